Source: an optimization exercise on an open RTL-to-GDS flow (aim: small area). Production flows keep margins and buffers that such runs may drop. Where RTL was checked, it was by simulation tests only, not by an equivalence proof against the original. Runs are listed by start time; runs that overlapped did not see each other's results, and the first one shown may already differ from the original design. The series may have gaps, and a smaller design here may also do less where the tests do not look. No functional check of the RTL was part of runs 3 to 12. No driver is modelled on the clock port, so clock power and skew are understated where the tree is cut down; a real chip needs a root buffer or a tree.

==> flow/design.v <==
`timescale 1ns / 1ps
module clkdiv #(parameter N = 8, parameter LOG2_N = 3)(
    input clkin, reset,
    output reg clkout,
    output tick
    );
    reg [LOG2_N-1:0] div;
    assign tick = ~reset & ~clkout & (div == N-1);
    always@(posedge clkin)
    begin
    if (reset) begin div <= 0; clkout <= 1'b1; end
    else begin
        if(div == N-1)
        begin
            clkout <= ~clkout;
            div <= 0;
        end
        else begin clkout <= clkout; div <= div + 1; end
    end
    end
endmodule
`timescale 1ns / 1ps
module register #(parameter WIDTH_DATA = 8)(
    input [WIDTH_DATA-1:0] datain,
    input clk, enable, reset,
    output reg [WIDTH_DATA-1:0] dataout
    );   
    always@(posedge clk, posedge reset)
    begin
    if (reset)
        dataout <= 'b0;
    else 
        if (enable)
            dataout <= datain;
        else dataout <= dataout;
    end
endmodule
`timescale 1ns / 1ps
 module counter_up #(parameter LOG2_N_TAPS = 4)(
    input reset, clk,
    output reg [(LOG2_N_TAPS-1):0] counter
);
      always@(posedge clk)
      begin
      if (reset)
        counter <= 0;
      else
        counter <= (counter + 1);
      end
endmodule
`timescale 1ns / 1ps
module counter_down #(parameter LOG2_N_TAPS=8)(
    input reset, clk,
    output reg [(LOG2_N_TAPS-1):0] counter
);
  always@(posedge clk)
  begin
  if (reset)
    counter <= {LOG2_N_TAPS{1'b1}};
  else
    counter <= (counter - 1);
  end
endmodule
`timescale 1ns / 1ps
module asr #(parameter WIDTH_DATA = 8, parameter N_TAPS = 16, parameter LOG2_N_TAPS = 4)(
    input clk, reset,
    input [WIDTH_DATA-1:0] q,
    input [LOG2_N_TAPS-1:0] addr,
    input enable,
    output reg [WIDTH_DATA-1:0] dataout,
    output reg [WIDTH_DATA-1:0] en
    );
   reg [WIDTH_DATA-1:0] rom [N_TAPS-1:0];
   integer index;
   always@(posedge clk, posedge reset)
   begin
   if (reset)
        for(index = 0; index < N_TAPS; index = index + 1) rom[index] <= 0;
   else if (enable)
       begin
        rom[0] <= q;
        for(index = 1; index < N_TAPS; index = index + 1) rom[index] <= rom[index-1];
       end
   end
   always@(*) begin dataout = rom[addr]; en = rom[N_TAPS-1]; end
endmodule
`timescale 1ns / 1ps
module adder #(parameter WIDTH_DATA=8)(
    input clk, rst,
    input [WIDTH_DATA-1:0] sum1,
    input [WIDTH_DATA-1:0] sum2,
    output reg [WIDTH_DATA-1:0] res
    );
    always@(posedge clk) begin
        if(rst) res <= 0; 
        else res <= sum1 + sum2;
    end
endmodule
`timescale 1ns / 1ps
module rom #(parameter WIDTH_COEF0 = 8, parameter N_TAPS = 16, parameter LOG2_N_TAPS = 4)(
    input clk, reset,
    input [LOG2_N_TAPS-1:0] address,
    output reg [WIDTH_COEF0-1:0] data
    );
    reg [WIDTH_COEF0-1:0] rom [0:N_TAPS-1];
  always @(posedge clk) 
    begin
      if (reset)
          data <= 'b0;
      else 
          data <= rom[address];
      end
  initial begin
    $readmemb("rom.mem",rom);
  end
endmodule
`timescale 1ns / 1ps
module comparador #(parameter LOG2_N_TAPS = 4)(
    input [(LOG2_N_TAPS-1):0] datain,
    input clk, rst,
    output reg dataout
    );
    always@(posedge clk) begin
        if(rst) dataout <= 0;
        else begin 
		if (datain == 0) dataout <= 1;
        	else dataout <= 0; end
    end
endmodule
`timescale 1ns/1ns
module retardo #(parameter WIDTH = 8, parameter R = 2)(
    input [WIDTH - 1:0] datain,
    input clk, rst, enable,
    output reg [WIDTH - 1:0] dataout);
    integer i;
    reg [WIDTH-1:0] rf [R-1:0];
    always @(posedge clk)
    begin
    if (rst) 
	begin
        dataout <= 'b0;
        for(i = 0; i < R; i=i+1)
            rf[i] <= 0;
	end
    else 
        if (enable)
            begin
              rf[0] <= datain;
              for(i = 0; i < R-1; i = i+1) begin
                  rf[i+1] <= rf[i];
                  end
              dataout <= rf[R-1];
            end
        else dataout <= 0;
    end
endmodule
`timescale 1ns / 1ps
module mac #(parameter WIDTH_DATA = 8, parameter N_TAPS = 16, parameter WIDTH_MAC_OUT = 8, parameter WIDTH_COEF0 = 8)(
    input [WIDTH_DATA - 1:0] a,
    input [WIDTH_COEF0 - 1:0]b,
    input rst, reset, clk,
    output reg [WIDTH_MAC_OUT - 1:0] dataout);
    reg [WIDTH_MAC_OUT - 1:0] q;
    always@(*)begin
        q = dataout + a*b;
    end
    always@(posedge clk)
    begin
    if (rst)
        dataout <= 0;
    else if (reset)
        dataout <= a*b;
    else 
        dataout <= q;
    end
endmodule
`timescale 1ns / 1ps
module fir2n #(parameter WIDTH_DATA = 8, parameter N_TAPS = 16, parameter LOG2_N_TAPS = 4, parameter WIDTH_COEF0 = 8, parameter WIDTH_MAC_OUT = 8)(
    input clk, rst,
    input [WIDTH_DATA-1:0] din,
    output [WIDTH_MAC_OUT-1:0] dout
    );
    wire clkout;
    wire tick;
    wire [WIDTH_DATA-1:0] q;
    wire [WIDTH_DATA-1:0] a;
    wire [WIDTH_DATA-1:0] b;
    wire [(LOG2_N_TAPS-1):0] addr1;
    wire [(LOG2_N_TAPS-1):0] addr2;
    wire [WIDTH_DATA - 1:0] m1;
    wire [WIDTH_COEF0 - 1:0] m2;
    wire r2;
    wire r3;
    wire [WIDTH_MAC_OUT-1:0] q1;
    wire [WIDTH_MAC_OUT-1:0] qfinal;
    wire [WIDTH_DATA - 1:0] aux1;
    wire [WIDTH_DATA - 1:0] nada;
    clkdiv #(N_TAPS>>1,3) clk2(.clkin(clk),.clkout(clkout), .tick(tick), .reset(rst));
    register #(WIDTH_DATA) reg1(.datain(din), .dataout(q), .reset(rst) ,.clk(clk), .enable(tick));
    counter_up #(LOG2_N_TAPS) counterup(.reset(rst), .clk(clk), .counter(addr1));
    counter_down #(LOG2_N_TAPS) counterdown(.reset(rst), .clk(clk), .counter(addr2));
    asr #(WIDTH_DATA, N_TAPS, LOG2_N_TAPS) asr1(.q(q), .addr(addr1), .clk(clk), .reset(rst), .enable(tick), .dataout(a), .en(aux1));
    asr #(WIDTH_DATA, N_TAPS, LOG2_N_TAPS) asr2(.q(aux1), .addr(addr2), .clk(clk), .reset(rst), .enable(tick), .dataout(b), .en(nada));
    adder #(WIDTH_DATA) sumador(.sum1(a), .sum2(b), .clk(clk), .res(m1), .rst(rst));
    rom #(WIDTH_COEF0, N_TAPS, LOG2_N_TAPS) rom1(.clk(clk), .reset(rst), .address(addr1), .data(m2));
    comparador #(LOG2_N_TAPS) comp(.datain(addr1), .clk(clk), .dataout(r2), .rst(rst));
    retardo #(1, 15) ret2(.datain(r2), .dataout(r3), .clk(clk), .rst(rst), .enable(1'b1));
    mac #(WIDTH_DATA, N_TAPS, WIDTH_MAC_OUT, WIDTH_COEF0) mac1(.a(m1), .b(m2), .rst(rst), .reset(r3), .clk(clk), .dataout(q1));
    register #(WIDTH_DATA) reg2(.datain(q1), .dataout(qfinal), .reset(rst) ,.clk(clk), .enable(r3));
    register #(WIDTH_DATA) reg3(.datain(qfinal), .dataout(dout), .reset(rst) ,.clk(clk), .enable(tick));
endmodule
==> flow/rom.mem <==
0000_0001
0000_0010
0000_0011
0000_0100
0000_0101
0000_0110
0000_0111
0000_1000
0000_1001
0000_1010
0000_1011
0000_1100
0000_1101
0000_1110
0000_1111
0001_0000
==> flow/run.sh <==
#!/bin/bash
# synth_recipe.tcl (not shown) runs the flow's synth.tcl, then flattens the netlist and writes it again
# the make line also repeats each setting of config.mk as NAME=value (left out here)
make -C /OpenROAD-flow-scripts/flow DESIGN_CONFIG=/design/flow/config.mk WORK_HOME=/design/flow/orfs CLKGATE_MAP_FILE= SYNTH_SCRIPT=/design/flow/synth_recipe.tcl finish
==> flow/config.mk <==
export PLATFORM = sky130hd
export DESIGN_NAME = fir2n
export DESIGN_NICKNAME = fir2n
export VERILOG_FILES = /design/flow/design.v
export SDC_FILE = /design/flow/constraint.sdc
export NUM_CORES = 4
export LEC_CHECK = 0
export CAP_MARGIN = 20
export CORE_MARGIN = 2
export CORE_UTILIZATION = 40
export SLEW_MARGIN = 20
==> flow/constraint.sdc <==
create_clock -name core_clock -period 4.5 [get_ports {clk}]
set_input_delay 0.9000 -clock core_clock [delete_from_list [all_inputs] [get_ports {clk}]]
set_output_delay 0.9000 -clock core_clock [all_outputs]
set_load 0.01 [all_outputs]
==> summary.txt, run 1 <==
slowest CP cell=fa_1; DRC=0; CTS max path bufs=3; IO Port Bufs=17; kind of critical path=reg2reg; Async SR Flop Fraction=0.854; Tmin final=~4.2 ns; largest net degree at the start of global routing=130; Yosys reg bits=328; Mean Syn Cell Area=12.7 um2; metal1 wirelength=14.1 mm; Die X=approximately 200 um; syn nets=1255; RSZ-0062 raised after global routing=false; Cell Chain, Critical Path=and2_1 > ha_1 > fa_1 > ha_1 > inv_1 > fa_1 > inv_1 > fa_1 > ha_1 > nand3_1 > o211ai_1 > o41ai_1 > xor2_1 > or3_1 > a21oi_1; Finished Layout Cells=around 1700; commonest non-fill, non-tap cells in the layout=280 x dfrtp_1, 264 x mux2_2, 54 x nand2_1; Final Hold Viols=0; Final Setup Violations=0; Mapped Cells=approximately 1200; via count=between 9000 and 10000; Inst Count DP=between 1500 and 2000; Cell variety after synth=52; # IOs=18; biggest cell delay along the critical path=0.52 ns; metal2 WL=between 10 and 15 mm; Worst Hold Class=reg2reg; HPWL after DPL=18.5 mm; mapped cell area=approximately 0.015 mm2; outcome=timing/DRC/antenna clean; Seq/Total Area, Yosys=0.526; clk root buf=clkbuf_16; critical path arrival=4.65 ns; starting density of the core=0.404; # Post-CTS Setup Buffers=0; # rows=71; core area=roughly 0.037 mm2; H-tree levels=2; Final nets=1264; first-pass GRT wire length=~49 mm; final WL=~29 mm; area leader, netlist=dfrtp_1; DR top layer=met4; GRT overflow=0; DR WL/cell=between 15 and 20 um; Most used DFF post-synth=dfrtp_1; Ys Warns=12; final worst slack=approximately 0.30 ns; Final Skew=between 0.01 and 0.015 ns; total track usage=0.155; GPL Wtd Cong=a little under 0.8; Achievable Freq=roughly 240 MHz; Die Height=199 um; CP endpoint kind=flop; TritonCTS Buffers=37; EDFF count, synth=0; growth of design area from synthesis to finish=12.8%; CTS tree=yes; commonest non-fill, non-tap cell in the layout=dfrtp_1; CP required=4.95 ns; max-slew violation count=0; Startpoint Class=flop; initial antenna violation count=0; vias per inst=about 5.3; post_cts resized=0; die area=0.0394 mm2; Worst slew margin=0.378; number of global-route vias before repair=around 9400; Max-Cap Viols=0; ANT nets after route=0; R2R Setup Slk=slightly above 0.3 ns; clock transition at the registers of the reported paths=roughly 0.060 ns; met3 wire len=roughly 900 um; worst slack, placed=slightly below 0.3 ns; Initial DRT Pass Iterations=5; antenna cells=0; clk sink count=328; Synth area leaders=dfrtp_1 46%, mux2_2 20%, dfxtp_1 6.3%, ha_1 3.4%, a222oi_1 1.8%; Worst Tran Pin Value=slightly above 0.9 ns; end-of-flow core utilization=0.455; Final Hold Slack=~0.43 ns; post-synth top area share=0.463; CP Max Fanout=6; Final period util=0.932; layout cell share with drive strength beyond 1=0.298; Post-CTS Hold Fix Bufs=0; clock latency (worst-skew pair)=between 0.5 and 0.6 ns; Iter 0 DRT Violations=between 500 and 600
-- worst max-delay path: cells and delay by family, from the launching register on --
kind	cells	cell delay [ns]
flops	1	0.34
fa+ha+maj	6	2.36
buf+inv	2	0.11
xor+xnor	1	0.13
compound gates	3	0.61
simple gates	3	0.57
-- routing by layer --
layer	track usage	vias to the layer above
met5	0	-
li1	-	4359
met2	0.244	128
met4	0.0509	0
met1	0.219	4640
met3	0.0234	48
-- cell usage after synthesis, drive strengths merged (2+ instances only) --
master	n
mux2	285
dfrtp	280
buf	65
nand2	54
dfxtp	48
ha	41
nor2	41
a21oi	33
inv	33
a222oi	27
a22oi	27
nand3	27
o21ai	27
nor2b	25
and2	23
a221oi	16
a22o	14
xnor2	14
clkbuf	13
fa	13
a31oi	12
nor3	10
xor2	7
a211oi	6
nor3b	6
a21o	5
mux2i	5
mux4	5
o211ai	5
or3	3
a21boi	2
a221o	2
a311oi	2
nand4	2
o41ai	2
xnor3	2
-- area by class of cell --
cell class | instances | area [um2]
repair buffers | 48 | 423
clock inverters | 11 | 141
fillers | 3460 | 20400
clock buffers | 54 | 1090
inverters | 33 | 128
flip-flops and latches | 328 | 7970
well taps | 511 | 639
multi-input cells | 752 | 6680
-- path summary, 6_finish.rpt --
path,startpoint,endpoint,cells after the start
max,rom1.data[2],mac1.dataout[7],15
min,clk2.div[0],clk2.div[0],1
max reg2reg,rom1.data[2],mac1.dataout[7],15
min reg2reg,clk2.div[0],clk2.div[0],1
max in group asynchronous,rst,asr2.rom[5][2],3
min in group asynchronous,rst,asr2.rom[15][0],2
-- sequential cells by signal, indices dropped and copies added, names as in the netlist --
signal / count
asr1.rom: 128
counterdown.counter: 4
asr2.rom: 128
reg3.dataout: 8
ret2.rf: 15
mac1.dataout: 8
rom1.data: 3
reg2.dataout: 8
ret2.dataout: 1
comp.dataout: 1
sumador.res: 8
reg1.dataout: 8
clk2.div: 3
counterup.counter: 4
clk2.clkout: 1
-- stage by stage --
| step | instance area (um2) | TNS, ns |
|---|---|---|
| global route | 17100 | 0 |
| detailed placement | 15800 | 0 |
| global placement | 15800 | 0 |
| finish | 17100 | 0 |
| CTS | 17100 | 0 |
| floorplan | 15200 | -95.98 |
-- cells by family (layout without fill, tap and decap cells) --
family / count (synthesis) / in the layout / synth area share
AND/OR/NAND/NOR: 194 / 194 / 0.0620
adder cells (fa/ha/maj): 54 / 54 / 0.0511
AO/OA/AOI/OAI: 186 / 186 / 0.0893
XOR/XNOR: 23 / 23 / 0.0156
flip-flops: 328 / 328 / 0.526
multiplexers: 295 / 295 / 0.223
buffers and inverters: 111 / 146 / 0.0327
Power of run 1 is not shown: the default activity estimate is doubtful for this run.
==> run 2, diff against run 1 <==
==> flow/design.v (replaced) <==
`timescale 1ns / 1ps
module fir2n #(parameter WIDTH_DATA = 8, parameter N_TAPS = 16, parameter LOG2_N_TAPS = 4, parameter WIDTH_COEF0 = 8, parameter WIDTH_MAC_OUT = 8)(
    input clk, rst,
    input [WIDTH_DATA-1:0] din,
    output reg [WIDTH_MAC_OUT-1:0] dout
    );
    reg [4:0] cnt;           
    reg       flush;         
    wire [3:0] ph = cnt[3:0];
    always @(posedge clk) begin
        if (rst) begin
            cnt <= 5'd0;
            flush <= 1'b1;
        end else begin
            cnt <= cnt + 5'd1;
            if (cnt == 5'd30) flush <= 1'b0;
        end
    end
    reg [7:0] e0, e1;
    reg [7:0] l1 [0:16];
    reg [7:0] l2 [0:14];
    integer i;
    always @(posedge clk) begin
        if (ph == 4'd15) begin
            e0 <= din;
            e1 <= e0;
        end
        l1[0] <= flush ? 8'd0 : (ph == 4'd14 ? e1 : l1[16]);
        for (i = 1; i < 17; i = i + 1) l1[i] <= l1[i-1];
        l2[0] <= flush ? 8'd0 : (ph == 4'd13 ? l1[15] : l2[14]);
        for (i = 1; i < 15; i = i + 1) l2[i] <= l2[i-1];
    end
    reg [7:0] a, b;
    wire first = (ph == 4'd15);
    always @(posedge clk) begin
        a <= (first ? 8'd0 : a) + l1[0] + l2[0];
        b <= first ? 8'd0 : b + a;
    end
    always @(posedge clk) begin
        if (rst)
            dout <= 8'd0;
        else if (first)
            dout <= flush ? 8'd0 : {a[3:0], 4'd0} - b;
    end
endmodule
removed: flow/rom.mem
==> run 2 against run 1 <==
Compared with the run above:
- global-route usage is 4.6 points lower
- clock-buffer cell count is 7 lower
- sequential share of layout area is 22 points higher
- worst hold slack worse by 0.11 ns
- cell count is 53% lower
- critical path depth is 4 lower
- critical path type unchanged
==> summary.txt, run 2 <==
growth of design area from synthesis to finish=18.2%; starting density of the core=0.409 (+0.00502); Initial DRT Pass Iterations=4 (-1); DR WL/cell=12.8 um (-24%); critical path arrival=3.59 ns (-1.06 ns); slowest CP cell=fa_1; EDFF count, synth=16 (+16); core area=0.0188 mm2 (-50%); number of global-route vias before repair=3709 (-60%); TritonCTS Buffers=29 (-22%); CP dominant cell by count=fa_1; # Post-CTS Setup Buffers=0 (unchanged); area leader, netlist=dfxtp_1; Seq/Total Area, Yosys=0.809 (+0.283); largest net degree at the start of global routing=26 (-80%); Post-CTS Hold Fix Bufs=0 (unchanged); max-slew violation count=0 (unchanged); RR Startpoint=cnt[0]; Final Hold Viols=0 (unchanged); HP Start=l1[2][5]; clock latency (worst-skew pair)=0.51 ns (-0.02 ns); Iter 0 DRT Violations=82 (-86%); CP endpoint kind=flop; CTS tree=yes; Final nets=597 (-53%); CP Max Fanout=24 (+18); clk sink count=302 (-7.9%); Worst slew margin=0.380 (+0.00139); HPWL after DPL=6.10 mm (-67%); WP buf/inv=1 (-1); Setup TNS=0 ns (unchanged); Biggest register=l1; H-tree levels=1 (-1); CP required=4.90 ns (-0.05 ns); Final period util=0.710 (-0.222); post_cts resized=0 (unchanged); max FFs per register=136; vias per inst=4.27 (-19%); initial antenna violation count=0 (unchanged); clk root buf=clkbuf_16; most common cell in the netlist=dfxtp_1; post-synth top area share=0.746 (+0.283); mapped cell area=0.00767 mm2 (-49%); Final Skew=0.0134 ns (+0.000638 ns); fill cell count=1647 (-52%); Die Height=142 um (-28%); registers with the most flip-flops=l1 (136), l2 (120); Achievable Freq=313 MHz (+31%); Cell variety after synth=42 (-19%); clock transition at the registers of the reported paths=0.06 ns (about the same); Worst Hold Class=reg2reg; first-pass GRT wire length=17.8 mm (-64%); DRC=0 (unchanged); final WL=10.4 mm (-64%); GPL Wtd Cong=0.744 (-6.0%); critical path depth=11 (-4); commonest non-fill, non-tap cells in the layout=286 x dfxtp_1, 31 x nor2_1, 31 x clkbuf_16; commonest non-fill, non-tap cell in the layout=dfxtp_1; Die X=142 um (-28%); Worst Tran Pin Value=0.929 ns (-0.00336 ns); Mapped Cells=516 (-57%); CTS max path bufs=3 (unchanged); Async SR Flop Fraction=0 (-0.854); Mean Syn Cell Area=14.9 um2 (+17%); antenna cells=0 (unchanged); Most used DFF post-synth=dfxtp_1; RSZ-0062 raised after global routing=false; Ys Warns=3 (-9); Commonest cells post-synth=286 x dfxtp_1, 31 x nor2_1, 24 x nand2_1; die area=0.0203 mm2 (-48%); syn nets=555 (-56%); Tmin final=3.20 ns (-0.999 ns); Cell Chain, Critical Path=ha_1 > nand3_2 > and2_1 > fa_1 > inv_1 > fa_1 > nor2b_1 > nor3_1 > o21bai_1 > a21oi_1 > xnor2_1; GRT overflow=0 (unchanged); kind of critical path=reg2reg; Synth area leaders=dfxtp_1 75%, edfxtp_1 6.3%, ha_1 3.3%, fa_1 2.3%, xnor2_1 1.7%; # rows=50 (-30%); outcome=timing/DRC/antenna clean; Final Setup Violations=0 (unchanged); Max-Cap Viols=0 (unchanged); Yosys reg bits=302 (-7.9%); hold path cells=0 (-1); layout cell share with drive strength beyond 1=0.0830 (-0.215); IO Port Bufs=17 (unchanged); Setup crit start=cnt[0]; worst reg-to-reg path cell count=11 (-4); Startpoint Class=flop; via count=3470 (-62%); CP delay by family, top=adder cells; total track usage=0.109 (-0.0457); # IOs=18 (unchanged); ANT nets after route=0 (unchanged); biggest cell delay along the critical path=0.51 ns (about the same)
run 2: metal layers:
metal | up-vias | GRT usage | wire (um)
li1 | 1755 | - | -
met1 | 1664 | 0.149 | 5250
met2 | 38 | 0.170 | 4650
met3 | 13 | 0.0259 | 345
met4 | 0 | 0.0401 | 142
met5 | - | 0 | 0
run 2: path summary, 6_finish.rpt:
path	to	slack [ns]
worst min-delay path	l1[3][5]	0.32
worst max register to register	a[7]	1.30
worst max-delay path	a[7]	1.30
worst min register to register	l1[3][5]	0.32
run 2: cells by family (layout without fill, tap and decap cells):
kind of cell    count (synthesis)  count (layout)  share of synthesized area
xor+xnor                       19              19                     0.0217
buf+inv                        30              92                     0.0150
flops                         302             302                      0.809
fa+ha+maj                      29              29                     0.0561
mux                             9               9                     0.0117
compound gates                 45              45                     0.0367
simple gates                   82              82                     0.0497
run 2: stage by stage:
step / instance area, um2 / instances / util / setup WS, ns / hold slack [ns]
3_5_place_dp: 8110 / 761 / 0.432 / 1.35 / 0.312
2_1_floorplan: 7670 / 516 / - / 1.59 / 0.310
5_1_grt: 9060 / 812 / 0.483 / 1.12 / 0.330
3_3_place_gp: 8110 / 761 / 0.432 / 1.48 / 0.311
4_1_cts: 9060 / 812 / 0.483 / 1.34 / 0.322
6_report: 9060 / 812 / 0.483 / 1.30 / 0.319
run 2: area by class of cell:
class,instances,area (um2),share of cell area
Sequential cell,302,6210,0.685
Multi-Input combinational cell,184,1350,0.149
Clock buffer,47,896,0.0988
Tap cell,234,293,0.0323
Timing Repair Buffer,18,178,0.0196
Inverter,23,86.3,0.00952
Clock inverter,4,56.3,0.00621
Power of run 2 is not shown: the default activity estimate is doubtful for this run.
==> run 3, diff against run 2 <==
--- a/flow/design.v
+++ b/flow/design.v
@@ -34,12 +34,12 @@
     wire first = (ph == 4'd15);
     always @(posedge clk) begin
         a <= (first ? 8'd0 : a) + l1[0] + l2[0];
-        b <= first ? 8'd0 : b + a;
+        b <= first ? 8'd0 : b - a;
     end
     always @(posedge clk) begin
         if (rst)
             dout <= 8'd0;
         else if (first)
-            dout <= flush ? 8'd0 : {a[3:0], 4'd0} - b;
+            dout <= flush ? 8'd0 : {a[3:0] + b[7:4], b[3:0]};
     end
 endmodule
--- a/flow/config.mk
+++ b/flow/config.mk
@@ -5,7 +5,8 @@
 export SDC_FILE = /design/flow/constraint.sdc
 export NUM_CORES = 4
 export LEC_CHECK = 0
+export ABC_AREA = 1
 export CAP_MARGIN = 20
 export CORE_MARGIN = 2
-export CORE_UTILIZATION = 40
+export CORE_UTILIZATION = 70
 export SLEW_MARGIN = 20
==> run 3 against run 2 <==
Compared with the run above:
- still clean on timing, DRC and antenna
- setup slack gained 0.11 ns
- via count grew 7.7%
- wire length grew 11%
- worst hold slack gained 0.00071 ns
- cell count shrank 5.0%
- clock skew grew 0.0063 ns
- area after synthesis grew 2.3%
- sequential share of layout area grew 1.0 points
- design area shrank 1.4%
- non-clock buffer count shrank 1
- critical endpoint unchanged
- highest routed layer unchanged
==> summary.txt, run 3 <==
outcome=timing/DRC/antenna clean; mapped cell area=0.00785 mm2 (+2.3%); Most used DFF post-synth=dfxtp_1; H-tree levels=1 (unchanged); Post-CTS Hold Fix Bufs=0 (unchanged); antenna cells=0 (unchanged); EDFF count, synth=16 (unchanged); Initial DRT Pass Iterations=4 (unchanged); commonest non-fill, non-tap cells in the layout=286 x dfxtp_1, 77 x nand2_1, 53 x inv_1; Final Skew=0.0197 ns (+0.00631 ns); number of global-route vias before repair=3845 (+3.7%); Tmin final=3.09 ns (-0.107 ns); Biggest register=l1; Final Setup Violations=0 (unchanged); Seq/Total Area, Yosys=0.791 (-0.0182); Max-Cap Viols=0 (unchanged); Final period util=0.687 (-0.0238); initial antenna violation count=0 (unchanged); Yosys reg bits=302 (unchanged); post_cts resized=0 (unchanged); TritonCTS Buffers=26 (-10%); CTS tree=yes; GRT overflow=0 (unchanged); Async SR Flop Fraction=0 (unchanged); # rows=38 (-24%); vias per inst=4.85 (+13%); clk sink count=302 (unchanged); Multi-input gate area=0.00135 mm2 (+0.28%); Startpoint Class=flop; DR WL/cell=14.9 um (+17%); Iter 0 DRT Violations=164 (+100%); # Post-CTS Setup Buffers=0 (unchanged); core area=0.0109 mm2 (-42%); Worst Hold Class=reg2reg; Cell variety after synth=29 (-31%); clk root buf=clkbuf_8; syn nets=617 (+11%); registers with the most flip-flops=l1 (136), l2 (120); max FFs per register=136 (unchanged); clock transition at the registers of the reported paths=0.07 ns (about the same); CP Max Fanout=26 (+8.3%); most common cell in the netlist=dfxtp_1; Final Hold Slack=0.320 ns (+0.000711 ns); die area=0.0121 mm2 (-41%); critical path arrival=3.57 ns (-0.02 ns); starting density of the core=0.721 (+0.312); growth of design area from synthesis to finish=13.8%; total track usage=0.205 (+0.0962); Mapped Cells=578 (+12%); Achievable Freq=324 MHz (+3.5%); final WL=11.5 mm (+11%); CP required=4.98 ns (+0.08 ns); layout cell share with drive strength beyond 1=0.0745 (-0.00856); Die Height=110 um (-23%); via count=3736 (+7.7%); commonest non-fill, non-tap cell in the layout=dfxtp_1; CTS max path bufs=3 (unchanged); DRC=0 (unchanged); Setup TNS=0 ns (unchanged); Mean Syn Cell Area=13.6 um2 (-8.7%); ANT nets after route=0 (unchanged); largest net degree at the start of global routing=27 (+3.8%); kind of critical path=reg2reg; Worst Tran Pin Value=0.850 ns (-0.0786 ns); GPL Wtd Cong=0.842 (+13%); Synth area leaders=dfxtp_1 73%, edfxtp_1 6.1%, nand2_1 3.7%, ha_1 3.0%, fa_1 2.6%; Final nets=651 (+9.0%); HPWL after DPL=6.84 mm (+12%); max-slew violation count=0 (unchanged); clock latency (worst-skew pair)=0.60 ns (+0.09 ns); first-pass GRT wire length=18.9 mm (+6.2%); Ys Warns=3 (unchanged); Worst slew margin=0.432 (+0.0525); CP endpoint kind=flop; # IOs=18 (unchanged); IO Port Bufs=17 (unchanged); post-synth top area share=0.730 (-0.0168); Final Hold Viols=0 (unchanged); FF/Latch Area=0.00621 mm2 (unchanged); area leader, netlist=dfxtp_1; end-of-flow core utilization=0.821 (+0.338); RSZ-0062 raised after global routing=false; Commonest cells post-synth=286 x dfxtp_1, 77 x nand2_1, 53 x inv_1; Die X=110 um (-23%); fill cell count=581 (-65%)
## run 3: kinds of logic (layout without fill, tap and decap cells)
family	Yosys count	after routing	share of synthesized area
DFF	302	302	0.791
and+or+nand+nor	132	132	0.0797
buffers and inverters	64	117	0.0367
AOI/OAI and AO/OA	44	44	0.0292
adders and majority gates	29	29	0.0558
xor gates and xnor gates	7	7	0.00781
## run 3: metrics by stage
stage	cells	setup WS (ns)	instance area, um2
finish	771	1.41	8930
global placement	724	1.54	8100
global route	771	1.19	8930
detailed placement	724	1.48	8100
CTS	771	1.42	8930
floorplan	578	2.03	7850
## run 3: area by class of cell
cell class                      count  area share
Sequential cell                   302       0.695
Multi-Input combinational cell    212       0.152
Clock buffer                       38      0.0775
Inverter                           53      0.0223
Tap cell                          140      0.0196
Timing Repair Buffer               17      0.0190
Clock inverter                      9      0.0154
## run 3: worst max-delay path: stages, from the launching register on
cell	delay [ns]
dfxtp_1	0.82
nand3_4	0.48
nand2_1	0.16
inv_1	0.07
fa_1	0.43
ha_1	0.23
fa_1	0.42
nand4_1	0.11
nand3_1	0.09
nand3_1	0.08
nand2_1	0.06
## run 3: path summary, 6_finish.rpt
path,to,slack (ns),from,cells after the start
setup / recovery,a[7],1.41,cnt[2],10
hold / removal,l1[3][5],0.32,l1[2][5],0
setup reg to reg,a[7],1.41,cnt[2],10
hold reg to reg,l1[3][5],0.32,l1[2][5],0
## run 3: per-layer routing
metal | GRT usage | part of all wire
met1 | 0.279 | 0.47
met2 | 0.336 | 0.47
met3 | 0.0350 | 0.039
met4 | 0.0705 | 0.026
met5 | 0 | 0
Power of run 3 is not shown: the default activity estimate is doubtful for this run.
==> run 4, diff against run 3 <==
--- a/flow/config.mk
+++ b/flow/config.mk
@@ -5,8 +5,10 @@
 export SDC_FILE = /design/flow/constraint.sdc
 export NUM_CORES = 4
 export LEC_CHECK = 0
-export ABC_AREA = 1
 export CAP_MARGIN = 20
 export CORE_MARGIN = 2
 export CORE_UTILIZATION = 70
+export CTS_BUF_LIST = sky130_fd_sc_hd__clkbuf_4 sky130_fd_sc_hd__clkbuf_8
+export CTS_CLUSTER_DIAMETER = 40
+export CTS_CLUSTER_SIZE = 16
 export SLEW_MARGIN = 20
==> run 4 against run 3 <==
Compared with the run above:
- still clean
- synthesized cell count fell by 11%
- non-clock buffer count rose by 1
- worst hold slack improved by 0.0030 ns
- cell count fell by 8.2%
- sequential share of layout area rose by 3.8 points
- critical path depth rose by 2
- clock-buffer cell count fell by 5
- register-to-register slack got worse by 0.53 ns
- setup slack got worse by 0.53 ns
- critical path type unchanged
==> summary.txt, run 4 <==
Final period util=0.804 (+0.117); syn nets=551 (-11%); Async SR Flop Fraction=0 (unchanged); area leader, netlist=dfxtp_1; outcome=timing/DRC/antenna clean; initial antenna violation count=0 (unchanged); slowest CP cell=fa_1; WP buf/inv=1 (unchanged); Achievable Freq=276 MHz (-15%); GRT overflow=0 (unchanged); HPWL after DPL=6.51 mm (-4.8%); Mean Syn Cell Area=14.9 um2 (+9.5%); mapped cell area=0.00761 mm2 (-3.0%); Mapped Cells=512 (-11%); first-pass GRT wire length=17.1 mm (-9.3%); # rows=38 (unchanged); final WL=10.3 mm (-10%); EDFF count, synth=16 (unchanged); Startpoint Class=flop; critical path depth=12 (+2); hold path cells=0 (unchanged); HP Start=l2[11][5]; Worst Hold Class=reg2reg; # IOs=18 (unchanged); critical path arrival=4.05 ns (+0.48 ns); Die X=108 um (-1.5%); Worst Tran Pin Value=1.06 ns (+0.208 ns); Worst slew margin=0.294 (-0.139); Die Height=108 um (-1.5%); Iter 0 DRT Violations=103 (-37%); core area=0.0107 mm2 (-1.3%); commonest non-fill, non-tap cell in the layout=dfxtp_1; Cell variety after synth=35 (+21%); clock transition at the registers of the reported paths=0.09 ns (+0.02 ns); CTS tree=yes; Post-CTS Hold Fix Bufs=0 (unchanged); FF/Latch Area=0.00621 mm2 (unchanged); starting density of the core=0.708 (-0.0123); DR WL/cell=14.5 um (-2.4%); post_cts resized=0 (unchanged); CP endpoint kind=flop; Setup TNS=0 ns (unchanged); fill cell count=647 (+11%); Synth area leaders=dfxtp_1 75%, edfxtp_1 6.3%, ha_1 3.1%, fa_1 2.6%, nand2_1 1.5%; clk sink count=302 (unchanged); IO Port Bufs=17 (unchanged); Max-Cap Viols=0 (unchanged); Multi-input gate area=0.00126 mm2 (-6.8%); antenna cells=0 (unchanged); total track usage=0.191 (-0.0145); CTS max path bufs=3 (unchanged); layout cell share with drive strength beyond 1=0.0863 (+0.0118); Ys Warns=3 (unchanged); number of global-route vias before repair=3583 (-6.8%); R2R Setup Slk=0.88 ns (-0.53 ns); Initial DRT Pass Iterations=4 (unchanged); DRC=0 (unchanged); post-synth top area share=0.752 (+0.0225); Seq/Total Area, Yosys=0.815 (+0.0244); Most used DFF post-synth=dfxtp_1; Final Skew=0.0179 ns (-0.00185 ns); kind of critical path=reg2reg; max-slew violation count=0 (unchanged); clock latency (worst-skew pair)=0.54 ns (-0.06 ns); worst reg-to-reg path cell count=12 (+2); most common cell in the netlist=dfxtp_1; via count=3410 (-8.7%); registers with the most flip-flops=l1 (136), l2 (120); largest net degree at the start of global routing=27 (unchanged); Tmin final=3.62 ns (+0.529 ns); TritonCTS Buffers=28 (+7.7%); Final Hold Viols=0 (unchanged); CP required=4.93 ns (-0.05 ns); vias per inst=4.82 (-0.60%); Final Setup Violations=0 (unchanged); CP Max Fanout=26 (unchanged); Biggest register=l1; Final nets=592 (-9.1%); CP delay by family, top=adder cells; max FFs per register=136 (unchanged); RSZ-0062 raised after global routing=false; Setup crit start=cnt[0]; ANT nets after route=0 (unchanged); clk root buf=clkbuf_8; # Post-CTS Setup Buffers=0 (unchanged); RR Startpoint=cnt[0]; commonest non-fill, non-tap cells in the layout=286 x dfxtp_1, 31 x nand2_1, 30 x clkbuf_8; Commonest cells post-synth=286 x dfxtp_1, 31 x nand2_1, 29 x inv_1; Cell Chain, Critical Path=ha_1 > nand3_2 > inv_2 > nor2_1 > fa_1 > ha_1 > fa_1 > a21o_1 > a21oi_1 > o21bai_1 > a21oi_1 > xnor2_1; Yosys reg bits=302 (unchanged); biggest cell delay along the critical path=0.45 ns (-0.37 ns); die area=0.0117 mm2 (-2.9%); GPL Wtd Cong=0.773 (-8.2%); growth of design area from synthesis to finish=11.3%; H-tree levels=1 (unchanged)
run 4: changes by cell type after synthesis, moves of 11 or more:
cell / delta
a21oi_1: -14
nor2_1: +15
nand2_1: -46
inv_1: -24
nand4_1: -17
nand3_1: -11
run 4: routing by layer:
metal,vias to the layer above,global-route usage,share of wire
met1,1621,0.271,0.50
met3,27,0.0392,0.032
met2,47,0.294,0.44
met4,0,0.0705,0.030
li1,1715,-,-
met5,-,0,0
run 4: final timing paths:
path,end
min reg2reg,l2[12][5]
max reg2reg,a[7]
min,l2[12][5]
max,a[7]
run 4: final cells by class:
class / count / share of cell area
Clock buffer: 33 / 0.0514
Clock inverter: 12 / 0.0125
Inverter: 30 / 0.0133
Multi-Input combinational cell: 173 / 0.149
Sequential cell: 302 / 0.732
Tap cell: 140 / 0.0207
Timing Repair Buffer: 18 / 0.0210
run 4: kinds of logic after synthesis:
group | after synthesis | share of synthesized area
flops | 302 | 0.815
simple gates | 80 | 0.0464
mux | 10 | 0.0131
xor+xnor | 16 | 0.0184
compound gates | 38 | 0.0302
buf+inv | 37 | 0.0191
fa+ha+maj | 29 | 0.0575
run 4: per-stage QoR:
stage / worst slack [ns] / instances / utilization / hold WS, ns / instance area, um2
2_1_floorplan: 1.49 / 512 / - / 0.310 / 7610
3_3_place_gp: 1.09 / 663 / 0.738 / 0.310 / 7930
3_5_place_dp: 0.878 / 663 / 0.738 / 0.312 / 7930
4_1_cts: 0.865 / 708 / 0.789 / 0.325 / 8470
5_1_grt: 0.605 / 708 / 0.789 / 0.325 / 8470
6_report: 0.881 / 708 / 0.789 / 0.323 / 8470
Power of run 4 is not shown: the default activity estimate is doubtful for this run.
==> run 5, diff against run 4 <==
--- a/flow/config.mk
+++ b/flow/config.mk
@@ -8,7 +8,7 @@
 export CAP_MARGIN = 20
 export CORE_MARGIN = 2
 export CORE_UTILIZATION = 70
-export CTS_BUF_LIST = sky130_fd_sc_hd__clkbuf_4 sky130_fd_sc_hd__clkbuf_8
-export CTS_CLUSTER_DIAMETER = 40
-export CTS_CLUSTER_SIZE = 16
+export CTS_BUF_LIST = sky130_fd_sc_hd__clkbuf_8 sky130_fd_sc_hd__clkbuf_16
+export CTS_CLUSTER_DIAMETER = 50
+export CTS_CLUSTER_SIZE = 20
 export SLEW_MARGIN = 20
==> run 5 against run 4 <==
Compared with the run above:
- sequential share of layout area rose by 0.39 points
- synthesized cell count did not move
- utilization fell by 0.42 points
- maximum frequency fell by 1.6%
- via count rose by 1.0%
- design area fell by 0.53%
- first-iteration DRC count rose by 43%
- critical path depth did not move
- setup slack got worse by 0.058 ns
- wire length rose by 11%
- largest cell class unchanged
==> summary.txt, run 5 <==
Max-Cap Viols=0 (unchanged); Final Setup Violations=0 (unchanged); biggest cell delay along the critical path=0.46 ns (about the same); post_cts resized=0 (unchanged); post-synth top area share=0.752 (unchanged); outcome=timing/DRC/antenna clean; # rows=38 (unchanged); clk root buf=clkbuf_8; Commonest cells post-synth=286 x dfxtp_1, 31 x nand2_1, 29 x inv_1; Most used DFF post-synth=dfxtp_1; HPWL after DPL=6.51 mm (unchanged); total track usage=0.211 (+0.0205); Final period util=0.817 (+0.0128); Startpoint Class=flop; number of global-route vias before repair=3676 (+2.6%); Cell variety after synth=35 (unchanged); Mean Syn Cell Area=14.9 um2 (unchanged); CTS tree=yes; WHS Endpoint=l1[14][2]; EDFF count, synth=16 (unchanged); max FFs per register=136 (unchanged); growth of design area from synthesis to finish=10.7%; Setup TNS=0 ns (unchanged); kind of critical path=reg2reg; syn nets=551 (unchanged); final WL=11.5 mm (+11%); hold path cells=0 (unchanged); critical path arrival=4.10 ns (+0.05 ns); Final Skew=0.0199 ns (+0.00196 ns); clock latency (worst-skew pair)=0.55 ns (about the same); Final nets=583 (-1.5%); worst reg-to-reg path cell count=12 (unchanged); RR Startpoint=cnt[0]; commonest non-fill, non-tap cell in the layout=dfxtp_1; CTS max path bufs=3 (unchanged); IO Port Bufs=17 (unchanged); CP required=4.92 ns (about the same); slowest CP cell=fa_1; largest net degree at the start of global routing=27 (unchanged); GRT overflow=0 (unchanged); dpl cell area=0.00793 mm2 (unchanged); clk sink count=302 (unchanged); Finished Cell Area=0.00843 mm2 (-0.53%); clock transition at the registers of the reported paths=0.08 ns (about the same); TritonCTS Buffers=19 (-32%); Achievable Freq=272 MHz (-1.6%); fill cell count=634 (-2.0%); via count=3445 (+1.0%); initial antenna violation count=0 (unchanged); commonest non-fill, non-tap cells in the layout=286 x dfxtp_1, 33 x inv_1, 31 x nand2_1; registers with the most flip-flops=l1 (136), l2 (120); R2R Setup Slk=0.82 ns (-0.06 ns); # Post-CTS Setup Buffers=0 (unchanged); die area=0.0117 mm2 (unchanged); Yosys reg bits=302 (unchanged); Worst slew margin=0.310 (+0.0160); Tmin final=3.68 ns (+0.0576 ns); max-slew violation count=0 (unchanged); area leader, netlist=dfxtp_1; Final Hold Viols=0 (unchanged); RSZ-0062 raised after global routing=false; most common cell in the netlist=dfxtp_1; ANT nets after route=0 (unchanged); first-pass GRT wire length=18.7 mm (+9.2%); Ys Warns=3 (unchanged); GPL Wtd Cong=0.773 (unchanged); mapped cell area=0.00761 mm2 (unchanged); Iter 0 DRT Violations=147 (+43%); Biggest register=l1; Initial DRT Pass Iterations=4 (unchanged); layout cell share with drive strength beyond 1=0.0509 (-0.0354); H-tree levels=1 (unchanged); CP Max Fanout=26 (unchanged); Worst Hold Class=reg2reg; DR WL/cell=16.6 um (+14%); # IOs=18 (unchanged); CP endpoint kind=flop; Synth area leaders=dfxtp_1 75%, edfxtp_1 6.3%, ha_1 3.1%, fa_1 2.6%, nand2_1 1.5%; Seq/Total Area, Yosys=0.815 (unchanged); FF-to-FF End=a[7]; starting density of the core=0.708 (unchanged); Die Height=108 um (unchanged); HP Start=l1[13][2]; Worst Tran Pin Value=1.03 ns (-0.0240 ns); Async SR Flop Fraction=0 (unchanged); Cell Chain, Critical Path=ha_1 > nand3_2 > inv_2 > nor2_1 > fa_1 > ha_1 > fa_1 > a21o_1 > a21oi_1 > o21bai_1 > a21oi_1 > xnor2_1; DRC=0 (unchanged); core area=0.0107 mm2 (unchanged); Die X=108 um (unchanged); Mapped Cells=512 (unchanged); vias per inst=4.99 (+3.7%); Post-CTS Hold Fix Bufs=0 (unchanged); antenna cells=0 (unchanged)
[run 5: worst max-delay path: cells and delay by family (launching register included)]
family | cells | cell delay [ns]
AND/OR/NAND/NOR | 2 | 0.54
XOR/XNOR | 1 | 0.09
AO/OA/AOI/OAI | 4 | 0.72
adder cells (fa/ha/maj) | 4 | 1.36
flip-flops | 1 | 0.42
buffers and inverters | 1 | 0.42
[run 5: cell type report]
type,instances,area (um2),share of cell area
clock buffer,20,455,0.0540
clock inverter,7,41.3,0.00490
inverter,30,113,0.0134
multi-input combinational,173,1260,0.150
sequential,302,6210,0.736
tap,140,175,0.0208
timing repair buffer,18,178,0.0211
[run 5: kinds of logic (layout without fill, tap and decap cells)]
logic type	Yosys count	in the layout	synth area share
compound gates	38	38	0.0302
xor+xnor	16	16	0.0184
fa+ha+maj	29	29	0.0575
buf+inv	37	75	0.0191
flops	302	302	0.815
mux	10	10	0.0131
simple gates	80	80	0.0464
[run 5: per-layer routing]
layer  vias up  track usage  part of all wire
li1       1690            -                 -
met2        55        0.343              0.47
met4         0       0.0650             0.028
met1      1677        0.297              0.47
met5         -            0                 0
met3        23       0.0344             0.028
[run 5: how the worst max path moves through the flow]
| stage | from | endpoint | slack [ns] | cells past startpoint |
|---|---|---|---|---|
| floorplan | cnt[0] | a[7] | 1.49 | 13 |
| global placement | cnt[0] | a[7] | 1.09 | 12 |
| detailed placement | cnt[0] | a[7] | 0.88 | 12 |
| CTS | cnt[0] | a[7] | 0.83 | 12 |
| global route | cnt[0] | a[7] | 0.57 | 12 |
| finish | cnt[0] | a[7] | 0.82 | 12 |
[run 5: through the flow]
step                worst slack [ns]  std cells   util  hold slack (ns)
detailed placement             0.878        663  0.738            0.312
global placement                1.09        663  0.738            0.310
finish                         0.824        690  0.784            0.317
global route                   0.565        690  0.784            0.325
floorplan                       1.49        512      -            0.310
CTS                            0.831        690  0.784            0.318
Power of run 5 is not shown: the default activity estimate is doubtful for this run.
==> run 6, diff against run 5 <==
==> flow/config.mk (replaced) <==
export PLATFORM = sky130hd
export DESIGN_NAME = fir2n
export DESIGN_NICKNAME = fir2n
export VERILOG_FILES = /design/flow/design.v
export SDC_FILE = /design/flow/constraint.sdc
export NUM_CORES = 4
export LEC_CHECK = 0
export CAP_MARGIN = 20
export CORE_MARGIN = 2
export CORE_UTILIZATION = 80
export CTS_BUF_LIST = sky130_fd_sc_hd__clkbuf_16
export CTS_CLUSTER_DIAMETER = 60
export CTS_CLUSTER_SIZE = 30
export SLEW_MARGIN = 20
==> run 6 against run 5 <==
Compared with the run above:
- still clean
- register-to-register slack got worse by 0.43 ns
- non-clock buffer count rose by 1
- sequential share of layout area rose by 0.69 points
- worst hold slack improved by 0.015 ns
- wire length rose by 64%
- cell count fell by 2.2%
- global-route usage rose by 17 points
- critical path type unchanged
- critical endpoint unchanged
==> summary.txt, run 6 <==
total track usage=0.381 (+0.170); Worst slew margin=0.286 (-0.0231); core area=0.00924 mm2 (-14%); FF-to-FF End=a[7]; Worst Tran Pin Value=1.07 ns (+0.0346 ns); final worst slack=0.392 ns (-0.431 ns); RR Startpoint=cnt[0]; outcome=timing/DRC/antenna clean; CP required=4.91 ns (about the same); grt met2 use=0.675 (+0.332); GPL Wtd Cong=0.770 (-0.44%); growth of design area from synthesis to finish=9.70%; CTS max path bufs=3 (unchanged); Mapped Cells=512 (unchanged); worst reg-to-reg path cell count=13 (+1); Worst Hold Class=reg2reg; fill cell count=238 (-62%); EDFF count, synth=16 (unchanged); Startpoint Class=flop; WHS Endpoint=l2[9][3]; HP Start=l2[8][3]; commonest non-fill, non-tap cell in the layout=dfxtp_1; Die X=102 um (-6.2%); Seq/Total Area, Yosys=0.815 (unchanged); kind of critical path=reg2reg; GRT overflow=0 (unchanged); HPWL after DPL=8.48 mm (+30%); hold path cells=0 (unchanged); Final nets=579 (-0.69%); Async SR Flop Fraction=0 (unchanged); CP endpoint kind=flop; number of global-route vias before repair=4425 (+20%); area leader, netlist=dfxtp_1; IO Port Bufs=17 (unchanged); via count=4060 (+18%); TritonCTS Buffers=14 (-5); Inst Count DP=653 (-1.5%); antenna cells=0 (unchanged); mapped cell area=0.00761 mm2 (unchanged); GRT met1 Usage=0.419 (+0.122); Tmin final=4.11 ns (+0.431 ns); largest net degree at the start of global routing=32 (+19%); CTS tree=yes; Most used DFF post-synth=dfxtp_1; Iter 0 DRT Violations=361 (+150%); most common cell in the netlist=dfxtp_1; post-synth top area share=0.752 (unchanged); Final Hold Viols=0 (unchanged); max FFs per register=136 (unchanged); Mean Syn Cell Area=14.9 um2 (unchanged); DRC=0 (unchanged); Biggest register=l1; H-tree levels=1 (unchanged); max-slew violation count=0 (unchanged); vias per inst=6.01 (+20%); ANT nets after route=0 (unchanged); Final period util=0.913 (+0.0959); Final Hold Slack=0.332 ns (+0.0147 ns); Yosys reg bits=302 (unchanged); clock latency (worst-skew pair)=0.50 ns (-0.05 ns); Final Setup Violations=0 (unchanged); # rows=35 (-7.9%); post_cts resized=0 (unchanged); Finished Layout Cells=675 (-2.2%); clk root buf=clkbuf_16; # IOs=18 (unchanged); Commonest cells post-synth=286 x dfxtp_1, 31 x nand2_1, 29 x inv_1; DR WL/cell=27.8 um (+67%); worst slack, placed=1.03 ns (+0.156 ns); clock transition at the registers of the reported paths=0.12 ns (+0.04 ns); Max-Cap Viols=0 (unchanged); registers with the most flip-flops=l1 (136), l2 (120); M3 GR Usage=0.0794 (+0.0450); die area=0.0103 mm2 (-12%); Ys Warns=3 (unchanged); RSZ-0062 raised after global routing=false; layout cell share with drive strength beyond 1=0.0458 (-0.00512); Initial DRT Pass Iterations=5 (+1); critical path arrival=4.51 ns (+0.41 ns); Final Skew=0.0256 ns (+0.00570 ns); commonest non-fill, non-tap cells in the layout=286 x dfxtp_1, 32 x inv_1, 31 x nand2_1; first-pass GRT wire length=27.4 mm (+46%); # Post-CTS Setup Buffers=0 (unchanged); CP Max Fanout=26 (unchanged); syn nets=551 (unchanged); Post-CTS Hold Fix Bufs=0 (unchanged); Achievable Freq=243 MHz (-11%); Die Height=102 um (-6.2%); Synth area leaders=dfxtp_1 75%, edfxtp_1 6.3%, ha_1 3.1%, fa_1 2.6%, nand2_1 1.5%; R2R Setup Slk=0.39 ns (-0.43 ns); gr busiest metal=met2; Setup TNS=0 ns (unchanged); initial antenna violation count=1 (+1); Cell variety after synth=35 (unchanged); starting density of the core=0.824 (+0.115); clk sink count=302 (unchanged); final WL=18.8 mm (+64%)
==> run 6: changes by cell type in the layout (fill, tap and decap cells not counted), sizes merged <==
cell and change:
buf +1, clkinv +2, clkbuf -5, inv -3, clkinvlp +1
==> run 6: final cells by class <==
| cell class | count | area [um2] | share of cell area |
|---|---|---|---|
| Timing Repair Buffer | 19 | 185 | 0.0222 |
| Sequential cell | 302 | 6210 | 0.743 |
| Multi-Input combinational cell | 173 | 1260 | 0.151 |
| Clock buffer | 15 | 375 | 0.0450 |
| Inverter | 30 | 113 | 0.0135 |
| Clock inverter | 7 | 48.8 | 0.00584 |
| Tap cell | 129 | 161 | 0.0193 |
==> run 6: kinds of logic after synthesis <==
kind of cell / Yosys count / synth area share
fa+ha+maj: 29 / 0.0575
flops: 302 / 0.815
xor+xnor: 16 / 0.0184
simple gates: 80 / 0.0464
mux: 10 / 0.0131
compound gates: 38 / 0.0302
buf+inv: 37 / 0.0191
==> run 6: how the worst max path moves through the flow <==
stage | start | end | slack (ns) | cells after the start
after floorplan | cnt[0] | a[7] | 1.49 | 13
after global placement | cnt[0] | a[7] | 1.36 | 13
after detailed placement | cnt[0] | a[7] | 1.03 | 13
after CTS | cnt[0] | a[7] | 0.52 | 13
after global routing | cnt[0] | a[7] | 0.37 | 13
final | cnt[0] | a[7] | 0.39 | 13
==> run 6: critical path, stage by stage (launching register included) <==
cell and delay [ns]:
dfxtp_1 0.48, ha_1 0.33, nand3_2 0.14, buf_4 0.28, inv_2 0.32, nor2_1 0.15
fa_1 0.48, ha_1 0.27, fa_1 0.44, a21o_1 0.21, a21oi_1 0.34, o21bai_1 0.11
a21oi_1 0.27, xnor2_1 0.19
==> run 6: per-stage QoR <==
stage	util	area, um2
floorplan	-	7610
global placement	0.858	7930
CTS	0.904	8350
global route	0.904	8350
finish	0.904	8350
detailed placement	0.858	7930
==> run 6: metal layers <==
| layer | part of all wire | wire, um | vias up |
|---|---|---|---|
| li1 | - | - | 1671 |
| met1 | 0.34 | 6450 | 1958 |
| met2 | 0.51 | 9550 | 309 |
| met3 | 0.074 | 1390 | 122 |
| met4 | 0.074 | 1390 | 0 |
| met5 | 0 | 0 | - |
Power of run 6 is not shown: the default activity estimate is doubtful for this run.
==> run 7, diff against run 6 <==
--- a/flow/design.v
+++ b/flow/design.v
@@ -13,7 +13,7 @@
             flush <= 1'b1;
         end else begin
             cnt <= cnt + 5'd1;
-            if (cnt == 5'd30) flush <= 1'b0;
+            if (cnt == 5'd31) flush <= 1'b0;
         end
     end
     reg [7:0] e0, e1;
@@ -27,7 +27,7 @@
         end
         l1[0] <= flush ? 8'd0 : (ph == 4'd14 ? e1 : l1[16]);
         for (i = 1; i < 17; i = i + 1) l1[i] <= l1[i-1];
-        l2[0] <= flush ? 8'd0 : (ph == 4'd13 ? l1[15] : l2[14]);
+        l2[0] <= (flush | ph == 4'd13) ? l1[15] : l2[14];
         for (i = 1; i < 15; i = i + 1) l2[i] <= l2[i-1];
     end
     reg [7:0] a, b;
--- a/flow/config.mk
+++ b/flow/config.mk
@@ -7,8 +7,8 @@
 export LEC_CHECK = 0
 export CAP_MARGIN = 20
 export CORE_MARGIN = 2
-export CORE_UTILIZATION = 80
+export CORE_UTILIZATION = 70
 export CTS_BUF_LIST = sky130_fd_sc_hd__clkbuf_16
-export CTS_CLUSTER_DIAMETER = 60
-export CTS_CLUSTER_SIZE = 30
+export CTS_CLUSTER_DIAMETER = 50
+export CTS_CLUSTER_SIZE = 40
 export SLEW_MARGIN = 20
==> run 7 against run 6 <==
Compared with the run above:
- non-clock buffer count unchanged
- clock-buffer cell count rose by 1
- maximum frequency increased by 28%
- global-route usage is 17 points lower
- clock skew decreased by 0.0022 ns
- register-to-register slack improved by 0.89 ns
- setup slack improved by 0.89 ns
- critical path type unchanged
==> summary.txt, run 7 <==
clk root buf=clkbuf_16; clock latency (worst-skew pair)=0.49 ns (about the same); Startpoint Class=flop; syn nets=535 (-2.9%); outcome=timing/DRC/antenna clean; clk sink count=302 (unchanged); Mean Syn Cell Area=15.4 um2 (+3.5%); Setup TNS=0 ns (unchanged); CTS max path bufs=3 (unchanged); number of global-route vias before repair=3512 (-21%); Worst Tran Pin Value=0.846 ns (-0.223 ns); Final Setup Violations=0 (unchanged); Synth area leaders=dfxtp_1 75%, edfxtp_1 6.3%, ha_1 3.3%, fa_1 2.6%, inv_1 1.5%; Seq/Total Area, Yosys=0.815 (about the same); clock transition at the registers of the reported paths=0.12 ns (about the same); layout cell share with drive strength beyond 1=0.0769 (+0.0311); Inst Count DP=647 (-0.92%); starting density of the core=0.709 (-0.115); Mapped Cells=495 (-3.3%); CP required=4.90 ns (about the same); CP endpoint kind=flop; Final Hold Viols=0 (unchanged); Biggest register=l1; Die X=108 um (+6.7%); critical path depth=12 (-1); worst reg-to-reg path cell count=12 (-1); CTS tree=yes; initial antenna violation count=0 (-1); TritonCTS Buffers=15 (+1); DR WL/cell=16.5 um (-41%); first-pass GRT wire length=18.2 mm (-33%); area leader, netlist=dfxtp_1; slowest CP cell=fa_1; Simple-Gate Fraction of Synth Area=0.0375 (-0.00889); CP delay by family, top=adder cells; commonest non-fill, non-tap cell in the layout=dfxtp_1; Iter 0 DRT Violations=131 (-64%); # IOs=18 (unchanged); max FFs per register=136 (unchanged); IO Port Bufs=17 (unchanged); Ys Warns=3 (unchanged); Final Skew=0.0234 ns (-0.00215 ns); ANT nets after route=0 (unchanged); dpl cell area=0.00794 mm2 (+0.21%); commonest non-fill, non-tap cells in the layout=286 x dfxtp_1, 31 x inv_1, 26 x nor2_1; biggest cell delay along the critical path=0.46 ns (-0.02 ns); Worst Hold Class=reg2reg; Final nets=564 (-2.6%); Post-CTS Hold Fix Bufs=0 (unchanged); Cell Chain, Critical Path=ha_1 > nand3_2 > inv_1 > nor2_1 > fa_1 > ha_1 > fa_1 > a21o_1 > a21oi_1 > o21bai_1 > a21oi_1 > xnor2_1; end-of-flow core utilization=0.791 (-0.113); RSZ-0062 raised after global routing=false; EDFF count, synth=16 (unchanged); max-slew violation count=0 (unchanged); H-tree levels=1 (unchanged); CP Max Fanout=11 (-58%); # Post-CTS Setup Buffers=0 (unchanged); kind of critical path=reg2reg; total track usage=0.207 (-0.174); Max-Cap Viols=0 (unchanged); via count=3274 (-19%); die area=0.0117 mm2 (+14%); mapped cell area=0.00762 mm2 (about the same); Async SR Flop Fraction=0 (unchanged); vias per inst=4.86 (-19%); registers with the most flip-flops=l1 (136), l2 (120); hold path cells=0 (unchanged); Commonest cells post-synth=286 x dfxtp_1, 31 x inv_1, 26 x nor2_1; Tmin final=3.21 ns (-0.894 ns); Yosys reg bits=302 (unchanged); critical path arrival=3.61 ns (-0.90 ns); GPL Wtd Cong=0.757 (-1.7%); HPWL after DPL=6.64 mm (-22%); Achievable Freq=311 MHz (+28%); Initial DRT Pass Iterations=4 (-1); growth of design area from synthesis to finish=11.6%; Cell variety after synth=35 (unchanged); Worst slew margin=0.434 (+0.148); adder-cell share of the synthesized area=0.0591 (+0.00161); core area=0.0107 mm2 (+16%); antenna cells=0 (unchanged); post-synth top area share=0.752 (about the same); largest net degree at the start of global routing=38 (+19%); main combinational cell family by area after synthesis=adder cells; post-synthesis mux area share=0.0250 (+0.0118); Finished Layout Cells=673 (-0.30%); final WL=11.1 mm (-41%); WP buf/inv=1 (-1); most common cell in the netlist=dfxtp_1; Finished Cell Area=0.00850 mm2 (+1.8%); Post-Synth XOR/XNOR Area=0.0172 (-0.00116); post_cts resized=0 (unchanged); compound-gate portion of the synthesized area=0.0266 (-0.00363); Most used DFF post-synth=dfxtp_1; # rows=38 (+8.6%); GRT overflow=0 (unchanged); fill cell count=597 (+150%); Final period util=0.714 (-0.199); Die Height=108 um (+6.7%); DRC=0 (unchanged)
## run 7: changes by cell type in the layout (fill, tap and decap cells not counted), moves of 4 or more
| cell | previous run | this run |
|---|---|---|
| clkinv_8 | 0 | 4 |
| nand2_1 | 31 | 14 |
| a21oi_1 | 21 | 13 |
| mux2_2 | 0 | 8 |
## run 7: metal layers
layer  track usage  wire, um
met1         0.286      5310
met2         0.352      5370
met3        0.0319       262
met4        0.0449       182
met5             0         0
## run 7: metrics by stage
step                setup WS (ns)  hold slack [ns]
finish                       1.29            0.328
global route                 1.11            0.331
global placement             1.48            0.311
floorplan                    1.48            0.310
detailed placement           1.34            0.312
CTS                          1.30            0.329
## run 7: worst register-to-register path, stage by stage (launching register included)
cell and delay, ns:
dfxtp_1 0.43, ha_1 0.25, nand3_2 0.09, inv_1 0.33
nor2_1 0.11, fa_1 0.47, ha_1 0.25, fa_1 0.41
a21o_1 0.19, a21oi_1 0.21, o21bai_1 0.09, a21oi_1 0.17
xnor2_1 0.13
## run 7: layout make-up
class | count | area [um2] | share of cell area
flip-flops and latches | 302 | 6210 | 0.730
clock inverters | 10 | 155 | 0.0183
repair buffers | 19 | 185 | 0.0218
multi-input cells | 155 | 1260 | 0.148
well taps | 140 | 175 | 0.0206
inverters | 31 | 116 | 0.0137
clock buffers | 16 | 400 | 0.0471
## run 7: path summary, 6_finish.rpt
kind                            slack, ns         to  startpoint
worst min register to register       0.33  l1[13][7]   l1[12][7]
worst min-delay path                 0.33  l1[13][7]   l1[12][7]
worst max-delay path                 1.29       a[7]      cnt[0]
worst max register to register       1.29       a[7]      cnt[0]
## run 7: cells by family (layout without fill, tap and decap cells)
kind of cell,count (synthesis),count (layout)
AND/OR/NAND/NOR,61,61
XOR/XNOR,15,15
AO/OA/AOI/OAI,31,31
adder cells (fa/ha/maj),30,30
flip-flops,302,302
multiplexers,18,18
buffers and inverters,38,76
Power of run 7 is not shown: the default activity estimate is doubtful for this run.
==> run 8, diff against run 7 <==
--- a/flow/config.mk
+++ b/flow/config.mk
@@ -9,6 +9,6 @@
 export CORE_MARGIN = 2
 export CORE_UTILIZATION = 70
 export CTS_BUF_LIST = sky130_fd_sc_hd__clkbuf_16
-export CTS_CLUSTER_DIAMETER = 50
-export CTS_CLUSTER_SIZE = 40
+export CTS_CLUSTER_DIAMETER = 60
+export CTS_CLUSTER_SIZE = 35
 export SLEW_MARGIN = 20
==> run 8 against run 7 <==
Compared with the run above:
- still clean
- clock skew rose by 0.0026 ns
- design area is 1.0% lower
- global-route usage grew 0.11 points
- largest cell class unchanged
- highest routed layer unchanged
==> summary.txt, run 8 <==
Max-Cap Viols=0 (unchanged); Finished Layout Cells=670 (-0.45%); layout cell share with drive strength beyond 1=0.0679 (-0.00900); post-synthesis mux area share=0.0250 (unchanged); Most used DFF post-synth=dfxtp_1; vias per inst=4.83 (-0.69%); clk sink count=302 (unchanged); most common cell in the netlist=dfxtp_1; FF/Latch Area=0.00621 mm2 (unchanged); Synth area leaders=dfxtp_1 75%, edfxtp_1 6.3%, ha_1 3.3%, fa_1 2.6%, inv_1 1.5%; DR WL/cell=16.8 um (+2.0%); total track usage=0.208 (+0.00107); Initial DRT Pass Iterations=4 (unchanged); growth of design area from synthesis to finish=10.4%; Tmin final=3.19 ns (-0.0265 ns); adder-cell share of the synthesized area=0.0591 (unchanged); RSZ-0062 raised after global routing=false; max FFs per register=136 (unchanged); DRC=0 (unchanged); CP endpoint kind=flop; mapped cell area=0.00762 mm2 (unchanged); post-synth top area share=0.752 (unchanged); main combinational cell family by area after synthesis=adder cells; CTS tree=yes; Final Hold Viols=0 (unchanged); Yosys reg bits=302 (unchanged); syn nets=535 (unchanged); Post-CTS Hold Fix Bufs=0 (unchanged); Commonest cells post-synth=286 x dfxtp_1, 31 x inv_1, 26 x nor2_1; final worst slack=1.31 ns (+0.0265 ns); Die Height=108 um (unchanged); Inst Count DP=647 (unchanged); HPWL after DPL=6.64 mm (unchanged); CP Max Fanout=11 (unchanged); Multi-input gate area=0.00126 mm2 (unchanged); Biggest register=l1; registers with the most flip-flops=l1 (136), l2 (120); Ys Warns=3 (unchanged); Startpoint Class=flop; max-slew violation count=0 (unchanged); antenna cells=0 (unchanged); post_cts resized=0 (unchanged); # Post-CTS Setup Buffers=0 (unchanged); RR Startpoint=cnt[0]; Mean Syn Cell Area=15.4 um2 (unchanged); HP Start=l1[6][3]; Mapped Cells=495 (unchanged); Achievable Freq=314 MHz (+0.83%); GPL Wtd Cong=0.757 (unchanged); Cell variety after synth=35 (unchanged); clock transition at the registers of the reported paths=0.11 ns (about the same); Worst slew margin=0.438 (+0.00387); # rows=38 (unchanged); EDFF count, synth=16 (unchanged); worst slack, placed=1.34 ns (unchanged); via count=3237 (-1.1%); Final nets=563 (-0.18%); Async SR Flop Fraction=0 (unchanged); core area=0.0107 mm2 (unchanged); fill cell count=615 (+3.0%); clock latency (worst-skew pair)=0.49 ns (about the same); Setup crit start=cnt[0]; starting density of the core=0.709 (unchanged); commonest non-fill, non-tap cell in the layout=dfxtp_1; Worst Tran Pin Value=0.840 ns (-0.00578 ns); initial antenna violation count=0 (unchanged); GRT overflow=0 (unchanged); clk root buf=clkbuf_16; number of global-route vias before repair=3488 (-0.68%); die area=0.0117 mm2 (unchanged); kind of critical path=reg2reg; outcome=timing/DRC/antenna clean; # IOs=18 (unchanged); largest net degree at the start of global routing=37 (-2.6%); Finished Cell Area=0.00841 mm2 (-1.0%); Simple-Gate Fraction of Synth Area=0.0375 (unchanged); TritonCTS Buffers=14 (-1); Final Setup Violations=0 (unchanged); area leader, netlist=dfxtp_1; final WL=11.3 mm (+1.5%); Die X=108 um (unchanged); H-tree levels=1 (unchanged); Final period util=0.708 (-0.00589); Setup TNS=0 ns (unchanged); dpl cell area=0.00794 mm2 (unchanged); CP required=4.91 ns (about the same); first-pass GRT wire length=18.3 mm (+0.38%); Post-Synth XOR/XNOR Area=0.0172 (unchanged); commonest non-fill, non-tap cells in the layout=286 x dfxtp_1, 32 x inv_1, 26 x nor2_1; Seq/Total Area, Yosys=0.815 (unchanged); compound-gate portion of the synthesized area=0.0266 (unchanged); critical path arrival=3.60 ns (about the same); Final Skew=0.0260 ns (+0.00259 ns); Worst Hold Class=reg2reg; ANT nets after route=0 (unchanged); CTS max path bufs=3 (unchanged); Iter 0 DRT Violations=137 (+4.6%); IO Port Bufs=17 (unchanged)
run 8: cell counts after synthesis:
No cell type changed its count.
run 8: path summary, 6_finish.rpt:
check             endpoint  slack, ns  depth (start not counted)
setup reg to reg      a[7]       1.31                         12
setup / recovery      a[7]       1.31                         12
hold reg to reg   l1[7][3]       0.31                          0
hold / removal    l1[7][3]       0.31                          0
run 8: critical path, cell delays in order, from the launching register on:
cell and delay, ns:
dfxtp_1 0.43, ha_1 0.24, nand3_2 0.09, inv_1 0.33, nor2_1 0.11, fa_1 0.46, ha_1 0.24, fa_1 0.40
a21o_1 0.19, a21oi_1 0.22, o21bai_1 0.09, a21oi_1 0.18, xnor2_1 0.14
run 8: cell families (layout without fill, tap and decap cells):
group | after synthesis | in the layout
fa+ha+maj | 30 | 30
mux | 18 | 18
simple gates | 61 | 61
xor+xnor | 15 | 15
compound gates | 31 | 31
flops | 302 | 302
buf+inv | 38 | 73
run 8: stage by stage:
stage | hold slack, ns | util
after floorplan | 0.310 | -
after global placement | 0.311 | 0.739
after detailed placement | 0.312 | 0.739
after CTS | 0.321 | 0.783
after global routing | 0.317 | 0.783
final | 0.315 | 0.783
run 8: layer usage:
layer  up-vias  wire length, um  GRT usage
met2        32             5410      0.349
met4         0              190     0.0440
met1      1560             5450      0.293
li1       1633                -          -
met3        12              236     0.0313
met5         -                0          0
run 8: area by class of cell:
cell class | count | share of cell area
clock buffer | 15 | 0.0446
inverter | 31 | 0.0138
multi-input combinational | 155 | 0.150
timing repair buffer | 19 | 0.0220
sequential | 302 | 0.738
tap | 140 | 0.0208
clock inverter | 8 | 0.0110
Power of run 8 is not shown: the default activity estimate is doubtful for this run.
==> run 9, diff against run 8 <==
==> flow/flow/run.sh (new file) <==
#!/bin/bash
# Standard layout, with small port buffers and power (size) recovery.
bash standard.sh BUFFER_PORTS_ARGS="-buffer_cell sky130_fd_sc_hd__buf_1" RECOVER_POWER=100 finish > standard.log 2>&1
==> flow/standard.sh (new file) <==
#!/bin/bash
# synth_recipe.tcl (not shown) runs the flow's synth.tcl, then flattens the netlist and writes it again
# the make line also repeats each setting of config.mk as NAME=value (left out here)
make -C /OpenROAD-flow-scripts/flow DESIGN_CONFIG=/design/flow/config.mk WORK_HOME=/design/flow/orfs CLKGATE_MAP_FILE= SYNTH_SCRIPT=/design/flow/synth_recipe.tcl "${@:-finish}"
removed: flow/run.sh
==> run 9 against run 8 <==
Compared with the run above:
- still clean
- sequential share of layout area up 1.7 points
- first-iteration DRC count up 12%
- critical path depth up 1
- cell count down 0.45%
- utilization down 1.8 points
- clock-buffer cell count down 2
- largest cell class unchanged
==> summary.txt, run 9 <==
outcome=timing/DRC/antenna clean; post-synth top area share=0.752 (unchanged); Final Skew=0.0158 ns (-0.0102 ns); R2R Setup Slk=1.36 ns (+0.04 ns); commonest non-fill, non-tap cells in the layout=286 x dfxtp_1, 33 x inv_1, 26 x nor2_1; # Post-CTS Setup Buffers=0 (unchanged); Initial DRT Pass Iterations=4 (unchanged); main combinational cell family by area after synthesis=adder cells; critical path depth=13 (+1); TritonCTS Buffers=13 (-1); initial antenna violation count=0 (unchanged); Setup crit start=cnt[0]; biggest cell delay along the critical path=0.43 ns (-0.03 ns); Iter 0 DRT Violations=153 (+12%); Worst Hold Class=reg2reg; Finished Layout Cells=667 (-0.45%); RR Startpoint=cnt[0]; Mapped Cells=495 (unchanged); RSZ-0062 raised after global routing=false; FF/Latch Area=0.00621 mm2 (unchanged); FF-to-FF End=a[7]; Post-Synth XOR/XNOR Area=0.0172 (unchanged); post_cts resized=0 (unchanged); CP required=4.91 ns (about the same); Inst Count DP=647 (unchanged); Worst Tran Pin Value=1.33 ns (+0.488 ns); HPWL after DPL=6.29 mm (-5.2%); compound-gate portion of the synthesized area=0.0266 (unchanged); adder-cell share of the synthesized area=0.0591 (unchanged); Die Height=108 um (unchanged); Final nets=562 (-0.18%); total track usage=0.199 (-0.00946); commonest non-fill, non-tap cell in the layout=dfxtp_1; Final period util=0.699 (-0.00967); H-tree levels=1 (unchanged); CP Max Fanout=26 (+15); final WL=10.9 mm (-3.3%); clock latency (worst-skew pair)=0.48 ns (about the same); Most used DFF post-synth=dfxtp_1; starting density of the core=0.709 (unchanged); DRC=0 (unchanged); via count=3235 (-0.062%); clk root buf=clkbuf_16; Synth area leaders=dfxtp_1 75%, edfxtp_1 6.3%, ha_1 3.3%, fa_1 2.6%, inv_1 1.5%; CTS tree=yes; Mean Syn Cell Area=15.4 um2 (unchanged); critical path arrival=3.56 ns (-0.04 ns); Async SR Flop Fraction=0 (unchanged); post-synthesis mux area share=0.0250 (unchanged); Die X=108 um (unchanged); Max-Cap Viols=0 (unchanged); first-pass GRT wire length=17.6 mm (-4.1%); GRT overflow=0 (unchanged); CTS max path bufs=3 (unchanged); WP buf/inv=2 (+1); layout cell share with drive strength beyond 1=0.0550 (-0.0129); Worst slew margin=0.110 (-0.328); Cell Chain, Critical Path=ha_1 > nand3_2 > buf_4 > inv_1 > nor2_1 > fa_1 > ha_1 > fa_1 > a21o_1 > a21oi_1 > o21bai_1 > a21oi_1 > xnor2_1; worst reg-to-reg path cell count=13 (+1); Ys Warns=3 (unchanged); slowest CP cell=fa_1; Startpoint Class=flop; most common cell in the netlist=dfxtp_1; Commonest cells post-synth=286 x dfxtp_1, 31 x inv_1, 26 x nor2_1; ANT nets after route=0 (unchanged); syn nets=535 (unchanged); Tmin final=3.14 ns (-0.0435 ns); Setup TNS=0 ns (unchanged); core area=0.0107 mm2 (unchanged); clock transition at the registers of the reported paths=0.12 ns (about the same); CP endpoint kind=flop; Final Hold Slack=0.329 ns (+0.0142 ns); IO Port Bufs=17 (unchanged); Biggest register=l1; mapped cell area=0.00762 mm2 (unchanged); EDFF count, synth=16 (unchanged); Yosys reg bits=302 (unchanged); GPL Wtd Cong=0.805 (+6.4%); area leader, netlist=dfxtp_1; die area=0.0117 mm2 (unchanged); Achievable Freq=318 MHz (+1.4%); antenna cells=0 (unchanged); Simple-Gate Fraction of Synth Area=0.0375 (unchanged); kind of critical path=reg2reg; Final Setup Violations=0 (unchanged); max-slew violation count=0 (unchanged); clk sink count=302 (unchanged); # rows=38 (unchanged); fill cell count=618 (+0.49%); # IOs=18 (unchanged); end-of-flow core utilization=0.765 (-0.0179); max FFs per register=136 (unchanged); number of global-route vias before repair=3389 (-2.8%); Seq/Total Area, Yosys=0.815 (unchanged); Post-CTS Hold Fix Bufs=0 (unchanged); Cell variety after synth=35 (unchanged); registers with the most flip-flops=l1 (136), l2 (120); vias per inst=4.85 (+0.39%); growth of design area from synthesis to finish=7.90%; largest net degree at the start of global routing=37 (unchanged); Multi-input gate area=0.00124 mm2 (-1.2%); CP delay by family, top=adder cells; Critical Path End=a[7]; Final Hold Viols=0 (unchanged); DR WL/cell=16.4 um (-2.9%)
run 9: cell families after synthesis:
family / count (synthesis)
xor gates and xnor gates: 15
buffers and inverters: 38
muxes: 18
adders and majority gates: 30
and+or+nand+nor: 61
DFF: 302
AOI/OAI and AO/OA: 31
run 9: per-stage QoR:
step,instance area (um2),setup WS [ns]
final,8220,1.36
after global routing,8220,1.15
after CTS,8230,1.34
after detailed placement,7840,1.33
after global placement,7840,1.47
after floorplan,7620,1.48
run 9: cell type report:
type                    instances  share of cell area
repair buffers                 19             0.00959
flip-flops and latches        302               0.755
clock inverters                 7             0.00868
multi-input cells             155               0.151
clock buffers                  13              0.0396
inverters                      31              0.0142
well taps                     140              0.0213
run 9: worst register-to-register path: stages (launching register included):
cell      delay, ns
dfxtp_1        0.37
ha_1           0.25
nand3_2        0.08
buf_4          0.27
inv_1          0.12
nor2_1         0.15
fa_1           0.43
ha_1           0.23
fa_1           0.40
a21o_1         0.19
a21oi_1        0.22
o21bai_1       0.09
a21oi_1        0.17
xnor2_1        0.13
run 9: worst min-delay path by stage:
| stage | start | endpoint | slack, ns | depth (start not counted) |
|---|---|---|---|---|
| final | l2[9][6] | l2[10][6] | 0.33 | 0 |
| after CTS | l2[13][6] | l2[14][6] | 0.33 | 0 |
| after detailed placement | l1[2][3] | l1[3][3] | 0.31 | 0 |
| after floorplan | l1[9][0] | l1[10][0] | 0.31 | 0 |
| after global placement | l2[6][4] | l2[7][4] | 0.31 | 0 |
| after global routing | l2[6][0] | l2[7][0] | 0.33 | 0 |
run 9: metal layers:
| metal | routed length [um] | share of wire | GRT usage | vias to the layer above |
|---|---|---|---|---|
| li1 | - | - | - | 1619 |
| met1 | 5150 | 0.47 | 0.281 | 1554 |
| met2 | 5130 | 0.47 | 0.318 | 46 |
| met3 | 427 | 0.039 | 0.0404 | 16 |
| met4 | 203 | 0.019 | 0.0549 | 0 |
| met5 | 0 | 0 | 0 | - |
Power of run 9 is not shown: the default activity estimate is doubtful for this run.
==> run 10, diff against run 9 <==
==> flow/flow/run.sh (replaced) <==
#!/bin/bash
# Standard layout, with small port buffers and power (size) recovery.
bash standard.sh BUFFER_PORTS_ARGS="-buffer_cell sky130_fd_sc_hd__buf_1" finish > standard.log 2>&1
==> run 10 against run 9 <==
Compared with the run above:
- critical path depth unchanged
- design area increased by 0.18%
- sequential cell count unchanged
- worst hold slack about the same
- critical path type unchanged
- largest cell class unchanged
==> summary.txt, run 10 <==
commonest non-fill, non-tap cells in the layout=286 x dfxtp_1, 33 x inv_1, 26 x nor2_1; Final Hold Viols=0 (unchanged); # IOs=18 (unchanged); fill cell count=614 (-0.65%); HPWL after DPL=6.29 mm (unchanged); CTS max path bufs=3 (unchanged); clock transition at the registers of the reported paths=0.12 ns (about the same); antenna cells=0 (unchanged); # Post-CTS Setup Buffers=0 (unchanged); Worst Hold Class=reg2reg; Initial DRT Pass Iterations=4 (unchanged); kind of critical path=reg2reg; first-pass GRT wire length=17.6 mm (unchanged); RSZ-0062 raised after global routing=false; post_cts resized=0 (unchanged); DR WL/cell=16.4 um (about the same); Yosys reg bits=302 (unchanged); Cell Chain, Critical Path=ha_1 > nand3_2 > buf_4 > inv_1 > nor2_1 > fa_1 > ha_1 > fa_1 > a21o_1 > a21oi_1 > o21bai_1 > a21oi_1 > xnor2_1; starting density of the core=0.709 (unchanged); Inst Count DP=647 (unchanged); largest net degree at the start of global routing=37 (unchanged); GRT overflow=0 (unchanged); max-slew violation count=0 (unchanged); clock latency (worst-skew pair)=0.48 ns (about the same); Final Hold Slack=0.329 ns (-0.0000810 ns); total track usage=0.199 (unchanged); Die Height=108 um (unchanged); die area=0.0117 mm2 (unchanged); syn nets=535 (unchanged); Biggest register=l1; outcome=timing/DRC/antenna clean; worst reg-to-reg path cell count=13 (unchanged); hold path cells=0 (unchanged); Final nets=562 (unchanged); max FFs per register=136 (unchanged); CP Max Fanout=26 (unchanged); CTS tree=yes; initial antenna violation count=0 (unchanged); CP required=4.91 ns (about the same); Post-CTS Hold Fix Bufs=0 (unchanged); Cell variety after synth=35 (unchanged); EDFF count, synth=16 (unchanged); Mapped Cells=495 (unchanged); vias per inst=4.86 (+0.28%); end-of-flow core utilization=0.766 (+0.00140); IO Port Bufs=17 (unchanged); layout cell share with drive strength beyond 1=0.0626 (+0.00759); mapped cell area=0.00762 mm2 (unchanged); number of global-route vias before repair=3389 (unchanged); CP endpoint kind=flop; Seq/Total Area, Yosys=0.815 (unchanged); Iter 0 DRT Violations=157 (+2.6%); core area=0.0107 mm2 (unchanged); Max-Cap Viols=0 (unchanged); commonest non-fill, non-tap cell in the layout=dfxtp_1; H-tree levels=1 (unchanged); Mean Syn Cell Area=15.4 um2 (unchanged); Synth area leaders=dfxtp_1 75%, edfxtp_1 6.3%, ha_1 3.3%, fa_1 2.6%, inv_1 1.5%; Commonest cells post-synth=286 x dfxtp_1, 31 x inv_1, 26 x nor2_1; CP delay by family, top=adder cells; Startpoint Class=flop; final WL=10.9 mm (about the same); slowest CP cell=fa_1; registers with the most flip-flops=l1 (136), l2 (120); most common cell in the netlist=dfxtp_1; area leader, netlist=dfxtp_1; Most used DFF post-synth=dfxtp_1; via count=3244 (+0.28%); DRC=0 (unchanged); Finished Layout Cells=667 (unchanged); biggest cell delay along the critical path=0.43 ns (about the same); # rows=38 (unchanged); growth of design area from synthesis to finish=8.10%; Worst slew margin=0.469 (+0.359); TritonCTS Buffers=13 (unchanged); Ys Warns=3 (unchanged); critical path depth=13 (unchanged); clk root buf=clkbuf_16; Worst Tran Pin Value=0.796 ns (-0.533 ns); clk sink count=302 (unchanged); Die X=108 um (unchanged); Final period util=0.701 (+0.00293); post-synth top area share=0.752 (unchanged); GPL Wtd Cong=0.805 (unchanged); Achievable Freq=317 MHz (-0.42%); Setup TNS=0 ns (unchanged); Final Skew=0.0158 ns (-0.00000330 ns); ANT nets after route=0 (unchanged); critical path arrival=3.57 ns (about the same); WP buf/inv=2 (unchanged); Tmin final=3.16 ns (+0.0132 ns); Async SR Flop Fraction=0 (unchanged); Final Setup Violations=0 (unchanged)
[run 10: layer usage]
metal / GRT usage / up-vias / routed length, um
met4: 0.0549 / 0 / 244
met2: 0.318 / 39 / 5080
met5: 0 / - / 0
met3: 0.0404 / 19 / 356
met1: 0.281 / 1563 / 5240
li1: - / 1623 / -
[run 10: logic make-up (layout without fill, tap and decap cells)]
logic type,count (synthesis),after routing,synth area share
xor gates and xnor gates,15,15,0.0172
buffers and inverters,38,70,0.0197
muxes,18,18,0.0250
adders and majority gates,30,30,0.0591
AOI/OAI and AO/OA,31,31,0.0266
DFF,302,302,0.815
and+or+nand+nor,61,61,0.0375
[run 10: worst reg2reg max path: stages, from the launching register on]
cell and delay (ns):
dfxtp_1 0.37, ha_1 0.26, nand3_2 0.08, buf_4 0.27, inv_1 0.12, nor2_1 0.15
fa_1 0.43, ha_1 0.23, fa_1 0.40, a21o_1 0.19, a21oi_1 0.22, o21bai_1 0.09
a21oi_1 0.17, xnor2_1 0.13
[run 10: metrics by stage]
step           setup slack, ns  area [um2]
3_3_place_gp              1.47        7840
6_report                  1.34        8230
2_1_floorplan             1.48        7620
5_1_grt                   1.15        8230
3_5_place_dp              1.33        7840
4_1_cts                   1.34        8230
[run 10: area by class of cell]
type / count / area (um2) / area share
Tap cell: 140 / 175 / 0.0213
Clock buffer: 13 / 325 / 0.0395
Multi-Input combinational cell: 155 / 1260 / 0.153
Timing Repair Buffer: 19 / 78.8 / 0.00957
Sequential cell: 302 / 6210 / 0.754
Clock inverter: 7 / 71.3 / 0.00866
Inverter: 31 / 116 / 0.0141
[run 10: final timing paths]
kind,from,to,slack [ns]
max,cnt[0],a[7],1.34
min,l2[9][6],l2[10][6],0.33
max reg2reg,cnt[0],a[7],1.34
min reg2reg,l2[9][6],l2[10][6],0.33
Power of run 10 is not shown: the default activity estimate is doubtful for this run.
==> run 11, diff against run 10 <==
==> flow/flow/run.sh (replaced) <==
#!/bin/bash
# Standard layout, with small port buffers, no CTS dummy loads and power (size) recovery.
bash standard.sh BUFFER_PORTS_ARGS="-buffer_cell sky130_fd_sc_hd__buf_1" RECOVER_POWER=100 \
  CTS_ARGS="-sink_clustering_enable -repair_clock_nets -dont_use_dummy_load -buf_list sky130_fd_sc_hd__clkbuf_16 -sink_clustering_size 45 -sink_clustering_max_diameter 50" \
  finish > standard.log 2>&1
==> flow/config.mk (replaced) <==
export PLATFORM = sky130hd
export DESIGN_NAME = fir2n
export DESIGN_NICKNAME = fir2n
export VERILOG_FILES = /design/flow/design.v
export SDC_FILE = /design/flow/constraint.sdc
export NUM_CORES = 4
export LEC_CHECK = 0
export CAP_MARGIN = 20
export CORE_MARGIN = 2
export CORE_UTILIZATION = 85
export PLACE_DENSITY = 0.9
export SLEW_MARGIN = 20
==> run 11 against run 10 <==
Compared with the run above:
- the run now fails in 4_1_cts
- synthesized cell count stayed put
- area after synthesis stayed put
==> summary.txt, run 11 <==
outcome=aborted with a tool error; area leader, netlist=dfxtp_1; syn nets=535 (unchanged); post-synth top area share=0.752 (unchanged); # rows=34 (-11%); Mapped Cells=495 (unchanged); Synth area leaders=dfxtp_1 75%, edfxtp_1 6.3%, ha_1 3.3%, fa_1 2.6%, inv_1 1.5%; Mean Syn Cell Area=15.4 um2 (unchanged); TritonCTS Buffers=15 (+2); Die X=98.7 um (-8.9%); Most used DFF post-synth=dfxtp_1; Stopped at=4_1_cts; Post-CTS Hold Fix Bufs=0 (unchanged); clk sink count=302 (unchanged); most common cell in the netlist=dfxtp_1; Cell variety after synth=35 (unchanged); EDFF count, synth=16 (unchanged); # IOs=18 (unchanged); GPL Wtd Cong=0.843 (+4.7%); Ys Warns=3 (unchanged); HPWL after DPL=8.47 mm (+35%); # Post-CTS Setup Buffers=0 (unchanged); H-tree levels=1 (unchanged); starting density of the core=0.873 (+0.165); stop err=[ERROR DPL-0033] detailed placement checks failed during check placement.; Inst Count DP=615 (-4.9%); Async SR Flop Fraction=0 (unchanged); Commonest cells post-synth=286 x dfxtp_1, 31 x inv_1, 26 x nor2_1; Die Height=98.7 um (-8.9%); clk root buf=clkbuf_16; Seq/Total Area, Yosys=0.815 (unchanged); Yosys reg bits=302 (unchanged); mapped cell area=0.00762 mm2 (unchanged); post_cts resized=0 (unchanged); IO Port Bufs=17 (unchanged); dpl cell area=0.00780 mm2 (-0.51%); CTS max path bufs=3 (unchanged)
[run 11: kinds of logic after synthesis]
| family | Yosys count | share of synthesized area |
|---|---|---|
| flip-flops | 302 | 0.815 |
| AND/OR/NAND/NOR | 61 | 0.0375 |
| buffers and inverters | 38 | 0.0197 |
| AO/OA/AOI/OAI | 31 | 0.0266 |
| adder cells (fa/ha/maj) | 30 | 0.0591 |
| multiplexers | 18 | 0.0250 |
| XOR/XNOR | 15 | 0.0172 |
[run 11: how the worst max path moves through the flow]
stage / end / slack (ns) / depth (start not counted)
after detailed placement: a[7] / 0.75 / 13
after global placement: a[7] / 1.31 / 13
after floorplan: a[7] / 1.48 / 13
[run 11: stage by stage]
stage | hold slack [ns] | setup slack [ns] | utilization
detailed placement | 0.312 | 0.751 | 0.894
floorplan | 0.310 | 1.48 | -
global placement | 0.310 | 1.31 | 0.894
==> run 12, diff against run 11 <==
==> flow/flow/run.sh (replaced) <==
#!/bin/bash
# Standard layout, with small port buffers, no CTS dummy loads and power (size) recovery.
bash standard.sh BUFFER_PORTS_ARGS="-buffer_cell sky130_fd_sc_hd__buf_1" RECOVER_POWER=100 \
  CTS_ARGS="-sink_clustering_enable -repair_clock_nets -dont_use_dummy_load -buf_list sky130_fd_sc_hd__clkbuf_16 -sink_clustering_size 35 -sink_clustering_max_diameter 60" \
  finish > standard.log 2>&1
--- a/flow/config.mk
+++ b/flow/config.mk
@@ -7,6 +7,5 @@
 export LEC_CHECK = 0
 export CAP_MARGIN = 20
 export CORE_MARGIN = 2
-export CORE_UTILIZATION = 85
-export PLACE_DENSITY = 0.9
+export CORE_UTILIZATION = 70
 export SLEW_MARGIN = 20
==> run 12 against run 11 <==
Compared with the run above:
- now clean on timing, DRC and antenna
- synthesized cell count stayed put
- area after synthesis did not move
==> summary.txt, run 12 <==
Most used DFF post-synth=dfxtp_1; area leader, netlist=dfxtp_1; DR WL/cell=about 16 um; Final Skew=roughly 0.037 ns; Achievable Freq=approximately 320 MHz; RSZ-0062 raised after global routing=false; clk root buf=clkbuf_16; commonest non-fill, non-tap cells in the layout=286 x dfxtp_1, 31 x inv_1, 26 x nor2_1; HPWL after DPL=6.29 mm (-26%); Mapped Cells=495 (unchanged); via count=around 3200; clk sink count=302 (unchanged); Mean Syn Cell Area=15.4 um2 (unchanged); Post-CTS Hold Fix Bufs=0 (unchanged); post_cts resized=0 (unchanged); DRC=0; registers with the most flip-flops=l1 (136), l2 (120); final WL=between 10 and 15 mm; first-pass GRT wire length=17.0 mm; Cell variety after synth=35 (unchanged); Final Hold Viols=0; main combinational cell family by area after synthesis=adder cells; antenna cells=0; clock latency (worst-skew pair)=0.48 ns; starting density of the core=0.709 (-0.165); initial antenna violation count=0; Setup TNS=0 ns; dpl cell area=0.00784 mm2 (+0.51%); CTS max path bufs=3 (unchanged); IO Port Bufs=17 (unchanged); Worst slew margin=0.113; die area=about 0.012 mm2; Worst Tran Pin Value=~1.3 ns; Initial DRT Pass Iterations=4; CP required=about 4.9 ns; Final nets=about 560; max FFs per register=roughly 140; growth of design area from synthesis to finish=6.97%; R2R Setup Slk=between 1 and 1.5 ns; number of global-route vias before repair=between 3000 and 4000; Seq/Total Area, Yosys=0.815 (unchanged); Commonest cells post-synth=286 x dfxtp_1, 31 x inv_1, 26 x nor2_1; max-slew violation count=0; most common cell in the netlist=dfxtp_1; GPL Wtd Cong=0.805 (-4.5%); core area=between 0.01 and 0.015 mm2; TritonCTS Buffers=13 (-2); adder-cell share of the synthesized area=0.0591 (unchanged); total track usage=0.190; Finished Layout Cells=between 600 and 700; Startpoint Class=flop; Inst Count DP=647 (+5.2%); Async SR Flop Fraction=0 (unchanged); commonest non-fill, non-tap cell in the layout=dfxtp_1; Yosys reg bits=302 (unchanged); post-synth top area share=0.752 (unchanged); critical path arrival=approximately 3.5 ns; Iter 0 DRT Violations=about 100; worst slack, placed=1.33 ns (+0.579 ns); Die Height=108 um (+9.8%); Finished Cell Area=0.00815 mm2; Synth area leaders=dfxtp_1 75%, edfxtp_1 6.3%, ha_1 3.3%, fa_1 2.6%, inv_1 1.5%; Final Setup Violations=0; layout cell share with drive strength beyond 1=0.0481; CP Max Fanout=26; ANT nets after route=0; # IOs=18 (unchanged); clock transition at the registers of the reported paths=0.12 ns; syn nets=535 (unchanged); Ys Warns=3 (unchanged); post-synthesis mux area share=0.0250 (unchanged); GRT overflow=0; Biggest register=l1; final worst slack=about 1.4 ns; # Post-CTS Setup Buffers=0 (unchanged); vias per inst=4.86; kind of critical path=reg2reg; Max-Cap Viols=0; outcome=timing/DRC/antenna clean; CTS tree=yes; Post-Synth XOR/XNOR Area=0.0172 (unchanged); Tmin final=roughly 3.1 ns; EDFF count, synth=16 (unchanged); compound-gate portion of the synthesized area=0.0266 (unchanged); # rows=38 (+12%); Simple-Gate Fraction of Synth Area=0.0375 (unchanged); Die X=108 um (+9.8%); CP endpoint kind=flop; largest net degree at the start of global routing=36; Worst Hold Class=reg2reg; H-tree levels=1 (unchanged); Final period util=0.696; mapped cell area=0.00762 mm2 (unchanged)
-- run 12: cell counts after synthesis --
No cell type changed its count.
-- run 12: layout make-up --
cell class                      count  area [um2]
Timing Repair Buffer               19        78.8
Sequential cell                   302        6210
Multi-Input combinational cell    155        1240
Fill cell                         621        2600
Tap cell                          140         175
Clock buffer                       13         325
Inverter                           31         116
-- run 12: kinds of logic (layout without fill, tap and decap cells) --
group	after synthesis	in the layout
AOI/OAI and AO/OA	31	31
xor gates and xnor gates	15	15
DFF	302	302
and+or+nand+nor	61	61
buffers and inverters	38	63
adders and majority gates	30	30
muxes	18	18
-- run 12: worst paths after layout --
kind | to | startpoint | depth (start not counted)
setup / recovery | a[7] | cnt[0] | 13
hold / removal | l2[7][0] | l2[6][0] | 0
setup reg to reg | a[7] | cnt[0] | 13
hold reg to reg | l2[7][0] | l2[6][0] | 0
-- run 12: metrics by stage --
step / hold WS [ns] / util
5_1_grt: 0.304 / 0.758
4_1_cts: 0.310 / 0.760
2_1_floorplan: 0.310 / -
3_5_place_dp: 0.312 / 0.729
6_report: 0.306 / 0.758
3_3_place_gp: 0.310 / 0.729
-- run 12: metal layers --
layer  wire [um]  vias to the layer above  track usage
met5           0                        -            0
met4         184                        0       0.0540
met3         399                       17       0.0338
met2        4830                       46        0.306
met1        5060                     1535        0.270
li1            -                     1612            -
-- run 12: critical path, stage by stage (launching register included) --
cell	delay [ns]
dfxtp_1	0.36
ha_1	0.25
nand3_2	0.08
buf_4	0.27
inv_1	0.11
nor2_1	0.15
fa_1	0.43
ha_1	0.23
fa_1	0.40
a21o_1	0.19
a21oi_1	0.22
o21bai_1	0.09
a21oi_1	0.17
xnor2_1	0.13
Power of run 12 is not shown: the default activity estimate is doubtful for this run.
==> run 13, diff against run 12 <==
--- a/flow/design.v
+++ b/flow/design.v
@@ -30,16 +30,27 @@
         l2[0] <= (flush | ph == 4'd13) ? l1[15] : l2[14];
         for (i = 1; i < 15; i = i + 1) l2[i] <= l2[i-1];
     end
-    reg [7:0] a, b;
+    reg [7:0] a, nb;
     wire first = (ph == 4'd15);
+    wire [7:0] a0 = first ? 8'd0 : a;
+    wire [7:0] s1 = a0 ^ l1[0] ^ l2[0];
+    wire [7:0] c1 = (a0 & l1[0]) | (a0 & l2[0]) | (l1[0] & l2[0]);
+    wire [7:0] sa, ca;
+    wire [7:0] x2 = {c1[6:0], 1'b0};
+    assign sa = s1 ^ x2 ^ {ca[6:0], 1'b0};
+    assign ca = (s1 & x2) | (s1 & {ca[6:0], 1'b0}) | (x2 & {ca[6:0], 1'b0});
+    wire [7:0] sb, cb;
+    assign sb = nb ^ a ^ {cb[6:0], 1'b0};
+    assign cb = (nb & a) | (nb & {cb[6:0], 1'b0}) | (a & {cb[6:0], 1'b0});
     always @(posedge clk) begin
-        a <= (first ? 8'd0 : a) + l1[0] + l2[0];
-        b <= first ? 8'd0 : b - a;
+        a <= sa;
+        nb <= first ? 8'hff : sb;
     end
+    wire [7:0] y = {a[3:0] + ~nb[7:4], ~nb[3:0]};
     always @(posedge clk) begin
         if (rst)
             dout <= 8'd0;
         else if (first)
-            dout <= flush ? 8'd0 : {a[3:0] + b[7:4], b[3:0]};
+            dout <= flush ? 8'd0 : y;
     end
 endmodule
==> run 13 against run 12 <==
Compared with the run above:
- synthesized cell count shrank 13%
- die area down 3.2%
- first-iteration DRC count grew 25%
- sequential cell count stayed put
- critical path depth stayed put
- register-to-register slack got worse by 1.1 ns
- worst hold slack worse by 0.047 ns
- design area down 3.2%
- via count shrank 12%
- clock-buffer cell count unchanged
- sequential share of layout area grew 2.5 points
- setup slack worse by 1.1 ns
- highest routed layer unchanged
==> summary.txt, run 13 <==
Final nets=496 (-12%); GPL Wtd Cong=0.734 (-8.9%); WP buf/inv=0 (-2); CP Max Fanout=10 (-62%); post-synth top area share=0.778 (+0.0262); Seq/Total Area, Yosys=0.843 (+0.0284); area leader, netlist=dfxtp_1; worst slack, placed=0.263 ns (-1.07 ns); Mean Syn Cell Area=17.0 um2 (+11%); syn nets=470 (-12%); Worst Hold Class=reg2reg; RR Startpoint=cnt[0]; outcome=timing/DRC/antenna clean; Achievable Freq=235 MHz (-27%); Final period util=0.948 (+0.251); fill cell count=619 (-0.32%); Post-CTS Hold Fix Bufs=0 (unchanged); Final Hold Viols=0 (unchanged); # IOs=18 (unchanged); mapped cell area=0.00736 mm2 (-3.4%); number of global-route vias before repair=3043 (-11%); DRC=0 (unchanged); hold path cells=0 (unchanged); final worst slack=0.236 ns (-1.13 ns); initial antenna violation count=0 (unchanged); GRT overflow=0 (unchanged); CP delay by family, top=adder cells; growth of design area from synthesis to finish=7.12%; antenna cells=0 (unchanged); Async SR Flop Fraction=0 (unchanged); starting density of the core=0.716 (+0.00731); most common cell in the netlist=dfxtp_1; registers with the most flip-flops=l1 (136), l2 (120); CTS max path bufs=3 (unchanged); worst reg-to-reg path cell count=13 (unchanged); WHS Endpoint=l2[7][6]; max-slew violation count=0 (unchanged); critical path arrival=4.66 ns (+1.12 ns); # rows=37 (-2.6%); Setup TNS=0 ns (unchanged); DR WL/cell=15.5 um (-2.3%); ANT nets after route=0 (unchanged); first-pass GRT wire length=15.3 mm (-10%); CP required=4.90 ns (about the same); CP dominant cell by count=fa_1; biggest cell delay along the critical path=0.46 ns (+0.03 ns); clk sink count=302 (unchanged); Yosys reg bits=302 (unchanged); total track usage=0.175 (-0.0154); Final Setup Violations=0 (unchanged); Mapped Cells=432 (-13%); Max-Cap Viols=0 (unchanged); max FFs per register=136 (unchanged); core area=0.0103 mm2 (-4.4%); HPWL after DPL=5.36 mm (-15%); Die X=107 um (-1.6%); RSZ-0062 raised after global routing=false; FF-to-FF End=a[7]; HP Start=l2[6][6]; Die Height=107 um (-1.6%); CTS tree=yes; Final Skew=0.0603 ns (+0.0237 ns); IO Port Bufs=17 (unchanged); Startpoint Class=flop; H-tree levels=1 (unchanged); clock transition at the registers of the reported paths=0.11 ns (about the same); Iter 0 DRT Violations=127 (+25%); clk root buf=clkbuf_16; Most used DFF post-synth=dfxtp_1; slowest CP cell=fa_1; Ys Warns=3 (unchanged); kind of critical path=reg2reg; Synth area leaders=dfxtp_1 78%, edfxtp_1 6.5%, fa_1 5.2%, ha_1 1.5%, mux2_2 1.2%; CP endpoint kind=flop; layout cell share with drive strength beyond 1=0.0504 (+0.00236); largest net degree at the start of global routing=36 (unchanged); Tmin final=4.26 ns (+1.13 ns); Worst Tran Pin Value=1.23 ns (-0.0925 ns); vias per inst=4.74 (-2.4%); EDFF count, synth=16 (unchanged); clock latency (worst-skew pair)=0.46 ns (-0.02 ns); Cell Chain, Critical Path=ha_1 > nand3_2 > and2_0 > fa_1 > ha_1 > fa_1 > fa_1 > fa_1 > fa_1 > fa_1 > xor2_1 > xnor2_1 > xnor2_1; post_cts resized=0 (unchanged); Cell variety after synth=27 (-23%); Biggest register=l1; via count=2809 (-12%); Worst slew margin=0.175 (+0.0619); Initial DRT Pass Iterations=4 (unchanged); final WL=9.18 mm (-12%); Commonest cells post-synth=286 x dfxtp_1, 19 x fa_1, 16 x edfxtp_1; TritonCTS Buffers=13 (unchanged); commonest non-fill, non-tap cells in the layout=286 x dfxtp_1, 19 x fa_1, 16 x edfxtp_1, 16 x buf_1, 13 x clkbuf_16; # Post-CTS Setup Buffers=0 (unchanged); commonest non-fill, non-tap cell in the layout=dfxtp_1; die area=0.0113 mm2 (-3.2%); R2R Setup Slk=0.24 ns (-1.13 ns)
==> run 13: cell types whose count changed after synthesis, sizes merged, moves of 5 or more <==
cell,previous run,this run
nor3,6,0
fa,10,19
xnor2,11,6
and2,1,7
ha,20,9
inv,31,7
nor2,26,12
a21oi,15,9
nand2,14,9
==> run 13: metrics by stage <==
stage / utilization / cell area (um2) / std cells / hold WS (ns)
floorplan: - / 7360 / 432 / 0.310
global placement: 0.737 / 7570 / 579 / 0.311
detailed placement: 0.737 / 7570 / 579 / 0.312
CTS: 0.768 / 7900 / 592 / 0.262
global route: 0.767 / 7880 / 592 / 0.253
finish: 0.767 / 7880 / 592 / 0.259
==> run 13: worst register-to-register path, stage by stage (launching register included) <==
cell,delay (ns)
dfxtp_1,0.42
ha_1,0.24
nand3_2,0.20
and2_0,0.24
fa_1,0.46
ha_1,0.24
fa_1,0.38
fa_1,0.39
fa_1,0.39
fa_1,0.39
fa_1,0.39
xor2_1,0.16
xnor2_1,0.18
xnor2_1,0.13
==> run 13: how the worst max path moves through the flow <==
stage | end | start | depth (start not counted) | slack [ns]
after floorplan | a[7] | cnt[0] | 15 | 0.32
after global placement | a[7] | cnt[0] | 13 | 0.36
after detailed placement | a[7] | cnt[0] | 13 | 0.26
after CTS | a[7] | cnt[0] | 13 | 0.22
after global routing | a[7] | cnt[0] | 13 | 0.06
final | a[7] | cnt[0] | 13 | 0.24
==> run 13: routing by layer <==
layer | track usage | wire, um | vias to the layer above
met5 | 0 | 0 | -
met4 | 0.0492 | 176 | 0
met3 | 0.0325 | 272 | 14
met2 | 0.282 | 4220 | 28
met1 | 0.248 | 4520 | 1358
li1 | - | - | 1409
==> run 13: kinds of logic (layout without fill, tap and decap cells) <==
group / after synthesis / in the layout / synth area share
and+or+nand+nor: 50 / 50 / 0.0369
buffers and inverters: 14 / 38 / 0.00782
xor gates and xnor gates: 10 / 10 / 0.0119
adders and majority gates: 28 / 28 / 0.0670
muxes: 16 / 16 / 0.0231
DFF: 302 / 302 / 0.843
AOI/OAI and AO/OA: 12 / 12 / 0.0100
==> run 13: area by class of cell <==
class	instances	area, um2	area share
repair buffers	18	71.3	0.00905
flip-flops and latches	302	6210	0.787
clock buffers	13	325	0.0413
well taps	136	170	0.0216
inverters	7	26.3	0.00333
multi-input cells	116	1080	0.138
Power of run 13 is not shown: the default activity estimate is doubtful for this run.
==> run 14, diff against run 13 <==
--- a/flow/design.v
+++ b/flow/design.v
@@ -16,19 +16,18 @@
             if (cnt == 5'd31) flush <= 1'b0;
         end
     end
-    reg [7:0] e0, e1;
+    reg [7:0] e1;
     reg [7:0] l1 [0:16];
     reg [7:0] l2 [0:14];
     integer i;
     always @(posedge clk) begin
-        if (ph == 4'd15) begin
-            e0 <= din;
-            e1 <= e0;
-        end
-        l1[0] <= flush ? 8'd0 : (ph == 4'd14 ? e1 : l1[16]);
-        for (i = 1; i < 17; i = i + 1) l1[i] <= l1[i-1];
         l2[0] <= (flush | ph == 4'd13) ? l1[15] : l2[14];
-        for (i = 1; i < 15; i = i + 1) l2[i] <= l2[i-1];
+        l2[1] <= (ph == 4'd15) ? din : l2[0];
+        for (i = 2; i < 15; i = i + 1) l2[i] <= l2[i-1];
+        if (ph == 4'd13) e1 <= l2[14];
+        l1[0] <= flush ? 8'd0 : l1[16];
+        for (i = 1; i < 16; i = i + 1) l1[i] <= l1[i-1];
+        l1[16] <= (ph == 4'd13) ? e1 : l1[15];
     end
     reg [7:0] a, nb;
     wire first = (ph == 4'd15);
==> run 14 against run 13 <==
Compared with the run above:
- wire length is 2.2% higher
- synthesized cell count is 3.7% higher
- critical endpoint unchanged
- highest routed layer unchanged
- global-route usage increased by 0.46 points
- maximum frequency is 0.62% higher
- non-clock buffer count up 1
- clock skew fell by 0.021 ns
- cell count increased by 2.5%
- register-to-register slack gained 0.03 ns
==> summary.txt, run 14 <==
die area=0.0112 mm2 (-1.0%); Biggest register=l1; CP required=4.89 ns (about the same); Post-Synth XOR/XNOR Area=0.0120 (+0.000127); commonest non-fill, non-tap cell in the layout=dfxtp_1; Async SR Flop Fraction=0 (unchanged); compound-gate portion of the synthesized area=0.00893 (-0.00110); Simple-Gate Fraction of Synth Area=0.0545 (+0.0176); main combinational cell family by area after synthesis=adder cells; Seq/Total Area, Yosys=0.819 (-0.0240); Final nets=510 (+2.8%); Multi-input gate area=0.00120 mm2 (+10%); vias per inst=4.77 (+0.62%); Most used DFF post-synth=dfxtp_1; Mean Syn Cell Area=16.3 um2 (-4.6%); clock latency (worst-skew pair)=0.47 ns (about the same); post_cts resized=0 (unchanged); DR WL/cell=15.5 um (-0.35%); clk root buf=clkbuf_16; Achievable Freq=236 MHz (+0.62%); Die Height=106 um (-0.51%); layout cell share with drive strength beyond 1=0.0594 (+0.00901); syn nets=485 (+3.2%); CTS max path bufs=3 (unchanged); GRT overflow=0 (unchanged); total track usage=0.180 (+0.00457); EDFF count, synth=8 (-8); Iter 0 DRT Violations=98 (-23%); post-synthesis mux area share=0.0289 (+0.00574); growth of design area from synthesis to finish=6.46%; FF/Latch Area=0.00597 mm2 (-3.9%); worst slack, placed=0.342 ns (+0.0793 ns); final worst slack=0.262 ns (+0.0262 ns); TritonCTS Buffers=13 (unchanged); Final period util=0.942 (-0.00582); CP endpoint kind=flop; area leader, netlist=dfxtp_1; Tmin final=4.24 ns (-0.0262 ns); end-of-flow core utilization=0.758 (-0.00937); Worst slew margin=0.301 (+0.126); kind of critical path=reg2reg; number of global-route vias before repair=3007 (-1.2%); adder-cell share of the synthesized area=0.0660 (-0.00100); most common cell in the netlist=dfxtp_1; ANT nets after route=0 (unchanged); IO Port Bufs=17 (unchanged); Ys Warns=3 (unchanged); max-slew violation count=0 (unchanged); antenna cells=0 (unchanged); largest net degree at the start of global routing=36 (unchanged); CTS tree=yes; first-pass GRT wire length=15.3 mm (about the same); HPWL after DPL=5.69 mm (+6.2%); Commonest cells post-synth=286 x dfxtp_1, 33 x nand2_1, 19 x fa_1; Worst Tran Pin Value=1.05 ns (-0.183 ns); # Post-CTS Setup Buffers=0 (unchanged); max FFs per register=136 (unchanged); Worst Hold Class=reg2reg; Cell variety after synth=29 (+7.4%); via count=2898 (+3.2%); Startpoint Class=flop; Final Setup Violations=0 (unchanged); Initial DRT Pass Iterations=7 (+3); GPL Wtd Cong=0.756 (+3.0%); Post-CTS Hold Fix Bufs=0 (unchanged); Final Hold Viols=0 (unchanged); outcome=timing/DRC/antenna clean; clock transition at the registers of the reported paths=0.11 ns (about the same); # rows=37 (unchanged); H-tree levels=1 (unchanged); initial antenna violation count=0 (unchanged); mapped cell area=0.00728 mm2 (-1.1%); starting density of the core=0.712 (-0.00434); RSZ-0062 raised after global routing=false; fill cell count=620 (+0.16%); Die X=106 um (-0.51%); registers with the most flip-flops=l1 (136), l2 (120); Yosys reg bits=294 (-2.6%); CP Max Fanout=8 (-2); DRC=0 (unchanged); # IOs=18 (unchanged); Final Skew=0.0389 ns (-0.0214 ns); post-synth top area share=0.786 (+0.00829); Mapped Cells=448 (+3.7%); final WL=9.38 mm (+2.2%); Setup TNS=0 ns (unchanged); Synth area leaders=dfxtp_1 79%, fa_1 5.2%, edfxtp_1 3.3%, nand2_1 1.7%, mux2_4 1.6%; core area=0.0102 mm2 (-0.45%); critical path arrival=4.63 ns (-0.03 ns); commonest non-fill, non-tap cells in the layout=286 x dfxtp_1, 33 x nand2_1, 19 x fa_1; Max-Cap Viols=0 (unchanged); clk sink count=294 (-2.6%)
==> run 14: changes by cell type after synthesis, sizes merged, moves of 2 or more <==
cell | previous run | this run
nor2 | 12 | 5
edfxtp | 16 | 8
mux2 | 8 | 16
mux2i | 8 | 0
clkbuf | 4 | 6
nor2b | 1 | 9
nand2 | 9 | 33
==> run 14: logic make-up after synthesis <==
family,count (synthesis)
adder cells (fa/ha/maj),27
buffers and inverters,15
flip-flops,294
XOR/XNOR,10
AND/OR/NAND/NOR,75
multiplexers,16
AO/OA/AOI/OAI,11
==> run 14: layout make-up <==
| cell class | instances | area share |
|---|---|---|
| multi-input cells | 139 | 0.154 |
| well taps | 136 | 0.0219 |
| clock buffers | 13 | 0.0420 |
| repair buffers | 19 | 0.00920 |
| inverters | 6 | 0.00291 |
| flip-flops and latches | 294 | 0.770 |
==> run 14: routing by layer <==
layer,vias to the layer above,part of all wire,GRT usage
met1,1409,0.48,0.247
met4,0,0.014,0.0479
met5,-,0,0
met3,13,0.030,0.0300
li1,1445,-,-
met2,31,0.48,0.301
==> run 14: critical path, stage by stage (launching register included) <==
cell and delay, ns:
dfxtp_1 0.41, ha_1 0.22, nand3_2 0.16, clkbuf_1 0.22, and2_0 0.20, fa_1 0.46, fa_1 0.45, fa_1 0.40
fa_1 0.40, fa_1 0.39, fa_1 0.38, xor2_1 0.16, xnor2_1 0.20, xnor2_1 0.13
==> run 14: path summary, 6_finish.rpt <==
kind	start	end	slack [ns]	depth (start not counted)
worst min-delay path	l2[3][0]	l2[4][0]	0.29	0
worst max register to register	cnt[0]	a[7]	0.26	13
worst max-delay path	cnt[0]	a[7]	0.26	13
worst min register to register	l2[3][0]	l2[4][0]	0.29	0
==> run 14: per-stage QoR <==
stage,hold WS (ns),std cells,cell area [um2]
6_report,0.293,607,7750
5_1_grt,0.303,607,7750
4_1_cts,0.296,607,7800
3_5_place_dp,0.312,594,7480
3_3_place_gp,0.311,594,7480
2_1_floorplan,0.310,448,7280
Power of run 14 is not shown: the default activity estimate is doubtful for this run.
==> run 15, diff against run 14 <==
==> flow/flow/run.sh (replaced) <==
#!/bin/bash
# Standard layout, with small port buffers, no CTS dummy loads and power (size) recovery.
bash standard.sh BUFFER_PORTS_ARGS="-buffer_cell sky130_fd_sc_hd__buf_1" RECOVER_POWER=100 \
  CTS_ARGS="-sink_clustering_enable -repair_clock_nets -dont_use_dummy_load -buf_list sky130_fd_sc_hd__clkbuf_16 -sink_clustering_size 30 -sink_clustering_max_diameter 80" \
  finish > standard.log 2>&1
==> run 15 against run 14 <==
Compared with the run above:
- still clean on timing, DRC and antenna
- clock-buffer cell count stayed put
- synthesized cell count unchanged
- wire length increased by 3.2%
- maximum frequency increased by 0.11%
- sequential share of layout area about the same
- sequential cell count stayed put
- utilization about the same
- first-iteration DRC count up 22%
- non-clock buffer count unchanged
- setup slack improved by 0.0048 ns
==> summary.txt, run 15 <==
CP dominant cell by count=fa_1; ANT nets after route=0 (unchanged); Worst Hold Class=reg2reg; CP required=4.90 ns (about the same); Mean Syn Cell Area=16.3 um2 (unchanged); CP Max Fanout=8 (unchanged); # rows=37 (unchanged); Post-CTS Hold Fix Bufs=0 (unchanged); HPWL after DPL=5.69 mm (unchanged); final WL=9.68 mm (+3.2%); Die X=106 um (unchanged); layout cell share with drive strength beyond 1=0.0594 (unchanged); die area=0.0112 mm2 (unchanged); Most used DFF post-synth=dfxtp_1; Final Setup Violations=0 (unchanged); Final nets=510 (unchanged); Cell Chain, Critical Path=ha_1 > nand3_1 > buf_4 > and2_1 > fa_1 > fa_1 > fa_1 > fa_1 > fa_1 > fa_1 > xor2_1 > xnor2_1 > xnor2_1; core area=0.0102 mm2 (unchanged); EDFF count, synth=8 (unchanged); syn nets=485 (unchanged); max-slew violation count=0 (unchanged); CTS max path bufs=3 (unchanged); biggest cell delay along the critical path=0.46 ns (about the same); registers with the most flip-flops=l1 (136), l2 (120); Setup TNS=0 ns (unchanged); Seq/Total Area, Yosys=0.819 (unchanged); area leader, netlist=dfxtp_1; post-synth top area share=0.786 (unchanged); first-pass GRT wire length=16.0 mm (+4.8%); Final period util=0.941 (-0.00106); H-tree levels=1 (unchanged); WP buf/inv=1 (unchanged); Startpoint Class=flop; Achievable Freq=236 MHz (+0.11%); clock transition at the registers of the reported paths=0.10 ns (about the same); CTS tree=yes; Async SR Flop Fraction=0 (unchanged); Mapped Cells=448 (unchanged); RSZ-0062 raised after global routing=false; Initial DRT Pass Iterations=6 (-1); Yosys reg bits=294 (unchanged); # IOs=18 (unchanged); # Post-CTS Setup Buffers=0 (unchanged); Worst slew margin=0.310 (+0.00935); via count=2891 (-0.24%); CP endpoint kind=flop; critical path arrival=4.63 ns (about the same); commonest non-fill, non-tap cell in the layout=dfxtp_1; antenna cells=0 (unchanged); total track usage=0.186 (+0.00677); max FFs per register=136 (unchanged); clock latency (worst-skew pair)=0.46 ns (about the same); Commonest cells post-synth=286 x dfxtp_1, 33 x nand2_1, 19 x fa_1; DR WL/cell=15.9 um (+3.2%); vias per inst=4.76 (-0.24%); outcome=timing/DRC/antenna clean; largest net degree at the start of global routing=31 (-14%); Biggest register=l1; most common cell in the netlist=dfxtp_1; Max-Cap Viols=0 (unchanged); kind of critical path=reg2reg; IO Port Bufs=17 (unchanged); Cell variety after synth=29 (unchanged); Iter 0 DRT Violations=120 (+22%); commonest non-fill, non-tap cells in the layout=286 x dfxtp_1, 33 x nand2_1, 19 x fa_1; post_cts resized=0 (unchanged); CP delay by family, top=adder cells; DRC=0 (unchanged); Tmin final=4.23 ns (-0.00479 ns); clk sink count=294 (unchanged); TritonCTS Buffers=13 (unchanged); Die Height=106 um (unchanged); Final Skew=0.0218 ns (-0.0171 ns); GRT overflow=0 (unchanged); Synth area leaders=dfxtp_1 79%, fa_1 5.2%, edfxtp_1 3.3%, nand2_1 1.7%, mux2_4 1.6%; initial antenna violation count=0 (unchanged); Final Hold Viols=0 (unchanged); Worst Tran Pin Value=1.03 ns (-0.0178 ns); starting density of the core=0.712 (unchanged); GPL Wtd Cong=0.756 (unchanged); mapped cell area=0.00728 mm2 (unchanged); number of global-route vias before repair=3149 (+4.7%); Ys Warns=3 (unchanged); slowest CP cell=fa_1; clk root buf=clkbuf_16; growth of design area from synthesis to finish=6.44% (about the same)
run 15: cell counts after synthesis:
No cell type changed its count.
run 15: layer usage:
metal,part of all wire,vias to the layer above,global-route usage,wire (um)
met5,0,-,0,0
li1,-,1445,-,-
met4,0.013,0,0.0432,122
met2,0.48,28,0.318,4680
met1,0.48,1407,0.255,4660
met3,0.023,11,0.0300,220
run 15: layout make-up:
class / instances / area (um2)
well taps: 136 / 170
flip-flops and latches: 294 / 5970
inverters: 6 / 22.5
clock buffers: 13 / 325
multi-input cells: 139 / 1190
fillers: 588 / 2480
repair buffers: 19 / 75.1
run 15: worst paths after layout:
kind                               start       end  slack (ns)  depth (start not counted)
worst max-delay path              cnt[0]      a[7]        0.27                         13
worst min-delay path            l1[7][5]  l1[8][5]        0.31                          0
worst max register to register    cnt[0]      a[7]        0.27                         13
worst min register to register  l1[7][5]  l1[8][5]        0.31                          0
run 15: stage by stage:
stage          instances  hold WS, ns  worst slack (ns)   util  instance area [um2]
2_1_floorplan        448        0.310             0.361      -                 7280
3_3_place_gp         594        0.311             0.433  0.731                 7480
3_5_place_dp         594        0.312             0.342  0.731                 7480
4_1_cts              607        0.315             0.331  0.763                 7800
5_1_grt              607        0.319             0.102  0.758                 7750
6_report             607        0.311             0.267  0.758                 7750
run 15: cell families (layout without fill, tap and decap cells):
group,count (synthesis),after routing,synth area share
compound gates,11,11,0.00894
mux,16,16,0.0289
xor+xnor,10,10,0.0120
simple gates,75,75,0.0545
flops,294,294,0.819
buf+inv,15,38,0.0105
fa+ha+maj,27,27,0.0660
run 15: worst reg2reg max path, stage by stage (launching register included):
cell,delay (ns)
dfxtp_1,0.40
ha_1,0.21
nand3_1,0.22
buf_4,0.24
and2_1,0.16
fa_1,0.46
fa_1,0.45
fa_1,0.39
fa_1,0.39
fa_1,0.38
fa_1,0.38
xor2_1,0.16
xnor2_1,0.20
xnor2_1,0.13
Power of run 15 is not shown: the default activity estimate is doubtful for this run.
==> run 16, diff against run 15 <==
==> flow/flow/run.sh (replaced) <==
#!/bin/bash
# Standard layout, with small port buffers, no CTS dummy loads and power (size) recovery.
bash standard.sh BUFFER_PORTS_ARGS="-buffer_cell sky130_fd_sc_hd__buf_1" RECOVER_POWER=100 \
  CTS_ARGS="-sink_clustering_enable -repair_clock_nets -dont_use_dummy_load -buf_list sky130_fd_sc_hd__clkbuf_16 -sink_clustering_size 40 -sink_clustering_max_diameter 60" \
  finish > standard.log 2>&1
==> run 16 against run 15 <==
Compared with the run above:
- via count decreased by 0.59%
- global-route usage down 1.8 points
- critical path depth is the same
- worst hold slack worse by 0.010 ns
- critical endpoint unchanged
- area after synthesis unchanged
- clock skew rose by 0.011 ns
- wire length is 9.2% lower
- synthesized cell count did not move
- still clean
- die area did not move
==> summary.txt, run 16 <==
slowest CP cell=fa_1; commonest non-fill, non-tap cell in the layout=dfxtp_1; Async SR Flop Fraction=0 (unchanged); Biggest register=l1; Final nets=509 (-0.20%); Mapped Cells=448 (unchanged); # rows=37 (unchanged); critical path depth=13 (unchanged); HPWL after DPL=5.69 mm (unchanged); syn nets=485 (unchanged); Synth area leaders=dfxtp_1 79%, fa_1 5.2%, edfxtp_1 3.3%, nand2_1 1.7%, mux2_4 1.6%; GPL Wtd Cong=0.756 (unchanged); Tmin final=4.22 ns (-0.0170 ns); RSZ-0062 raised after global routing=false; die area=0.0112 mm2 (unchanged); CP Max Fanout=8 (unchanged); worst reg-to-reg path cell count=13 (unchanged); CTS tree=yes; WP buf/inv=1 (unchanged); outcome=timing/DRC/antenna clean; Final Hold Viols=0 (unchanged); end-of-flow core utilization=0.755 (-0.00232); clk root buf=clkbuf_16; Final Setup Violations=0 (unchanged); Max-Cap Viols=0 (unchanged); Post-CTS Hold Fix Bufs=0 (unchanged); # Post-CTS Setup Buffers=0 (unchanged); Initial DRT Pass Iterations=6 (unchanged); most common cell in the netlist=dfxtp_1; EDFF count, synth=8 (unchanged); CTS max path bufs=3 (unchanged); clk sink count=294 (unchanged); CP endpoint kind=flop; DR WL/cell=14.5 um (-9.0%); mapped cell area=0.00728 mm2 (unchanged); kind of critical path=reg2reg; commonest non-fill, non-tap cells in the layout=286 x dfxtp_1, 33 x nand2_1, 19 x fa_1; CP dominant cell by count=fa_1; Ys Warns=3 (unchanged); post_cts resized=0 (unchanged); CP delay by family, top=adder cells; total track usage=0.168 (-0.0184); max-slew violation count=0 (unchanged); CP required=4.90 ns (about the same); first-pass GRT wire length=14.5 mm (-9.4%); M3 GR Usage=0.0270 (-0.00307); via count=2874 (-0.59%); Startpoint Class=flop; final WL=8.80 mm (-9.2%); Worst Hold Class=reg2reg; Mean Syn Cell Area=16.3 um2 (unchanged); initial antenna violation count=0 (unchanged); ANT nets after route=0 (unchanged); Iter 0 DRT Violations=82 (-32%); Cell variety after synth=29 (unchanged); core area=0.0102 mm2 (unchanged); registers with the most flip-flops=l1 (136), l2 (120); grt met2 use=0.276 (-0.0419); post-synth top area share=0.786 (unchanged); GRT overflow=0 (unchanged); gr busiest metal=met2; clock latency (worst-skew pair)=0.47 ns (about the same); Commonest cells post-synth=286 x dfxtp_1, 33 x nand2_1, 19 x fa_1; number of global-route vias before repair=2940 (-6.6%); H-tree levels=1 (unchanged); Final period util=0.937 (-0.00378); IO Port Bufs=17 (unchanged); Most used DFF post-synth=dfxtp_1; area leader, netlist=dfxtp_1; Setup TNS=0 ns (unchanged); fill cell count=619 (+5.3%); starting density of the core=0.712 (unchanged); Final Skew=0.0328 ns (+0.0110 ns); antenna cells=0 (unchanged); layout cell share with drive strength beyond 1=0.0596 (+0.000126); Achievable Freq=237 MHz (+0.40%); Yosys reg bits=294 (unchanged); growth of design area from synthesis to finish=6.12%; max FFs per register=136 (unchanged); Die X=106 um (unchanged); Worst slew margin=0.328 (+0.0177); clock transition at the registers of the reported paths=0.11 ns (about the same); # IOs=18 (unchanged); hold path cells=0 (unchanged); GRT met1 Usage=0.238 (-0.0169); critical path arrival=4.61 ns (-0.02 ns); Worst Tran Pin Value=1.01 ns (-0.0227 ns); Cell Chain, Critical Path=ha_1 > nand3_2 > clkbuf_1 > and2_0 > fa_1 > fa_1 > fa_1 > fa_1 > fa_1 > fa_1 > xor2_1 > xnor2_1 > xnor2_1; Die Height=106 um (unchanged); Seq/Total Area, Yosys=0.819 (unchanged); biggest cell delay along the critical path=0.46 ns (about the same); largest net degree at the start of global routing=41 (+32%); vias per inst=4.74 (-0.42%); TritonCTS Buffers=12 (-1); DRC=0 (unchanged)
## run 16: cell types whose count changed in the layout (fill, tap and decap cells not counted), sizes merged
cell / previous run / this run
buf: 17 / 16
## run 16: path summary, 6_finish.rpt
check           start        to  slack, ns
max            cnt[0]      a[7]       0.28
min          l1[5][1]  l1[6][1]       0.30
max reg2reg    cnt[0]      a[7]       0.28
min reg2reg  l1[5][1]  l1[6][1]       0.30
## run 16: final cells by class
type | instances | area [um2] | area share
multi-input cells | 139 | 1200 | 0.155
clock buffers | 12 | 300 | 0.0389
inverters | 6 | 22.5 | 0.00291
flip-flops and latches | 294 | 5970 | 0.772
repair buffers | 19 | 71.3 | 0.00923
well taps | 136 | 170 | 0.0220
## run 16: routing by layer
metal	part of all wire	vias to the layer above
li1	-	1440
met3	0.028	13
met1	0.50	1389
met5	0	-
met4	0.015	0
met2	0.46	32
## run 16: cells by family after synthesis
family                   after synthesis  synth area share
flip-flops                           294             0.819
AND/OR/NAND/NOR                       75            0.0545
adder cells (fa/ha/maj)               27            0.0660
buffers and inverters                 15            0.0105
AO/OA/AOI/OAI                         11           0.00894
multiplexers                          16            0.0289
XOR/XNOR                              10            0.0120
## run 16: worst reg2reg max path, stage by stage (launching register included)
cell and delay (ns):
dfxtp_1 0.41, ha_1 0.22, nand3_2 0.16, clkbuf_1 0.21
and2_0 0.20, fa_1 0.46, fa_1 0.44, fa_1 0.40
fa_1 0.40, fa_1 0.39, fa_1 0.38, xor2_1 0.16
xnor2_1 0.20, xnor2_1 0.13
## run 16: metrics by stage
step           area, um2  hold WS [ns]  std cells  setup slack, ns
2_1_floorplan       7280         0.310        448            0.361
3_3_place_gp        7480         0.311        594            0.433
3_5_place_dp        7480         0.312        594            0.342
4_1_cts             7780         0.305        606            0.298
5_1_grt             7730         0.306        606           0.0832
6_report            7730         0.301        606            0.284
Power of run 16 is not shown: the default activity estimate is doubtful for this run.
==> run 17, diff against run 16 <==
==> flow/flow/run.sh (replaced) <==
#!/bin/bash
# Standard layout, with small port buffers, no CTS dummy loads, a clock tree
# of one root buffer and leaf buffers, and power (size) recovery.
bash standard.sh BUFFER_PORTS_ARGS="-buffer_cell sky130_fd_sc_hd__buf_1" RECOVER_POWER=100 \
  CTS_ARGS="-sink_clustering_enable -repair_clock_nets -dont_use_dummy_load -buf_list sky130_fd_sc_hd__clkbuf_16 -sink_clustering_size 40 -sink_clustering_max_diameter 60" \
  POST_CTS_TCL="$PWD/flow/post_cts.tcl" \
  finish > standard.log 2>&1
==> flow/flow/post_cts.tcl (new file) <==
# Collapse the intermediate levels of the clock tree: every clock buffer
# whose output drives only other clock buffers is removed and its loads
# are moved to its input net.
set block [ord::get_db_block]
set changed 1
while {$changed} {
  set changed 0
  foreach inst [$block getInsts] {
    set master [[$inst getMaster] getName]
    if {![string match "sky130_fd_sc_hd__clkbuf_*" $master]} { continue }
    set a [$inst findITerm A]
    set x [$inst findITerm X]
    if {$a == "NULL" || $x == "NULL"} { continue }
    set in [$a getNet]
    set out [$x getNet]
    if {$in == "NULL" || $out == "NULL"} { continue }
    # the input must come from another buffer, not from the clock port
    if {[llength [$in getBTerms]] > 0} { continue }
    set only_bufs 1
    set loads {}
    foreach it [$out getITerms] {
      if {[$it getInst] == $inst} { continue }
      set m [[[$it getInst] getMaster] getName]
      if {![string match "sky130_fd_sc_hd__clkbuf_*" $m]} { set only_bufs 0; break }
      lappend loads $it
    }
    if {!$only_bufs || [llength $loads] == 0} { continue }
    puts "collapse clock buffer [$inst getName] ([llength $loads] loads)"
    foreach it $loads {
      $it disconnect
      $it connect $in
    }
    $a disconnect
    $x disconnect
    odb::dbInst_destroy $inst
    odb::dbNet_destroy $out
    set changed 1
    break
  }
}
estimate_parasitics -placement
report_clock_skew
==> run 17 against run 16 <==
Compared with the run above:
- maximum frequency about the same
- clock skew up 0.0098 ns
- synthesized cell count unchanged
- sequential cell count unchanged
- sequential share of layout area up 0.50 points
- die area unchanged
- first-iteration DRC count up 21%
- critical endpoint unchanged
- largest cell class unchanged
==> summary.txt, run 17 <==
outcome=timing/DRC/antenna clean; GPL Wtd Cong=0.756 (unchanged); clock latency (worst-skew pair)=0.41 ns (-0.06 ns); DR top layer=met4; max-slew violation count=0 (unchanged); area leader, netlist=dfxtp_1; Mean Syn Cell Area=16.3 um2 (unchanged); Async SR Flop Fraction=0 (unchanged); worst reg-to-reg path cell count=13 (unchanged); total track usage=0.177 (+0.00902); core area=0.0102 mm2 (unchanged); Initial DRT Pass Iterations=4 (-2); HPWL after DPL=5.69 mm (unchanged); ANT nets after route=0 (unchanged); hold path cells=0 (unchanged); most common cell in the netlist=dfxtp_1; biggest cell delay along the critical path=0.46 ns (about the same); CP endpoint kind=flop; Worst slew margin=0.342 (+0.0138); RSZ-0062 raised after global routing=false; RR Startpoint=cnt[0]; clock transition at the registers of the reported paths=0.11 ns (about the same); Worst Tran Pin Value=0.988 ns (-0.0207 ns); Biggest register=l1; FF-to-FF End=a[7]; growth of design area from synthesis to finish=5.43%; initial antenna violation count=0 (unchanged); CP Max Fanout=8 (unchanged); CP required=4.84 ns (-0.06 ns); kind of critical path=reg2reg; Cell Chain, Critical Path=ha_1 > nand3_2 > clkbuf_1 > and2_0 > fa_1 > fa_1 > fa_1 > fa_1 > fa_1 > fa_1 > xor2_1 > xnor2_1 > xnor2_1; mapped cell area=0.00728 mm2 (unchanged); clk sink count=294 (unchanged); syn nets=485 (unchanged); Cell variety after synth=29 (unchanged); DRC=0 (unchanged); Startpoint Class=flop; Final Setup Violations=0 (unchanged); Die X=106 um (unchanged); critical path depth=13 (unchanged); commonest non-fill, non-tap cell in the layout=dfxtp_1; GRT overflow=0 (unchanged); fill cell count=621 (+0.32%); Ys Warns=3 (unchanged); critical path arrival=4.55 ns (-0.06 ns); layout cell share with drive strength beyond 1=0.0556 (-0.00402); CP dominant cell by count=fa_1; Synth area leaders=dfxtp_1 79%, fa_1 5.2%, edfxtp_1 3.3%, nand2_1 1.7%, mux2_4 1.6%; final WL=8.81 mm (+0.13%); Most used DFF post-synth=dfxtp_1; met3 wire len=259 um (+3.6%); Final Hold Slack=0.301 ns (+0.000338 ns); HP Start=l1[5][1]; IO Port Bufs=17 (unchanged); EDFF count, synth=8 (unchanged); largest net degree at the start of global routing=41 (unchanged); Max-Cap Viols=0 (unchanged); FF/Latch Area=0.00597 mm2 (unchanged); Final Skew=0.0426 ns (+0.00985 ns); Final period util=0.937 (about the same); Commonest cells post-synth=286 x dfxtp_1, 33 x nand2_1, 19 x fa_1; # rows=37 (unchanged); CP delay by family, top=adder cells; Final Hold Viols=0 (unchanged); DR WL/cell=14.6 um (+0.46%); commonest non-fill, non-tap cells in the layout=286 x dfxtp_1, 33 x nand2_1, 19 x fa_1; Final nets=507 (-0.39%); vias per inst=4.72 (-0.51%); slowest CP cell=fa_1; WHS Endpoint=l1[6][1]; Mapped Cells=448 (unchanged); die area=0.0112 mm2 (unchanged); Achievable Freq=237 MHz (about the same); metal2 WL=3.97 mm (-1.6%); number of global-route vias before repair=2907 (-1.1%); post-synth top area share=0.786 (unchanged); antenna cells=0 (unchanged); Setup TNS=0 ns (unchanged); end-of-flow core utilization=0.750 (-0.00489); metal1 wirelength=4.42 mm (+0.94%); registers with the most flip-flops=l1 (136), l2 (120); Die Height=106 um (unchanged); Seq/Total Area, Yosys=0.819 (unchanged); Yosys reg bits=294 (unchanged); R2R Setup Slk=0.28 ns (about the same); first-pass GRT wire length=14.5 mm (unchanged); max FFs per register=136 (unchanged); Iter 0 DRT Violations=99 (+21%); # IOs=18 (unchanged); Multi-input gate area=0.00120 mm2 (unchanged); WP buf/inv=1 (unchanged); Tmin final=4.22 ns (-0.000693 ns); Worst Hold Class=reg2reg; starting density of the core=0.712 (unchanged); via count=2850 (-0.84%)
## run 17: worst register-to-register path, cell delays in order (launching register included)
cell and delay (ns):
dfxtp_1 0.40, ha_1 0.22, nand3_2 0.16, clkbuf_1 0.22, and2_0 0.20, fa_1 0.46
fa_1 0.45, fa_1 0.40, fa_1 0.40, fa_1 0.39, fa_1 0.38, xor2_1 0.16
xnor2_1 0.20, xnor2_1 0.13
## run 17: worst max path at each step
stage | slack [ns] | startpoint | to
2_1_floorplan | 0.36 | cnt[0] | a[7]
3_3_place_gp | 0.43 | cnt[0] | a[7]
3_5_place_dp | 0.34 | cnt[0] | a[7]
6_report | 0.28 | cnt[0] | a[7]
5_1_grt | 0.09 | cnt[0] | a[7]
## run 17: cell families after synthesis
family                     Yosys count  share of synthesized area
buffers and inverters               15                     0.0105
adders and majority gates           27                     0.0660
DFF                                294                      0.819
and+or+nand+nor                     75                     0.0545
AOI/OAI and AO/OA                   11                    0.00894
xor gates and xnor gates            10                     0.0120
muxes                               16                     0.0289
## run 17: cell type report
cell class	count	area share
Multi-Input combinational cell	139	0.156
Inverter	6	0.00293
Clock buffer	10	0.0326
Timing Repair Buffer	19	0.00929
Sequential cell	294	0.777
Tap cell	136	0.0222
## run 17: metrics by stage
step	cells	setup WS [ns]	area, um2
2_1_floorplan	448	0.361	7280
3_3_place_gp	594	0.433	7480
3_5_place_dp	594	0.342	7480
5_1_grt	604	0.0925	7680
6_report	604	0.285	7680
## run 17: per-layer routing
layer	up-vias	global-route usage
li1	1438	-
met1	1369	0.237
met2	30	0.276
met3	13	0.0503
met4	0	0.0705
met5	-	0
Power of run 17 is not shown: the default activity estimate is doubtful for this run.
==> run 18, diff against run 17 <==
--- a/flow/design.v
+++ b/flow/design.v
@@ -17,7 +17,8 @@
         end
     end
     reg [7:0] e1;
-    reg [7:0] l1 [0:16];
+    reg [7:0] l1 [0:15];
+    reg [7:0] l1n16;         
     reg [7:0] l2 [0:14];
     integer i;
     always @(posedge clk) begin
@@ -25,9 +26,9 @@
         l2[1] <= (ph == 4'd15) ? din : l2[0];
         for (i = 2; i < 15; i = i + 1) l2[i] <= l2[i-1];
         if (ph == 4'd13) e1 <= l2[14];
-        l1[0] <= flush ? 8'd0 : l1[16];
+        l1[0] <= ~({8{flush}} | l1n16);
         for (i = 1; i < 16; i = i + 1) l1[i] <= l1[i-1];
-        l1[16] <= (ph == 4'd13) ? e1 : l1[15];
+        l1n16 <= ~((ph == 4'd13) ? e1 : l1[15]);
     end
     reg [7:0] a, nb;
     wire first = (ph == 4'd15);
@@ -46,10 +47,11 @@
         nb <= first ? 8'hff : sb;
     end
     wire [7:0] y = {a[3:0] + ~nb[7:4], ~nb[3:0]};
+    wire clr = rst | (first & flush);
     always @(posedge clk) begin
-        if (rst)
+        if (clr)
             dout <= 8'd0;
         else if (first)
-            dout <= flush ? 8'd0 : y;
+            dout <= y;
     end
 endmodule
--- a/flow/flow/post_cts.tcl
+++ b/flow/flow/post_cts.tcl
@@ -38,5 +38,25 @@
     break
   }
 }
+
+# Downsize the root buffer, which drives only leaf buffers, and leaf
+# buffers with few sinks.
+set small [[ord::get_db] findMaster sky130_fd_sc_hd__clkbuf_8]
+foreach inst [$block getInsts] {
+  if {[[$inst getMaster] getName] != "sky130_fd_sc_hd__clkbuf_16"} { continue }
+  set out [[$inst findITerm X] getNet]
+  if {$out == "NULL"} { continue }
+  set n 0
+  set bufs 0
+  foreach it [$out getITerms] {
+    if {[$it getInst] == $inst} { continue }
+    incr n
+    if {[string match "sky130_fd_sc_hd__clkbuf_*" [[[$it getInst] getMaster] getName]]} { incr bufs }
+  }
+  if {($bufs == $n && $n <= 12) || $n <= 20} {
+    puts "downsize clock buffer [$inst getName] ($n loads)"
+    $inst swapMaster $small
+  }
+}
 estimate_parasitics -placement
 report_clock_skew
==> run 18 against run 17 <==
Compared with the run above:
- clock skew down 0.014 ns
- design area down 0.37%
- global-route usage up 1.1 points
- synthesized cell count unchanged
- wire length up 5.4%
- sequential share of layout area up 0.29 points
- worst hold slack better by 0.0070 ns
- first-iteration DRC count up 36%
- via count up 0.11%
==> summary.txt, run 18 <==
EDFF count, synth=8 (unchanged); DRC=0 (unchanged); syn nets=485 (unchanged); initial antenna violation count=0 (unchanged); dpl cell area=0.00741 mm2 (-0.87%); mapped cell area=0.00722 mm2 (-0.86%); Final Skew=0.0283 ns (-0.0144 ns); core area=0.0102 mm2 (-0.45%); Tmin final=4.22 ns (+0.00215 ns); clock transition at the registers of the reported paths=0.12 ns (about the same); Final nets=508 (+0.20%); number of global-route vias before repair=2899 (-0.28%); ANT nets after route=0 (unchanged); critical path arrival=4.61 ns (+0.06 ns); Biggest register=l1; post-synth top area share=0.793 (+0.00681); Worst slew margin=0.198 (-0.144); Setup crit start=cnt[0]; RSZ-0062 raised after global routing=false; Commonest cells post-synth=286 x dfxtp_1, 33 x nand2_1, 19 x fa_1; Mapped Cells=448 (unchanged); vias per inst=4.72 (about the same); Finished Cell Area=0.00765 mm2 (-0.37%); commonest non-fill, non-tap cell in the layout=dfxtp_1; # rows=37 (unchanged); Final Setup Violations=0 (unchanged); final WL=9.28 mm (+5.4%); Async SR Flop Fraction=0 (unchanged); die area=0.0111 mm2 (-0.83%); GPL Wtd Cong=0.765 (+1.2%); layout cell share with drive strength beyond 1=0.0384 (-0.0172); HPWL after DPL=5.54 mm (-2.7%); kind of critical path=reg2reg; Yosys reg bits=294 (unchanged); Die Height=106 um (-0.42%); Achievable Freq=237 MHz (about the same); Iter 0 DRT Violations=135 (+36%); Ys Warns=3 (unchanged); IO Port Bufs=17 (unchanged); clk sink count=294 (unchanged); largest net degree at the start of global routing=39 (-4.9%); CP endpoint kind=flop; first-pass GRT wire length=15.2 mm (+4.6%); Setup TNS=0 ns (unchanged); growth of design area from synthesis to finish=5.94%; Most used DFF post-synth=dfxtp_1; Seq/Total Area, Yosys=0.826 (+0.00710); starting density of the core=0.709 (-0.00291); max-slew violation count=0 (unchanged); clock latency (worst-skew pair)=0.49 ns (+0.08 ns); RR Startpoint=cnt[0]; commonest non-fill, non-tap cells in the layout=286 x dfxtp_1, 33 x nand2_1, 19 x fa_1; Final period util=0.937 (about the same); Mean Syn Cell Area=16.1 um2 (-0.86%); Synth area leaders=dfxtp_1 79%, fa_1 5.3%, edfxtp_1 3.3%, nand2_1 1.7%, ha_1 1.4%; GRT overflow=0 (unchanged); area leader, netlist=dfxtp_1; CP Max Fanout=13 (+5); CP required=4.89 ns (+0.05 ns); Worst Tran Pin Value=1.20 ns (+0.215 ns); Final Hold Viols=0 (unchanged); antenna cells=0 (unchanged); max FFs per register=128 (-5.9%); DR WL/cell=15.3 um (+5.2%); registers with the most flip-flops=l1 (128), l2 (120); HP Start=l2[8][3]; Max-Cap Viols=0 (unchanged); via count=2853 (+0.11%); # IOs=18 (unchanged); total track usage=0.188 (+0.0112); Cell variety after synth=26 (-10%); Startpoint Class=flop; outcome=timing/DRC/antenna clean; most common cell in the netlist=dfxtp_1; fill cell count=641 (+3.2%); Initial DRT Pass Iterations=4 (unchanged); Die X=106 um (-0.42%); Worst Hold Class=reg2reg
run 18: cell types whose count changed after synthesis, moves of 8 or more:
cell     previous run  this run
mux2_4              8         0
mux2i_1             0         8
nor2_1              4        12
nor2b_1             9         1
run 18: worst paths after layout:
path / to / slack (ns) / cells past startpoint
worst max-delay path: a[7] / 0.28 / 13
worst min-delay path: l2[9][3] / 0.31 / 0
worst max register to register: a[7] / 0.28 / 13
worst min register to register: l2[9][3] / 0.31 / 0
run 18: final cells by class:
| cell class | count | area [um2] | share of cell area |
|---|---|---|---|
| well taps | 136 | 170 | 0.0222 |
| clock buffers | 11 | 253 | 0.0330 |
| flip-flops and latches | 294 | 5970 | 0.780 |
| repair buffers | 19 | 71.3 | 0.00932 |
| inverters | 6 | 22.5 | 0.00294 |
| multi-input cells | 139 | 1170 | 0.152 |
run 18: worst max-delay path: stages, from the launching register on:
cell	delay, ns
dfxtp_1	0.40
ha_1	0.25
nand3_4	0.17
and2_0	0.22
fa_1	0.44
ha_1	0.22
fa_1	0.38
fa_1	0.39
fa_1	0.39
fa_1	0.39
fa_1	0.38
xor2_1	0.16
xnor2_1	0.19
xnor2_1	0.15
run 18: layer usage:
layer	up-vias	wire length, um	GRT usage
met4	0	185	0.0846
met5	-	0	0
met2	23	4220	0.279
met3	15	244	0.0482
li1	1435	-	-
met1	1380	4630	0.265
run 18: per-stage QoR:
step	std cells	hold WS (ns)	worst slack [ns]	util
finish	605	0.308	0.283	0.751
detailed placement	594	0.312	0.229	0.728
floorplan	448	0.310	0.359	-
global placement	594	0.310	0.346	0.728
global route	605	0.316	0.0717	0.751
run 18: logic make-up (layout without fill, tap and decap cells):
group	count (synthesis)	in the layout	synth area share
fa+ha+maj	27	27	0.0666
buf+inv	15	36	0.0109
mux	16	16	0.0236
compound gates	11	11	0.00849
xor+xnor	10	10	0.0121
flops	294	294	0.826
simple gates	75	75	0.0520
Power of run 18 is not shown: the default activity estimate is doubtful for this run.
==> run 19, diff against run 18 <==
==> flow/flow/run.sh (replaced) <==
#!/bin/bash
# Standard layout, with small port buffers, no CTS dummy loads, a clock tree
# of one root buffer and leaf buffers, and power (size) recovery.
bash standard.sh BUFFER_PORTS_ARGS="-buffer_cell sky130_fd_sc_hd__buf_1" RECOVER_POWER=100 \
  CTS_ARGS="-sink_clustering_enable -repair_clock_nets -dont_use_dummy_load -buf_list sky130_fd_sc_hd__clkbuf_8 -sink_clustering_size 20 -sink_clustering_max_diameter 50" \
  POST_CTS_TCL="$PWD/flow/post_cts.tcl" \
  finish > standard.log 2>&1
==> run 19 against run 18 <==
Compared with the run above:
- utilization is 0.26 points lower
- critical path depth stayed put
- die area stayed put
- first-iteration DRC count is 22% lower
- clock skew is 0.015 ns higher
==> summary.txt, run 19 <==
outcome=timing/DRC/antenna clean; growth of design area from synthesis to finish=5.58%; clock transition at the registers of the reported paths=0.11 ns (about the same); Setup TNS=0 ns (unchanged); slowest CP cell=fa_1; critical path depth=13 (unchanged); # IOs=18 (unchanged); HPWL after DPL=5.54 mm (unchanged); Async SR Flop Fraction=0 (unchanged); Worst slew margin=0.170 (-0.0283); area leader, netlist=dfxtp_1; Initial DRT Pass Iterations=4 (unchanged); hold path cells=0 (unchanged); Final Hold Viols=0 (unchanged); post-synth top area share=0.793 (unchanged); Yosys reg bits=294 (unchanged); layout cell share with drive strength beyond 1=0.0526 (+0.0143); starting density of the core=0.709 (unchanged); total track usage=0.178 (-0.00991); worst reg-to-reg path cell count=13 (unchanged); WP buf/inv=0 (unchanged); Die X=106 um (unchanged); Worst Tran Pin Value=1.25 ns (+0.0425 ns); GPL Wtd Cong=0.765 (unchanged); Commonest cells post-synth=286 x dfxtp_1, 33 x nand2_1, 19 x fa_1; # rows=37 (unchanged); commonest non-fill, non-tap cells in the layout=286 x dfxtp_1, 33 x nand2_1, 19 x fa_1; CP required=4.90 ns (about the same); number of global-route vias before repair=2888 (-0.38%); Mapped Cells=448 (unchanged); Cell Chain, Critical Path=ha_1 > nand3_2 > and2_0 > fa_1 > ha_1 > fa_1 > fa_1 > fa_1 > fa_1 > fa_1 > xor2_1 > xnor2_1 > xnor2_1; Die Height=106 um (unchanged); Max-Cap Viols=0 (unchanged); Achievable Freq=239 MHz (+0.63%); commonest non-fill, non-tap cell in the layout=dfxtp_1; ANT nets after route=0 (unchanged); clock latency (worst-skew pair)=0.46 ns (-0.03 ns); biggest cell delay along the critical path=0.44 ns (about the same); initial antenna violation count=0 (unchanged); Seq/Total Area, Yosys=0.826 (unchanged); max FFs per register=128 (unchanged); Cell variety after synth=26 (unchanged); Final period util=0.931 (-0.00586); via count=2840 (-0.46%); die area=0.0111 mm2 (unchanged); Final nets=514 (+1.2%); mapped cell area=0.00722 mm2 (unchanged); DR WL/cell=14.1 um (-8.0%); CP delay by family, top=adder cells; Ys Warns=3 (unchanged); most common cell in the netlist=dfxtp_1; EDFF count, synth=8 (unchanged); CP endpoint kind=flop; CP Max Fanout=13 (unchanged); Worst Hold Class=reg2reg; Synth area leaders=dfxtp_1 79%, fa_1 5.3%, edfxtp_1 3.3%, nand2_1 1.7%, ha_1 1.4%; clk sink count=294 (unchanged); IO Port Bufs=17 (unchanged); vias per inst=4.65 (-1.4%); core area=0.0102 mm2 (unchanged); CP dominant cell by count=fa_1; DRC=0 (unchanged); syn nets=485 (unchanged); first-pass GRT wire length=14.5 mm (-4.4%); Iter 0 DRT Violations=105 (-22%); RSZ-0062 raised after global routing=false; Tmin final=4.19 ns (-0.0264 ns); Startpoint Class=flop; largest net degree at the start of global routing=27 (-31%); Final Skew=0.0437 ns (+0.0154 ns); antenna cells=0 (unchanged); Biggest register=l1; fill cell count=647 (+0.94%); critical path arrival=4.59 ns (-0.02 ns); GRT overflow=0 (unchanged); Final Setup Violations=0 (unchanged); kind of critical path=reg2reg; registers with the most flip-flops=l1 (128), l2 (120); Mean Syn Cell Area=16.1 um2 (unchanged); final WL=8.62 mm (-7.1%); Most used DFF post-synth=dfxtp_1; max-slew violation count=0 (unchanged)
run 19: kinds of logic after synthesis:
kind of cell               after synthesis  share of synthesized area
AOI/OAI and AO/OA                       11                    0.00849
adders and majority gates               27                     0.0666
and+or+nand+nor                         75                     0.0520
muxes                                   16                     0.0236
DFF                                    294                      0.826
buffers and inverters                   15                     0.0109
xor gates and xnor gates                10                     0.0121
run 19: final timing paths:
kind                            startpoint       end  slack (ns)
worst min register to register    l2[6][6]  l2[7][6]        0.27
worst min-delay path              l2[6][6]  l2[7][6]        0.27
worst max register to register      cnt[0]      a[7]        0.31
worst max-delay path                cnt[0]      a[7]        0.31
run 19: area by class of cell:
class                      instances  area (um2)  area share
clock buffer                      17         234      0.0307
inverter                           6        22.5     0.00295
multi-input combinational        139        1160       0.152
sequential                       294        5970       0.783
tap                              136         170      0.0223
timing repair buffer              19        71.3     0.00936
run 19: routing by layer:
metal / global-route usage / part of all wire
met1: 0.254 / 0.51
met3: 0.0631 / 0.033
met2: 0.254 / 0.44
met5: 0 / 0
met4: 0.0677 / 0.012
run 19: per-stage QoR:
step | utilization | setup WS (ns) | std cells | instance area [um2] | hold slack, ns
2_1_floorplan | - | 0.359 | 448 | 7220 | 0.310
3_3_place_gp | 0.728 | 0.346 | 594 | 7410 | 0.310
3_5_place_dp | 0.728 | 0.229 | 594 | 7410 | 0.312
5_1_grt | 0.748 | 0.0528 | 611 | 7620 | 0.269
6_report | 0.748 | 0.309 | 611 | 7620 | 0.275
Power of run 19 is not shown: the default activity estimate is doubtful for this run.
==> run 20, diff against run 19 <==
==> flow/flow/run.sh (replaced) <==
#!/bin/bash
# Standard layout, with small port buffers, no CTS dummy loads, a clock tree
# of one root buffer and leaf buffers, and power (size) recovery.
bash standard.sh BUFFER_PORTS_ARGS="-buffer_cell sky130_fd_sc_hd__buf_1" RECOVER_POWER=100 \
  CTS_ARGS="-sink_clustering_enable -repair_clock_nets -dont_use_dummy_load -buf_list sky130_fd_sc_hd__clkbuf_16 -sink_clustering_size 45 -sink_clustering_max_diameter 60" \
  POST_CTS_TCL="$PWD/flow/post_cts.tcl" \
  finish > standard.log 2>&1
==> run 20 against run 19 <==
Compared with the run above:
- still clean on timing, DRC and antenna
- register-to-register slack got worse by 0.03 ns
- first-iteration DRC count is 29% higher
- non-clock buffer count is the same
- utilization is 0.26 points higher
- cell count decreased by 0.98%
- worst hold slack better by 0.033 ns
- synthesized cell count stayed put
- die area is the same
- critical path depth unchanged
- highest routed layer unchanged
==> summary.txt, run 20 <==
growth of design area from synthesis to finish=5.94%; initial antenna violation count=0 (unchanged); # rows=37 (unchanged); Ys Warns=3 (unchanged); Biggest register=l1; vias per inst=4.72 (+1.5%); die area=0.0111 mm2 (unchanged); DR WL/cell=15.3 um (+8.7%); # IOs=18 (unchanged); max-slew violation count=0 (unchanged); via count=2853 (+0.46%); core area=0.0102 mm2 (unchanged); antenna cells=0 (unchanged); layout cell share with drive strength beyond 1=0.0384 (-0.0143); Final period util=0.937 (+0.00586); GPL Wtd Cong=0.765 (unchanged); syn nets=485 (unchanged); Worst Hold Class=reg2reg; largest net degree at the start of global routing=39 (+44%); slowest CP cell=fa_1; Final nets=508 (-1.2%); Worst Tran Pin Value=1.20 ns (-0.0425 ns); Setup crit start=cnt[0]; Mapped Cells=448 (unchanged); Seq/Total Area, Yosys=0.826 (unchanged); Tmin final=4.22 ns (+0.0264 ns); Synth area leaders=dfxtp_1 79%, fa_1 5.3%, edfxtp_1 3.3%, nand2_1 1.7%, ha_1 1.4%; Cell variety after synth=26 (unchanged); Final Setup Violations=0 (unchanged); RSZ-0062 raised after global routing=false; post-synth top area share=0.793 (unchanged); HP Start=l2[8][3]; IO Port Bufs=17 (unchanged); CP required=4.89 ns (about the same); critical path arrival=4.61 ns (+0.02 ns); RR Startpoint=cnt[0]; CP dominant cell by count=fa_1; Most used DFF post-synth=dfxtp_1; clock latency (worst-skew pair)=0.49 ns (+0.03 ns); R2R Setup Slk=0.28 ns (-0.03 ns); max FFs per register=128 (unchanged); Die X=106 um (unchanged); commonest non-fill, non-tap cell in the layout=dfxtp_1; registers with the most flip-flops=l1 (128), l2 (120); number of global-route vias before repair=2899 (+0.38%); Die Height=106 um (unchanged); Yosys reg bits=294 (unchanged); CP endpoint kind=flop; Cell Chain, Critical Path=ha_1 > nand3_4 > and2_0 > fa_1 > ha_1 > fa_1 > fa_1 > fa_1 > fa_1 > fa_1 > xor2_1 > xnor2_1 > xnor2_1; Startpoint Class=flop; Initial DRT Pass Iterations=4 (unchanged); clk sink count=294 (unchanged); commonest non-fill, non-tap cells in the layout=286 x dfxtp_1, 33 x nand2_1, 19 x fa_1; Achievable Freq=237 MHz (-0.63%); mapped cell area=0.00722 mm2 (unchanged); DRC=0 (unchanged); Max-Cap Viols=0 (unchanged); EDFF count, synth=8 (unchanged); Worst slew margin=0.198 (+0.0283); kind of critical path=reg2reg; Async SR Flop Fraction=0 (unchanged); final WL=9.28 mm (+7.7%); clock transition at the registers of the reported paths=0.12 ns (about the same); outcome=timing/DRC/antenna clean; Setup TNS=0 ns (unchanged); CP Max Fanout=13 (unchanged); HPWL after DPL=5.54 mm (unchanged); Final Skew=0.0283 ns (-0.0154 ns); starting density of the core=0.709 (unchanged); first-pass GRT wire length=15.2 mm (+4.6%); most common cell in the netlist=dfxtp_1; Mean Syn Cell Area=16.1 um2 (unchanged); fill cell count=641 (-0.93%); GRT overflow=0 (unchanged); area leader, netlist=dfxtp_1; total track usage=0.188 (+0.00991); Commonest cells post-synth=286 x dfxtp_1, 33 x nand2_1, 19 x fa_1; Iter 0 DRT Violations=135 (+29%); ANT nets after route=0 (unchanged); Final Hold Viols=0 (unchanged); biggest cell delay along the critical path=0.44 ns (about the same)
run 20: cell counts after synthesis:
No cell type changed its count.
run 20: worst paths after layout:
path,to,cells past startpoint
hold / removal,l2[9][3],0
setup reg to reg,a[7],13
setup / recovery,a[7],13
hold reg to reg,l2[9][3],0
run 20: cell type report:
cell class / instances / area [um2] / area share
tap: 136 / 170 / 0.0222
multi-input combinational: 139 / 1170 / 0.152
clock buffer: 11 / 253 / 0.0330
sequential: 294 / 5970 / 0.780
inverter: 6 / 22.5 / 0.00294
timing repair buffer: 19 / 71.3 / 0.00932
run 20: cell families (layout without fill, tap and decap cells):
group	Yosys count	after routing	share of synthesized area
AO/OA/AOI/OAI	11	11	0.00849
XOR/XNOR	10	10	0.0121
flip-flops	294	294	0.826
buffers and inverters	15	36	0.0109
multiplexers	16	16	0.0236
adder cells (fa/ha/maj)	27	27	0.0666
AND/OR/NAND/NOR	75	75	0.0520
run 20: critical path: cells and delay by family, from the launching register on:
family	cells	cell delay, ns
xor gates and xnor gates	3	0.50
adders and majority gates	8	2.84
DFF	1	0.40
and+or+nand+nor	2	0.39
run 20: metrics by stage:
stage          setup slack, ns  utilization  hold slack, ns  area, um2  std cells
2_1_floorplan            0.359            -           0.310       7220        448
3_3_place_gp             0.346        0.728           0.310       7410        594
3_5_place_dp             0.229        0.728           0.312       7410        594
5_1_grt                 0.0717        0.751           0.316       7650        605
6_report                 0.283        0.751           0.308       7650        605
run 20: layer usage:
| metal | vias to the layer above | wire [um] | global-route usage |
|---|---|---|---|
| met2 | 23 | 4220 | 0.279 |
| met1 | 1380 | 4630 | 0.265 |
| met4 | 0 | 185 | 0.0846 |
| li1 | 1435 | - | - |
| met3 | 15 | 244 | 0.0482 |
| met5 | - | 0 | 0 |
Power of run 20 is not shown: the default activity estimate is doubtful for this run.
==> run 21, diff against run 20 <==
==> flow/flow/run.sh (replaced) <==
#!/bin/bash
# Standard layout, with small port buffers, no CTS dummy loads, a clock tree
# of one root buffer and leaf buffers, and power (size) recovery.
bash standard.sh BUFFER_PORTS_ARGS="-buffer_cell sky130_fd_sc_hd__buf_1" RECOVER_POWER=100 \
  CTS_ARGS="-sink_clustering_enable -repair_clock_nets -dont_use_dummy_load -buf_list sky130_fd_sc_hd__clkbuf_8 -sink_clustering_size 22 -sink_clustering_max_diameter 60" \
  POST_CTS_TCL="$PWD/flow/post_cts.tcl" \
  finish > standard.log 2>&1
==> run 21 against run 20 <==
Compared with the run above:
- via count is 0.14% lower
- worst hold slack worse by 0.0079 ns
- sequential share of layout area is 0.55 points higher
- utilization is 0.53 points lower
- maximum frequency is 0.64% lower
- global-route usage is 1.0 points lower
==> summary.txt, run 21 <==
R2R Setup Slk=0.26 ns (-0.03 ns); clock latency (worst-skew pair)=0.46 ns (-0.03 ns); Worst Tran Pin Value=1.25 ns (+0.0504 ns); # rows=37 (unchanged); Cell variety after synth=26 (unchanged); DR WL/cell=14.2 um (-7.5%); RSZ-0062 raised after global routing=false; commonest non-fill, non-tap cell in the layout=dfxtp_1; EDFF count, synth=8 (unchanged); Setup TNS=0 ns (unchanged); # IOs=18 (unchanged); end-of-flow core utilization=0.746 (-0.00528); critical path arrival=4.63 ns (+0.02 ns); Critical Path End=a[7]; clock transition at the registers of the reported paths=0.12 ns (about the same); HPWL after DPL=5.54 mm (unchanged); Synth area leaders=dfxtp_1 79%, fa_1 5.3%, edfxtp_1 3.3%, nand2_1 1.7%, ha_1 1.4%; starting density of the core=0.709 (unchanged); worst reg-to-reg path cell count=13 (unchanged); Async SR Flop Fraction=0 (unchanged); Mean Syn Cell Area=16.1 um2 (unchanged); Commonest cells post-synth=286 x dfxtp_1, 33 x nand2_1, 19 x fa_1; DRC=0 (unchanged); Biggest register=l1; Achievable Freq=236 MHz (-0.64%); Setup crit start=cnt[0]; Final nets=512 (+0.79%); Max-Cap Viols=0 (unchanged); first-pass GRT wire length=14.4 mm (-5.1%); IO Port Bufs=17 (unchanged); die area=0.0111 mm2 (unchanged); post-synth top area share=0.793 (unchanged); area leader, netlist=dfxtp_1; largest net degree at the start of global routing=27 (-31%); Ys Warns=3 (unchanged); Final Setup Violations=0 (unchanged); Final period util=0.943 (+0.00605); total track usage=0.178 (-0.00998); Most used DFF post-synth=dfxtp_1; outcome=timing/DRC/antenna clean; syn nets=485 (unchanged); Worst slew margin=0.164 (-0.0336); mapped cell area=0.00722 mm2 (unchanged); Yosys reg bits=294 (unchanged); initial antenna violation count=0 (unchanged); antenna cells=0 (unchanged); Seq/Total Area, Yosys=0.826 (unchanged); growth of design area from synthesis to finish=5.20%; Iter 0 DRT Violations=114 (-16%); Mapped Cells=448 (unchanged); registers with the most flip-flops=l1 (128), l2 (120); Startpoint Class=flop; clk sink count=294 (unchanged); Worst Hold Class=reg2reg; max-slew violation count=0 (unchanged); Die Height=106 um (unchanged); ANT nets after route=0 (unchanged); kind of critical path=reg2reg; vias per inst=4.68 (-0.80%); Final Skew=0.0342 ns (+0.00589 ns); FF-to-FF End=a[7]; max FFs per register=128 (unchanged); CP Max Fanout=13 (unchanged); via count=2849 (-0.14%); most common cell in the netlist=dfxtp_1; GPL Wtd Cong=0.765 (unchanged); RR Startpoint=cnt[0]; Initial DRT Pass Iterations=4 (unchanged); Final Hold Viols=0 (unchanged); CP endpoint kind=flop; Tmin final=4.24 ns (+0.0272 ns); layout cell share with drive strength beyond 1=0.0486 (+0.0102); commonest non-fill, non-tap cells in the layout=286 x dfxtp_1, 33 x nand2_1, 19 x fa_1; GRT overflow=0 (unchanged); number of global-route vias before repair=2836 (-2.2%); core area=0.0102 mm2 (unchanged); final WL=8.64 mm (-6.9%); Die X=106 um (unchanged); CP required=4.89 ns (about the same)
==> run 21: changes by cell type in the layout (fill, tap and decap cells not counted) <==
cell | before | now
clkbuf_16 | 9 | 0
clkbuf_8 | 2 | 15
nand3_4 | 1 | 0
mux2_2 | 6 | 7
and2_0 | 2 | 1
mux2_1 | 2 | 1
and2_1 | 5 | 6
nand3_2 | 0 | 1
==> run 21: worst min-delay path by stage <==
stage | startpoint | cells past startpoint | to | slack, ns
2_1_floorplan | l1[9][0] | 0 | l1[10][0] | 0.31
3_3_place_gp | l2[2][1] | 0 | l2[3][1] | 0.31
3_5_place_dp | l1[11][5] | 0 | l1[12][5] | 0.31
5_1_grt | l1[4][6] | 0 | l1[5][6] | 0.30
6_report | l2[8][6] | 0 | l2[9][6] | 0.30
==> run 21: per-layer routing <==
metal	track usage	wire length, um	share of wire
met4	0.0677	139	0.016
met3	0.0686	291	0.034
met2	0.251	3840	0.44
met1	0.253	4370	0.51
met5	0	0	0
==> run 21: metrics by stage <==
| stage | cell area [um2] | instances | hold slack [ns] | setup slack [ns] |
|---|---|---|---|---|
| 2_1_floorplan | 7220 | 448 | 0.310 | 0.359 |
| 3_3_place_gp | 7410 | 594 | 0.310 | 0.346 |
| 5_1_grt | 7590 | 609 | 0.301 | 0.00553 |
| 6_report | 7590 | 609 | 0.300 | 0.255 |
| 3_5_place_dp | 7410 | 594 | 0.312 | 0.229 |
==> run 21: logic make-up (layout without fill, tap and decap cells) <==
logic type               Yosys count  in the layout  synth area share
AND/OR/NAND/NOR                   75             75            0.0520
adder cells (fa/ha/maj)           27             27            0.0666
XOR/XNOR                          10             10            0.0121
multiplexers                      16             16            0.0236
flip-flops                       294            294             0.826
buffers and inverters             15             40            0.0109
AO/OA/AOI/OAI                     11             11           0.00849
==> run 21: area by class of cell <==
type | count | area (um2)
Inverter | 6 | 22.5
Multi-Input combinational cell | 139 | 1160
Clock buffer | 15 | 206
Timing Repair Buffer | 19 | 71.3
Sequential cell | 294 | 5970
Fill cell | 652 | 2590
Tap cell | 136 | 170
==> run 21: critical path, cell delays in order, from the launching register on <==
cell,delay (ns)
dfxtp_1,0.39
ha_1,0.22
nand3_2,0.23
and2_1,0.26
fa_1,0.43
ha_1,0.22
fa_1,0.38
fa_1,0.39
fa_1,0.39
fa_1,0.39
fa_1,0.38
xor2_1,0.17
xnor2_1,0.19
xnor2_1,0.15
Power of run 21 is not shown: the default activity estimate is doubtful for this run.
==> run 22, diff against run 21 <==
--- a/flow/config.mk
+++ b/flow/config.mk
@@ -7,5 +7,5 @@
 export LEC_CHECK = 0
 export CAP_MARGIN = 20
 export CORE_MARGIN = 2
-export CORE_UTILIZATION = 70
+export CORE_UTILIZATION = 60
 export SLEW_MARGIN = 20
==> run 22 against run 21 <==
Compared with the run above:
- largest cell class unchanged
- still clean
- critical endpoint unchanged
- setup slack better by 0.12 ns
- clock-buffer cell count stayed put
- first-iteration DRC count is 13% higher
- worst hold slack hardly changed
- cell count is 1.8% higher
- maximum frequency is 2.9% higher
==> summary.txt, run 22 <==
Achievable Freq=242 MHz (+2.9%); Final nets=512 (unchanged); Worst Tran Pin Value=0.836 ns (-0.417 ns); registers with the most flip-flops=l1 (128), l2 (120); Finished Cell Area=0.00761 mm2 (+0.23%); mapped cell area=0.00722 mm2 (unchanged); Tmin final=4.12 ns (-0.120 ns); post-synth top area share=0.793 (unchanged); clock transition at the registers of the reported paths=0.12 ns (about the same); CP dominant cell by count=fa_1; Final Hold Viols=0 (unchanged); Seq/Total Area, Yosys=0.826 (unchanged); post-synthesis mux area share=0.0236 (unchanged); Final Skew=0.0294 ns (-0.00479 ns); clk sink count=294 (unchanged); compound-gate portion of the synthesized area=0.00849 (unchanged); vias per inst=4.61 (-1.5%); largest net degree at the start of global routing=34 (+26%); Setup TNS=0 ns (unchanged); syn nets=485 (unchanged); Async SR Flop Fraction=0 (unchanged); R2R Setup Slk=0.38 ns (+0.12 ns); Initial DRT Pass Iterations=4 (unchanged); commonest non-fill, non-tap cells in the layout=286 x dfxtp_1, 33 x nand2_1, 19 x fa_1; most common cell in the netlist=dfxtp_1; Simple-Gate Fraction of Synth Area=0.0520 (unchanged); Final Setup Violations=0 (unchanged); CP required=4.91 ns (+0.02 ns); Biggest register=l1; Most used DFF post-synth=dfxtp_1; CP Max Fanout=6 (-7); GPL Wtd Cong=0.739 (-3.4%); growth of design area from synthesis to finish=5.44%; total track usage=0.151 (-0.0271); Final period util=0.917 (-0.0266); commonest non-fill, non-tap cell in the layout=dfxtp_1; starting density of the core=0.609 (-0.100); biggest cell delay along the critical path=0.44 ns (about the same); clock latency (worst-skew pair)=0.47 ns (about the same); IO Port Bufs=17 (unchanged); Iter 0 DRT Violations=129 (+13%); Mapped Cells=448 (unchanged); adder-cell share of the synthesized area=0.0666 (unchanged); Worst slew margin=0.441 (+0.276); DR WL/cell=13.7 um (-3.3%); Cell variety after synth=26 (unchanged); Die X=114 um (+7.7%); Commonest cells post-synth=286 x dfxtp_1, 33 x nand2_1, 19 x fa_1; core area=0.0119 mm2 (+16%); worst reg-to-reg path cell count=13 (unchanged); critical path arrival=4.53 ns (-0.10 ns); area leader, netlist=dfxtp_1; GRT overflow=0 (unchanged); dpl cell area=0.00743 mm2 (+0.19%); max-slew violation count=0 (unchanged); EDFF count, synth=8 (unchanged); outcome=timing/DRC/antenna clean; die area=0.0129 mm2 (+16%); max FFs per register=128 (unchanged); Synth area leaders=dfxtp_1 79%, fa_1 5.3%, edfxtp_1 3.3%, nand2_1 1.7%, ha_1 1.4%; fill cell count=914 (+40%); Yosys reg bits=294 (unchanged); DRC=0 (unchanged); first-pass GRT wire length=14.2 mm (-1.3%); Startpoint Class=flop; HPWL after DPL=5.23 mm (-5.6%); # IOs=18 (unchanged); kind of critical path=reg2reg; # rows=40 (+8.1%); layout cell share with drive strength beyond 1=0.0529 (+0.00423); Die Height=114 um (+7.7%); main combinational cell family by area after synthesis=adder cells; number of global-route vias before repair=2856 (+0.71%); final WL=8.50 mm (-1.6%); Mean Syn Cell Area=16.1 um2 (unchanged); Ys Warns=3 (unchanged); RSZ-0062 raised after global routing=false; via count=2857 (+0.28%); Max-Cap Viols=0 (unchanged); CP endpoint kind=flop; antenna cells=0 (unchanged); hold path cells=0 (unchanged); Worst Hold Class=reg2reg; ANT nets after route=0 (unchanged); slowest CP cell=fa_1; Post-Synth XOR/XNOR Area=0.0121 (unchanged); initial antenna violation count=0 (unchanged); Cell Chain, Critical Path=ha_1 > nand3_2 > and2_0 > fa_1 > ha_1 > fa_1 > fa_1 > fa_1 > fa_1 > fa_1 > xor2_1 > xnor2_1 > xnor2_1
[run 22: critical path: cells and delay by family, from the launching register on]
| family | cells | cell delay, ns |
|---|---|---|
| DFF | 1 | 0.40 |
| and+or+nand+nor | 2 | 0.34 |
| xor gates and xnor gates | 3 | 0.50 |
| adders and majority gates | 8 | 2.82 |
[run 22: logic make-up after synthesis]
family,count (synthesis)
DFF,294
and+or+nand+nor,75
AOI/OAI and AO/OA,11
buffers and inverters,15
muxes,16
adders and majority gates,27
xor gates and xnor gates,10
[run 22: metrics by stage]
step / hold slack, ns / worst slack (ns) / utilization / cells
2_1_floorplan: 0.310 / 0.359 / - / 448
3_3_place_gp: 0.310 / 0.475 / 0.626 / 605
3_5_place_dp: 0.312 / 0.395 / 0.626 / 605
5_1_grt: 0.301 / 0.140 / 0.642 / 620
6_report: 0.300 / 0.375 / 0.642 / 620
[run 22: area by class of cell]
class / count / area, um2 / area share
Clock buffer: 15 / 206 / 0.0271
Inverter: 6 / 22.5 / 0.00296
Multi-Input combinational cell: 139 / 1160 / 0.152
Sequential cell: 294 / 5970 / 0.784
Tap cell: 147 / 184 / 0.0242
Timing Repair Buffer: 19 / 75.1 / 0.00986
[run 22: worst paths after layout]
kind | from | end
setup / recovery | cnt[0] | a[7]
hold / removal | l2[1][0] | l2[2][0]
setup reg to reg | cnt[0] | a[7]
hold reg to reg | l2[1][0] | l2[2][0]
[run 22: layer usage]
metal  wire (um)  part of all wire  track usage  up-vias
met5           0                 0            0        -
met4         199             0.023       0.0780        0
met3         286             0.034       0.0622       17
met2        3500              0.41        0.201       23
met1        4510              0.53        0.213     1371
li1            -                 -            -     1446
Power of run 22 is not shown: the default activity estimate is doubtful for this run.
==> run 23, diff against run 22 <==
--- a/flow/config.mk
+++ b/flow/config.mk
@@ -7,5 +7,5 @@
 export LEC_CHECK = 0
 export CAP_MARGIN = 20
 export CORE_MARGIN = 2
-export CORE_UTILIZATION = 60
+export CORE_UTILIZATION = 75
 export SLEW_MARGIN = 20
==> run 23 against run 22 <==
Compared with the run above:
- still clean on timing, DRC and antenna
- utilization up 18 points
- sequential share of layout area is 0.27 points higher
- wire length up 22%
- clock skew rose by 0.0079 ns
- first-iteration DRC count down 51%
- critical path depth unchanged
- area after synthesis unchanged
- global-route usage increased by 7.3 points
- largest cell class unchanged
- highest routed layer unchanged
==> summary.txt, run 23 <==
ANT nets after route=0 (unchanged); first-pass GRT wire length=16.2 mm (+14%); Final Setup Violations=0 (unchanged); number of global-route vias before repair=3133 (+9.7%); Achievable Freq=234 MHz (-3.3%); post-synth top area share=0.793 (unchanged); Final Hold Slack=0.295 ns (-0.00554 ns); max-slew violation count=0 (unchanged); total track usage=0.224 (+0.0731); Final period util=0.948 (+0.0317); starting density of the core=0.778 (+0.169); Cell Chain, Critical Path=ha_1 > nand3_2 > and2_0 > fa_1 > ha_1 > fa_1 > fa_1 > fa_1 > fa_1 > fa_1 > xor2_1 > xnor2_1 > xnor2_1; max FFs per register=128 (unchanged); Cell variety after synth=26 (unchanged); Seq/Total Area, Yosys=0.826 (unchanged); registers with the most flip-flops=l1 (128), l2 (120); core area=0.00928 mm2 (-22%); Mapped Cells=448 (unchanged); Worst slew margin=0.0991 (-0.342); Setup crit start=cnt[0]; Initial DRT Pass Iterations=4 (unchanged); Final Hold Viols=0 (unchanged); Final Skew=0.0373 ns (+0.00790 ns); Yosys reg bits=294 (unchanged); fill cell count=486 (-47%); WP buf/inv=0 (unchanged); GRT overflow=0 (unchanged); R2R Setup Slk=0.23 ns (-0.14 ns); Max-Cap Viols=0 (unchanged); via count=2930 (+2.6%); IO Port Bufs=17 (unchanged); Die X=102 um (-10%); Commonest cells post-synth=286 x dfxtp_1, 33 x nand2_1, 19 x fa_1; HPWL after DPL=6.28 mm (+20%); commonest non-fill, non-tap cell in the layout=dfxtp_1; kind of critical path=reg2reg; Finished Layout Cells=602 (-2.9%); EDFF count, synth=8 (unchanged); Async SR Flop Fraction=0 (unchanged); Ys Warns=3 (unchanged); Critical Path End=a[7]; slowest CP cell=fa_1; outcome=timing/DRC/antenna clean; area leader, netlist=dfxtp_1; DRC=0 (unchanged); # rows=35 (-13%); critical path depth=13 (unchanged); Die Height=102 um (-10%); Synth area leaders=dfxtp_1 79%, fa_1 5.3%, edfxtp_1 3.3%, nand2_1 1.7%, ha_1 1.4%; DR WL/cell=17.2 um (+25%); Setup TNS=0 ns (unchanged); Startpoint Class=flop; most common cell in the netlist=dfxtp_1; critical path arrival=4.67 ns (+0.14 ns); commonest non-fill, non-tap cells in the layout=286 x dfxtp_1, 33 x nand2_1, 19 x fa_1; RSZ-0062 raised after global routing=false; CP Max Fanout=10 (+4); die area=0.0104 mm2 (-19%); vias per inst=4.87 (+5.6%); CP delay by family, top=adder cells; Worst Hold Class=reg2reg; clock latency (worst-skew pair)=0.47 ns (about the same); worst reg-to-reg path cell count=13 (unchanged); initial antenna violation count=0 (unchanged); biggest cell delay along the critical path=0.46 ns (+0.02 ns); antenna cells=0 (unchanged); growth of design area from synthesis to finish=5.08%; end-of-flow core utilization=0.817 (+0.175); largest net degree at the start of global routing=30 (-12%); Final nets=512 (unchanged); CP dominant cell by count=fa_1; final WL=10.3 mm (+22%); CP required=4.91 ns (about the same); RR Startpoint=cnt[0]; CP endpoint kind=flop; mapped cell area=0.00722 mm2 (unchanged); Most used DFF post-synth=dfxtp_1; clk sink count=294 (unchanged); Biggest register=l1; clock transition at the registers of the reported paths=0.12 ns (about the same); layout cell share with drive strength beyond 1=0.0444 (-0.00846); Worst Tran Pin Value=1.35 ns (+0.515 ns); Tmin final=4.27 ns (+0.143 ns); GPL Wtd Cong=0.794 (+7.4%); # IOs=18 (unchanged); FF-to-FF End=a[7]; Iter 0 DRT Violations=63 (-51%); syn nets=485 (unchanged); Mean Syn Cell Area=16.1 um2 (unchanged); Inst Count DP=587 (-3.0%)
run 23: stage by stage:
stage	setup WS (ns)	area, um2
6_report	0.232	7590
3_3_place_gp	0.429	7400
5_1_grt	0.0457	7590
2_1_floorplan	0.359	7220
3_5_place_dp	0.295	7400
run 23: cells by family after synthesis:
kind of cell | share of synthesized area
AOI/OAI and AO/OA | 0.00849
xor gates and xnor gates | 0.0121
adders and majority gates | 0.0666
buffers and inverters | 0.0109
DFF | 0.826
muxes | 0.0236
and+or+nand+nor | 0.0520
run 23: how the worst min path moves through the flow:
stage / slack [ns] / startpoint / depth (start not counted) / endpoint
2_1_floorplan: 0.31 / l1[9][0] / 0 / l1[10][0]
3_3_place_gp: 0.31 / l1[5][2] / 0 / l1[6][2]
3_5_place_dp: 0.31 / l1[6][7] / 0 / l1[7][7]
5_1_grt: 0.29 / l1[8][6] / 0 / l1[9][6]
6_report: 0.29 / l1[8][6] / 0 / l1[9][6]
run 23: per-layer routing:
| metal | wire length [um] | global-route usage |
|---|---|---|
| met5 | 0 | 0 |
| met4 | 240 | 0.0995 |
| met3 | 272 | 0.0698 |
| met2 | 5040 | 0.364 |
| met1 | 4790 | 0.280 |
run 23: layout make-up:
type | instances | area [um2] | share of cell area
Clock buffer | 15 | 206 | 0.0272
Timing Repair Buffer | 19 | 71.3 | 0.00940
Multi-Input combinational cell | 139 | 1160 | 0.153
Tap cell | 129 | 161 | 0.0213
Inverter | 6 | 22.5 | 0.00297
Sequential cell | 294 | 5970 | 0.786
Power of run 23 is not shown: the default activity estimate is doubtful for this run.
==> run 24, diff against run 23 <==
==> flow/flow/run.sh (replaced) <==
#!/bin/bash
# Standard layout, with small port buffers, no CTS dummy loads, a clock tree
# of one root buffer and leaf buffers, and power (size) recovery.
bash standard.sh BUFFER_PORTS_ARGS="-buffer_cell sky130_fd_sc_hd__buf_1" RECOVER_POWER=100 \
  CTS_ARGS="-sink_clustering_enable -repair_clock_nets -dont_use_dummy_load -buf_list sky130_fd_sc_hd__clkbuf_8 -sink_clustering_size 21 -sink_clustering_max_diameter 60" \
  POST_CTS_TCL="$PWD/flow/post_cts.tcl" \
  finish > standard.log 2>&1
--- a/flow/config.mk
+++ b/flow/config.mk
@@ -7,5 +7,5 @@
 export LEC_CHECK = 0
 export CAP_MARGIN = 20
 export CORE_MARGIN = 2
-export CORE_UTILIZATION = 75
+export CORE_UTILIZATION = 65
 export SLEW_MARGIN = 20
==> run 24 against run 23 <==
Compared with the run above:
- still clean on timing, DRC and antenna
- global-route usage shrank 6.2 points
- wire length decreased by 19%
- maximum frequency shrank 0.52%
- clock skew grew 0.0082 ns
- via count is 4.0% lower
- sequential share of layout area fell by 0.28 points
- area after synthesis unchanged
- setup slack lost 0.022 ns
- worst hold slack worse by 0.019 ns
- sequential cell count is the same
- highest routed layer unchanged
==> summary.txt, run 24 <==
outcome=timing/DRC/antenna clean; Biggest register=l1; GPL Wtd Cong=0.735 (-7.4%); antenna cells=0 (unchanged); Tmin final=4.29 ns (+0.0221 ns); growth of design area from synthesis to finish=5.46%; via count=2812 (-4.0%); Cell variety after synth=26 (unchanged); Async SR Flop Fraction=0 (unchanged); Most used DFF post-synth=dfxtp_1; Mean Syn Cell Area=16.1 um2 (unchanged); first-pass GRT wire length=13.9 mm (-15%); dpl cell area=0.00742 mm2 (+0.19%); Max-Cap Viols=0 (unchanged); GRT overflow=0 (unchanged); IO Port Bufs=17 (unchanged); number of global-route vias before repair=2805 (-10%); Commonest cells post-synth=286 x dfxtp_1, 33 x nand2_1, 19 x fa_1; CP endpoint kind=flop; Iter 0 DRT Violations=99 (+57%); Final period util=0.953 (+0.00492); HPWL after DPL=5.28 mm (-16%); commonest non-fill, non-tap cell in the layout=dfxtp_1; Final Skew=0.0455 ns (+0.00820 ns); mapped cell area=0.00722 mm2 (unchanged); clk sink count=294 (unchanged); RR Startpoint=cnt[0]; largest net degree at the start of global routing=26 (-13%); core area=0.0108 mm2 (+17%); Startpoint Class=flop; compound-gate portion of the synthesized area=0.00849 (unchanged); Seq/Total Area, Yosys=0.826 (unchanged); clock transition at the registers of the reported paths=0.11 ns (about the same); CP dominant cell by count=fa_1; Die Height=109 um (+7.1%); FF-to-FF End=a[7]; Simple-Gate Fraction of Synth Area=0.0520 (unchanged); CP required=4.89 ns (-0.02 ns); area leader, netlist=dfxtp_1; kind of critical path=reg2reg; Mapped Cells=448 (unchanged); Post-Synth XOR/XNOR Area=0.0121 (unchanged); most common cell in the netlist=dfxtp_1; max-slew violation count=0 (unchanged); # IOs=18 (unchanged); Final nets=513 (+0.20%); Final Hold Viols=0 (unchanged); starting density of the core=0.666 (-0.112); Cell Chain, Critical Path=ha_1 > nand3_2 > and2_0 > fa_1 > ha_1 > fa_1 > fa_1 > fa_1 > fa_1 > fa_1 > xor2_1 > xnor2_1 > xnor2_1; total track usage=0.163 (-0.0616); Ys Warns=3 (unchanged); Worst Tran Pin Value=1.21 ns (-0.142 ns); DR WL/cell=13.7 um (-20%); DRC=0 (unchanged); biggest cell delay along the critical path=0.45 ns (about the same); RSZ-0062 raised after global routing=false; fill cell count=750 (+54%); registers with the most flip-flops=l1 (128), l2 (120); Worst Hold Class=reg2reg; CP Max Fanout=14 (+4); clock latency (worst-skew pair)=0.46 ns (about the same); die area=0.0120 mm2 (+15%); Achievable Freq=233 MHz (-0.52%); EDFF count, synth=8 (unchanged); Setup TNS=0 ns (unchanged); R2R Setup Slk=0.21 ns (-0.02 ns); Yosys reg bits=294 (unchanged); # rows=38 (+8.6%); HP Start=l1[2][7]; adder-cell share of the synthesized area=0.0666 (unchanged); Finished Cell Area=0.00761 mm2 (+0.36%); critical path arrival=4.68 ns (about the same); end-of-flow core utilization=0.702 (-0.115); Initial DRT Pass Iterations=4 (unchanged); Die X=109 um (+7.1%); main combinational cell family by area after synthesis=adder cells; max FFs per register=128 (unchanged); Worst slew margin=0.193 (+0.0944); slowest CP cell=fa_1; vias per inst=4.58 (-5.9%); commonest non-fill, non-tap cells in the layout=286 x dfxtp_1, 33 x nand2_1, 19 x fa_1; worst reg-to-reg path cell count=13 (unchanged); post-synth top area share=0.793 (unchanged); ANT nets after route=0 (unchanged); Critical Path End=a[7]; layout cell share with drive strength beyond 1=0.0506 (+0.00624); final WL=8.42 mm (-19%); syn nets=485 (unchanged); initial antenna violation count=0 (unchanged); Setup crit start=cnt[0]; Final Setup Violations=0 (unchanged); post-synthesis mux area share=0.0236 (unchanged); Synth area leaders=dfxtp_1 79%, fa_1 5.3%, edfxtp_1 3.3%, nand2_1 1.7%, ha_1 1.4%
-- run 24: worst min-delay path by stage --
stage,to,slack [ns],cells after the start
floorplan,l1[10][0],0.31,0
finish,l1[3][7],0.28,0
global placement,l2[4][4],0.31,0
detailed placement,l1[7][7],0.31,0
global route,l1[3][7],0.28,0
-- run 24: metal layers --
metal,global-route usage,vias up,part of all wire
met5,0,-,0
met4,0.0696,0,0.017
met3,0.0658,12,0.031
met2,0.224,22,0.42
met1,0.229,1334,0.53
li1,-,1444,-
-- run 24: kinds of logic (layout without fill, tap and decap cells) --
kind of cell | count (synthesis) | after routing
AO/OA/AOI/OAI | 11 | 11
XOR/XNOR | 10 | 10
adder cells (fa/ha/maj) | 27 | 27
buffers and inverters | 15 | 41
flip-flops | 294 | 294
multiplexers | 16 | 16
AND/OR/NAND/NOR | 75 | 75
-- run 24: worst max-delay path, delay by kind of cell, from the launching register on --
family | cells | cell delay (ns)
adder cells (fa/ha/maj) | 8 | 2.85
flip-flops | 1 | 0.40
AND/OR/NAND/NOR | 2 | 0.50
XOR/XNOR | 3 | 0.49
-- run 24: layout make-up --
type / instances / area (um2) / share of cell area
Tap cell: 140 / 175 / 0.0230
Inverter: 6 / 22.5 / 0.00296
Multi-Input combinational cell: 139 / 1160 / 0.152
Clock buffer: 16 / 220 / 0.0289
Timing Repair Buffer: 19 / 71.3 / 0.00937
Sequential cell: 294 / 5970 / 0.784
-- run 24: through the flow --
step	hold WS [ns]	cells	worst slack [ns]
floorplan	0.310	448	0.359
global placement	0.310	598	0.330
detailed placement	0.312	598	0.245
global route	0.277	614	0.0400
finish	0.275	614	0.210
Power of run 24 is not shown: the default activity estimate is doubtful for this run.
==> run 25, diff against run 24 <==
==> flow/flow/run.sh (replaced) <==
#!/bin/bash
# Standard layout, with small port buffers, no CTS dummy loads, a clock tree
# of one root buffer and leaf buffers, and power (size) recovery.
bash standard.sh BUFFER_PORTS_ARGS="-buffer_cell sky130_fd_sc_hd__buf_1" RECOVER_POWER=100 \
  CTS_ARGS="-sink_clustering_enable -repair_clock_nets -dont_use_dummy_load -buf_list sky130_fd_sc_hd__clkbuf_8 -sink_clustering_size 22 -sink_clustering_max_diameter 60" \
  POST_CTS_TCL="$PWD/flow/post_cts.tcl" \
  finish > standard.log 2>&1
--- a/flow/flow/post_cts.tcl
+++ b/flow/flow/post_cts.tcl
@@ -41,9 +41,9 @@
 
 # Downsize the root buffer, which drives only leaf buffers, and leaf
 # buffers with few sinks.
-set small [[ord::get_db] findMaster sky130_fd_sc_hd__clkbuf_8]
+set small [[ord::get_db] findMaster sky130_fd_sc_hd__clkbuf_4]
 foreach inst [$block getInsts] {
-  if {[[$inst getMaster] getName] != "sky130_fd_sc_hd__clkbuf_16"} { continue }
+  if {![string match "sky130_fd_sc_hd__clkbuf_*" [[$inst getMaster] getName]]} { continue }
   set out [[$inst findITerm X] getNet]
   if {$out == "NULL"} { continue }
   set n 0
@@ -53,7 +53,7 @@
     incr n
     if {[string match "sky130_fd_sc_hd__clkbuf_*" [[[$it getInst] getMaster] getName]]} { incr bufs }
   }
-  if {($bufs == $n && $n <= 12) || $n <= 20} {
+  if {($bufs == $n && $n <= 16) || $n <= 13} {
     puts "downsize clock buffer [$inst getName] ($n loads)"
     $inst swapMaster $small
   }
--- a/flow/config.mk
+++ b/flow/config.mk
@@ -7,5 +7,5 @@
 export LEC_CHECK = 0
 export CAP_MARGIN = 20
 export CORE_MARGIN = 2
-export CORE_UTILIZATION = 65
+export CORE_UTILIZATION = 70
 export SLEW_MARGIN = 20
==> run 25 against run 24 <==
Compared with the run above:
- global-route usage grew 1.6 points
- first-iteration DRC count grew 20%
- critical path depth is the same
- worst hold slack gained 0.045 ns
- utilization grew 4.2 points
- clock-buffer cell count shrank 1
- die area shrank 6.9%
- synthesized cell count is the same
- critical endpoint unchanged
==> summary.txt, run 25 <==
commonest non-fill, non-tap cells in the layout=286 x dfxtp_1, 33 x nand2_1, 19 x fa_1; CP delay by family, top=adder cells; area leader, netlist=dfxtp_1; Worst Hold Class=reg2reg; Commonest cells post-synth=286 x dfxtp_1, 33 x nand2_1, 19 x fa_1; registers with the most flip-flops=l1 (128), l2 (120); Achievable Freq=236 MHz (+1.1%); total track usage=0.179 (+0.0160); Die X=106 um (-3.5%); CP Max Fanout=13 (-1); IO Port Bufs=17 (unchanged); Finished Layout Cells=609 (-0.81%); Worst Tran Pin Value=1.24 ns (+0.0340 ns); clock latency (worst-skew pair)=0.59 ns (+0.13 ns); largest net degree at the start of global routing=27 (+3.8%); ANT nets after route=0 (unchanged); Tmin final=4.24 ns (-0.0460 ns); DR WL/cell=14.2 um (+3.2%); # rows=37 (-2.6%); growth of design area from synthesis to finish=5.03%; Die Height=106 um (-3.5%); CP required=5.01 ns (+0.12 ns); Mean Syn Cell Area=16.1 um2 (unchanged); Startpoint Class=flop; Inst Count DP=594 (-0.67%); Ys Warns=3 (unchanged); mapped cell area=0.00722 mm2 (unchanged); Final nets=512 (-0.19%); Cell variety after synth=26 (unchanged); biggest cell delay along the critical path=0.43 ns (-0.02 ns); Final Hold Viols=0 (unchanged); final WL=8.63 mm (+2.4%); Finished Cell Area=0.00758 mm2 (-0.41%); Final period util=0.943 (-0.0102); Setup TNS=0 ns (unchanged); CP endpoint kind=flop; initial antenna violation count=0 (unchanged); via count=2850 (+1.4%); GRT overflow=0 (unchanged); post-synth top area share=0.793 (unchanged); dpl cell area=0.00741 mm2 (about the same); HPWL after DPL=5.54 mm (+5.0%); EDFF count, synth=8 (unchanged); Yosys reg bits=294 (unchanged); commonest non-fill, non-tap cell in the layout=dfxtp_1; clock transition at the registers of the reported paths=0.12 ns (about the same); Final Setup Violations=0 (unchanged); max FFs per register=128 (unchanged); Iter 0 DRT Violations=119 (+20%); syn nets=485 (unchanged); CP dominant cell by count=fa_1; starting density of the core=0.709 (+0.0429); Seq/Total Area, Yosys=0.826 (unchanged); RSZ-0062 raised after global routing=false; layout cell share with drive strength beyond 1=0.0486 (-0.00201); Initial DRT Pass Iterations=4 (unchanged); die area=0.0111 mm2 (-6.9%); vias per inst=4.68 (+2.2%); Worst slew margin=0.171 (-0.0227); Biggest register=l1; # IOs=18 (unchanged); GPL Wtd Cong=0.765 (+4.1%); Final Skew=0.0229 ns (-0.0226 ns); Max-Cap Viols=0 (unchanged); Cell Chain, Critical Path=ha_1 > nand3_2 > and2_1 > fa_1 > ha_1 > fa_1 > fa_1 > fa_1 > fa_1 > fa_1 > xor2_1 > xnor2_1 > xnor2_1; critical path arrival=4.76 ns (+0.08 ns); number of global-route vias before repair=2836 (+1.1%); core area=0.0102 mm2 (-6.0%); clk sink count=294 (unchanged); Synth area leaders=dfxtp_1 79%, fa_1 5.3%, edfxtp_1 3.3%, nand2_1 1.7%, ha_1 1.4%; kind of critical path=reg2reg; antenna cells=0 (unchanged); max-slew violation count=0 (unchanged); Mapped Cells=448 (unchanged); fill cell count=655 (-13%); most common cell in the netlist=dfxtp_1; slowest CP cell=fa_1; first-pass GRT wire length=14.4 mm (+3.8%); WP buf/inv=0 (unchanged); outcome=timing/DRC/antenna clean; DRC=0 (unchanged); Async SR Flop Fraction=0 (unchanged); Most used DFF post-synth=dfxtp_1
## run 25: cell counts after synthesis
Identical to the previous run, type by type.
## run 25: logic make-up (layout without fill, tap and decap cells)
| logic type | Yosys count | after routing | share of synthesized area |
|---|---|---|---|
| flip-flops | 294 | 294 | 0.826 |
| AND/OR/NAND/NOR | 75 | 75 | 0.0520 |
| adder cells (fa/ha/maj) | 27 | 27 | 0.0666 |
| multiplexers | 16 | 16 | 0.0236 |
| buffers and inverters | 15 | 40 | 0.0109 |
| AO/OA/AOI/OAI | 11 | 11 | 0.00849 |
| XOR/XNOR | 10 | 10 | 0.0121 |
## run 25: worst paths after layout
kind / startpoint / end / slack, ns / cells past startpoint
worst min register to register: l2[1][1] / l2[2][1] / 0.32 / 0
worst max register to register: cnt[0] / a[7] / 0.26 / 13
worst max-delay path: cnt[0] / a[7] / 0.26 / 13
worst min-delay path: l2[1][1] / l2[2][1] / 0.32 / 0
## run 25: final cells by class
class | instances | area (um2) | share of cell area
multi-input combinational | 139 | 1160 | 0.153
tap | 136 | 170 | 0.0224
sequential | 294 | 5970 | 0.787
timing repair buffer | 19 | 71.3 | 0.00941
inverter | 6 | 22.5 | 0.00297
clock buffer | 15 | 194 | 0.0256
## run 25: worst register-to-register path: stages (launching register included)
cell and delay [ns]:
dfxtp_1 0.39, ha_1 0.22, nand3_2 0.23, and2_1 0.26, fa_1 0.43, ha_1 0.22
fa_1 0.38, fa_1 0.39, fa_1 0.39, fa_1 0.39, fa_1 0.38, xor2_1 0.17
xnor2_1 0.19, xnor2_1 0.15
## run 25: per-stage QoR
| stage | worst slack [ns] | utilization | hold slack [ns] |
|---|---|---|---|
| 6_report | 0.256 | 0.744 | 0.320 |
| 5_1_grt | 0.00510 | 0.744 | 0.322 |
| 3_5_place_dp | 0.229 | 0.728 | 0.312 |
| 3_3_place_gp | 0.346 | 0.728 | 0.310 |
| 2_1_floorplan | 0.359 | - | 0.310 |
## run 25: routing by layer
metal,wire length (um),part of all wire,vias up,track usage
li1,-,-,1445,-
met1,4370,0.51,1361,0.253
met2,3830,0.44,32,0.251
met3,290,0.034,12,0.0705
met4,140,0.016,0,0.0677
met5,0,0,-,0
Power of run 25 is not shown: the default activity estimate is doubtful for this run.
==> run 26, diff against run 25 <==
==> flow/flow/run.sh (replaced) <==
#!/bin/bash
# Standard layout, with small port buffers, no CTS dummy loads, a clock tree
# of one root buffer and leaf buffers, and power (size) recovery.
bash standard.sh BUFFER_PORTS_ARGS="-buffer_cell sky130_fd_sc_hd__buf_1" RECOVER_POWER=100 \
  CTS_ARGS="-sink_clustering_enable -repair_clock_nets -dont_use_dummy_load -buf_list sky130_fd_sc_hd__clkbuf_8 -sink_clustering_size 23 -sink_clustering_max_diameter 45" \
  POST_CTS_TCL="$PWD/flow/post_cts.tcl" \
  finish > standard.log 2>&1
==> run 26 against run 25 <==
Compared with the run above:
- still clean on timing, DRC and antenna
- cell count rose by 0.33%
- first-iteration DRC count rose by 0.84%
- maximum frequency rose by 1.1%
- worst hold slack got worse by 0.0032 ns
- non-clock buffer count did not move
==> summary.txt, run 26 <==
GPL Wtd Cong=0.765 (unchanged); WHS Endpoint=l1[9][2]; Worst Hold Class=reg2reg; initial antenna violation count=0 (unchanged); vias per inst=4.67 (-0.19%); Mapped Cells=448 (unchanged); # rows=37 (unchanged); post-synth top area share=0.793 (unchanged); registers with the most flip-flops=l1 (128), l2 (120); Final Hold Viols=0 (unchanged); Commonest cells post-synth=286 x dfxtp_1, 33 x nand2_1, 19 x fa_1; via count=2854 (+0.14%); Worst slew margin=0.156 (-0.0148); Setup TNS=0 ns (unchanged); EDFF count, synth=8 (unchanged); Startpoint Class=flop; clock transition at the registers of the reported paths=0.12 ns (about the same); final WL=8.72 mm (+1.0%); Final Skew=0.0425 ns (+0.0197 ns); Die X=106 um (unchanged); outcome=timing/DRC/antenna clean; commonest non-fill, non-tap cell in the layout=dfxtp_1; first-pass GRT wire length=14.4 mm (about the same); max FFs per register=128 (unchanged); CP Max Fanout=13 (unchanged); Seq/Total Area, Yosys=0.826 (unchanged); DR WL/cell=14.3 um (+0.71%); starting density of the core=0.709 (unchanged); HP Start=l1[8][2]; Multi-input gate area=0.00117 mm2 (+0.65%); Iter 0 DRT Violations=120 (+0.84%); Mean Syn Cell Area=16.1 um2 (unchanged); hold path cells=0 (unchanged); RSZ-0062 raised after global routing=false; Final nets=514 (+0.39%); total track usage=0.179 (+0.000184); CP endpoint kind=flop; commonest non-fill, non-tap cells in the layout=286 x dfxtp_1, 33 x nand2_1, 19 x fa_1; area leader, netlist=dfxtp_1; Yosys reg bits=294 (unchanged); core area=0.0102 mm2 (unchanged); Max-Cap Viols=0 (unchanged); layout cell share with drive strength beyond 1=0.0526 (+0.00401); IO Port Bufs=17 (unchanged); clk sink count=294 (unchanged); number of global-route vias before repair=2828 (-0.28%); Ys Warns=3 (unchanged); Achievable Freq=238 MHz (+1.1%); # IOs=18 (unchanged); antenna cells=0 (unchanged); growth of design area from synthesis to finish=5.25%; clock latency (worst-skew pair)=0.62 ns (+0.03 ns); DRC=0 (unchanged); Biggest register=l1; mapped cell area=0.00722 mm2 (unchanged); Async SR Flop Fraction=0 (unchanged); die area=0.0111 mm2 (unchanged); most common cell in the netlist=dfxtp_1; Final Setup Violations=0 (unchanged); max-slew violation count=0 (unchanged); FF-to-FF End=a[7]; FF/Latch Area=0.00597 mm2 (unchanged); Most used DFF post-synth=dfxtp_1; syn nets=485 (unchanged); RR Startpoint=cnt[0]; Worst Tran Pin Value=1.27 ns (+0.0222 ns); kind of critical path=reg2reg; Cell variety after synth=26 (unchanged); Synth area leaders=dfxtp_1 79%, fa_1 5.3%, edfxtp_1 3.3%, nand2_1 1.7%, ha_1 1.4%; Die Height=106 um (unchanged); GRT overflow=0 (unchanged); R2R Setup Slk=0.30 ns (+0.05 ns); fill cell count=653 (-0.31%); largest net degree at the start of global routing=27 (unchanged); ANT nets after route=0 (unchanged); worst reg-to-reg path cell count=13 (unchanged); Final period util=0.933 (-0.0105); HPWL after DPL=5.54 mm (unchanged); Initial DRT Pass Iterations=4 (unchanged); Tmin final=4.20 ns (-0.0472 ns); CP required=5.03 ns (+0.02 ns); critical path arrival=4.73 ns (-0.03 ns)
-- run 26: cell counts after synthesis --
Identical to the previous run, type by type.
-- run 26: kinds of logic (layout without fill, tap and decap cells) --
family	Yosys count	in the layout	share of synthesized area
multiplexers	16	16	0.0236
AND/OR/NAND/NOR	75	75	0.0520
adder cells (fa/ha/maj)	27	27	0.0666
buffers and inverters	15	42	0.0109
XOR/XNOR	10	10	0.0121
flip-flops	294	294	0.826
AO/OA/AOI/OAI	11	11	0.00849
-- run 26: worst max-delay path by stage --
stage | slack, ns | endpoint | cells past startpoint | start
after global placement | 0.35 | a[7] | 13 | cnt[0]
after detailed placement | 0.23 | a[7] | 13 | cnt[0]
after global routing | 0.07 | a[7] | 13 | cnt[0]
final | 0.30 | a[7] | 13 | cnt[0]
after floorplan | 0.36 | a[7] | 15 | cnt[0]
-- run 26: cell type report --
cell class / instances / share of cell area
Clock buffer: 17 / 0.0267
Tap cell: 136 / 0.0224
Sequential cell: 294 / 0.785
Multi-Input combinational cell: 139 / 0.153
Inverter: 6 / 0.00296
Timing Repair Buffer: 19 / 0.00939
-- run 26: metrics by stage --
step / cells / hold WS, ns / instance area [um2] / worst slack (ns) / utilization
final: 611 / 0.317 / 7600 / 0.303 / 0.746
after global routing: 611 / 0.329 / 7600 / 0.0695 / 0.746
after detailed placement: 594 / 0.312 / 7410 / 0.229 / 0.728
after global placement: 594 / 0.310 / 7410 / 0.346 / 0.728
after floorplan: 448 / 0.310 / 7220 / 0.359 / -
-- run 26: critical path, stage by stage, from the launching register on --
cell     delay [ns]
dfxtp_1        0.40
ha_1           0.25
nand3_4        0.17
and2_0         0.22
fa_1           0.43
ha_1           0.22
fa_1           0.38
fa_1           0.39
fa_1           0.39
fa_1           0.39
fa_1           0.38
xor2_1         0.17
xnor2_1        0.19
xnor2_1        0.14
-- run 26: per-layer routing --
layer / GRT usage / wire length [um] / share of wire
met3: 0.0724 / 328 / 0.038
met1: 0.256 / 4480 / 0.51
met5: 0 / 0 / 0
met4: 0.0677 / 116 / 0.013
met2: 0.247 / 3790 / 0.43
Power of run 26 is not shown: the default activity estimate is doubtful for this run.

## what the ideal ports hide
No port has a modelled driver above. Below, the same layouts with a new extraction and two added sets of constraints. Step 1: set_driving_cell puts a clkbuf_16 on clk and a buf_2 on each other input, an assumption about the parent block. Step 2 times the ports against the registers' clock, not the clock port: input delays grow and output delays shrink by t, the midpoint of the rising clock arrivals with the driver on. Three values: ideal, step 1, step 2; two values: the first two.
run | t, ns | slack for setup (ns) | hold slack, ns | latest minus earliest clock arrival (ns) | slew at the worst register clock pin (ns)
run 1 | 0.568 | 0.304 / 0.304 / 0.304 | 0.428 / 0.428 / 0.428 | 0.018 / 0.018 | 0.06 / 0.06
run 2 | 0.549 | 1.303 / 1.303 / 1.303 | 0.319 / 0.319 / 0.319 | 0.014 / 0.014 | 0.06 / 0.06
run 3 | 0.622 | 1.410 / 1.410 / 1.410 | 0.320 / 0.320 / 0.320 | 0.022 / 0.022 | 0.07 / 0.07
run 4 | 0.566 | 0.881 / 0.881 / 0.881 | 0.323 / 0.323 / 0.323 | 0.024 / 0.023 | 0.09 / 0.09
run 5 | 0.575 | 0.824 / 0.824 / 0.824 | 0.317 / 0.317 / 0.317 | 0.021 / 0.020 | 0.08 / 0.08
run 6 | 0.529 | 0.392 / 0.392 / 0.392 | 0.332 / 0.332 / 0.332 | 0.025 / 0.026 | 0.12 / 0.12
run 7 | 0.518 | 1.286 / 1.286 / 1.286 | 0.328 / 0.328 / 0.328 | 0.025 / 0.025 | 0.12 / 0.12
run 8 | 0.513 | 1.313 / 1.313 / 1.313 | 0.315 / 0.315 / 0.315 | 0.028 / 0.028 | 0.12 / 0.12
run 9 | 0.506 | 1.356 / 1.356 / 1.356 | 0.329 / 0.329 / 0.329 | 0.018 / 0.019 | 0.12 / 0.12
run 10 | 0.506 | 1.343 / 1.343 / 1.343 | 0.329 / 0.329 / 0.329 | 0.019 / 0.019 | 0.12 / 0.12
run 12 | 0.495 | 1.366 / 1.366 / 1.366 | 0.306 / 0.306 / 0.306 | 0.037 / 0.038 | 0.12 / 0.12
run 13 | 0.475 | 0.236 / 0.236 / 0.236 | 0.259 / 0.259 / 0.259 | 0.072 / 0.072 | 0.12 / 0.12
run 14 | 0.495 | 0.262 / 0.262 / 0.262 | 0.293 / 0.293 / 0.293 | 0.045 / 0.044 | 0.12 / 0.12
run 15 | 0.491 | 0.267 / 0.267 / 0.267 | 0.311 / 0.311 / 0.311 | 0.024 / 0.025 | 0.11 / 0.11
run 16 | 0.493 | 0.284 / 0.284 / 0.284 | 0.301 / 0.301 / 0.301 | 0.046 / 0.046 | 0.12 / 0.12
run 17 | 0.425 | 0.285 / 0.285 / 0.285 | 0.301 / 0.301 / 0.301 | 0.044 / 0.044 | 0.12 / 0.12
run 18 | 0.509 | 0.282 / 0.283 / 0.283 | 0.308 / 0.308 / 0.308 | 0.030 / 0.030 | 0.12 / 0.12
run 19 | 0.473 | 0.309 / 0.309 / 0.309 | 0.275 / 0.275 / 0.275 | 0.051 / 0.052 | 0.11 / 0.11
run 20 | 0.509 | 0.282 / 0.283 / 0.283 | 0.308 / 0.308 / 0.308 | 0.030 / 0.030 | 0.12 / 0.12
run 21 | 0.475 | 0.255 / 0.255 / 0.255 | 0.300 / 0.300 / 0.300 | 0.035 / 0.035 | 0.12 / 0.12
run 22 | 0.492 | 0.375 / 0.375 / 0.375 | 0.300 / 0.300 / 0.300 | 0.029 / 0.029 | 0.12 / 0.12
run 23 | 0.485 | 0.232 / 0.232 / 0.232 | 0.295 / 0.295 / 0.295 | 0.037 / 0.038 | 0.12 / 0.12
run 24 | 0.474 | 0.210 / 0.210 / 0.210 | 0.275 / 0.275 / 0.275 | 0.048 / 0.048 | 0.12 / 0.12
run 25 | 0.609 | 0.256 / 0.256 / 0.256 | 0.320 / 0.320 / 0.320 | 0.026 / 0.025 | 0.12 / 0.12
run 26 | 0.629 | 0.303 / 0.303 / 0.303 | 0.317 / 0.317 / 0.317 | 0.043 / 0.043 | 0.12 / 0.12
After both steps every run listed still meets setup and hold.
